This design comes from an exercise in tuning for a short achievable clock period and few clock cycles on the open sky130 flow, not from production work.
Where RTL was checked, it was by simulation tests only, not by an equivalence proof against the original.
Runs are listed by start time; runs that overlapped did not see each other's results, and the first one shown may already differ from the original design.
Some runs may be left out. An edit can pass the tests and still lose a function that they never use.
Only the layout flow was run in runs 9 and 10; the RTL was not checked for function there.
Power and IR drop assume default switching activity.

==> flow/design.v <==
module cpu(
    input            clk,
    input            rst,
    input            prog_we,
    input      [3:0] prog_addr,
    input      [7:0] prog_data,
    output reg [7:0] output_register,
    output reg       out_valid
);
localparam LDA = 4'b0001;
localparam ADD = 4'b0010;
localparam OUT = 4'b0011;
localparam JMP = 4'b0100;
localparam STA = 4'b0101;
localparam LDI = 4'b0110;
localparam SUB = 4'b0111;
reg pc_in;
reg pc_out;
reg pc_add;
reg mar_in;
reg ram_in;
reg ram_out;
reg ir_in;
reg ir_out;
reg a_in;
reg a_imm_in;
reg a_out;
reg b_in;
reg b_out;
reg alu_out;
reg output_in;
reg last_step;
reg [7:0] pc;
reg [3:0] mar;
reg [7:0] ram [0:15];
reg [7:0] ir;
reg [7:0] a_reg;
reg [7:0] b_reg;
reg [7:0] alu;
wire [7:0] bus;
assign bus =
    pc_out  ? pc :
    ram_out ? ram[mar] :
    ir_out  ? {4'b0, ir[3:0]} :
    a_out   ? a_reg :
    b_out   ? b_reg :
    alu_out ? alu :
    8'b0;
reg [2:0] step;
always @(posedge clk) begin
    if (rst)
        step <= 3'd1;
    else if (last_step)
        step <= 3'd1;
    else
        step <= step + 3'd1;
end
always @(posedge clk) begin
    if (rst) begin
        pc <= 8'd0;
    end else begin
        if (pc_add) begin
            pc <= pc + 8'd1;
        end
        if (pc_in) begin
            pc <= {4'b0, bus[3:0]};
        end
    end
end
always @(posedge clk) begin
    if (mar_in) begin
        mar <= bus[3:0];
    end
end
always @(posedge clk) begin
    if (rst) begin
        if (prog_we)
            ram[prog_addr] <= prog_data;
    end else if (ram_in) begin
        ram[mar] <= bus;
    end
end
always @(posedge clk) begin
    if (rst)
        ir <= 8'd0;
    else if (ir_in)
        ir <= bus;
end
always @(posedge clk) begin
    if (rst) begin
        output_register <= 8'd0;
        out_valid <= 1'b0;
    end else begin
        out_valid <= output_in;
        if (output_in) begin
            output_register <= bus;
        end
    end
end
always @(posedge clk) begin
    if (rst) begin
        a_reg <= 8'd0;
    end else if (a_in) begin
        a_reg <= bus;
    end else if (a_imm_in) begin
        a_reg <= {4'b0, bus[3:0]};
    end
end
always @(posedge clk) begin
    if (b_in) begin
        b_reg <= bus;
    end
end
always @(posedge clk) begin
    if (ir[7:4] == ADD)
        alu <= a_reg + b_reg;
    else if (ir[7:4] == SUB)
        alu <= a_reg - b_reg;
    else
        alu <= a_reg;
end
always @(*) begin
    pc_in = 0;
    pc_out = 0;
    pc_add = 0;
    mar_in = 0;
    ram_in = 0;
    ram_out = 0;
    ir_in = 0;
    ir_out = 0;
    a_in = 0;
    a_imm_in = 0;
    a_out = 0;
    b_in = 0;
    b_out = 0;
    alu_out = 0;
    output_in = 0;
    last_step = 0;
    if (step == 1) begin
        pc_out = 1;
        mar_in = 1;
    end
    else if (step == 2) begin
        ram_out = 1;
        ir_in = 1;
        pc_add = 1;
    end
    else if (ir[7:4] == ADD || ir[7:4] == SUB) begin  
        if (step == 3) begin
            ir_out = 1;
            mar_in = 1;
        end
        else if (step == 4) begin
            ram_out = 1;
            b_in = 1;
        end
        else if (step == 6) begin
            alu_out = 1;
            a_in = 1;
            last_step = 1;
        end
    end
    else if (ir[7:4] == LDA) begin  
        if (step == 3) begin
            ir_out = 1;
            mar_in = 1;
        end
        else if (step == 4) begin
            ram_out = 1;
            a_in = 1;
            last_step = 1;
        end
    end
    else if (ir[7:4] == LDI) begin  
        if (step == 3) begin
            ir_out = 1;
            a_imm_in = 1;
            last_step = 1;
        end
    end
    else if (ir[7:4] == STA) begin  
        if (step == 3) begin
            ir_out = 1;
            mar_in = 1;
        end
        else if (step == 4) begin
            a_out = 1;
            ram_in = 1;
            last_step = 1;
        end
    end
    else if (ir[7:4] == OUT) begin  
        if (step == 3) begin
            a_out = 1;
            output_in = 1;
            last_step = 1;
        end
    end
    else if (ir[7:4] == JMP) begin  
        if (step == 3) begin
            ir_out = 1;
            pc_in = 1;
            last_step = 1;
        end
    end
    else begin  
        if (step == 3)
            last_step = 1;
    end
end
endmodule
==> flow/run.sh <==
#!/bin/bash
# synth_recipe.tcl (not shown) runs the flow's synth.tcl, then flattens the netlist and writes it again
# the make line also repeats each setting of config.mk as NAME=value (left out here)
make -C /OpenROAD-flow-scripts/flow DESIGN_CONFIG=/design/flow/config.mk WORK_HOME=/design/flow/orfs CLKGATE_MAP_FILE= SYNTH_SCRIPT=/design/flow/synth_recipe.tcl finish
==> flow/config.mk <==
export PLATFORM = sky130hd
export DESIGN_NAME = cpu
export DESIGN_NICKNAME = cpu
export VERILOG_FILES = /design/flow/design.v
export SDC_FILE = /design/flow/constraint.sdc
export NUM_CORES = 4
export LEC_CHECK = 0
export CAP_MARGIN = 20
export CORE_MARGIN = 2
export CORE_UTILIZATION = 40
export SLEW_MARGIN = 20
==> flow/constraint.sdc <==
create_clock -name core_clock -period 6.0 [get_ports {clk}]
set_input_delay 1.2000 -clock core_clock [delete_from_list [all_inputs] [get_ports {clk}]]
set_output_delay 1.2000 -clock core_clock [all_outputs]
set_load 0.01 [all_outputs]
==> metrics.yaml, run 1 <==
status: "no timing/DRC/antenna violations"
yosysTopAreaCell: "edfxtp_1"
htree_num_levels: 4
totalWireLength_microns: 20200
required_ps: 6130
hpwl_microns: 14500
crit_end: "ram[9][5]$_DFFE_PP_"
maxCapViolCount: 0
drc: 0
areaGrowthSynthToFinish_pct: 12.7
ios: 24
fp.dieH_microns: 150
async_reset_ff_frac: 0
avgSynthCellArea_sq_um: 13.2
synth_top_area_frac: 0.492
cts_tree: "done"
dr.pass1.iters: 5
drtIter0Drc: 487
fill_cells: 1830
fin_cells: 956
synth-seq-area-share: 0.604
largest_reg_flops: 128
peakVddDrop_v: 0.000289
vias: 5460
cp.arrival_ps: 3550
ff2ff_path_depth: 6
min_period_ps: 3430
synth_area_leaders: "edfxtp_1 49%, dfxtp_1 11%, mux4_2 8.4%"
port_buffers: 23
grt_first_pass_wirelength_microns: 31200
multi_input_area_sq_um: 3140
syn_area_sq_um: 8550
synth.net_count: 687
endpoint_kind: "register"
antenna_cells: 0
grt_antenna_before_repair: 0
ant_nets: 0
fin_skew_ps: 27.1
gr-usage-all-layers: 0.189
largest-register: "ram"
finalWorstSetupSlack_ps: 2570
drive_gt1_frac: 0.141
hold_viol: 0
synth_seq_cells: 188
gp_congestion: 0.867
slew_violations: 0
cts_buffers: 17
avgViaCountPerCell: 5.71
first_global_vias: 5461
yosysWarningCount: 1
dp.cells: 924
tns_ps: 0
p_leak_nw: 3.19
nets: 705
initial_utilization: 0.407
ctsHoldBuffers: 0
cts_sinks: 188
cts_resized: 0
fp.dieArea_sq_um: 22600
fmaxAchievable_mhz: 292
core_sq_um: 21000
grt_setup_unrepaired: "no"
path_max_fanout: 25
die_w_microns: 150
r2r_end: "ram[9][5]$_DFFE_PP_"
rows: 53
fin_crit_sh: 0.571
clockBufferDepth: 2
grt_remaining_overflow: 0
clock-root-buffer: "clkbuf_16"
setup_viol: 0
yosysUniqueCellTypes: 68
clk_latency_ps: 450
ys.flop_type: "edfxtp_1"
slew_headroom: 0.313
post_cts_buffers: 0
grt_max_degree: 41
dp_slack_ps: 2220
worstMarginPinSlew_ps: 1030
hp-class: "register to register"
clk_pin_slew_ps: 80
crit_type: "register to register"
netlist_instances: 650
cp-start-kind: "register"
seq_area_sq_um: 5170
wire_per_inst_microns: 21.1
power_per_cell_area_nw_per_um2: 351
r2r_slack_ps: 2570
hp-start: "step[0]$_SDFF_PP1_"
synth_edf_count: 140
[Yosys cell counts (5+ instances only)]
library cell / instances
a211oi_1: 13
nor4_1: 6
nor2b_1: 10
nand2_1: 45
nor3_1: 21
nand2b_1: 5
clkbuf_1: 21
a22o_1: 9
dfxtp_1: 48
mux2_2: 7
a31oi_1: 6
o21ai_0: 13
mux4_2: 32
ha_1: 20
nor3b_1: 7
and2_1: 6
a221oi_1: 7
edfxtp_1: 140
buf_2: 7
or3_1: 7
mux2i_1: 5
a21oi_1: 29
xnor2_1: 6
nor2_1: 70
a22oi_1: 8
inv_1: 26
[per-stage QoR]
stage	util	hold slack, ps	cell area (sq um)	power [mW]
floorplan	-	392	8550	2.09
global placement	0.430	402	9040	2.30
detailed placement	0.430	422	9040	2.30
CTS	0.458	448	9620	3.39
global route	0.458	474	9640	3.53
finish	0.458	442	9640	3.38
[metal layers]
| metal | track usage | vias up | wire (microns) |
|---|---|---|---|
| met5 | 0 | - | 0 |
| met4 | 0.0656 | 0 | 461 |
| met3 | 0.0503 | 28 | 1310 |
| met2 | 0.304 | 185 | 9810 |
| met1 | 0.248 | 2729 | 8580 |
| li1 | - | 2518 | - |
[how the worst min path moves through the flow]
stage                               endpoint  slack (ps)  cells after the start
after global routing      step[0]$_SDFF_PP1_         470                      1
after floorplan           step[0]$_SDFF_PP1_         390                      1
after CTS                 step[0]$_SDFF_PP1_         450                      1
after global placement    step[0]$_SDFF_PP1_         400                      1
final                     step[0]$_SDFF_PP1_         440                      1
after detailed placement  step[0]$_SDFF_PP1_         420                      1
[layout make-up]
| class | instances | share of cell area |
|---|---|---|
| Multi-Input combinational cell | 400 | 0.326 |
| Tap cell | 275 | 0.0357 |
| Timing Repair Buffer | 33 | 0.0317 |
| Sequential cell | 188 | 0.536 |
| Clock buffer | 17 | 0.0442 |
| Clock inverter | 15 | 0.0158 |
| Inverter | 28 | 0.0109 |
[cell usage in the layout (no fill, tap or decap), drive strengths merged, types with 3 or more instances in the layout]
| cell type | count |
|---|---|
| a22o | 9 |
| edfxtp | 140 |
| clkdlybuf4s50 | 23 |
| clkbuf | 17 |
| xnor2 | 6 |
| o221ai | 6 |
| mux2i | 5 |
| nor2b | 10 |
| nand3 | 4 |
| nand3b | 3 |
| nand2b | 5 |
| o22ai | 4 |
| nor2 | 70 |
| nor4 | 6 |
| o21ai | 15 |
| buf | 10 |
| clkinv | 11 |
| ha | 20 |
| o211a | 3 |
| mux2 | 7 |
| xor2 | 3 |
| mux4 | 32 |
| inv | 32 |
| or3 | 7 |
| nand4 | 3 |
| and2 | 6 |
| nand2 | 45 |
| nor3b | 7 |
| a21oi | 30 |
| a22oi | 8 |
| a221oi | 7 |
| nor3 | 21 |
| a31oi | 6 |
| a211oi | 15 |
| a311o | 4 |
| dfxtp | 48 |
[kinds of logic (layout without fill, tap and decap cells)]
logic type | Yosys count | count (layout) | synth area share
xor+xnor | 9 | 9 | 0.00922
compound gates | 126 | 126 | 0.110
mux | 44 | 44 | 0.0994
simple gates | 199 | 199 | 0.113
flops | 188 | 188 | 0.604
buf+inv | 62 | 93 | 0.0304
fa+ha+maj | 22 | 22 | 0.0340
[report_power, final]
part           leakage (nW)  internal [mW]  switching, mW  total (mW)
Sequential             1.66           1.46          0.116        1.58
Clock                 0.288          0.554          0.538        1.09
Combinational          1.25          0.310          0.402       0.712
Total                  3.19           2.33           1.06        3.38
[critical path, stage by stage (launching register included)]
cell	delay (ps)
dfxtp_2	920
buf_4	340
mux4_2	540
a22o_1	240
nor2_1	180
o221ai_1	330
mux2_2	540
Testbench counts, summed over its fixed seeds: cycles 108,791.
==> run 2: changes to the inputs <==
==> flow/design.v (replaced) <==
module cpu(
    input            clk,
    input            rst,
    input            prog_we,
    input      [3:0] prog_addr,
    input      [7:0] prog_data,
    output reg [7:0] output_register,
    output reg       out_valid
);
localparam LDA = 4'b0001;
localparam ADD = 4'b0010;
localparam OUT = 4'b0011;
localparam JMP = 4'b0100;
localparam STA = 4'b0101;
localparam LDI = 4'b0110;
localparam SUB = 4'b0111;
reg [7:0] ram [0:15];
reg [3:0] pc;
reg [7:0] ir;       
reg       ir_v;
reg [7:0] ex;       
reg       ex_v;
reg [7:0] opnd;
reg [7:0] a_reg;
wire ex_sta = ex_v && ex[7:4] == STA;
wire       fwd_f  = ex_sta && ex[3:0] == pc;
wire       stall  = ir_v && ir[7:4] == STA && ir[3:0] == pc;
wire [7:0] fetch  = fwd_f ? a_reg : ram[pc];
wire       f_jmp  = fetch[7:4] == JMP;
always @(posedge clk) begin
    if (rst) begin
        pc   <= 4'd0;
        ir_v <= 1'b0;
        ir   <= 8'd0;
    end else if (stall) begin
        ir_v <= 1'b0;
    end else begin
        ir_v <= 1'b1;
        ir   <= fetch;
        pc   <= f_jmp ? fetch[3:0] : pc + 4'd1;
    end
end
wire [7:0] mem_rd = (ex_sta && ex[3:0] == ir[3:0]) ? a_reg : ram[ir[3:0]];
always @(posedge clk) begin
    if (rst) begin
        ex_v <= 1'b0;
        ex   <= 8'd0;
    end else begin
        ex_v <= ir_v;
        ex   <= ir;
        opnd <= (ir[7:4] == LDI) ? {4'b0, ir[3:0]} : mem_rd;
    end
end
always @(posedge clk) begin
    if (rst) begin
        a_reg <= 8'd0;
        output_register <= 8'd0;
        out_valid <= 1'b0;
    end else begin
        out_valid <= ex_v && ex[7:4] == OUT;
        if (ex_v && ex[7:4] == OUT)
            output_register <= a_reg;
        if (ex_v) begin
            case (ex[7:4])
                LDA, LDI: a_reg <= opnd;
                ADD:      a_reg <= a_reg + opnd;
                SUB:      a_reg <= a_reg - opnd;
                default:  ;
            endcase
        end
    end
end
always @(posedge clk) begin
    if (rst) begin
        if (prog_we)
            ram[prog_addr] <= prog_data;
    end else if (ex_sta) begin
        ram[ex[3:0]] <= a_reg;
    end
end
endmodule
==> metrics.yaml, run 2 <==
status: "no timing/DRC/antenna violations"
hpwl_microns: 16000
tns_ps: 0
cp_top_family: "multiplexers"
crit_type: "register to register"
wire_per_inst_microns: 25.0
drive_gt1_frac: 0.197
clk_pin_slew_ps: 70
fp.dieArea_sq_um: 23000
grt_remaining_overflow: 0
nets: 616
async_reset_ff_frac: 0
slew_headroom: 0.284
totalWireLength_microns: 22100
synth.net_count: 596
comb_power_share: 0.318
worstPathBufferInverterCount: 1
top_layer_used: "met4"
slew_violations: 0
final_cell_mix: "136 x edfxtp_1, 74 x mux4_2, 55 x nor2_1"
grt_setup_unrepaired: "no"
clockBufferDepth: 2
die_w_microns: 152
fin_crit_sh: 0.554
largest-register: "ram"
slowest_delay_ps: 790
internal_power_mw: 2.79
yosysWarningCount: 1
clock-root-buffer: "clkbuf_16"
cts_resized: 0
gr-usage-all-layers: 0.206
drtIter0Drc: 404
yosysTopAreaCell: "edfxtp_1"
peakVddDrop_v: 0.000193
seq_power_share: 0.407
drc: 0
wl_met1_microns: 8930
hp-class: "register to register"
synth_seq_cells: 183
setup_viol: 0
met3_length_microns: 1390
ios: 24
post_cts_buffers: 0
fill_cells: 1918
avgSynthCellArea_sq_um: 15.3
wl_met2_microns: 11000
avgViaCountPerCell: 5.88
cp-start-kind: "register"
grt_antenna_before_repair: 0
dr.pass1.iters: 5
synth.most_common_cell: "edfxtp_1"
r2r_slack_ps: 2670
power_mw: 4.15
synth-seq-area-share: 0.576
synth_top_area_frac: 0.468
htree_num_levels: 4
power_frac_clock: 0.275
fp.dieH_microns: 152
cpMostUsedCell: "mux4_2"
crit_chain: "buf_4, mux4_2, mux4_2, mux2i_1, a21oi_2, and2_4, a311o_1"
ant_nets: 0
cts_buffers: 17
min_period_ps: 3330
required_ps: 6320
p_leak_nw: 3.30
fin_util: 0.454
vias: 5196
layout.cells.most_common: "edfxtp_1"
first_global_vias: 5240
power.switching_mw: 1.36
yosysUniqueCellTypes: 54
clk_latency_ps: 440
netlist_top_cells_count: "136 x edfxtp_1, 74 x mux4_2, 55 x nor2_1"
largest_reg_flops: 128
maxCapViolCount: 0
port_buffers: 23
hold_viol: 0
rows: 54
slowest_stage: "dfxtp_2"
ys.flop_type: "edfxtp_1"
ctsHoldBuffers: 0
antenna_cells: 0
gp_congestion: 0.886
initial_utilization: 0.403
synth_area_leaders: "edfxtp_1 47%, mux4_2 19%, dfxtp_1 11%"
cp.arrival_ps: 3650
netlist_instances: 571
fmaxAchievable_mhz: 301
cts_sinks: 183
worstMarginPinSlew_ps: 1070
path_max_fanout: 19
grt_max_degree: 41
syn_area_sq_um: 8720
p_sw_frac: 0.327
core_sq_um: 21600
fin_skew_ps: 11.5
synth_edf_count: 136
dp.cells: 852
power_per_cell_area_nw_per_um2: 423
grt_first_pass_wirelength_microns: 33400
fin_cells: 884
cts_tree: "done"
areaGrowthSynthToFinish_pct: 12.5
endpoint_kind: "register"
## run 2: path summary, 6_finish.rpt
check / from / end / cells after the start
max: register / register / 7
min: ir[6]$_SDFFE_PP0N_ / ex[6]$_SDFF_PP0_ / 1
max reg2reg: register / register / 7
min reg2reg: ir[6]$_SDFFE_PP0N_ / ex[6]$_SDFF_PP0_ / 1
## run 2: through the flow
step	instance area (sq um)	hold slack [ps]	setup WS (ps)
detailed placement	9220	475	2260
global placement	9220	463	2270
floorplan	8720	445	3080
CTS	9810	483	2630
global route	9810	499	2480
finish	9810	478	2670
## run 2: cell families after synthesis
group	Yosys count	synth area share
compound gates	67	0.0506
xor+xnor	25	0.0251
fa+ha+maj	10	0.0152
buf+inv	41	0.0212
flops	183	0.576
mux	117	0.242
simple gates	128	0.0701
## run 2: layer usage
metal  up-vias  global-route usage
li1       2290                   -
met3        49              0.0446
met2       188               0.334
met1      2669               0.265
met5         -                   0
met4         0              0.0940
## run 2: layout make-up
| type | instances | area [sq um] | area share |
|---|---|---|---|
| Multi-Input combinational cell | 347 | 3510 | 0.358 |
| Clock inverter | 13 | 161 | 0.0164 |
| Tap cell | 280 | 350 | 0.0357 |
| Inverter | 12 | 45.0 | 0.00459 |
| Timing Repair Buffer | 30 | 283 | 0.0288 |
| Clock buffer | 19 | 433 | 0.0441 |
| Sequential cell | 183 | 5030 | 0.512 |
## run 2: worst reg2reg max path, stage by stage, from the launching register on
cell and delay [ps]:
dfxtp_2 790, buf_4 450, mux4_2 540, mux4_2 500, mux2i_1 260, a21oi_2 120, and2_4 190, a311o_1 360
## run 2: power groups by stage
stage / registers, mW / logic, mW / clock network, mW
4_1_cts: 1.69 / 1.32 / 1.15
6_report: 1.69 / 1.32 / 1.14
3_3_place_gp: 1.71 / 1.31 / 0
2_1_floorplan: 1.58 / 1.09 / 0
3_5_place_dp: 1.71 / 1.31 / 0
5_1_grt: 1.71 / 1.42 / 1.21
Testbench counts for the RTL of run 2, summed over its fixed seeds: cycles 28,098.
==> run 3: changes to the inputs <==
--- a/flow/config.mk
+++ b/flow/config.mk
@@ -5,7 +5,10 @@
 export SDC_FILE = /design/flow/constraint.sdc
 export NUM_CORES = 4
 export LEC_CHECK = 0
+export ABC_CLOCK_PERIOD_IN_PS = 1000
 export CAP_MARGIN = 20
 export CORE_MARGIN = 2
-export CORE_UTILIZATION = 40
+export CORE_UTILIZATION = 30
+export SETUP_SLACK_MARGIN = 4
 export SLEW_MARGIN = 20
+export TNS_END_PERCENT = 100
==> metrics.yaml, run 3 <==
grt_first_pass_wirelength_microns: 39700
hold_viol: 0
power_per_cell_area_nw_per_um2: 408
finalWorstSetupSlack_ps: 3420
die_w_microns: 175
slew_violations: 0
largest_reg_flops: 128
netlist_instances: 571
clk_pin_slew_ps: 80
dr.pass1.iters: 5
wire_per_inst_microns: 25.3
fin_crit_sh: 0.429
drive_gt1_frac: 0.462
syn_area_sq_um: 8720
totalWireLength_microns: 27200
grt_max_degree: 33
cts_sinks: 183
synth-seq-area-share: 0.576
grt_setup_unrepaired: "yes"
vias: 6056
fp.dieArea_sq_um: 30500
avgSynthCellArea_sq_um: 15.3
gp_congestion: 0.893
cts_tree: "done"
holdPathStages: 1
synth_seq_cells: 183
yosysUniqueCellTypes: 54
netlist_top_cells_count: "136 x edfxtp_1, 74 x mux4_2, 55 x nor2_1"
cp-start-kind: "register"
clk_latency_ps: 450
core_sq_um: 28700
fmaxAchievable_mhz: 388
endpoint_kind: "register"
layout.cells.most_common: "edfxtp_1"
hp-class: "register to register"
fin_skew_ps: 12.2
crit_type: "register to register"
first_global_vias: 6044
fp.dieH_microns: 175
fill_cells: 2492
synth_area_leaders: "edfxtp_1 47%, mux4_2 19%, dfxtp_1 11%"
slew_headroom: 0.551
cp.arrival_ps: 2900
status: "no timing/DRC/antenna violations"
grt_antenna_before_repair: 0
synth.net_count: 596
power_mw: 4.82
drtIter0Drc: 824
ant_nets: 0
peakVddDrop_v: 0.000277
gr-usage-all-layers: 0.179
r2r_slack_ps: 3420
required_ps: 6330
ys.flop_type: "edfxtp_1"
path_max_fanout: 6
async_reset_ff_frac: 0
synth_edf_count: 136
p_leak_nw: 4.08
ctsHoldBuffers: 0
htree_num_levels: 4
worstMarginPinSlew_ps: 674
yosysWarningCount: 1
synth.most_common_cell: "edfxtp_1"
rows: 62
final_cell_mix: "136 x edfxtp_1, 74 x mux4_2, 38 x buf_4"
tns_ps: 0
clock-root-buffer: "clkbuf_16"
yosysTopAreaCell: "edfxtp_1"
ff2ff_path_depth: 7
nets: 704
hpwl_microns: 16400
hp-start: "ir[5]$_SDFFE_PP0N_"
grt_remaining_overflow: 0
cts_buffers: 17
initial_utilization: 0.304
drc: 0
synth_top_area_frac: 0.468
port_buffers: 23
avgViaCountPerCell: 5.63
dp_slack_ps: 2620
setup_viol: 0
clockBufferDepth: 2
maxCapViolCount: 0
largest-register: "ram"
ios: 24
min_period_ps: 2580
holdPathEnd: "ex[5]$_SDFF_PP0_"
antenna_cells: 0
areaGrowthSynthToFinish_pct: 35.7
==> run 3: routing by layer <==
| layer | vias to the layer above | share of wire | wire length (microns) | global-route usage |
|---|---|---|---|---|
| li1 | 2488 | - | - | - |
| met1 | 3118 | 0.37 | 10100 | 0.223 |
| met2 | 348 | 0.47 | 12700 | 0.283 |
| met3 | 102 | 0.10 | 2800 | 0.0560 |
| met4 | 0 | 0.058 | 1570 | 0.0882 |
| met5 | - | 0 | 0 | 0 |
==> run 3: worst max-delay path, cell delays in order (launching register included) <==
cell,delay [ps]
dfxtp_4,390
buf_8,150
mux4_2,560
mux4_2,540
mux2i_4,220
a21oi_4,70
and2_4,200
a311o_1,320
==> run 3: layout make-up <==
cell class / instances / area, sq um / share of cell area
clock inverter: 15 / 199 / 0.0168
sequential: 183 / 5060 / 0.428
multi-input combinational: 356 / 4270 / 0.361
inverter: 12 / 47.5 / 0.00402
clock buffer: 17 / 425 / 0.0359
tap: 384 / 480 / 0.0406
timing repair buffer: 109 / 1350 / 0.114
==> run 3: through the flow <==
| stage | utilization | instances | hold WS [ps] | instance area (sq um) |
|---|---|---|---|---|
| after floorplan | - | 571 | 445 | 9040 |
| after global placement | 0.334 | 954 | 463 | 9570 |
| after detailed placement | 0.334 | 954 | 471 | 9570 |
| after CTS | 0.395 | 1046 | 477 | 11300 |
| after global routing | 0.412 | 1076 | 484 | 11800 |
| final | 0.412 | 1076 | 476 | 11800 |
==> run 3: cells by family after synthesis <==
group           Yosys count  share of synthesized area
flops                   183                      0.576
mux                     117                      0.242
simple gates            128                     0.0701
fa+ha+maj                10                     0.0152
compound gates           67                     0.0506
xor+xnor                 25                     0.0251
buf+inv                  41                     0.0212
==> run 3: how the worst max path moves through the flow <==
stage,from,end
after detailed placement,rst,ram[0][5]$_DFFE_PP_
after global placement,rst,ram[7][5]$_DFFE_PP_
after floorplan,rst,ram[1][0]$_DFFE_PP_
after CTS,opnd[0]$_DFFE_PN_,a_reg[5]$_SDFFE_PP0P_
after global routing,register,register
final,register,register
==> run 3: power by group <==
part           internal (mW)  switching, mW  leakage (nW)
combinational           1.05          0.903          2.16
sequential              1.49          0.206          1.63
clock                  0.606          0.572         0.300
==> run 3: what timing repair did <==
item,CTS,global route
gates resized for setup,156,47
setup endpoints to repair,301,299
pin swaps,38,26
setup buffers,45,29
hold endpoints to repair,0,0
gates cloned,15,1
==> run 4: changes to the inputs <==
==> flow/config.mk (replaced) <==
export PLATFORM = sky130hd
export DESIGN_NAME = cpu
export DESIGN_NICKNAME = cpu
export VERILOG_FILES = /design/flow/design.v
export SDC_FILE = /design/flow/constraint.sdc
export NUM_CORES = 4
export LEC_CHECK = 0
export ABC_CLOCK_PERIOD_IN_PS = 1500
export CAP_MARGIN = 20
export CORE_MARGIN = 2
export CORE_UTILIZATION = 40
export SETUP_SLACK_MARGIN = 4
export SLEW_MARGIN = 20
==> metrics.yaml, run 4 <==
status: "no timing/DRC/antenna violations"
ctsHoldBuffers: 0
placement.cell_area_sq_um: 9440
synth.most_common_cell: "edfxtp_1"
fin_skew_ps: 7.59
fp.dieH_microns: 152
finalWorstSetupSlack_ps: 3480
ys.flop_type: "edfxtp_1"
clock-root-buffer: "clkbuf_16"
nets: 683
crit_type: "register to register"
avgSynthCellArea_sq_um: 15.3
netlist_instances: 571
hp-class: "register to register"
fin_crit_sh: 0.420
synth_seq_cells: 183
port_buffers: 23
ant_nets: 0
yosysUniqueCellTypes: 54
synth.net_count: 596
slew_violations: 0
largest-register: "ram"
tns_ps: 0
yosysTopAreaCell: "edfxtp_1"
cp-start-kind: "register"
synth_compound_area_frac: 0.0506
worstMarginPinSlew_ps: 1040
synth_area_leaders: "edfxtp_1 47%, mux4_2 19%, dfxtp_1 11%"
slowest_stage: "mux4_2"
peakVddDrop_v: 0.000229
cts_sinks: 183
endpoint_kind: "register"
crit_chain: "buf_12, mux4_2, mux4_2, mux2i_4, a21oi_4, and2_4, a311o_1"
vias: 5840
drc: 0
power_mw: 4.76
synth_fa_ha_area_frac: 0.0152
grt_max_degree: 33
maxCapViolCount: 0
async_reset_ff_frac: 0
synthMuxAreaShare: 0.242
p_leak_nw: 3.94
hold_ws_ps: 472
path_max_fanout: 8
first_global_vias: 5814
core_sq_um: 21600
gp_congestion: 0.854
clockBufferDepth: 2
grt_setup_unrepaired: "yes"
slowest_delay_ps: 560
antenna_cells: 0
drtIter0Drc: 465
hold_viol: 0
largest_reg_flops: 128
grt_remaining_overflow: 0
synth_edf_count: 136
fin_cells: 951
netlist_top_cells_count: "136 x edfxtp_1, 74 x mux4_2, 55 x nor2_1"
synth_top_family_by_area: "multiplexers"
grt_first_pass_wirelength_microns: 38400
fmaxAchievable_mhz: 397
synth-seq-area-share: 0.576
totalWireLength_microns: 26300
power_per_cell_area_nw_per_um2: 419
grt_antenna_before_repair: 2
final_cell_mix: "136 x edfxtp_1, 74 x mux4_2, 34 x nor2_1"
required_ps: 6320
yosysWarningCount: 1
syn_area_sq_um: 8720
cts_tree: "done"
rows: 54
ios: 24
slew_headroom: 0.294
clk_pin_slew_ps: 70
cts_buffers: 17
areaGrowthSynthToFinish_pct: 30.3
setup_viol: 0
clk_latency_ps: 440
dp.cells: 849
die_w_microns: 152
cp.arrival_ps: 2840
dr.pass1.iters: 5
drive_gt1_frac: 0.452
cpMostUsedCell: "mux4_2"
design_area_sq_um: 11400
fp.dieArea_sq_um: 23000
htree_num_levels: 4
initial_utilization: 0.403
fin_util: 0.526
synth-xor-area-share: 0.0251
hpwl_microns: 16500
layout.cells.most_common: "edfxtp_1"
synth-simple-area-share: 0.0701
min_period_ps: 2520
avgViaCountPerCell: 6.14
wire_per_inst_microns: 27.7
synth_top_area_frac: 0.468
gr-usage-all-layers: 0.241
dp_slack_ps: 2600
-- run 4: cell counts after synthesis --
Identical to the previous run, type by type.
-- run 4: cell type report --
cell class              count  area [sq um]
repair buffers             88          1070
inverters                  12          47.5
multi-input cells         356          4250
fillers                  1742         10200
clock buffers              17           425
flip-flops and latches    183          5060
well taps                 280           350
clock inverters            15           168
-- run 4: cells by family after synthesis --
family,Yosys count
adders and majority gates,10
xor gates and xnor gates,25
and+or+nand+nor,128
muxes,117
buffers and inverters,41
DFF,183
AOI/OAI and AO/OA,67
-- run 4: path summary, 6_finish.rpt --
| kind | start | end | slack (ps) | depth (start not counted) |
|---|---|---|---|---|
| worst max-delay path | register | register | 3480 | 7 |
| worst min-delay path | ir[5]$_SDFFE_PP0N_ | ex[5]$_SDFF_PP0_ | 470 | 1 |
| worst max register to register | register | register | 3480 | 7 |
| worst min register to register | ir[5]$_SDFFE_PP0N_ | ex[5]$_SDFF_PP0_ | 470 | 1 |
-- run 4: repair_timing --
item | in CTS | in global routing
endpoints found under the setup margin | 301 | 298
buffers inserted | 40 | 15
resized for setup | 151 | 38
pin swaps | 38 | 30
cloned | 14 | 1
-- run 4: per-layer routing --
metal	GRT usage	vias to the layer above	wire (microns)
li1	-	2456	-
met1	0.302	2954	10100
met2	0.387	327	12800
met3	0.0671	101	2080
met4	0.117	2	1330
met5	0	-	12
-- run 4: worst max-delay path: cells and delay by family (launching register included) --
family                 cells  cell delay (ps)
multiplexers               3             1290
AND/OR/NAND/NOR            1              170
buffers and inverters      1              140
AO/OA/AOI/OAI              2              400
flip-flops                 1              400
-- run 4: power by group --
group	switching (mW)	internal (mW)	total, mW	leakage (nW)
clock	0.515	0.624	1.14	0.291
combinational	0.884	1.05	1.94	2.02
sequential	0.196	1.49	1.69	1.63
==> run 5: changes to the inputs <==
==> flow/design.v (replaced) <==
module cpu(
    input            clk,
    input            rst,
    input            prog_we,
    input      [3:0] prog_addr,
    input      [7:0] prog_data,
    output reg [7:0] output_register,
    output reg       out_valid
);
localparam K = 3;
localparam LDA = 4'b0001;
localparam ADD = 4'b0010;
localparam OUT = 4'b0011;
localparam JMP = 4'b0100;
localparam STA = 4'b0101;
localparam LDI = 4'b0110;
localparam SUB = 4'b0111;
reg  [7:0]   ram [0:15];
wire [127:0] mem;
reg  [7:0]   a_reg;
reg  [3:0]   pc;
reg [K-1:0]   r_v;
reg [8*K-1:0] r_ins;
reg [K-1:0]   e_v;
reg [K-1:0]   e_sta;
reg [K-1:0]   e_out;
reg [4*K-1:0] e_n;
reg [8*K-1:0] e_x;      
reg [K-1:0]   e_xa;     
reg [K:0]       e_keep;
reg [K*K+K-1:0] e_use;
reg [K-1:0]     e_neg;
genvar g;
generate
    for (g = 0; g < 16; g = g + 1) begin : mem_rd
        assign mem[8*g +: 8] = ram[g];
    end
endgenerate
reg [8*K-1:0]   xv;
reg [8*K+7:0]   aval;     
reg [7:0]       t, s, c, s2, c2;
integer         ei, ej;
always @(*) begin
    for (ej = 0; ej < K; ej = ej + 1)
        xv[8*ej +: 8] = e_xa[ej] ? a_reg : e_x[8*ej +: 8];
    aval[7:0] = a_reg;
    for (ej = 1; ej <= K; ej = ej + 1) begin
        s = e_keep[ej] ? a_reg : 8'd0;
        c = 8'd0;
        for (ei = 0; ei < K; ei = ei + 1) begin
            t = e_use[K*ej + ei] ? (e_neg[ei] ? ~xv[8*ei +: 8] : xv[8*ei +: 8]) : 8'd0;
            s2 = s ^ c ^ t;
            c2 = (s & c) | (s & t) | (c & t);
            s = s2;
            c = {c2[6:0], e_use[K*ej + ei] & e_neg[ei]};
        end
        aval[8*ej +: 8] = s + c;
    end
end
reg       any_out;
reg [7:0] out_val;
integer   oj;
always @(*) begin
    any_out = 1'b0;
    out_val = a_reg;
    for (oj = 0; oj < K; oj = oj + 1)
        if (e_v[oj] && e_out[oj]) begin
            any_out = 1'b1;
            out_val = aval[8*oj +: 8];
        end
end
always @(posedge clk) begin
    if (rst) begin
        a_reg <= 8'd0;
        output_register <= 8'd0;
        out_valid <= 1'b0;
    end else begin
        a_reg <= aval[8*K +: 8];
        out_valid <= any_out;
        if (any_out)
            output_register <= out_val;
    end
end
generate
    for (g = 0; g < 16; g = g + 1) begin : mem_wr
        reg       st;
        reg [7:0] sv;
        integer   wj;
        always @(*) begin
            st = 1'b0;
            sv = aval[7:0];
            for (wj = 0; wj < K; wj = wj + 1)
                if (e_v[wj] && e_sta[wj] && e_n[4*wj +: 4] == g) begin
                    st = 1'b1;
                    sv = aval[8*wj +: 8];
                end
        end
        always @(posedge clk) begin
            if (rst) begin
                if (prog_we && prog_addr == g)
                    ram[g] <= prog_data;
            end else if (st) begin
                ram[g] <= sv;
            end
        end
    end
endgenerate
reg [8*K-1:0]   rd;
reg [K:0]       keep_n;
reg [K*K+K-1:0] use_n;
reg [K-1:0]     neg_n, xa_n, sta_n, out_n;
reg [3:0]       rop, rn;
reg             ld;
integer         ri, rj;
always @(*) begin
    for (rj = 0; rj < K; rj = rj + 1) begin
        rop = r_ins[8*rj+4 +: 4];
        rn  = r_ins[8*rj +: 4];
        rd[8*rj +: 8] = mem[8*rn +: 8];
        for (ri = 0; ri < K; ri = ri + 1)
            if (e_v[ri] && e_sta[ri] && e_n[4*ri +: 4] == rn)
                rd[8*rj +: 8] = aval[8*ri +: 8];
        if (rop == LDI)
            rd[8*rj +: 8] = {4'b0, rn};
        neg_n[rj] = rop == SUB;
        sta_n[rj] = rop == STA;
        out_n[rj] = rop == OUT;
        xa_n[rj]  = (rj > 0) && r_ins[7:4] == STA && r_ins[3:0] == rn &&
                    (rop == LDA || rop == ADD || rop == SUB);
    end
    for (rj = 0; rj <= K; rj = rj + 1) begin
        keep_n[rj] = 1'b1;
        use_n[K*rj +: K] = {K{1'b0}};
        for (ri = 0; ri < K; ri = ri + 1)
            if (ri < rj && r_v[ri]) begin
                rop = r_ins[8*ri+4 +: 4];
                ld = rop == LDA || rop == LDI;
                if (ld) begin
                    keep_n[rj] = 1'b0;
                    use_n[K*rj +: K] = {K{1'b0}};
                end
                if (ld || rop == ADD || rop == SUB)
                    use_n[K*rj + ri] = 1'b1;
            end
    end
end
always @(posedge clk) begin
    e_sta  <= sta_n;
    e_out  <= out_n;
    e_n    <= {r_ins[8*2 +: 4], r_ins[8*1 +: 4], r_ins[0 +: 4]};
    e_x    <= rd;
    e_xa   <= xa_n;
    e_keep <= keep_n;
    e_neg  <= neg_n;
    e_use  <= use_n;
    if (rst)
        e_v <= {K{1'b0}};
    else
        e_v <= r_v;
end
reg [4*K-1:0] fa;
reg [8*K-1:0] w;
reg [K-1:0]   fv;
reg [3:0]     npc, fj, wop, wn, iop, in_;
reg           haz, stop;
integer       fi, fk;
always @(*) begin
    for (fk = 0; fk < K; fk = fk + 1) begin
        fj = pc + fk;
        fa[4*fk +: 4] = fj;
        w[8*fk +: 8] = (e_v[0] && e_sta[0] && e_n[3:0] == fj) ? a_reg : mem[8*fj +: 8];
    end
    fv = {K{1'b0}};
    npc = pc;
    stop = 1'b0;
    for (fk = 0; fk < K; fk = fk + 1) begin
        fj  = fa[4*fk +: 4];
        wop = w[8*fk+4 +: 4];
        wn  = w[8*fk +: 4];
        haz = 1'b0;
        for (fi = 0; fi < K; fi = fi + 1) begin
            if (r_v[fi] && r_ins[8*fi+4 +: 4] == STA && r_ins[8*fi +: 4] == fj)
                haz = 1'b1;
            if (fi > 0 && e_v[fi] && e_sta[fi] && e_n[4*fi +: 4] == fj)
                haz = 1'b1;
        end
        for (fi = 0; fi < K; fi = fi + 1)
            if (fi < fk) begin
                iop = w[8*fi+4 +: 4];
                in_ = w[8*fi +: 4];
                if (iop == STA && in_ == fj)
                    haz = 1'b1;
                if (iop == OUT && wop == OUT)
                    haz = 1'b1;
                if (fi > 0 && iop == STA && in_ == wn &&
                    (wop == LDA || wop == ADD || wop == SUB))
                    haz = 1'b1;
            end
        if (haz)
            stop = 1'b1;
        if (!stop) begin
            fv[fk] = 1'b1;
            npc = (wop == JMP) ? wn : fj + 4'd1;
            if (wop == JMP)
                stop = 1'b1;
        end
    end
end
always @(posedge clk) begin
    r_ins <= w;
    if (rst) begin
        pc  <= 4'd0;
        r_v <= {K{1'b0}};
    end else begin
        pc  <= npc;
        r_v <= fv;
    end
end
endmodule
==> metrics.yaml, run 5 <==
synth_seq_cells: 235
clockBufferDepth: 3
multi_input_area_sq_um: 18000
clk_latency_ps: 590
hp-class: "register to register"
ctsHoldBuffers: 0
synth.net_count: 2472
die_w_microns: 243
gr-usage-all-layers: 0.341
yosysWarningCount: 2
syn_area_sq_um: 22800
nets: 2696
clock-root-buffer: "clkbuf_16"
maxCapViolCount: 0
cp-start-kind: "register"
synth_area_leaders: "mux4_2 21%, edfxtp_1 17%, dfxtp_1 9.4%"
fp.dieArea_sq_um: 58900
dp_slack_ps: 1360
cts_tree: "done"
worstMarginPinSlew_ps: 845
synth-seq-area-share: 0.263
peakVddDrop_v: 0.000267
tns_ps: 0
endpoint_kind: "register"
dp.cells: 2979
slew_violations: 0
clk_pin_slew_ps: 70
p_leak_nw: 11.8
min_period_ps: 3930
largestRegisters: "ram x128, e_x x24, r_ins x24"
path_max_fanout: 6
synth.most_common_cell: "nand2_1"
cts_buffers: 28
synth_edf_count: 128
first_global_vias: 21400
async_reset_ff_frac: 0
finalWorstSetupSlack_ps: 2070
placement.cell_area_sq_um: 24100
largest-register: "ram"
setup_viol: 0
yosysUniqueCellTypes: 89
largest_reg_flops: 128
yosysTopAreaCell: "mux4_2"
seq_area_sq_um: 6110
power_per_cell_area_nw_per_um2: 560
areaGrowthSynthToFinish_pct: 38.7
grt_antenna_before_repair: 1
slew_headroom: 0.434
grt_setup_unrepaired: "yes"
drtIter0Drc: 4020
hold_viol: 0
drc: 0
ys.flop_type: "edfxtp_1"
final_cell_mix: "226 x nand2_1, 218 x mux4_2, 200 x buf_4"
cts_sinks: 235
required_ps: 6430
avgSynthCellArea_sq_um: 9.62
fin_crit_sh: 0.654
rows: 87
gp_congestion: 1.00
status: "no timing/DRC/antenna violations"
grt_first_pass_wirelength_microns: 148000
design_area_sq_um: 31600
vias: 23200
crit_type: "register to register"
wire_per_inst_microns: 31.8
grt_max_degree: 77
fill_cells: 4632
power_mw: 17.7
grt_remaining_overflow: 0
fin_skew_ps: 14.8
cp.arrival_ps: 4350
drive_gt1_frac: 0.426
ios: 24
fmaxAchievable_mhz: 255
htree_num_levels: 1
netlist_instances: 2369
core_sq_um: 56400
fp.dieH_microns: 243
layout.cells.most_common: "nand2_1"
initial_utilization: 0.404
netlist_top_cells_count: "245 x nand2_1, 219 x o21ai_0, 216 x mux4_2"
dr.pass1.iters: 8
synth_top_area_frac: 0.213
avgViaCountPerCell: 6.86
fin_cells: 3374
ant_nets: 0
hpwl_microns: 64700
port_buffers: 23
totalWireLength_microns: 107000
==> run 5: cell count changes after synthesis, sizes merged, moves of 49 or more <==
cell    previous run  this run
mux2i             34       108
ha                 9        64
and2               3        64
inv               12        70
nand2             24       245
o21ai             11       222
xnor2             13       119
nor2              55       199
a21oi             19       174
nand3              6        81
dfxtp             47       107
mux4              74       222
buf               17        66
clkbuf            12       163
==> run 5: cell families after synthesis <==
kind of cell               count (synthesis)  synth area share
and+or+nand+nor                          708             0.144
xor gates and xnor gates                 173            0.0723
DFF                                      235             0.263
buffers and inverters                    299            0.0587
adders and majority gates                 88            0.0562
muxes                                    345             0.276
AOI/OAI and AO/OA                        521             0.130
==> run 5: cell type report <==
type / count / area share
sequential: 235 / 0.193
multi-input combinational: 1838 / 0.568
tap: 756 / 0.0299
clock buffer: 36 / 0.0258
clock inverter: 16 / 0.00685
inverter: 70 / 0.00954
antenna: 3 / 0.000237
timing repair buffer: 420 / 0.167
==> run 5: path summary, 6_finish.rpt <==
check | cells after the start | slack (ps) | start | to
min reg2reg | 1 | 480 | r_v[2]$_SDFF_PP0_ | e_v[2]$_SDFF_PP0_
max | 13 | 2070 | pc[2]$_SDFFE_PP0P_ | pc[0]$_SDFFE_PP0P_
min | 1 | 480 | r_v[2]$_SDFF_PP0_ | e_v[2]$_SDFF_PP0_
max reg2reg | 13 | 2070 | pc[2]$_SDFFE_PP0P_ | pc[0]$_SDFFE_PP0P_
==> run 5: worst max-delay path: stages, from the launching register on <==
cell	delay [ps]
dfxtp_4	440
buf_12	160
mux4_2	510
mux2_4	310
a21oi_4	300
or4b_4	510
buf_4	160
a21oi_4	300
buf_4	250
mux2i_2	280
a211oi_4	80
a41o_1	220
nor3_2	170
a211oi_1	80
==> run 5: stage by stage <==
| stage | hold slack (ps) | utilization |
|---|---|---|
| global route | 484 | 0.561 |
| floorplan | 329 | - |
| finish | 479 | 0.561 |
| detailed placement | 463 | 0.427 |
| CTS | 474 | 0.522 |
| global placement | 463 | 0.426 |
==> run 5: metal layers <==
metal	share of wire	global-route usage
met5	0	0
met4	0.086	0.206
met3	0.15	0.102
met2	0.42	0.499
met1	0.35	0.443
==> run 5: report_power, final <==
group	total (mW)	internal [mW]	switching, mW
Combinational	12.9	6.34	6.60
Sequential	2.79	2.10	0.692
Clock	1.96	1.17	0.789
==> run 5: what timing repair did <==
action,CTS,global route
cloned,31,8
pin swaps,88,70
gates resized for setup,498,230
setup buffers,184,117
setup endpoints to repair,340,335
Testbench counts for the RTL of run 5, summed over its fixed seeds: cycles 11,977.
==> run 6: changes to the inputs <==
==> flow/design.v (replaced) <==
module cpu(
    input            clk,
    input            rst,
    input            prog_we,
    input      [3:0] prog_addr,
    input      [7:0] prog_data,
    output reg [7:0] output_register,
    output reg       out_valid
);
localparam K = 3;
localparam LDA = 4'b0001;
localparam ADD = 4'b0010;
localparam OUT = 4'b0011;
localparam JMP = 4'b0100;
localparam STA = 4'b0101;
localparam LDI = 4'b0110;
localparam SUB = 4'b0111;
reg  [7:0]   ram [0:15];
wire [127:0] mem;
reg  [7:0]   a_reg;
reg  [15:0]  pc;        
reg [K-1:0]    r_v;
reg [8*K-1:0]  r_ins;
reg [16*K-1:0] r_sel;   
reg [K-1:0]    e_v;
reg [16*K-1:0] e_st;    
reg [K-1:0]    e_out;   
reg [K:1]      e_keep;  
reg [8*K+7:0]  e_s, e_c;
genvar g;
generate
    for (g = 0; g < 16; g = g + 1) begin : mem_rd
        assign mem[8*g +: 8] = ram[g];
    end
endgenerate
reg [8*K+7:0] aval;     
reg [7:0]     ka, cs, cc;
integer       ep;
always @(*) begin
    aval[7:0] = a_reg;
    for (ep = 1; ep <= K; ep = ep + 1) begin
        ka = e_keep[ep] ? a_reg : 8'd0;
        cs = ka ^ e_s[8*ep +: 8] ^ e_c[8*ep +: 8];
        cc = (ka & e_s[8*ep +: 8]) | (ka & e_c[8*ep +: 8]) | (e_s[8*ep +: 8] & e_c[8*ep +: 8]);
        aval[8*ep +: 8] = cs + {cc[6:0], 1'b0};
    end
end
reg       any_out;
reg [7:0] out_val;
integer   oj;
always @(*) begin
    any_out = 1'b0;
    out_val = 8'd0;
    for (oj = 0; oj < K; oj = oj + 1)
        if (e_v[oj] && e_out[oj]) begin
            any_out = 1'b1;
            out_val = out_val | aval[8*oj +: 8];
        end
end
always @(posedge clk) begin
    if (rst) begin
        a_reg <= 8'd0;
        output_register <= 8'd0;
        out_valid <= 1'b0;
    end else begin
        a_reg <= aval[8*K +: 8];
        out_valid <= any_out;
        if (any_out)
            output_register <= out_val;
    end
end
generate
    for (g = 0; g < 16; g = g + 1) begin : mem_wr
        reg       st;
        reg [7:0] sv;
        integer   wj;
        always @(*) begin
            st = 1'b0;
            sv = 8'd0;
            for (wj = 0; wj < K; wj = wj + 1)
                if (e_v[wj] && e_st[16*wj + g]) begin
                    st = 1'b1;
                    sv = sv | aval[8*wj +: 8];
                end
        end
        always @(posedge clk) begin
            if (rst) begin
                if (prog_we && prog_addr == g)
                    ram[g] <= prog_data;
            end else if (st) begin
                ram[g] <= sv;
            end
        end
    end
endgenerate
reg [8*K-1:0]   x, t;
reg [K-1:0]     cin;
reg [K:1]       keep_n;
reg [8*K+7:0]   s_n, c_n;
reg [16*K-1:0]  st_n;
reg [K-1:0]     out_n;
reg [3:0]       rop;
reg [7:0]       s1, c1, tz;
reg             ld, lds;
integer         ri, rj, rb;
always @(*) begin
    for (rj = 0; rj < K; rj = rj + 1) begin
        rop = r_ins[8*rj+4 +: 4];
        x[8*rj +: 8] = 8'd0;
        for (rb = 0; rb < 16; rb = rb + 1)
            if (r_sel[16*rj + rb])
                x[8*rj +: 8] = x[8*rj +: 8] | mem[8*rb +: 8];
        if (rop == LDI)
            x[8*rj +: 8] = {4'b0, r_ins[8*rj +: 4]};
        out_n[rj] = r_v[rj] && rop == OUT;
        for (rb = 0; rb < 16; rb = rb + 1) begin
            st_n[16*rj + rb] = r_v[rj] && rop == STA && r_ins[8*rj +: 4] == rb;
            for (ri = 0; ri < K; ri = ri + 1)
                if (ri > rj && r_v[ri] && r_ins[8*ri+4 +: 4] == STA && r_ins[8*ri +: 4] == rb)
                    st_n[16*rj + rb] = 1'b0;
        end
    end
    s_n[7:0] = 8'd0;
    c_n[7:0] = 8'd0;
    for (rj = 1; rj <= K; rj = rj + 1) begin
        keep_n[rj] = 1'b1;
        t = {8*K{1'b0}};
        cin = {K{1'b0}};
        for (ri = 0; ri < K; ri = ri + 1)
            if (ri < rj && r_v[ri]) begin
                rop = r_ins[8*ri+4 +: 4];
                ld = rop == LDA || rop == LDI;
                if (ld) begin
                    keep_n[rj] = 1'b0;
                    t = {8*K{1'b0}};
                    cin = {K{1'b0}};
                end
                if (ld || rop == ADD)
                    t[8*ri +: 8] = x[8*ri +: 8];
                if (rop == SUB) begin
                    t[8*ri +: 8] = ~x[8*ri +: 8];
                    cin[ri] = 1'b1;
                end
            end
        s1 = t[7:0];
        c1 = {7'd0, cin[0]};
        for (ri = 1; ri < K; ri = ri + 1) begin
            tz = t[8*ri +: 8];
            {s1, c1} = {s1 ^ c1 ^ tz,
                        ((s1 & c1) | (s1 & tz) | (c1 & tz)) << 1 | cin[ri]};
        end
        s_n[8*rj +: 8] = s1;
        c_n[8*rj +: 8] = c1;
    end
end
always @(posedge clk) begin
    e_st  <= st_n;
    e_out <= out_n;
    if (rst) begin
        e_v    <= {K{1'b0}};
        e_keep <= {K{1'b1}};
        e_s    <= {(8*K+8){1'b0}};
        e_c    <= {(8*K+8){1'b0}};
    end else begin
        e_v    <= r_v;
        e_keep <= keep_n;
        e_s    <= s_n;
        e_c    <= c_n;
    end
end
reg  [127:0] mf;
reg  [15:0]  is_jmp, is_out, is_sta, is_rd, blocked, rmask, raw_r;
reg  [255:0] nxt;        
reg  [16*K-1:0] cond;    
reg  [7:0]   wb, wf;
reg          bad;
integer      fb, fi, fj, fd;
always @(*) begin
    for (fb = 0; fb < 16; fb = fb + 1) begin
        mf[8*fb +: 8] = (e_v[0] && e_st[fb]) ? a_reg : mem[8*fb +: 8];
        wb = mf[8*fb +: 8];
        is_jmp[fb] = wb[7:4] == JMP;
        is_out[fb] = wb[7:4] == OUT;
        is_sta[fb] = wb[7:4] == STA;
        is_rd[fb]  = wb[7:4] == LDA || wb[7:4] == ADD || wb[7:4] == SUB;
        nxt[16*fb +: 16] = is_jmp[fb] ? (16'd1 << wb[3:0]) : (16'd1 << ((fb + 1) % 16));
        blocked[fb] = 1'b0;
        rmask[fb] = 1'b0;
        for (fi = 0; fi < K; fi = fi + 1) begin
            if (r_v[fi] && r_ins[8*fi+4 +: 4] == STA && r_ins[8*fi +: 4] == fb) begin
                blocked[fb] = 1'b1;
                rmask[fb] = 1'b1;
            end
            if (fi > 0 && e_v[fi] && e_st[16*fi + fb])
                blocked[fb] = 1'b1;
        end
    end
    for (fb = 0; fb < 16; fb = fb + 1) begin
        wb = mf[8*fb +: 8];
        raw_r[fb] = is_rd[fb] && rmask[wb[3:0]];
    end
    for (fj = 0; fj < K; fj = fj + 1)
        for (fb = 0; fb < 16; fb = fb + 1) begin
            bad = blocked[fb] || raw_r[fb];
            if (fj > 0 && is_jmp[(fb + 15) % 16])
                bad = 1'b1;
            for (fi = 0; fi < K; fi = fi + 1)
                if (fi < fj) begin
                    fd = fj - fi;
                    wb = mf[8*((fb + 16 - fd) % 16) +: 8];
                    wf = mf[8*fb +: 8];
                    if (wb[7:4] == STA && wb[3:0] == fb)
                        bad = 1'b1;
                    if (wb[7:4] == STA && is_rd[fb] && wb[3:0] == wf[3:0])
                        bad = 1'b1;
                    if (wb[7:4] == OUT && is_out[fb])
                        bad = 1'b1;
                end
            cond[16*fj + fb] = !bad;
        end
end
reg [K-1:0]   fv;
reg [8*K-1:0] w;
reg [16*K-1:0] wsel;
reg [15:0]    npc, nj;
reg           ok;
integer       sj, sb;
always @(*) begin
    npc = 16'd0;
    for (sj = 0; sj < K; sj = sj + 1) begin
        ok = 1'b0;
        w[8*sj +: 8] = 8'd0;
        nj = 16'd0;
        for (sb = 0; sb < 16; sb = sb + 1)
            if (pc[sb]) begin
                ok = ok | cond[16*sj + (sb + sj) % 16];
                w[8*sj +: 8] = w[8*sj +: 8] | mf[8*((sb + sj) % 16) +: 8];
                nj = nj | nxt[16*((sb + sj) % 16) +: 16];
            end
        fv[sj] = ok && (sj == 0 || fv[sj-1]);
        if (fv[sj])
            npc = nj;
        wsel[16*sj +: 16] = 16'd1 << w[8*sj +: 4];
    end
    if (!fv[0])
        npc = pc;
end
reg  [K-1:0]   fv0;
reg  [15:0]    npc0;
reg  [7:0]     za, zb;
reg            bad0;
integer        zi, zj;
always @(*) begin
    npc0 = 16'd1;
    for (zj = 0; zj < K; zj = zj + 1) begin
        za = mem[8*zj +: 8];
        bad0 = zj > 0 && !fv0[zj-1];
        for (zi = 0; zi < K; zi = zi + 1)
            if (zi < zj) begin
                zb = mem[8*zi +: 8];
                if (zb[7:4] == JMP && zi == zj - 1)
                    bad0 = 1'b1;
                if (zb[7:4] == STA && zb[3:0] == zj)
                    bad0 = 1'b1;
                if (zb[7:4] == STA && zb[3:0] == za[3:0] &&
                    (za[7:4] == LDA || za[7:4] == ADD || za[7:4] == SUB))
                    bad0 = 1'b1;
                if (zb[7:4] == OUT && za[7:4] == OUT)
                    bad0 = 1'b1;
            end
        fv0[zj] = !bad0;
        if (!bad0)
            npc0 = (za[7:4] == JMP) ? (16'd1 << za[3:0]) : (16'd1 << (zj + 1));
    end
end
wire pre_hit = prog_we && prog_addr < K;
reg [16*K-1:0] wsel0;
integer        qj;
always @(*)
    for (qj = 0; qj < K; qj = qj + 1)
        wsel0[16*qj +: 16] = 16'd1 << mem[8*qj +: 4];
always @(posedge clk) begin
    if (rst) begin
        r_ins <= mem[8*K-1:0];
        r_sel <= wsel0;
        pc    <= pre_hit ? 16'd1 : npc0;
        r_v   <= pre_hit ? {K{1'b0}} : fv0;
    end else begin
        r_ins <= w;
        r_sel <= wsel;
        pc    <= npc;
        r_v   <= fv;
    end
end
endmodule
==> metrics.yaml, run 6 <==
status: "stopped before the end"
flow.stopped_at: "global routing"
stop_error: "[ERROR GRT-0232] Routing congestion too high. Check the congestion heatmap in the GUI."
async_reset_ff_frac: 0
htree_num_levels: 2
synth_seq_cells: 333
clockBufferDepth: 3
grt_max_degree: 87
yosysTopAreaCell: "edfxtp_1"
ios: 24
gp_congestion: 1.28
cts_sinks: 333
synth-seq-area-share: 0.214
avgSynthCellArea_sq_um: 7.34
synth_top_area_frac: 0.114
rows: 112
hpwl_microns: 259000
synth_area_leaders: "edfxtp_1 11%, dfxtp_1 10%, a221oi_1 5.8%"
placement.cell_area_sq_um: 43000
syn_area_sq_um: 37900
gr-usage-all-layers: 0.760
port_buffers: 23
netlist_top_cells_count: "546 x nand2_1, 422 x clkbuf_1, 416 x nor2_1"
netlist_instances: 5157
clock-root-buffer: "clkbuf_16"
yosysUniqueCellTypes: 107
synth.net_count: 5244
synth.most_common_cell: "nand2_1"
yosysWarningCount: 4
grt_remaining_overflow: 2
die_w_microns: 312
synth_edf_count: 144
cts_buffers: 41
initial_utilization: 0.405
ys.flop_type: "dfxtp_1"
fp.dieH_microns: 312
-- run 6: what timing repair did --
action / in CTS
pin swaps: 131
buffers inserted: 363
endpoints found under the hold margin: 0
gates cloned: 8
endpoints found under the setup margin: 457
hold buffers: 0
resized for setup: 742
-- run 6: kinds of logic after synthesis --
group | Yosys count | share of synthesized area
xor gates and xnor gates | 183 | 0.0423
DFF | 333 | 0.214
adders and majority gates | 72 | 0.0289
AOI/OAI and AO/OA | 1879 | 0.361
buffers and inverters | 655 | 0.0691
muxes | 127 | 0.0346
and+or+nand+nor | 1908 | 0.250
-- run 6: stage by stage --
step	cells	power [mW]	setup slack (ps)	hold WS, ps	utilization
global placement	6311	12.0	545	449	0.458
detailed placement	6313	11.9	555	454	0.459
CTS	6759	16.3	1590	465	0.542
floorplan	5157	8.31	2080	432	-
-- run 6: power by group through the flow --
stage          clock [mW]  combinational (mW)  sequential [mW]
2_1_floorplan           0                5.45             2.86
3_3_place_gp            0                8.48             3.48
3_5_place_dp            0                8.47             3.47
4_1_cts              2.67                10.2             3.40
-- run 6: layer usage --
layer  GRT overflow  global-route usage
met3              1               0.670
met1              0               0.799
met4              0               0.651
met5              0               0.500
met2              1               0.857
-- run 6: how the worst min path moves through the flow --
stage          slack, ps                       startpoint  depth (start not counted)                         endpoint
2_1_floorplan        430                r_ins[15]$_DFF_P_                          1                 e_out[1]$_DFF_P_
3_3_place_gp         450  output_register[5]$_SDFFE_PP0P_                          2  output_register[5]$_SDFFE_PP0P_
3_5_place_dp         450  output_register[5]$_SDFFE_PP0P_                          2  output_register[5]$_SDFFE_PP0P_
4_1_cts              470  output_register[7]$_SDFFE_PP0P_                          2  output_register[7]$_SDFFE_PP0P_
Testbench counts for the RTL of run 6, summed over its fixed seeds: cycles 12,005.
==> run 7: changes to the inputs <==
--- a/flow/design.v
+++ b/flow/design.v
@@ -7,7 +7,7 @@
     output reg [7:0] output_register,
     output reg       out_valid
 );
-localparam K = 3;
+localparam K = 4;
 localparam LDA = 4'b0001;
 localparam ADD = 4'b0010;
 localparam OUT = 4'b0011;
==> metrics.yaml, run 7 <==
synth_top_family_by_area: "compound AO/OA/AOI/OAI gates"
synthMuxAreaShare: 0.0329
port_buffers: 23
synth_seq_cells: 391
clock-root-buffer: "clkbuf_16"
gp_congestion: 1.27
ios: 24
synth.most_common_cell: "clkbuf_1"
clockBufferDepth: 3
cts_sinks: 391
synth-xor-area-share: 0.0480
flow.stopped_at: "global routing"
synth_fa_ha_area_frac: 0.0395
synth.net_count: 6443
netlist_top_cells_count: "539 x clkbuf_1, 510 x a22oi_1, 482 x nor2_1"
ctsHoldBuffers: 0
yosysWarningCount: 4
synth_compound_area_frac: 0.367
synth_edf_count: 144
grt_max_degree: 97
fp.dieH_microns: 348
async_reset_ff_frac: 0
yosysUniqueCellTypes: 120
placement.cell_area_sq_um: 54100
synth_area_leaders: "dfxtp_1 10%, edfxtp_1 9.1%, a22oi_1 8.1%"
synth-seq-area-share: 0.196
ys.flop_type: "dfxtp_1"
syn_area_sq_um: 47300
hpwl_microns: 317000
grt_remaining_overflow: 440
initial_utilization: 0.402
first_global_vias: 77800
dp_slack_ps: 155
grt_first_pass_wirelength_microns: 716000
cts_buffers: 46
rows: 126
netlist_instances: 6307
die_w_microns: 348
avgSynthCellArea_sq_um: 7.50
stop_error: "[ERROR GRT-0116] Global routing finished with congestion. Check the congestion regions in the DRC Viewer."
synth_top_area_frac: 0.105
yosysTopAreaCell: "dfxtp_1"
gr-usage-all-layers: 0.814
synth-simple-area-share: 0.245
status: "stopped before the end"
htree_num_levels: 2
-- run 7: worst min path at each step --
stage / startpoint / end / slack, ps / depth (start not counted)
4_1_cts: output_register[2]$_SDFFE_PP0P_ / output_register[2]$_SDFFE_PP0P_ / 480 / 2
3_5_place_dp: output_register[2]$_SDFFE_PP0P_ / output_register[2]$_SDFFE_PP0P_ / 470 / 2
3_3_place_gp: output_register[2]$_SDFFE_PP0P_ / output_register[2]$_SDFFE_PP0P_ / 480 / 2
2_1_floorplan: r_ins[14]$_DFF_P_ / e_out[1]$_DFF_P_ / 450 / 1
-- run 7: through the flow --
step / total power [mW] / std cells
after floorplan: 9.88 / 6307
after global placement: 14.7 / 7810
after detailed placement: 14.7 / 7810
after CTS: 21.2 / 8320
-- run 7: per-layer routing --
metal  GRT usage  GRT overflow
met1       0.819             2
met2       0.929           204
met3       0.722            16
met4       0.781           214
met5       0.439             4
-- run 7: timing repair --
item / in CTS
gates resized for setup: 1008
setup endpoints to repair: 476
pin swaps: 302
buffers inserted: 404
cloned: 20
-- run 7: power groups by stage --
| stage | registers [mW] | clock network [mW] | logic, mW |
|---|---|---|---|
| after floorplan | 3.31 | 0 | 6.58 |
| after global placement | 4.01 | 0 | 10.6 |
| after detailed placement | 4.01 | 0 | 10.6 |
| after CTS | 3.90 | 3.11 | 14.2 |
-- run 7: cells by family after synthesis --
| group | after synthesis |
|---|---|
| AOI/OAI and AO/OA | 2321 |
| xor gates and xnor gates | 259 |
| adders and majority gates | 121 |
| buffers and inverters | 843 |
| DFF | 391 |
| muxes | 145 |
| and+or+nand+nor | 2227 |
Testbench counts for the RTL of run 7, summed over its fixed seeds: cycles 10,286.
==> run 8: changes to the inputs <==
==> flow/design.v (replaced) <==
module cpu(
    input            clk,
    input            rst,
    input            prog_we,
    input      [3:0] prog_addr,
    input      [7:0] prog_data,
    output reg [7:0] output_register,
    output reg       out_valid
);
localparam K = 3;
localparam LDA = 4'b0001;
localparam ADD = 4'b0010;
localparam OUT = 4'b0011;
localparam JMP = 4'b0100;
localparam STA = 4'b0101;
localparam LDI = 4'b0110;
localparam SUB = 4'b0111;
reg  [7:0]   ram [0:15];
wire [127:0] mem;
reg  [7:0]   a_reg;
reg  [3:0]   pc;
reg [K-1:0]   r_v;
reg [8*K-1:0] r_ins;
reg [K-1:0]   e_v;
reg [K-1:0]   e_sta;
reg [K-1:0]   e_out;
reg [4*K-1:0] e_n;
reg [8*K-1:0] e_x;      
reg [K-1:0]   e_xa;     
reg [K:0]       e_keep;
reg [K*K+K-1:0] e_use;
reg [K-1:0]     e_neg;
genvar g;
generate
    for (g = 0; g < 16; g = g + 1) begin : mem_rd
        assign mem[8*g +: 8] = ram[g];
    end
endgenerate
reg [8*K-1:0]   xv;
reg [8*K+7:0]   aval;     
reg [7:0]       t, s, c, s2, c2;
integer         ei, ej;
always @(*) begin
    for (ej = 0; ej < K; ej = ej + 1)
        xv[8*ej +: 8] = e_xa[ej] ? a_reg : e_x[8*ej +: 8];
    aval[7:0] = a_reg;
    for (ej = 1; ej <= K; ej = ej + 1) begin
        s = e_keep[ej] ? a_reg : 8'd0;
        c = 8'd0;
        for (ei = 0; ei < K; ei = ei + 1) begin
            t = e_use[K*ej + ei] ? (e_neg[ei] ? ~xv[8*ei +: 8] : xv[8*ei +: 8]) : 8'd0;
            s2 = s ^ c ^ t;
            c2 = (s & c) | (s & t) | (c & t);
            s = s2;
            c = {c2[6:0], e_use[K*ej + ei] & e_neg[ei]};
        end
        aval[8*ej +: 8] = s + c;
    end
end
reg       any_out;
reg [7:0] out_val;
integer   oj;
always @(*) begin
    any_out = 1'b0;
    out_val = a_reg;
    for (oj = 0; oj < K; oj = oj + 1)
        if (e_v[oj] && e_out[oj]) begin
            any_out = 1'b1;
            out_val = aval[8*oj +: 8];
        end
end
always @(posedge clk) begin
    if (rst) begin
        a_reg <= 8'd0;
        output_register <= 8'd0;
        out_valid <= 1'b0;
    end else begin
        a_reg <= aval[8*K +: 8];
        out_valid <= any_out;
        if (any_out)
            output_register <= out_val;
    end
end
generate
    for (g = 0; g < 16; g = g + 1) begin : mem_wr
        reg       st;
        reg [7:0] sv;
        integer   wj;
        always @(*) begin
            st = 1'b0;
            sv = aval[7:0];
            for (wj = 0; wj < K; wj = wj + 1)
                if (e_v[wj] && e_sta[wj] && e_n[4*wj +: 4] == g) begin
                    st = 1'b1;
                    sv = aval[8*wj +: 8];
                end
        end
        always @(posedge clk) begin
            if (rst) begin
                if (prog_we && prog_addr == g)
                    ram[g] <= prog_data;
            end else if (st) begin
                ram[g] <= sv;
            end
        end
    end
endgenerate
reg [8*K-1:0]   rd;
reg [K:0]       keep_n;
reg [K*K+K-1:0] use_n;
reg [K-1:0]     neg_n, xa_n, sta_n, out_n;
reg [3:0]       rop, rn;
reg             ld;
integer         ri, rj;
always @(*) begin
    for (rj = 0; rj < K; rj = rj + 1) begin
        rop = r_ins[8*rj+4 +: 4];
        rn  = r_ins[8*rj +: 4];
        rd[8*rj +: 8] = mem[8*rn +: 8];
        for (ri = 0; ri < K; ri = ri + 1)
            if (e_v[ri] && e_sta[ri] && e_n[4*ri +: 4] == rn)
                rd[8*rj +: 8] = aval[8*ri +: 8];
        if (rop == LDI)
            rd[8*rj +: 8] = {4'b0, rn};
        neg_n[rj] = rop == SUB;
        sta_n[rj] = rop == STA;
        out_n[rj] = rop == OUT;
        xa_n[rj]  = (rj > 0) && r_ins[7:4] == STA && r_ins[3:0] == rn &&
                    (rop == LDA || rop == ADD || rop == SUB);
    end
    for (rj = 0; rj <= K; rj = rj + 1) begin
        keep_n[rj] = 1'b1;
        use_n[K*rj +: K] = {K{1'b0}};
        for (ri = 0; ri < K; ri = ri + 1)
            if (ri < rj && r_v[ri]) begin
                rop = r_ins[8*ri+4 +: 4];
                ld = rop == LDA || rop == LDI;
                if (ld) begin
                    keep_n[rj] = 1'b0;
                    use_n[K*rj +: K] = {K{1'b0}};
                end
                if (ld || rop == ADD || rop == SUB)
                    use_n[K*rj + ri] = 1'b1;
            end
    end
end
always @(posedge clk) begin
    e_sta  <= sta_n;
    e_out  <= out_n;
    for (rj = 0; rj < K; rj = rj + 1)
        e_n[4*rj +: 4] <= r_ins[8*rj +: 4];
    e_x    <= rd;
    e_xa   <= xa_n;
    e_neg  <= neg_n;
    if (rst) begin
        e_keep <= {(K+1){1'b1}};
        e_use  <= {(K*K+K){1'b0}};
    end else begin
        e_keep <= keep_n;
        e_use  <= use_n;
    end
    if (rst)
        e_v <= {K{1'b0}};
    else
        e_v <= r_v;
end
function [K+3:0] group;
    input [3:0]     base;
    input [8*K-1:0] words;
    input [K-1:0]   blocked;
    reg   [K-1:0]   gv;
    reg   [3:0]     gpc, ga, wop, wn, iop, in_;
    reg             haz, stop;
    integer         gi, gk;
    begin
        gv = {K{1'b0}};
        gpc = base;
        stop = 1'b0;
        for (gk = 0; gk < K; gk = gk + 1) begin
            ga  = base + gk;
            wop = words[8*gk+4 +: 4];
            wn  = words[8*gk +: 4];
            haz = blocked[gk];
            for (gi = 0; gi < K; gi = gi + 1)
                if (gi < gk) begin
                    iop = words[8*gi+4 +: 4];
                    in_ = words[8*gi +: 4];
                    if (iop == STA && in_ == ga)
                        haz = 1'b1;
                    if (iop == OUT && wop == OUT)
                        haz = 1'b1;
                    if (gi > 0 && iop == STA && in_ == wn &&
                        (wop == LDA || wop == ADD || wop == SUB))
                        haz = 1'b1;
                end
            if (haz)
                stop = 1'b1;
            if (!stop) begin
                gv[gk] = 1'b1;
                gpc = (wop == JMP) ? wn : ga + 4'd1;
                if (wop == JMP)
                    stop = 1'b1;
            end
        end
        group = {gpc, gv};
    end
endfunction
reg [8*K-1:0] w;
reg [K-1:0]   blk;
reg [3:0]     fj;
integer       fi, fk;
always @(*) begin
    for (fk = 0; fk < K; fk = fk + 1) begin
        fj = pc + fk;
        w[8*fk +: 8] = (e_v[0] && e_sta[0] && e_n[3:0] == fj) ? a_reg : mem[8*fj +: 8];
        blk[fk] = 1'b0;
        for (fi = 0; fi < K; fi = fi + 1) begin
            if (r_v[fi] && r_ins[8*fi+4 +: 4] == STA && r_ins[8*fi +: 4] == fj)
                blk[fk] = 1'b1;
            if (fi > 0 && e_v[fi] && e_sta[fi] && e_n[4*fi +: 4] == fj)
                blk[fk] = 1'b1;
        end
    end
end
wire [K+3:0] grp = group(pc, w, blk);
wire [8*K-1:0] w0   = mem[8*K-1:0];
wire [K+3:0]   grp0 = group(4'd0, w0, {K{1'b0}});
wire           pre_hit = prog_we && prog_addr < K;
always @(posedge clk) begin
    if (rst) begin
        r_ins <= w0;
        pc    <= pre_hit ? 4'd0 : grp0[K +: 4];
        r_v   <= pre_hit ? {K{1'b0}} : grp0[K-1:0];
    end else begin
        r_ins <= w;
        pc    <= grp[K +: 4];
        r_v   <= grp[K-1:0];
    end
end
endmodule
==> metrics.yaml, run 8 <==
synth_edf_count: 132
status: "no timing/DRC/antenna violations"
crit_path_start: "e_xa[1]$_DFF_P_"
fp.dieArea_sq_um: 60600
nets: 2761
synth-simple-area-share: 0.137
vias: 24300
cp-start-kind: "register"
hpwl_microns: 67100
core_sq_um: 57800
dr.pass1.iters: 12
hold_viol: 0
port_buffers: 23
synth-xor-area-share: 0.0715
grt_first_pass_wirelength_microns: 160000
final_cell_mix: "220 x mux4_2, 197 x buf_4, 193 x nand2_1"
die_w_microns: 246
fp.dieH_microns: 246
grt_setup_unrepaired: "yes"
grt_antenna_before_repair: 3
synth_compound_area_frac: 0.135
ctsHoldBuffers: 0
slew_violations: 0
syn_area_sq_um: 23500
avgViaCountPerCell: 7.06
ys.flop_type: "edfxtp_1"
min_period_ps: 4080
hp-class: "register to register"
placement.cell_area_sq_um: 25000
gr-usage-all-layers: 0.364
required_ps: 6320
tns_ps: 0
crit_type: "register to register"
initial_utilization: 0.406
netlist_instances: 2417
areaGrowthSynthToFinish_pct: 43.6
synth-seq-area-share: 0.257
yosysTopAreaCell: "mux4_2"
clockBufferDepth: 3
synth_top_area_frac: 0.211
holdPathStages: 2
largest-register: "ram"
fin_crit_sh: 0.680
p_leak_nw: 12.5
yosysUniqueCellTypes: 84
synth.net_count: 2519
wire_per_inst_microns: 34.2
ios: 24
async_reset_ff_frac: 0
hp-start: "output_register[5]$_SDFFE_PP0P_"
clock-root-buffer: "clkbuf_16"
design_area_sq_um: 33700
power_per_cell_area_nw_per_um2: 594
synth_top_family_by_area: "multiplexers"
grt_max_degree: 52
gp_congestion: 1.01
totalWireLength_microns: 118000
cts_buffers: 30
synth.most_common_cell: "nand2_1"
avgSynthCellArea_sq_um: 9.71
cts_sinks: 235
slew_headroom: 0.386
endpoint_kind: "register"
synth_fa_ha_area_frac: 0.0541
synth_area_leaders: "mux4_2 21%, edfxtp_1 17%, dfxtp_1 8.8%"
grt_remaining_overflow: 0
reg2reg_from: "e_xa[1]$_DFF_P_"
hold_ws_ps: 477
largestRegisters: "ram x128, e_x x24, r_ins x24"
layout.cells.most_common: "mux4_2"
rows: 88
netlist_top_cells_count: "222 x nand2_1, 220 x mux4_2, 212 x o21ai_0"
clk_latency_ps: 610
cts_tree: "done"
htree_num_levels: 1
drc: 0
worstMarginPinSlew_ps: 919
setup_viol: 0
ff2ff_path_depth: 18
synthMuxAreaShare: 0.292
fin_skew_ps: 33.5
yosysWarningCount: 2
synth_seq_cells: 235
first_global_vias: 22600
cp.arrival_ps: 4400
fmaxAchievable_mhz: 245
path_max_fanout: 8
clk_pin_slew_ps: 70
ant_nets: 0
maxCapViolCount: 0
drtIter0Drc: 4071
peakVddDrop_v: 0.000307
drive_gt1_frac: 0.470
largest_reg_flops: 128
fin_util: 0.583
-- run 8: area by class of cell --
cell class | instances | area, sq um
antenna | 2 | 5.00
inverter | 62 | 269
clock buffer | 35 | 833
timing repair inverter | 2 | 22.5
tap | 765 | 957
sequential | 235 | 6130
clock inverter | 20 | 218
timing repair buffer | 451 | 5820
multi-input combinational | 1877 | 19400
fill | 4437 | 24100
-- run 8: report_power, final --
group | switching (mW) | internal [mW]
Sequential | 0.793 | 2.10
Clock | 0.805 | 1.16
Combinational | 7.54 | 7.62
-- run 8: worst paths after layout --
kind | end | slack, ps
setup reg to reg | ram[14][7]$_DFFE_PP_ | 1920
hold reg to reg | output_register[5]$_SDFFE_PP0P_ | 480
hold / removal | output_register[5]$_SDFFE_PP0P_ | 480
setup / recovery | ram[14][7]$_DFFE_PP_ | 1920
-- run 8: stage by stage --
stage          power, mW  worst slack (ps)  instances
6_report            20.0              1920       3449
5_1_grt             20.4              1830       3447
4_1_cts             17.6              2170       3348
3_5_place_dp        11.9              1490       3016
3_3_place_gp        11.8              1430       3016
2_1_floorplan       9.81              2370       2417
-- run 8: routing by layer --
metal / wire length (microns) / track usage / vias up
met5: 13 / 0 / -
met4: 10800 / 0.251 / 2
met3: 18500 / 0.123 / 640
met2: 48500 / 0.520 / 2405
met1: 40000 / 0.463 / 11800
li1: - / - / 9491
-- run 8: cells by family (layout without fill, tap and decap cells) --
| family | count (synthesis) | after routing |
|---|---|---|
| simple gates | 665 | 665 |
| mux | 403 | 403 |
| flops | 235 | 235 |
| other cells | 0 | 2 |
| fa+ha+maj | 87 | 87 |
| compound gates | 537 | 537 |
| buf+inv | 307 | 570 |
| xor+xnor | 183 | 185 |
-- run 8: worst max-delay path, cell delays in order, from the launching register on --
cell and delay (ps):
dfxtp_4 450, buf_6 130, mux2i_2 250, xnor2_1 180, nand2_1 130, fa_1 610
inv_2 60, ha_4 250, fa_2 360, a21oi_2 160, nor2_2 50, nor2_2 150
o21bai_1 120, a21oi_2 200, xnor2_2 150, buf_4 170, clkbuf_16 160, a21oi_2 140
o21ai_1 70
-- run 8: repair_timing --
item,CTS,global route
setup buffers,242,89
pin swaps,115,120
resized for setup,522,289
cloned,35,10
endpoints found under the setup margin,350,326
Testbench counts for the RTL of run 8, summed over its fixed seeds: cycles 11,644.
==> run 9: changes to the inputs <==
==> flow/design.v (replaced) <==
module cpu_group #(parameter K = 3) (
    input      [8*K-1:0]      w,       
    input      [16*K+15:0]    pcoh,    
    input      [K-1:0]        blk,     
    input      [K-1:0]        r_sta,   
    input      [8*K-1:0]      r_ins,
    output reg [K-1:0]        v,       
    output reg [15:0]         npc_oh,  
    output reg [16*K-1:0]     sel,     
    output reg [15:0]         stm      
);
    localparam LDA = 4'b0001;
    localparam ADD = 4'b0010;
    localparam OUT = 4'b0011;
    localparam JMP = 4'b0100;
    localparam STA = 4'b0101;
    localparam SUB = 4'b0111;
    reg [K-1:0] jmp, sta, out, rd, haz, last;
    reg [3:0]   n [0:K-1];
    reg [4*K-1:0] pcb;     
    integer     i, j, k;
    always @(*) begin
        for (j = 0; j < K; j = j + 1) begin
            pcb[4*j +: 4] = 4'd0;
            for (k = 0; k < 16; k = k + 1)
                if (pcoh[16*j + k])
                    pcb[4*j +: 4] = pcb[4*j +: 4] | k;
        end
        for (j = 0; j < K; j = j + 1) begin
            n[j]   = w[8*j +: 4];
            jmp[j] = w[8*j+4 +: 4] == JMP;
            sta[j] = w[8*j+4 +: 4] == STA;
            out[j] = w[8*j+4 +: 4] == OUT;
            rd[j]  = w[8*j+4 +: 4] == LDA || w[8*j+4 +: 4] == ADD ||
                     w[8*j+4 +: 4] == SUB;
            sel[16*j +: 16] = 16'd1 << n[j];
        end
        for (j = 0; j < K; j = j + 1) begin
            haz[j] = blk[j];
            for (i = 0; i < K; i = i + 1) begin
                if (rd[j] && r_sta[i] && r_ins[8*i +: 4] == n[j])
                    haz[j] = 1'b1;
                if (i < j) begin
                    if (sta[i] && n[i] == pcb[4*j +: 4])
                        haz[j] = 1'b1;
                    if (sta[i] && rd[j] && n[i] == n[j])
                        haz[j] = 1'b1;
                    if (out[i] && out[j])
                        haz[j] = 1'b1;
                    if (jmp[i])
                        haz[j] = 1'b1;
                end
            end
        end
        for (j = 0; j < K; j = j + 1)
            v[j] = (haz & ((2 << j) - 1)) == 0;
        for (j = 0; j < K; j = j + 1)
            last[j] = v[j] && (j == K - 1 || !v[j+1]);
        npc_oh = v[0] ? 16'd0 : pcoh[15:0];
        stm = 16'd0;
        for (j = 0; j < K; j = j + 1) begin
            if (last[j]) begin
                npc_oh = npc_oh | (jmp[j] ? sel[16*j +: 16] : pcoh[16*(j+1) +: 16]);
            end
            if (v[j] && sta[j])
                stm = stm | sel[16*j +: 16];
        end
    end
endmodule
module cpu(
    input            clk,
    input            rst,
    input            prog_we,
    input      [3:0] prog_addr,
    input      [7:0] prog_data,
    output reg [7:0] output_register,
    output reg       out_valid
);
localparam K = 4;
localparam LDA = 4'b0001;
localparam ADD = 4'b0010;
localparam OUT = 4'b0011;
localparam JMP = 4'b0100;
localparam STA = 4'b0101;
localparam LDI = 4'b0110;
localparam SUB = 4'b0111;
reg  [7:0]   ram [0:15];
wire [127:0] mem;
reg  [7:0]   a_reg;
reg  [16*K+15:0] pcoh;   
reg [K-1:0]    r_v;
reg [8*K-1:0]  r_ins;
reg [16*K-1:0] r_sel;   
reg [K-1:0]    r_sta;   
reg [15:0]     r_stm;   
reg [K-1:0]    e_v;
reg [16*K-1:0] e_st;    
reg [15:0]     e_stm;   
reg [K-1:0]    e_out;   
reg [K:1]      e_keep;  
reg [8*K+7:0]  e_s, e_c;
reg [2*K+1:0]  e_ci;    
genvar g;
generate
    for (g = 0; g < 16; g = g + 1) begin : mem_rd
        assign mem[8*g +: 8] = ram[g];
    end
endgenerate
reg [8*K+7:0] aval;     
reg [7:0]     ka, cs, cc;
integer       ep;
always @(*) begin
    aval[7:0] = a_reg;
    for (ep = 1; ep <= K; ep = ep + 1) begin
        ka = e_keep[ep] ? a_reg : 8'd0;
        cs = ka ^ e_s[8*ep +: 8] ^ e_c[8*ep +: 8];
        cc = (ka & e_s[8*ep +: 8]) | (ka & e_c[8*ep +: 8]) | (e_s[8*ep +: 8] & e_c[8*ep +: 8]);
        aval[8*ep +: 8] = cs + {cc[6:0], e_ci[2*ep]} + e_ci[2*ep+1];
    end
end
reg       any_out;
reg [7:0] out_val;
integer   oj;
always @(*) begin
    any_out = 1'b0;
    out_val = 8'd0;
    for (oj = 0; oj < K; oj = oj + 1)
        if (e_out[oj]) begin
            any_out = 1'b1;
            out_val = out_val | aval[8*oj +: 8];
        end
end
always @(posedge clk) begin
    if (rst) begin
        a_reg <= 8'd0;
        output_register <= 8'd0;
        out_valid <= 1'b0;
    end else begin
        a_reg <= aval[8*K +: 8];
        out_valid <= any_out;
        if (any_out)
            output_register <= out_val;
    end
end
generate
    for (g = 0; g < 16; g = g + 1) begin : mem_wr
        reg       st;
        reg [7:0] sv;
        integer   wj;
        always @(*) begin
            st = 1'b0;
            sv = 8'd0;
            for (wj = 0; wj < K; wj = wj + 1)
                if (e_st[16*wj + g]) begin
                    st = 1'b1;
                    sv = sv | aval[8*wj +: 8];
                end
        end
        always @(posedge clk) begin
            if (rst) begin
                if (prog_we && prog_addr == g)
                    ram[g] <= prog_data;
            end else if (st) begin
                ram[g] <= sv;
            end
        end
    end
endgenerate
reg [8*K-1:0]   x, t;
reg [K-1:0]     cin;
reg [K:1]       keep_n;
reg [8*K+7:0]   s_n, c_n;
reg [2*K+1:0]   ci_n;
reg [16*K-1:0]  st_n;
reg [15:0]      stm_n;
reg [K-1:0]     out_n;
reg [3:0]       rop;
reg [7:0]       s1, c1, tz;
reg             ld;
integer         ri, rj, rb;
always @(*) begin
    stm_n = 16'd0;
    for (rj = 0; rj < K; rj = rj + 1) begin
        rop = r_ins[8*rj+4 +: 4];
        x[8*rj +: 8] = 8'd0;
        for (rb = 0; rb < 16; rb = rb + 1)
            if (r_sel[16*rj + rb])
                x[8*rj +: 8] = x[8*rj +: 8] | mem[8*rb +: 8];
        if (rop == LDI)
            x[8*rj +: 8] = {4'b0, r_ins[8*rj +: 4]};
        out_n[rj] = r_v[rj] && rop == OUT;
        st_n[16*rj +: 16] = r_sta[rj] ? r_sel[16*rj +: 16] : 16'd0;
        for (ri = 0; ri < K; ri = ri + 1)
            if (ri > rj && r_sta[ri])
                st_n[16*rj +: 16] = st_n[16*rj +: 16] & ~r_sel[16*ri +: 16];
        stm_n = stm_n | st_n[16*rj +: 16];
    end
    s_n[7:0] = 8'd0;
    c_n[7:0] = 8'd0;
    ci_n[1:0] = 2'd0;
    for (rj = 1; rj <= K; rj = rj + 1) begin
        keep_n[rj] = 1'b1;
        t = {8*K{1'b0}};
        cin = {K{1'b0}};
        for (ri = 0; ri < K; ri = ri + 1)
            if (ri < rj && r_v[ri]) begin
                rop = r_ins[8*ri+4 +: 4];
                ld = rop == LDA || rop == LDI;
                if (ld) begin
                    keep_n[rj] = 1'b0;
                    t = {8*K{1'b0}};
                    cin = {K{1'b0}};
                end
                if (ld || rop == ADD)
                    t[8*ri +: 8] = x[8*ri +: 8];
                if (rop == SUB) begin
                    t[8*ri +: 8] = ~x[8*ri +: 8];
                    cin[ri] = 1'b1;
                end
            end
        if (K == 1) begin
            s1 = t[7:0];
            c1 = 8'd0;
            ci_n[2*rj +: 2] = {1'b0, cin[0]};
        end else if (K == 2) begin
            s1 = t[7:0];
            c1 = t[15:8];
            ci_n[2*rj +: 2] = cin[1:0];
        end else begin
            s1 = t[7:0];
            c1 = t[15:8];
            for (ri = 2; ri < K; ri = ri + 1) begin
                tz = t[8*ri +: 8];
                {s1, c1} = {s1 ^ c1 ^ tz,
                            ((s1 & c1) | (s1 & tz) | (c1 & tz)) << 1 | cin[ri-2]};
            end
            ci_n[2*rj +: 2] = cin[K-1:K-2];
        end
        s_n[8*rj +: 8] = s1;
        c_n[8*rj +: 8] = c1;
    end
end
always @(posedge clk) begin
    if (rst) begin
        e_v    <= {K{1'b0}};
        e_out  <= {K{1'b0}};
        e_st   <= {16*K{1'b0}};
        e_stm  <= 16'd0;
        e_keep <= {K{1'b1}};
        e_s    <= {(8*K+8){1'b0}};
        e_c    <= {(8*K+8){1'b0}};
        e_ci   <= {(2*K+2){1'b0}};
    end else begin
        e_v    <= r_v;
        e_out  <= out_n;
        e_st   <= st_n;
        e_stm  <= stm_n;
        e_keep <= keep_n;
        e_s    <= s_n;
        e_c    <= c_n;
        e_ci   <= ci_n;
    end
end
reg [8*K-1:0] w;
reg [K-1:0]   blk;
integer       fj, fb;
always @(*)
    for (fj = 0; fj < K; fj = fj + 1) begin
        w[8*fj +: 8] = 8'd0;
        for (fb = 0; fb < 16; fb = fb + 1)
            if (pcoh[16*fj + fb])
                w[8*fj +: 8] = w[8*fj +: 8] | mem[8*fb +: 8];
        blk[fj] = |(pcoh[16*fj +: 16] & (r_stm | e_stm));
    end
wire [K-1:0]     fv;
wire [15:0]      npc_oh, stm;
wire [16*K-1:0]  wsel;
cpu_group #(.K(K)) fetch_group (
    .w(w), .pcoh(pcoh), .blk(blk), .r_sta(r_sta), .r_ins(r_ins),
    .v(fv), .npc_oh(npc_oh), .sel(wsel), .stm(stm));
wire [16*K+15:0] pcoh0;
generate
    for (g = 0; g < 16; g = g + 1) begin : reset_pc
        if (g <= K)
            assign pcoh0[16*g +: 16] = 16'd1 << g;
    end
endgenerate
wire [K-1:0]     fv0;
wire [15:0]      npc_oh0, stm0;
wire [16*K-1:0]  wsel0;
cpu_group #(.K(K)) reset_group (
    .w(mem[8*K-1:0]), .pcoh(pcoh0), .blk({K{1'b0}}),
    .r_sta({K{1'b0}}), .r_ins({8*K{1'b0}}),
    .v(fv0), .npc_oh(npc_oh0), .sel(wsel0), .stm(stm0));
wire pre_hit = prog_we && prog_addr < K;
integer pj;
always @(posedge clk) begin
    if (rst) begin
        r_ins <= mem[8*K-1:0];
        r_sel <= wsel0;
        if (pre_hit) begin
            pcoh  <= pcoh0;
            r_v   <= {K{1'b0}};
            r_sta <= {K{1'b0}};
            r_stm <= 16'd0;
        end else begin
            for (pj = 0; pj <= K; pj = pj + 1)
                pcoh[16*pj +: 16] <= {npc_oh0, npc_oh0} >> (16 - pj);
            r_v   <= fv0;
            for (pj = 0; pj < K; pj = pj + 1)
                r_sta[pj] <= fv0[pj] && mem[8*pj+4 +: 4] == STA;
            r_stm <= stm0;
        end
    end else begin
        r_ins <= w;
        r_sel <= wsel;
        for (pj = 0; pj <= K; pj = pj + 1)
            pcoh[16*pj +: 16] <= {npc_oh, npc_oh} >> (16 - pj);
        r_v   <= fv;
        for (pj = 0; pj < K; pj = pj + 1)
            r_sta[pj] <= fv[pj] && w[8*pj+4 +: 4] == STA;
        r_stm <= stm;
    end
end
endmodule
==> metrics.yaml, run 9 <==
status: "stopped before the end"
flow.stopped_at: "global routing"
stop_error: "[ERROR GRT-0232] Routing congestion too high. Check the congestion heatmap in the GUI."
dp.cells: 4516
synth_edf_count: 128
yosysUniqueCellTypes: 78
gp_congestion: 1.16
clock-root-buffer: "clkbuf_16"
syn_area_sq_um: 32400
cts_sinks: 429
synth_top_area_frac: 0.186
clockBufferDepth: 3
async_reset_ff_frac: 0
synth_seq_cells: 429
grt_max_degree: 158
cts_buffers: 52
dp_slack_ps: 1240
yosysTopAreaCell: "dfxtp_1"
rows: 104
ctsHoldBuffers: 0
synth-seq-area-share: 0.304
netlist_top_cells_count: "395 x clkbuf_1, 322 x a221oi_1, 301 x dfxtp_1"
yosysWarningCount: 5
synth.most_common_cell: "clkbuf_1"
synth.net_count: 4009
htree_num_levels: 2
ys.flop_type: "dfxtp_1"
synth_area_leaders: "dfxtp_1 19%, edfxtp_1 12%, a221oi_1 8.7%"
placement.cell_area_sq_um: 34100
die_w_microns: 289
gr-usage-all-layers: 0.540
netlist_instances: 3893
port_buffers: 23
initial_utilization: 0.403
fp.dieH_microns: 289
avgSynthCellArea_sq_um: 8.33
ios: 24
grt_remaining_overflow: 1
hpwl_microns: 131000
## run 9: layer usage
| layer | track usage | overflow |
|---|---|---|
| met4 | 0.451 | 0 |
| met1 | 0.579 | 0 |
| met5 | 0.233 | 0 |
| met3 | 0.394 | 0 |
| met2 | 0.676 | 1 |
## run 9: power groups by stage
stage	logic [mW]	registers, mW	clock network, mW
after global placement	12.8	5.34	0
after floorplan	10.1	3.72	0
after detailed placement	12.8	5.30	0
after CTS	18.1	4.96	3.31
## run 9: worst min-delay path by stage
stage                                      endpoint  slack (ps)  depth (start not counted)
floorplan                       e_out[2]$_SDFF_PP0_         440                          2
global placement    output_register[1]$_SDFFE_PP0P_         460                          2
detailed placement  output_register[1]$_SDFFE_PP0P_         470                          2
CTS                 output_register[1]$_SDFFE_PP0P_         490                          2
## run 9: cells by family after synthesis
family,Yosys count,synth area share
mux,81,0.0259
buf+inv,648,0.0846
compound gates,1377,0.323
fa+ha+maj,101,0.0501
simple gates,1080,0.164
flops,429,0.304
xor+xnor,177,0.0478
## run 9: repair_timing
item | in CTS
setup buffers | 526
pin swaps | 198
resized for setup | 660
gates cloned | 13
setup endpoints to repair | 531
==> run 10: changes to the inputs <==
--- a/flow/config.mk
+++ b/flow/config.mk
@@ -8,6 +8,7 @@
 export ABC_CLOCK_PERIOD_IN_PS = 1500
 export CAP_MARGIN = 20
 export CORE_MARGIN = 2
-export CORE_UTILIZATION = 40
+export CORE_UTILIZATION = 55
+export PLACE_DENSITY = 0.72
 export SETUP_SLACK_MARGIN = 4
 export SLEW_MARGIN = 20
==> metrics.yaml, run 10 <==
netlist_instances: 3893
cts_sinks: 429
stop_error: "[ERROR GRT-0116] Global routing finished with congestion. Check the congestion regions in the DRC Viewer."
netlist_top_cells_count: "395 x clkbuf_1, 322 x a221oi_1, 301 x dfxtp_1"
synth_edf_count: 128
clockBufferDepth: 3
synth.most_common_cell: "clkbuf_1"
synth_seq_cells: 429
flow.stopped_at: "global routing"
htree_num_levels: 2
initial_utilization: 0.559
grt_first_pass_wirelength_microns: 369000
synth_top_area_frac: 0.186
yosysTopAreaCell: "dfxtp_1"
avgSynthCellArea_sq_um: 8.33
yosysUniqueCellTypes: 78
synth-seq-area-share: 0.304
grt_max_degree: 82
gr-usage-all-layers: 0.818
first_global_vias: 46200
cts_buffers: 49
ios: 24
die_w_microns: 247
synth_area_leaders: "dfxtp_1 19%, edfxtp_1 12%, a221oi_1 8.7%"
grt_remaining_overflow: 791
yosysWarningCount: 5
port_buffers: 23
status: "stopped before the end"
hpwl_microns: 129000
synth.net_count: 4009
fp.dieH_microns: 247
rows: 88
ctsHoldBuffers: 0
gp_congestion: 1.18
syn_area_sq_um: 32400
clock-root-buffer: "clkbuf_16"
ys.flop_type: "dfxtp_1"
async_reset_ff_frac: 0
## run 10: cell counts after synthesis
Identical to the previous run, type by type.
## run 10: metrics by stage
step	std cells	hold slack (ps)	area, sq um	worst slack [ps]	power, mW
after global placement	4223	464	33700	1070	17.7
after CTS	4817	525	43300	2280	27.0
after floorplan	3893	444	35000	2480	13.8
after detailed placement	4224	474	33700	898	17.9
## run 10: timing repair
action                     CTS
cloned                      18
pin swaps                  181
buffers inserted           484
setup endpoints to repair  510
gates resized for setup    806
## run 10: metal layers
layer / GRT usage / GRT overflow
met1: 0.831 / 23
met2: 0.956 / 428
met3: 0.700 / 38
met4: 0.777 / 289
met5: 0.383 / 13
## run 10: how the worst min path moves through the flow
stage / from / end / slack, ps / cells past startpoint
CTS: output_register[1]$_SDFFE_PP0P_ / output_register[1]$_SDFFE_PP0P_ / 520 / 2
detailed placement: output_register[1]$_SDFFE_PP0P_ / output_register[1]$_SDFFE_PP0P_ / 470 / 2
global placement: output_register[1]$_SDFFE_PP0P_ / output_register[1]$_SDFFE_PP0P_ / 460 / 2
floorplan: r_ins[20]$_DFF_P_ / e_out[2]$_SDFF_PP0_ / 440 / 2
## run 10: cells by family after synthesis
| logic type | after synthesis | synth area share |
|---|---|---|
| compound gates | 1377 | 0.323 |
| xor+xnor | 177 | 0.0478 |
| fa+ha+maj | 101 | 0.0501 |
| buf+inv | 648 | 0.0846 |
| flops | 429 | 0.304 |
| mux | 81 | 0.0259 |
| simple gates | 1080 | 0.164 |
## run 10: power groups by stage
stage	clock (mW)	sequential (mW)	combinational [mW]
2_1_floorplan	0	3.72	10.1
3_5_place_dp	0	5.09	12.8
4_1_cts	3.28	4.90	18.8
3_3_place_gp	0	5.09	12.6
==> run 11: changes to the inputs <==
--- a/flow/design.v
+++ b/flow/design.v
@@ -91,6 +91,8 @@
 reg [K-1:0]    r_v;
 reg [8*K-1:0]  r_ins;
 reg [16*K-1:0] r_sel;   
+reg [16*K-1:0] r_pos;   
+reg [16*K-1:0] r_neg;   
 reg [K-1:0]    r_sta;   
 reg [15:0]     r_stm;   
 reg [K-1:0]    e_v;
@@ -182,12 +184,13 @@
     stm_n = 16'd0;
     for (rj = 0; rj < K; rj = rj + 1) begin
         rop = r_ins[8*rj+4 +: 4];
-        x[8*rj +: 8] = 8'd0;
-        for (rb = 0; rb < 16; rb = rb + 1)
-            if (r_sel[16*rj + rb])
+        x[8*rj +: 8] = (rop == LDI) ? {4'b0, r_ins[8*rj +: 4]} : 8'd0;
+        for (rb = 0; rb < 16; rb = rb + 1) begin
+            if (r_pos[16*rj + rb])
                 x[8*rj +: 8] = x[8*rj +: 8] | mem[8*rb +: 8];
-        if (rop == LDI)
-            x[8*rj +: 8] = {4'b0, r_ins[8*rj +: 4]};
+            if (r_neg[16*rj + rb])
+                x[8*rj +: 8] = x[8*rj +: 8] | ~mem[8*rb +: 8];
+        end
         out_n[rj] = r_v[rj] && rop == OUT;
         st_n[16*rj +: 16] = r_sta[rj] ? r_sel[16*rj +: 16] : 16'd0;
         for (ri = 0; ri < K; ri = ri + 1)
@@ -211,12 +214,10 @@
                     t = {8*K{1'b0}};
                     cin = {K{1'b0}};
                 end
-                if (ld || rop == ADD)
+                if (ld || rop == ADD || rop == SUB)
                     t[8*ri +: 8] = x[8*ri +: 8];
-                if (rop == SUB) begin
-                    t[8*ri +: 8] = ~x[8*ri +: 8];
+                if (rop == SUB)
                     cin[ri] = 1'b1;
-                end
             end
         if (K == 1) begin
             s1 = t[7:0];
@@ -298,6 +299,10 @@
     if (rst) begin
         r_ins <= mem[8*K-1:0];
         r_sel <= wsel0;
+        for (pj = 0; pj < K; pj = pj + 1) begin
+            r_pos[16*pj +: 16] <= (mem[8*pj+4 +: 4] == LDA || mem[8*pj+4 +: 4] == ADD) ? wsel0[16*pj +: 16] : 16'd0;
+            r_neg[16*pj +: 16] <= (mem[8*pj+4 +: 4] == SUB) ? wsel0[16*pj +: 16] : 16'd0;
+        end
         if (pre_hit) begin
             pcoh  <= pcoh0;
             r_v   <= {K{1'b0}};
@@ -314,6 +319,10 @@
     end else begin
         r_ins <= w;
         r_sel <= wsel;
+        for (pj = 0; pj < K; pj = pj + 1) begin
+            r_pos[16*pj +: 16] <= (w[8*pj+4 +: 4] == LDA || w[8*pj+4 +: 4] == ADD) ? wsel[16*pj +: 16] : 16'd0;
+            r_neg[16*pj +: 16] <= (w[8*pj+4 +: 4] == SUB) ? wsel[16*pj +: 16] : 16'd0;
+        end
         for (pj = 0; pj <= K; pj = pj + 1)
             pcoh[16*pj +: 16] <= {npc_oh, npc_oh} >> (16 - pj);
         r_v   <= fv;
--- a/flow/config.mk
+++ b/flow/config.mk
@@ -8,7 +8,6 @@
 export ABC_CLOCK_PERIOD_IN_PS = 1500
 export CAP_MARGIN = 20
 export CORE_MARGIN = 2
-export CORE_UTILIZATION = 55
-export PLACE_DENSITY = 0.72
+export CORE_UTILIZATION = 30
 export SETUP_SLACK_MARGIN = 4
 export SLEW_MARGIN = 20
==> metrics.yaml, run 11 <==
status: "no timing/DRC/antenna violations"
synth-seq-area-share: 0.311
netlist_top_cells_count: "526 x mux2i_1, 445 x nand2_1, 429 x dfxtp_1"
fin_skew_ps: 54.0
tns_ps: 0
layout.cells.most_common: "buf_4"
clock-root-buffer: "clkbuf_16"
grt_max_degree: 166
fin_crit_sh: 0.646
totalWireLength_microns: 300000
first_global_vias: 45000
yosysWarningCount: 5
largest_reg_flops: 128
worstMarginPinSlew_ps: 1330
dr.pass1.iters: 12
drc: 0
r2r_slack_ps: 2120
cp.arrival_ps: 4510
hp-class: "register to register"
crit_chain: "buf_6, buf_4, buf_4, a221oi_2, and4_4, xnor2_2, nor3_1, a31oi_2, a31oi_4, buf_6, nor2_4, nand3_4, buf_6, or4_4, o221ai_2"
design_area_sq_um: 62100
power_per_cell_area_nw_per_um2: 511
synth_top_area_frac: 0.215
die_w_microns: 369
maxCapViolCount: 0
drtIter0Drc: 9102
synth_edf_count: 128
dp_slack_ps: 1270
grt_remaining_overflow: 0
largest-register: "ram"
placement.cell_area_sq_um: 43700
synth_area_leaders: "dfxtp_1 21%, mux2i_1 13%, edfxtp_1 9.6%"
cts_tree: "done"
fp.dieArea_sq_um: 136000
core_sq_um: 132000
grt_antenna_before_repair: 33
synth_seq_cells: 557
peakVddDrop_v: 0.000379
areaGrowthSynthToFinish_pct: 55.3
path_max_fanout: 7
slew_headroom: 0.115
hpwl_microns: 204000
avgSynthCellArea_sq_um: 8.46
p_leak_nw: 24.3
fp.dieH_microns: 369
endpoint_kind: "register"
clk_pin_slew_ps: 70
syn_area_sq_um: 40000
final_cell_mix: "545 x buf_4, 516 x mux2i_1, 380 x dfxtp_1"
synth.net_count: 4845
yosysTopAreaCell: "dfxtp_1"
gr-usage-all-layers: 0.415
cp_top_family: "simple AND/OR/NAND/NOR gates"
cp.depth: 15
nets: 5358
finalWorstSetupSlack_ps: 2120
ant_nets: 0
netlist_instances: 4729
clk_latency_ps: 710
vias: 49200
cts_buffers: 67
worstPathBufferInverterCount: 5
cts_sinks: 557
yosysUniqueCellTypes: 91
holdPathStages: 1
slew_violations: 0
ios: 24
gp_congestion: 1.12
clockBufferDepth: 3
grt_setup_unrepaired: "yes"
cpMostUsedCell: "buf_6"
async_reset_ff_frac: 0
synth.most_common_cell: "mux2i_1"
avgViaCountPerCell: 6.97
drive_gt1_frac: 0.436
ff2ff_path_depth: 15
cp-start-kind: "register"
setup_viol: 0
htree_num_levels: 3
slowest_stage: "or4_4"
fmaxAchievable_mhz: 258
crit_type: "register to register"
required_ps: 6630
rows: 133
port_buffers: 23
initial_utilization: 0.303
slowest_delay_ps: 600
fill_cells: 11800
hold_viol: 0
grt_first_pass_wirelength_microns: 390000
wire_per_inst_microns: 42.6
min_period_ps: 3880
ys.flop_type: "dfxtp_1"
[run 11: final timing paths]
path                              end                start
setup / recovery     r_stm[6]$_DFF_P_  ram[4][3]$_DFFE_PP_
hold / removal    e_out[3]$_SDFF_PP0_    r_ins[30]$_DFF_P_
setup reg to reg     r_stm[6]$_DFF_P_  ram[4][3]$_DFFE_PP_
hold reg to reg   e_out[3]$_SDFF_PP0_    r_ins[30]$_DFF_P_
[run 11: layout make-up]
| class | count | area, sq um | share of cell area |
|---|---|---|---|
| Tap cell | 1755 | 2200 | 0.0354 |
| Clock inverter | 23 | 360 | 0.00580 |
| Antenna cell | 11 | 27.5 | 0.000443 |
| Timing Repair inverter | 6 | 62.6 | 0.00101 |
| Inverter | 100 | 452 | 0.00727 |
| Sequential cell | 557 | 12600 | 0.202 |
| Clock buffer | 93 | 1910 | 0.0307 |
| Multi-Input combinational cell | 3429 | 32300 | 0.520 |
| Timing Repair Buffer | 1081 | 12200 | 0.197 |
[run 11: timing repair]
| item | in CTS | in global routing |
|---|---|---|
| setup endpoints to repair | 669 | 519 |
| cloned | 29 | 6 |
| buffers inserted | 628 | 176 |
| hold buffers | 0 | 0 |
| endpoints found under the hold margin | 0 | 0 |
| resized for setup | 1267 | 507 |
| pin swaps | 334 | 260 |
[run 11: through the flow]
| stage | instances | hold slack (ps) | total power [mW] | util |
|---|---|---|---|---|
| 6_report | 7055 | 457 | 31.7 | 0.470 |
| 3_3_place_gp | 6089 | 447 | 16.1 | 0.331 |
| 4_1_cts | 6862 | 453 | 27.5 | 0.437 |
| 5_1_grt | 7048 | 474 | 32.0 | 0.470 |
| 2_1_floorplan | 4729 | 421 | 12.8 | - |
| 3_5_place_dp | 6089 | 441 | 16.1 | 0.331 |
[run 11: kinds of logic after synthesis]
family	Yosys count	share of synthesized area
adder cells (fa/ha/maj)	101	0.0406
multiplexers	537	0.135
AND/OR/NAND/NOR	1395	0.177
flip-flops	557	0.311
buffers and inverters	754	0.0759
AO/OA/AOI/OAI	1206	0.222
XOR/XNOR	179	0.0392
[run 11: metal layers]
layer | global-route usage | up-vias | share of wire
met5 | 0.00463 | - | 0.0021
met4 | 0.284 | 28 | 0.10
met3 | 0.221 | 1725 | 0.17
met2 | 0.566 | 4820 | 0.38
met1 | 0.494 | 23800 | 0.35
li1 | - | 18800 | -
[run 11: power breakdown]
group / total [mW] / internal, mW / leakage (nW) / switching (mW)
Clock: 4.34 / 2.39 / 1.10 / 1.95
Sequential: 5.35 / 4.34 / 4.67 / 1.01
Combinational: 22.0 / 9.71 / 18.5 / 12.3
Testbench counts for the RTL of run 11, summed over its fixed seeds: cycles 10,569.
==> run 12: changes to the inputs <==
--- a/flow/design.v
+++ b/flow/design.v
@@ -76,7 +76,7 @@
     output reg [7:0] output_register,
     output reg       out_valid
 );
-localparam K = 4;
+localparam K = 3;
 localparam LDA = 4'b0001;
 localparam ADD = 4'b0010;
 localparam OUT = 4'b0011;
--- a/flow/config.mk
+++ b/flow/config.mk
@@ -8,6 +8,6 @@
 export ABC_CLOCK_PERIOD_IN_PS = 1500
 export CAP_MARGIN = 20
 export CORE_MARGIN = 2
-export CORE_UTILIZATION = 30
+export CORE_UTILIZATION = 35
 export SETUP_SLACK_MARGIN = 4
 export SLEW_MARGIN = 20
==> metrics.yaml, run 12 <==
clk_pin_slew_ps: 60
synth.most_common_cell: "nand2_1"
fin_util: 0.519
synth.net_count: 3688
seq_power_share: 0.189
synth-simple-area-share: 0.178
grt_antenna_before_repair: 18
fin_cells: 5097
synth-seq-area-share: 0.346
synth_top_area_frac: 0.220
totalWireLength_microns: 197000
synth_edf_count: 128
internal_power_mw: 12.7
synth_top_family_by_area: "compound AO/OA/AOI/OAI gates"
hp-start: "output_register[1]$_SDFFE_PP0P_"
wire_per_inst_microns: 38.7
worstMarginPinSlew_ps: 1090
final_cell_mix: "423 x buf_4, 394 x mux2i_1, 304 x dfxtp_1"
synth-xor-area-share: 0.0289
layout.cells.most_common: "buf_4"
r2r_end: "r_stm[5]$_DFF_P_"
slew_headroom: 0.269
power_frac_clock: 0.142
cts_sinks: 465
p_sw_frac: 0.481
maxCapViolCount: 0
crit_type: "register to register"
status: "no timing/DRC/antenna violations"
vias: 35900
cp.arrival_ps: 4160
yosysTopAreaCell: "dfxtp_1"
drive_gt1_frac: 0.417
ff2ff_path_depth: 13
ios: 24
initial_utilization: 0.353
grt_setup_unrepaired: "yes"
min_period_ps: 3600
setup_viol: 0
largest-register: "ram"
drc: 0
slowest_stage: "or4_4"
synthMuxAreaShare: 0.133
netlist_top_cells_count: "449 x nand2_1, 400 x mux2i_1, 337 x dfxtp_1"
seq_area_sq_um: 10700
fp.dieArea_sq_um: 89900
grt_first_pass_wirelength_microns: 260000
rows: 108
drtIter0Drc: 6812
cpMostUsedCell: "buf_4"
endpoint_kind: "register"
synth_seq_cells: 465
synth_area_leaders: "dfxtp_1 22%, mux2i_1 13%, edfxtp_1 13%"
holdPathStages: 2
nets: 3965
comb_power_share: 0.669
hold_viol: 0
htree_num_levels: 2
grt_max_degree: 77
hold_ws_ps: 471
port_buffers: 23
cts_tree: "done"
syn_area_sq_um: 30600
clk_latency_ps: 650
fmaxAchievable_mhz: 278
avgViaCountPerCell: 7.05
slowest_delay_ps: 600
crit_chain: "buf_4, a22o_1, a221oi_1, and4_4, buf_12, xor2_1, nor4_1, nand2_1, a311oi_2, or3_4, buf_4, or4_4, o221ai_2"
yosysUniqueCellTypes: 73
reg2reg_from: "ram[0][0]$_DFFE_PP_"
areaGrowthSynthToFinish_pct: 46.9
grt_remaining_overflow: 0
die_w_microns: 300
fp.dieH_microns: 300
async_reset_ff_frac: 0
r2r_slack_ps: 2400
slew_violations: 0
clockBufferDepth: 3
ys.flop_type: "dfxtp_1"
holdPathEnd: "output_register[1]$_SDFFE_PP0P_"
first_global_vias: 32600
fin_crit_sh: 0.600
cts_buffers: 53
p_leak_nw: 18.1
power_mw: 24.5
fill_cells: 7567
dp.cells: 4420
gp_congestion: 1.07
cp_top_family: "simple AND/OR/NAND/NOR gates"
dr.pass1.iters: 9
avgSynthCellArea_sq_um: 8.47
multi_input_area_sq_um: 23100
synth_fa_ha_area_frac: 0.0301
yosysWarningCount: 5
clock-root-buffer: "clkbuf_16"
tns_ps: 0
worstPathBufferInverterCount: 3
path_max_fanout: 9
power.switching_mw: 11.8
fin_skew_ps: 38.6
hpwl_microns: 130000
power_per_cell_area_nw_per_um2: 544
cp.depth: 13
core_sq_um: 86800
gr-usage-all-layers: 0.409
hp-class: "register to register"
cp-start-kind: "register"
largest_reg_flops: 128
ant_nets: 0
synth_compound_area_frac: 0.208
peakVddDrop_v: 0.000500
netlist_instances: 3615
required_ps: 6560
[run 12: worst max path at each step]
stage                   startpoint                 to  slack [ps]
2_1_floorplan  ram[5][3]$_DFFE_PP_  r_stm[10]$_DFF_P_        2770
3_3_place_gp      pcoh[48]$_DFF_P_   pcoh[57]$_DFF_P_        1360
3_5_place_dp      pcoh[48]$_DFF_P_   pcoh[55]$_DFF_P_        1330
4_1_cts        ram[0][3]$_DFFE_PP_  r_stm[10]$_DFF_P_        2530
5_1_grt        ram[5][7]$_DFFE_PP_   pcoh[50]$_DFF_P_        2360
6_report       ram[0][0]$_DFFE_PP_   r_stm[5]$_DFF_P_        2400
[run 12: repair_timing]
action / in CTS / in global routing
hold buffers: 0 / 0
cloned: 15 / 5
pin swaps: 194 / 214
buffers inserted: 396 / 155
endpoints found under the setup margin: 549 / 503
gates resized for setup: 802 / 425
endpoints found under the hold margin: 0 / 0
[run 12: cells by family (layout without fill, tap and decap cells)]
group / after synthesis / in the layout
AO/OA/AOI/OAI: 921 / 921
XOR/XNOR: 101 / 102
adder cells (fa/ha/maj): 58 / 58
buffers and inverters: 569 / 885
flip-flops: 465 / 465
multiplexers: 405 / 405
other: 0 / 6
AND/OR/NAND/NOR: 1096 / 1100
[run 12: cell type report]
cell class,instances,share of cell area
antenna,6,0.000334
clock buffer,72,0.0331
clock inverter,27,0.00751
inverter,60,0.00623
multi-input combinational,2586,0.513
sequential,465,0.237
tap,1155,0.0321
timing repair buffer,725,0.170
timing repair inverter,1,0.000362
[run 12: metrics by stage]
| stage | instance area [sq um] | setup slack [ps] |
|---|---|---|
| 4_1_cts | 41600 | 2530 |
| 5_1_grt | 45000 | 2360 |
| 6_report | 45000 | 2400 |
| 2_1_floorplan | 33400 | 2770 |
| 3_5_place_dp | 32700 | 1330 |
| 3_3_place_gp | 32700 | 1360 |
[run 12: worst register-to-register path, delay by kind of cell, from the launching register on]
| family | cells | cell delay, ps |
|---|---|---|
| flip-flops | 1 | 440 |
| XOR/XNOR | 1 | 160 |
| buffers and inverters | 3 | 580 |
| AND/OR/NAND/NOR | 5 | 1550 |
| AO/OA/AOI/OAI | 4 | 770 |
[run 12: power by group through the flow]
stage / registers [mW] / clock network (mW) / logic, mW
floorplan: 3.94 / 0 / 7.06
global placement: 4.65 / 0 / 8.71
detailed placement: 4.63 / 0 / 8.70
CTS: 4.52 / 3.47 / 13.3
global route: 4.59 / 3.60 / 16.5
finish: 4.62 / 3.47 / 16.4
[run 12: metal layers]
| metal | up-vias | global-route usage | routed length (microns) |
|---|---|---|---|
| met5 | - | 0.000529 | 244 |
| met2 | 3607 | 0.573 | 76800 |
| met1 | 17200 | 0.511 | 70500 |
| met4 | 16 | 0.242 | 17300 |
| li1 | 14000 | - | - |
| met3 | 1111 | 0.185 | 32100 |
Testbench counts for the RTL of run 12, summed over its fixed seeds: cycles 12,419.
==> run 13: changes to the inputs <==
--- a/flow/design.v
+++ b/flow/design.v
@@ -76,7 +76,7 @@
     output reg [7:0] output_register,
     output reg       out_valid
 );
-localparam K = 3;
+localparam K = 4;
 localparam LDA = 4'b0001;
 localparam ADD = 4'b0010;
 localparam OUT = 4'b0011;
--- a/flow/config.mk
+++ b/flow/config.mk
@@ -6,8 +6,8 @@
 export NUM_CORES = 4
 export LEC_CHECK = 0
 export ABC_CLOCK_PERIOD_IN_PS = 1500
-export CAP_MARGIN = 20
+export CAP_MARGIN = 30
 export CORE_MARGIN = 2
-export CORE_UTILIZATION = 35
+export CORE_UTILIZATION = 30
 export SETUP_SLACK_MARGIN = 4
-export SLEW_MARGIN = 20
+export SLEW_MARGIN = 30
==> metrics.yaml, run 13 <==
grt_first_pass_wirelength_microns: 389000
clk_pin_slew_ps: 60
yosysUniqueCellTypes: 91
final_cell_mix: "520 x mux2i_1, 497 x buf_4, 370 x dfxtp_1"
wire_per_inst_microns: 42.5
slew_violations: 0
hold_ws_ps: 476
yosysWarningCount: 5
cts_buffers: 69
avgViaCountPerCell: 7.01
hpwl_microns: 204000
vias: 48800
clk_latency_ps: 720
ios: 24
path_max_fanout: 7
ant_nets: 0
netlist_top_cells_count: "526 x mux2i_1, 445 x nand2_1, 429 x dfxtp_1"
fin_crit_sh: 0.630
synth_seq_cells: 557
tns_ps: 0
drc: 0
synth_area_leaders: "dfxtp_1 21%, mux2i_1 13%, edfxtp_1 9.6%"
async_reset_ff_frac: 0
htree_num_levels: 3
cp.arrival_ps: 4360
fmaxAchievable_mhz: 265
areaGrowthSynthToFinish_pct: 50.8
nets: 5255
clock-root-buffer: "clkbuf_16"
synth_top_area_frac: 0.215
grt_setup_unrepaired: "yes"
totalWireLength_microns: 296000
p_leak_nw: 23.9
fin_cells: 6964
cts_sinks: 557
port_buffers: 23
layout.cells.most_common: "mux2i_1"
maxCapViolCount: 0
grt_use_met1: 0.497
syn_area_sq_um: 40000
peakVddDrop_v: 0.000418
setup_viol: 0
largest-register: "ram"
use_met2: 0.568
synth_edf_count: 128
grt_remaining_overflow: 0
fin_skew_ps: 37.4
yosysTopAreaCell: "dfxtp_1"
status: "no timing/DRC/antenna violations"
grt_max_degree: 84
largest_reg_flops: 128
crit_type: "register to register"
busiest_layer: "met2"
required_ps: 6580
die_w_microns: 369
netlist_instances: 4729
endpoint_kind: "register"
hp-class: "register to register"
rows: 133
drtIter0Drc: 9587
grt_util_met3: 0.212
clockBufferDepth: 3
core_sq_um: 132000
dp.cells: 6089
worstMarginPinSlew_ps: 1100
hold_viol: 0
synth.most_common_cell: "mux2i_1"
first_global_vias: 44400
gr-usage-all-layers: 0.415
cts_tree: "done"
synth-seq-area-share: 0.311
cp-start-kind: "register"
gp_congestion: 1.12
min_period_ps: 3780
fin_util: 0.457
power_per_cell_area_nw_per_um2: 498
ys.flop_type: "dfxtp_1"
initial_utilization: 0.303
avgSynthCellArea_sq_um: 8.46
grt_antenna_before_repair: 31
dr.pass1.iters: 14
slew_headroom: 0.265
synth.net_count: 4845
fp.dieArea_sq_um: 136000
fp.dieH_microns: 369
drive_gt1_frac: 0.422
[run 13: changes by cell type after synthesis, sizes merged, moves of 48 or more]
cell    before  now
xor2        27   75
a222oi       4   53
a22oi       49  108
a221o        0   61
nor2       131  257
mux2i      400  526
dfxtp      337  429
buf        200  270
clkbuf     309  384
[run 13: cell type report]
type                       instances  area (sq um)
inverter                         100           455
timing repair inverter             5          66.3
antenna                           17          42.5
multi-input combinational       3430         31600
sequential                       557         12600
clock inverter                    30           384
fill                           12100         71700
clock buffer                      94          2000
tap                             1755          2200
timing repair buffer             976         11000
[run 13: repair_timing]
item                       in CTS  in global routing
hold endpoints to repair        0                  0
resized for setup            1205                404
pin swaps                     333                240
setup endpoints to repair     663                508
gates cloned                   29                  4
hold buffers                    0                  0
buffers inserted              569                132
[run 13: critical path: stages, from the launching register on]
cell and delay (ps):
edfxtp_1 550, buf_6 200, a221oi_4 300, and4_4 400, buf_6 130, xnor2_2 100, nand2_1 90, or4_4 530
a31oi_4 280, or2_4 250, buf_8 160, buf_6 110, nor3_4 50, buf_12 160, a31oi_4 190, o221ai_4 120
[run 13: logic make-up after synthesis]
family	after synthesis	share of synthesized area
AND/OR/NAND/NOR	1395	0.177
AO/OA/AOI/OAI	1206	0.222
buffers and inverters	754	0.0759
flip-flops	557	0.311
multiplexers	537	0.135
XOR/XNOR	179	0.0392
adder cells (fa/ha/maj)	101	0.0406
[run 13: through the flow]
step	worst slack, ps	total power [mW]	cell area (sq um)
global placement	1230	16.1	43700
floorplan	2570	12.8	43900
global route	2230	30.3	60200
finish	2220	30.0	60300
detailed placement	1260	16.1	43800
CTS	2380	26.8	57100
[run 13: path summary, 6_finish.rpt]
kind	start	to	slack, ps	depth (start not counted)
hold / removal	r_ins[30]$_DFF_P_	e_out[3]$_SDFF_PP0_	480	1
setup reg to reg	ram[10][1]$_DFFE_PP_	r_stm[4]$_DFF_P_	2220	15
setup / recovery	ram[10][1]$_DFFE_PP_	r_stm[4]$_DFF_P_	2220	15
hold reg to reg	r_ins[30]$_DFF_P_	e_out[3]$_SDFF_PP0_	480	1
[run 13: layer usage]
layer / vias up / part of all wire
met3: 1635 / 0.16
met5: - / 0.0014
met2: 4915 / 0.38
met1: 23600 / 0.36
li1: 18600 / -
met4: 18 / 0.099
[run 13: power breakdown]
group          internal [mW]  total, mW  switching [mW]
clock network           2.55       4.49            1.94
registers               4.34       5.35            1.00
logic                   8.57       20.2            11.6
Testbench counts for the RTL of run 13, summed over its fixed seeds: cycles 10,569.
==> run 14: changes to the inputs <==
--- a/flow/design.v
+++ b/flow/design.v
@@ -93,8 +93,16 @@
 reg [16*K-1:0] r_sel;   
 reg [16*K-1:0] r_pos;   
 reg [16*K-1:0] r_neg;   
-reg [K-1:0]    r_sta;   
+reg [K-1:0]    r_stau;  
+wire [K-1:0]   r_sta = r_v & r_stau;   
 reg [15:0]     r_stm;   
+integer        mj;
+always @(*) begin
+    r_stm = 16'd0;
+    for (mj = 0; mj < K; mj = mj + 1)
+        if (r_sta[mj])
+            r_stm = r_stm | r_sel[16*mj +: 16];
+end
 reg [K-1:0]    e_v;
 reg [16*K-1:0] e_st;    
 reg [15:0]     e_stm;   
@@ -306,16 +314,13 @@
         if (pre_hit) begin
             pcoh  <= pcoh0;
             r_v   <= {K{1'b0}};
-            r_sta <= {K{1'b0}};
-            r_stm <= 16'd0;
         end else begin
             for (pj = 0; pj <= K; pj = pj + 1)
                 pcoh[16*pj +: 16] <= {npc_oh0, npc_oh0} >> (16 - pj);
             r_v   <= fv0;
-            for (pj = 0; pj < K; pj = pj + 1)
-                r_sta[pj] <= fv0[pj] && mem[8*pj+4 +: 4] == STA;
-            r_stm <= stm0;
         end
+        for (pj = 0; pj < K; pj = pj + 1)
+            r_stau[pj] <= mem[8*pj+4 +: 4] == STA;
     end else begin
         r_ins <= w;
         r_sel <= wsel;
@@ -327,8 +332,7 @@
             pcoh[16*pj +: 16] <= {npc_oh, npc_oh} >> (16 - pj);
         r_v   <= fv;
         for (pj = 0; pj < K; pj = pj + 1)
-            r_sta[pj] <= fv[pj] && w[8*pj+4 +: 4] == STA;
-        r_stm <= stm;
+            r_stau[pj] <= w[8*pj+4 +: 4] == STA;
     end
 end
 endmodule
==> metrics.yaml, run 14 <==
status: "no timing/DRC/antenna violations"
grt_antenna_before_repair: 20
required_ps: 6610
synth_compound_area_frac: 0.214
reg2reg_from: "ram[0][4]$_DFFE_PP_"
nets: 5172
fmaxAchievable_mhz: 277
ios: 24
hold_viol: 0
synth_seq_cells: 541
vias: 47100
ff2ff_path_depth: 14
finalWorstSetupSlack_ps: 2390
netlist_instances: 4475
grt_setup_unrepaired: "yes"
worstMarginPinSlew_ps: 1010
min_period_ps: 3610
synth_top_area_frac: 0.215
drive_gt1_frac: 0.448
endpoint_kind: "register"
layout.cells.most_common: "buf_4"
synth.most_common_cell: "mux2i_1"
setup_viol: 0
cts_sinks: 541
die_w_microns: 362
grt_first_pass_wirelength_microns: 379000
grt_remaining_overflow: 0
synthMuxAreaShare: 0.141
grt_max_degree: 69
netlist_top_cells_count: "531 x mux2i_1, 413 x dfxtp_1, 387 x nand2_1"
areaGrowthSynthToFinish_pct: 54.7
slew_headroom: 0.324
totalWireLength_microns: 293000
drc: 0
power_per_cell_area_nw_per_um2: 404
fp.dieArea_sq_um: 131000
async_reset_ff_frac: 0
syn_area_sq_um: 38500
synth-xor-area-share: 0.0398
fin_cells: 6782
ant_nets: 0
cp-start-kind: "register"
rows: 131
dr.pass1.iters: 12
hp-start: "r_sel[44]$_DFF_P_"
holdPathStages: 2
gr-usage-all-layers: 0.420
p_leak_nw: 24.0
first_global_vias: 43400
cts_buffers: 68
avgViaCountPerCell: 6.94
placement.cell_area_sq_um: 41400
synth.net_count: 4591
synth-simple-area-share: 0.172
holdPathEnd: "e_st[44]$_SDFF_PP0_"
yosysWarningCount: 5
synth-seq-area-share: 0.314
fp.dieH_microns: 362
yosysTopAreaCell: "dfxtp_1"
hpwl_microns: 194000
maxCapViolCount: 0
yosysUniqueCellTypes: 83
synth_fa_ha_area_frac: 0.0422
core_sq_um: 128000
clk_latency_ps: 700
port_buffers: 23
r2r_end: "pcoh[76]$_DFF_P_"
crit_type: "register to register"
cp.arrival_ps: 4220
final_cell_mix: "666 x buf_4, 518 x mux2i_1, 344 x dfxtp_1"
dp_slack_ps: 1550
hp-class: "register to register"
clock-root-buffer: "clkbuf_16"
tns_ps: 0
clk_pin_slew_ps: 70
htree_num_levels: 3
initial_utilization: 0.302
dp.cells: 5702
design_area_sq_um: 59600
gp_congestion: 1.07
path_max_fanout: 7
synth_edf_count: 128
ctsHoldBuffers: 0
ys.flop_type: "dfxtp_1"
fin_skew_ps: 56.4
fin_crit_sh: 0.601
largest_reg_flops: 128
drtIter0Drc: 8025
wire_per_inst_microns: 43.2
r2r_slack_ps: 2390
largest-register: "ram"
avgSynthCellArea_sq_um: 8.61
peakVddDrop_v: 0.000341
clockBufferDepth: 3
slew_violations: 0
cts_tree: "done"
synth_area_leaders: "dfxtp_1 21%, mux2i_1 14%, edfxtp_1 10%"
synth_top_family_by_area: "compound AO/OA/AOI/OAI gates"
fill_cells: 11700
-- run 14: cell count changes after synthesis, moves of 26 or more --
cell	delta
a21oi_1	+28
xor2_1	-30
and3_1	+38
nand2_1	-58
nor2_1	-50
o21ai_0	-98
clkbuf_1	-37
xnor2_1	+26
nor3b_1	-27
-- run 14: worst max-delay path by stage --
| stage | startpoint | end | slack (ps) | cells past startpoint |
|---|---|---|---|---|
| detailed placement | ram[2][7]$_DFFE_PP_ | pcoh[70]$_DFF_P_ | 1550 | 12 |
| floorplan | a_reg[1]$_SDFF_PP0_ | ram[10][7]$_DFFE_PP_ | 2790 | 16 |
| global placement | ram[2][7]$_DFFE_PP_ | pcoh[70]$_DFF_P_ | 1540 | 12 |
| finish | ram[0][4]$_DFFE_PP_ | pcoh[76]$_DFF_P_ | 2390 | 14 |
| CTS | ram[0][4]$_DFFE_PP_ | pcoh[76]$_DFF_P_ | 2540 | 14 |
| global route | ram[0][4]$_DFFE_PP_ | pcoh[76]$_DFF_P_ | 2400 | 14 |
-- run 14: cell type report --
class	count	area [sq um]	area share
flip-flops and latches	541	12300	0.206
repair inverters	6	86.3	0.00145
well taps	1662	2080	0.0349
repair buffers	1130	12200	0.204
clock buffers	96	2010	0.0338
diodes	11	27.5	0.000462
inverters	96	484	0.00812
clock inverters	27	408	0.00684
multi-input cells	3213	30100	0.505
-- run 14: where the power goes --
| part | leakage (nW) | switching (mW) | internal [mW] | total (mW) |
|---|---|---|---|---|
| Clock | 1.17 | 1.93 | 2.61 | 4.54 |
| Sequential | 4.56 | 0.833 | 4.10 | 4.94 |
| Combinational | 18.3 | 8.31 | 6.29 | 14.6 |
-- run 14: what timing repair did --
item | in CTS | in global routing
gates resized for setup | 1030 | 497
pin swaps | 329 | 309
cloned | 24 | 10
endpoints found under the setup margin | 631 | 510
buffers inserted | 743 | 169
-- run 14: critical path, cell delays in order, from the launching register on --
cell	delay (ps)
edfxtp_1	510
buf_6	190
a22o_1	210
a221oi_2	180
and4_1	240
buf_6	160
nand2b_4	150
nor2_2	50
a222oi_1	400
nand4_1	250
a211oi_4	220
buf_6	220
nand2b_4	110
or4_1	480
o211ai_1	110
-- run 14: cells by family (layout without fill, tap and decap cells) --
| kind of cell | count (synthesis) | count (layout) |
|---|---|---|
| and+or+nand+nor | 1272 | 1277 |
| AOI/OAI and AO/OA | 1119 | 1119 |
| buffers and inverters | 726 | 1355 |
| muxes | 541 | 541 |
| DFF | 541 | 541 |
| xor gates and xnor gates | 175 | 175 |
| adders and majority gates | 101 | 101 |
| other | 0 | 11 |
-- run 14: layer usage --
metal,part of all wire,GRT usage,vias up
li1,-,-,18100
met3,0.15,0.182,1451
met5,0.00062,0.000370,-
met1,0.35,0.495,23100
met2,0.39,0.592,4482
met4,0.10,0.331,20
-- run 14: stage by stage --
step | hold slack (ps) | total power [mW] | utilization
2_1_floorplan | 412 | 10.3 | -
3_3_place_gp | 440 | 12.7 | 0.324
3_5_place_dp | 431 | 12.7 | 0.325
4_1_cts | 444 | 21.3 | 0.435
5_1_grt | 474 | 24.3 | 0.467
6_report | 443 | 24.1 | 0.468
Testbench counts for the RTL of run 14, summed over its fixed seeds: cycles 10,569.
==> run 15: changes to the inputs <==
--- a/flow/config.mk
+++ b/flow/config.mk
@@ -8,6 +8,6 @@
 export ABC_CLOCK_PERIOD_IN_PS = 1500
 export CAP_MARGIN = 30
 export CORE_MARGIN = 2
-export CORE_UTILIZATION = 30
-export SETUP_SLACK_MARGIN = 4
+export CORE_UTILIZATION = 35
+export SETUP_SLACK_MARGIN = 2.6
 export SLEW_MARGIN = 30
==> metrics.yaml, run 15 <==
setup_viol: 0
fmaxAchievable_mhz: 259
cts_buffers: 67
fp.dieArea_sq_um: 113000
synth.most_common_cell: "mux2i_1"
drc: 0
clk_latency_ps: 680
slew_headroom: 0.271
crit_path_start: "rst"
p_leak_nw: 20.3
design_area_sq_um: 49100
endpoint_kind: "register"
fin_crit_sh: 0.644
finalWorstSetupSlack_ps: 2140
port_buffers: 23
hold_ws_ps: 451
initial_utilization: 0.353
grt_max_degree: 156
avgSynthCellArea_sq_um: 8.61
grt_first_pass_wirelength_microns: 346000
dr.pass1.iters: 13
multi_input_area_sq_um: 25300
fin_skew_ps: 35.3
synth_edf_count: 128
final_cell_mix: "572 x buf_4, 529 x mux2i_1, 389 x dfxtp_1"
totalWireLength_microns: 261000
clk_pin_slew_ps: 60
fp.dieH_microns: 336
cp-start-kind: "primary input"
ios: 24
vias: 44800
placement.cell_area_sq_um: 39400
grt_antenna_before_repair: 36
rows: 121
netlist_top_cells_count: "531 x mux2i_1, 413 x dfxtp_1, 387 x nand2_1"
largest_reg_flops: 128
areaGrowthSynthToFinish_pct: 27.3
wire_per_inst_microns: 42.4
nets: 4787
maxCapViolCount: 0
status: "no timing/DRC/antenna violations"
seq_area_sq_um: 12200
power_mw: 19.8
synth_area_leaders: "dfxtp_1 21%, mux2i_1 14%, edfxtp_1 10%"
r2r_end: "pcoh[70]$_DFF_P_"
hold_viol: 0
required_ps: 6480
dp_slack_ps: 1260
synth-seq-area-share: 0.314
r2r_slack_ps: 2140
cts_sinks: 541
avgViaCountPerCell: 7.27
async_reset_ff_frac: 0
power_per_cell_area_nw_per_um2: 405
gp_congestion: 1.12
ff2ff_path_depth: 15
grt_setup_unrepaired: "yes"
clockBufferDepth: 3
synth_top_area_frac: 0.215
path_max_fanout: 56
peakVddDrop_v: 0.000370
slew_violations: 0
ctsHoldBuffers: 0
netlist_instances: 4475
hp-class: "register to register"
first_global_vias: 41600
die_w_microns: 336
core_sq_um: 109000
syn_area_sq_um: 38500
grt_remaining_overflow: 0
ys.flop_type: "dfxtp_1"
cp.arrival_ps: 4340
crit_end: "r_sel[58]$_DFF_P_"
gr-usage-all-layers: 0.441
ant_nets: 0
hpwl_microns: 177000
min_period_ps: 3860
crit_type: "primary input to register"
clock-root-buffer: "clkbuf_16"
htree_num_levels: 3
holdPathStages: 2
yosysTopAreaCell: "dfxtp_1"
yosysUniqueCellTypes: 83
synth_seq_cells: 541
reg2reg_from: "ram[14][2]$_DFFE_PP_"
largest-register: "ram"
cts_tree: "done"
fill_cells: 10500
drive_gt1_frac: 0.252
synth.net_count: 4591
yosysWarningCount: 5
worstMarginPinSlew_ps: 1090
drtIter0Drc: 9013
layout.cells.most_common: "buf_4"
tns_ps: 0
run 15: changes by cell type in the layout (fill, tap and decap cells not counted), sizes merged:
cell,change
bufinv,-3
bufbuf,-5
clkbuf,-7
clkdlybuf4s15,-1
clkdlybuf4s50,+14
clkinvlp,-1
nand4,-1
buf,-378
nand3,-1
diode,+9
run 15: per-stage QoR:
stage | utilization | std cells
finish | 0.450 | 6160
global route | 0.450 | 6151
CTS | 0.438 | 6079
detailed placement | 0.362 | 5457
global placement | 0.361 | 5455
floorplan | - | 4475
run 15: critical path, cell delays in order:
cell and delay, ps:
buf_8 410, clkinv_2 740, buf_4 540, nor2_1 480
nand2_1 220, nand2_1 630
run 15: cell type report:
| type | count | share of cell area |
|---|---|---|
| multi-input combinational | 3211 | 0.517 |
| sequential | 541 | 0.249 |
| timing repair buffer | 754 | 0.143 |
| clock buffer | 95 | 0.0397 |
| tap | 1414 | 0.0361 |
| inverter | 96 | 0.00752 |
| clock inverter | 29 | 0.00740 |
| antenna | 20 | 0.00102 |
run 15: worst min path at each step:
stage | start | slack [ps] | to
after CTS | r_sel[33]$_DFF_P_ | 440 | e_st[33]$_SDFF_PP0_
after detailed placement | r_sel[43]$_DFF_P_ | 430 | e_st[43]$_SDFF_PP0_
after floorplan | r_sel[32]$_DFF_P_ | 410 | e_st[32]$_SDFF_PP0_
after global routing | r_sel[33]$_DFF_P_ | 460 | e_st[33]$_SDFF_PP0_
after global placement | r_sel[33]$_DFF_P_ | 420 | e_st[33]$_SDFF_PP0_
final | r_sel[33]$_DFF_P_ | 450 | e_st[33]$_SDFF_PP0_
run 15: timing repair:
| action | 4_1_cts | 5_1_grt |
|---|---|---|
| pin swaps | 106 | 97 |
| setup endpoints to repair | 205 | 108 |
| resized for setup | 344 | 169 |
| gates cloned | 8 | 8 |
| buffers inserted | 490 | 53 |
run 15: power breakdown:
part           leakage (nW)  internal (mW)  switching, mW
Clock                  1.13           2.42           1.91
Sequential             4.54           4.09          0.842
Combinational          14.6           4.04           6.55
Total                  20.3           10.5           9.30
run 15: kinds of logic after synthesis:
| family | Yosys count | share of synthesized area |
|---|---|---|
| and+or+nand+nor | 1272 | 0.172 |
| buffers and inverters | 726 | 0.0771 |
| muxes | 541 | 0.141 |
| AOI/OAI and AO/OA | 1119 | 0.214 |
| xor gates and xnor gates | 175 | 0.0398 |
| adders and majority gates | 101 | 0.0422 |
| DFF | 541 | 0.314 |
run 15: routing by layer:
metal | part of all wire | global-route usage | up-vias
li1 | - | - | 17200
met1 | 0.34 | 0.512 | 21400
met2 | 0.38 | 0.599 | 4521
met3 | 0.17 | 0.228 | 1537
met4 | 0.11 | 0.361 | 36
met5 | 0.0014 | 0.00638 | -
==> run 16: changes to the inputs <==
--- a/flow/config.mk
+++ b/flow/config.mk
@@ -8,6 +8,6 @@
 export ABC_CLOCK_PERIOD_IN_PS = 1500
 export CAP_MARGIN = 30
 export CORE_MARGIN = 2
-export CORE_UTILIZATION = 35
-export SETUP_SLACK_MARGIN = 2.6
+export CORE_UTILIZATION = 30
+export SETUP_SLACK_MARGIN = 5
 export SLEW_MARGIN = 30
==> metrics.yaml, run 16 <==
cts_buffers: 60
yosysWarningCount: 5
placement.cell_area_sq_um: 41200
yosysTopAreaCell: "dfxtp_1"
synth-seq-area-share: 0.314
port_buffers: 23
clock-root-buffer: "clkbuf_16"
ios: 24
grt_remaining_overflow: 3
synth_seq_cells: 541
status: "stopped before the end"
yosysUniqueCellTypes: 83
gr-usage-all-layers: 0.389
synth_top_area_frac: 0.215
gp_congestion: 1.06
rows: 131
hpwl_microns: 168000
synth.most_common_cell: "mux2i_1"
cts_sinks: 541
netlist_instances: 4475
ctsHoldBuffers: 0
stop_error: "[ERROR GRT-0232] Routing congestion too high. Check the congestion heatmap in the GUI."
synth.net_count: 4591
netlist_top_cells_count: "531 x mux2i_1, 413 x dfxtp_1, 387 x nand2_1"
htree_num_levels: 2
initial_utilization: 0.302
ys.flop_type: "dfxtp_1"
clockBufferDepth: 3
synth_edf_count: 128
die_w_microns: 362
grt_max_degree: 53
async_reset_ff_frac: 0
synth_area_leaders: "dfxtp_1 21%, mux2i_1 14%, edfxtp_1 10%"
syn_area_sq_um: 38500
flow.stopped_at: "global routing"
avgSynthCellArea_sq_um: 8.61
fp.dieH_microns: 362
## run 16: cell families after synthesis
kind of cell | after synthesis | share of synthesized area
multiplexers | 541 | 0.141
flip-flops | 541 | 0.314
AND/OR/NAND/NOR | 1272 | 0.172
buffers and inverters | 726 | 0.0771
AO/OA/AOI/OAI | 1119 | 0.214
XOR/XNOR | 175 | 0.0398
adder cells (fa/ha/maj) | 101 | 0.0422
## run 16: through the flow
stage          instances  setup slack (ps)  utilization  hold WS (ps)  power [mW]
4_1_cts             6516              2450        0.429           455        20.8
3_3_place_gp        5672              1110        0.323           448        12.6
3_5_place_dp        5672              1120        0.323           441        12.6
2_1_floorplan       4475              2790            -           417        10.4
## run 16: worst max path at each step
stage                     slack (ps)                   end           startpoint  cells past startpoint
after detailed placement        1120      pcoh[75]$_DFF_P_     pcoh[70]$_DFF_P_                     12
after global placement          1110      pcoh[75]$_DFF_P_     pcoh[70]$_DFF_P_                     12
after floorplan                 2790  ram[10][7]$_DFFE_PP_  a_reg[1]$_SDFF_PP0_                     16
after CTS                       2450      pcoh[78]$_DFF_P_  ram[4][6]$_DFFE_PP_                     13
## run 16: metal layers
metal / GRT usage / overflow
met1: 0.443 / 3
met2: 0.536 / 0
met3: 0.188 / 0
met4: 0.338 / 0
met5: 0.0474 / 0
## run 16: power by group through the flow
stage,Sequential (mW),Combinational (mW),Clock [mW]
global placement,5.04,7.59,0
floorplan,4.29,6.14,0
CTS,4.77,12.0,4.02
detailed placement,5.03,7.61,0
## run 16: repair_timing
action | CTS
setup endpoints to repair | 678
gates resized for setup | 998
cloned | 47
endpoints found under the hold margin | 0
setup buffers | 683
pin swaps | 374
==> run 17: changes to the inputs <==
--- a/flow/config.mk
+++ b/flow/config.mk
@@ -8,6 +8,6 @@
 export ABC_CLOCK_PERIOD_IN_PS = 1500
 export CAP_MARGIN = 30
 export CORE_MARGIN = 2
-export CORE_UTILIZATION = 30
-export SETUP_SLACK_MARGIN = 5
+export CORE_UTILIZATION = 25
+export SETUP_SLACK_MARGIN = 4
 export SLEW_MARGIN = 30
==> metrics.yaml, run 17 <==
drive_gt1_frac: 0.425
cp_top_family: "compound AO/OA/AOI/OAI gates"
fin_crit_sh: 0.613
synth_seq_cells: 541
clk_latency_ps: 720
totalWireLength_microns: 284000
final_cell_mix: "613 x buf_4, 506 x mux2i_1, 338 x dfxtp_1"
avgViaCountPerCell: 6.54
worstPathBufferInverterCount: 4
cts_sinks: 541
initial_utilization: 0.251
layout.cells.most_common: "buf_4"
grt_first_pass_wirelength_microns: 367000
ios: 24
areaGrowthSynthToFinish_pct: 53.7
syn_area_sq_um: 38500
async_reset_ff_frac: 0
r2r_slack_ps: 2320
synth.net_count: 4591
gp_congestion: 1.08
grt_remaining_overflow: 0
largest-register: "ram"
grt_max_degree: 44
yosysWarningCount: 5
vias: 46500
htree_num_levels: 3
largest_reg_flops: 128
p_leak_nw: 23.7
endpoint_kind: "register"
use_met2: 0.474
setup_viol: 0
clock-root-buffer: "clkbuf_16"
slowest_delay_ps: 610
wire_per_inst_microns: 39.9
nets: 5131
ys.flop_type: "dfxtp_1"
drc: 0
power_per_cell_area_nw_per_um2: 400
ant_nets: 0
dr.pass1.iters: 11
clk_pin_slew_ps: 60
grt_util_met3: 0.136
synth_edf_count: 128
die_w_microns: 397
design_area_sq_um: 59200
grt_antenna_before_repair: 31
cpMostUsedCell: "buf_4"
cp-start-kind: "register"
first_global_vias: 42400
fin_skew_ps: 47.4
core_sq_um: 154000
cts_buffers: 67
synth.most_common_cell: "mux2i_1"
peakVddDrop_v: 0.000301
grt_use_met1: 0.416
hp-class: "register to register"
synth-seq-area-share: 0.314
cp.arrival_ps: 4270
placement.cell_area_sq_um: 42100
cts_tree: "done"
synth_top_area_frac: 0.215
busiest_layer: "met2"
grt_setup_unrepaired: "yes"
slowest_stage: "or4_4"
gr-usage-all-layers: 0.338
status: "no timing/DRC/antenna violations"
worstMarginPinSlew_ps: 1170
netlist_top_cells_count: "531 x mux2i_1, 413 x dfxtp_1, 387 x nand2_1"
power_mw: 23.7
port_buffers: 23
crit_chain: "buf_12, buf_4, a22oi_2, nand2_2, or4_4, nand4_4, o31ai_4, a221oi_2, and3_4, o2111ai_4, buf_6, buf_4, mux2i_2, a221o_1"
slew_violations: 0
crit_type: "register to register"
clockBufferDepth: 3
required_ps: 6590
hpwl_microns: 190000
maxCapViolCount: 0
fin_cells: 7118
synth_area_leaders: "dfxtp_1 21%, mux2i_1 14%, edfxtp_1 10%"
netlist_instances: 4475
tns_ps: 0
fp.dieArea_sq_um: 157000
avgSynthCellArea_sq_um: 8.61
rows: 144
fill_cells: 14900
fp.dieH_microns: 397
fmaxAchievable_mhz: 272
slew_headroom: 0.216
yosysUniqueCellTypes: 83
min_period_ps: 3680
drtIter0Drc: 8177
fin_util: 0.386
path_max_fanout: 5
yosysTopAreaCell: "dfxtp_1"
dp.cells: 6104
hold_viol: 0
[run 17: cell counts after synthesis]
No cell type changed its count.
[run 17: per-layer routing]
metal / share of wire / up-vias / wire length (microns)
met1: 0.36 / 23000 / 104000
met5: 0.0026 / - / 753
met4: 0.097 / 28 / 27700
met3: 0.14 / 1232 / 40700
met2: 0.39 / 4238 / 112000
li1: - / 18000 / -
[run 17: worst paths after layout]
check	endpoint	depth (start not counted)	startpoint
max	pcoh[72]$_DFF_P_	14	pcoh[65]$_DFF_P_
min	e_st[40]$_SDFF_PP0_	2	r_sel[40]$_DFF_P_
max reg2reg	pcoh[72]$_DFF_P_	14	pcoh[65]$_DFF_P_
min reg2reg	e_st[40]$_SDFF_PP0_	2	r_sel[40]$_DFF_P_
[run 17: kinds of logic (layout without fill, tap and decap cells)]
family	after synthesis	after routing	share of synthesized area
AO/OA/AOI/OAI	1119	1120	0.214
AND/OR/NAND/NOR	1272	1282	0.172
flip-flops	541	541	0.314
multiplexers	541	541	0.141
adder cells (fa/ha/maj)	101	101	0.0422
other	0	7	0
XOR/XNOR	175	176	0.0398
buffers and inverters	726	1306	0.0771
[run 17: cell type report]
cell class | instances | area [sq um] | share of cell area
clock inverters | 36 | 458 | 0.00774
well taps | 2044 | 2560 | 0.0432
repair buffers | 1084 | 11900 | 0.201
repair inverters | 5 | 56.3 | 0.000951
flip-flops and latches | 541 | 12300 | 0.207
clock buffers | 85 | 1810 | 0.0306
multi-input cells | 3220 | 29700 | 0.501
inverters | 96 | 472 | 0.00797
diodes | 7 | 17.5 | 0.000296
[run 17: per-stage QoR]
stage | hold WS, ps | setup WS (ps)
floorplan | 412 | 2790
global placement | 423 | 889
detailed placement | 424 | 1470
CTS | 428 | 2480
global route | 458 | 2300
finish | 440 | 2320
[run 17: timing repair]
item / 4_1_cts / 5_1_grt
gates cloned: 21 / 16
hold buffers: 0 / 0
pin swaps: 354 / 286
setup endpoints to repair: 647 / 527
resized for setup: 940 / 482
setup buffers: 651 / 198
[run 17: where the power goes]
group          internal [mW]  leakage [nW]  switching [mW]
Sequential              4.10          4.56           0.831
Clock                   2.44          1.11            1.88
Combinational           6.10          18.1            8.32
[run 17: worst register-to-register path, delay by kind of cell (launching register included)]
family | cells | cell delay (ps)
compound gates | 5 | 1180
simple gates | 4 | 1170
buf+inv | 4 | 660
flops | 1 | 390
mux | 1 | 150
==> run 18: changes to the inputs <==
==> flow/config.mk (replaced) <==
export PLATFORM = sky130hd
export DESIGN_NAME = cpu
export DESIGN_NICKNAME = cpu
export VERILOG_FILES = /design/flow/design.v
export SDC_FILE = /design/flow/constraint.sdc
export NUM_CORES = 4
export LEC_CHECK = 0
export ABC_CLOCK_PERIOD_IN_PS = 1000
export CAP_MARGIN = 30
export CORE_MARGIN = 2
export CORE_UTILIZATION = 30
export SETUP_SLACK_MARGIN = 4
export SLEW_MARGIN = 30
==> metrics.yaml, run 18 <==
internal_power_mw: 13.0
hold_viol: 0
clk_pin_slew_ps: 70
synth-xor-area-share: 0.0398
fmaxAchievable_mhz: 277
largest_reg_flops: 128
grt_max_degree: 69
endpoint_kind: "register"
fin_crit_sh: 0.601
yosysUniqueCellTypes: 83
fin_util: 0.468
setup_viol: 0
fin_cells: 6782
largest-register: "ram"
slew_violations: 0
maxCapViolCount: 0
comb_power_share: 0.606
clockBufferDepth: 3
avgViaCountPerCell: 6.94
cts_sinks: 541
crit_chain: "buf_6, a22o_1, a221oi_2, and4_1, buf_6, nand2b_4, nor2_2, a222oi_1, nand4_1, a211oi_4, buf_6, nand2b_4, or4_1, o211ai_1"
hp-class: "register to register"
ios: 24
rows: 131
grt_first_pass_wirelength_microns: 379000
layout.cells.most_common: "buf_4"
power_frac_clock: 0.189
nets: 5172
synth_edf_count: 128
required_ps: 6610
synth_area_leaders: "dfxtp_1 21%, mux2i_1 14%, edfxtp_1 10%"
cts_tree: "done"
syn_area_sq_um: 38500
ant_nets: 0
cp_top_family: "simple AND/OR/NAND/NOR gates"
ys.flop_type: "dfxtp_1"
async_reset_ff_frac: 0
fin_skew_ps: 56.4
final_cell_mix: "666 x buf_4, 518 x mux2i_1, 344 x dfxtp_1"
crit_type: "register to register"
clock-root-buffer: "clkbuf_16"
initial_utilization: 0.302
synth.most_common_cell: "mux2i_1"
synth-simple-area-share: 0.172
grt_remaining_overflow: 0
grt_setup_unrepaired: "yes"
fp.dieArea_sq_um: 131000
min_period_ps: 3610
worstMarginPinSlew_ps: 1010
power.switching_mw: 11.1
first_global_vias: 43400
status: "no timing/DRC/antenna violations"
avgSynthCellArea_sq_um: 8.61
synth_seq_cells: 541
slew_headroom: 0.324
vias: 47100
drc: 0
power_per_cell_area_nw_per_um2: 404
synth_fa_ha_area_frac: 0.0422
cts_buffers: 68
fill_cells: 11700
synth.net_count: 4591
gr-usage-all-layers: 0.420
seq_power_share: 0.205
netlist_top_cells_count: "531 x mux2i_1, 413 x dfxtp_1, 387 x nand2_1"
core_sq_um: 128000
slowest_delay_ps: 510
p_leak_nw: 24.0
worstPathBufferInverterCount: 3
synthMuxAreaShare: 0.141
slowest_stage: "edfxtp_1"
peakVddDrop_v: 0.000341
totalWireLength_microns: 293000
power_mw: 24.1
yosysTopAreaCell: "dfxtp_1"
path_max_fanout: 7
cp.arrival_ps: 4220
grt_antenna_before_repair: 20
dr.pass1.iters: 12
die_w_microns: 362
gp_congestion: 1.07
tns_ps: 0
clk_latency_ps: 700
synth_compound_area_frac: 0.214
p_sw_frac: 0.460
drtIter0Drc: 8025
netlist_instances: 4475
cpMostUsedCell: "buf_6"
cp-start-kind: "register"
areaGrowthSynthToFinish_pct: 54.7
fp.dieH_microns: 362
hold_ws_ps: 443
htree_num_levels: 3
synth_top_area_frac: 0.215
synth_top_family_by_area: "compound AO/OA/AOI/OAI gates"
dp.cells: 5702
wire_per_inst_microns: 43.2
drive_gt1_frac: 0.448
hpwl_microns: 194000
synth-seq-area-share: 0.314
port_buffers: 23
yosysWarningCount: 5
[run 18: cell counts after synthesis]
Identical to the previous run, type by type.
[run 18: layout make-up]
| type | instances | area [sq um] | share of cell area |
|---|---|---|---|
| multi-input combinational | 3213 | 30100 | 0.505 |
| sequential | 541 | 12300 | 0.206 |
| timing repair buffer | 1130 | 12200 | 0.204 |
| tap | 1662 | 2080 | 0.0349 |
| clock buffer | 96 | 2010 | 0.0338 |
| inverter | 96 | 484 | 0.00812 |
| clock inverter | 27 | 408 | 0.00684 |
| timing repair inverter | 6 | 86.3 | 0.00145 |
| antenna | 11 | 27.5 | 0.000462 |
[run 18: routing by layer]
| metal | up-vias | global-route usage | routed length [microns] | share of wire |
|---|---|---|---|---|
| met5 | - | 0.000370 | 182 | 0.00062 |
| met4 | 20 | 0.331 | 30400 | 0.10 |
| met3 | 1451 | 0.182 | 43200 | 0.15 |
| met2 | 4482 | 0.592 | 115000 | 0.39 |
| met1 | 23100 | 0.495 | 104000 | 0.35 |
| li1 | 18100 | - | - | - |
[run 18: repair_timing]
action	4_1_cts	5_1_grt
pin swaps	329	309
gates resized for setup	1030	497
cloned	24	10
endpoints found under the setup margin	631	510
hold buffers	0	0
buffers inserted	743	169
[run 18: kinds of logic after synthesis]
| kind of cell | after synthesis |
|---|---|
| multiplexers | 541 |
| AND/OR/NAND/NOR | 1272 |
| adder cells (fa/ha/maj) | 101 |
| buffers and inverters | 726 |
| AO/OA/AOI/OAI | 1119 |
| XOR/XNOR | 175 |
| flip-flops | 541 |
[run 18: power groups by stage]
stage | combinational, mW | sequential (mW) | clock [mW]
CTS | 12.0 | 4.82 | 4.50
global route | 14.7 | 4.90 | 4.64
detailed placement | 7.56 | 5.14 | 0
floorplan | 6.04 | 4.28 | 0
global placement | 7.59 | 5.16 | 0
finish | 14.6 | 4.94 | 4.54
[run 18: final timing paths]
path | from | endpoint | slack [ps] | cells past startpoint
hold reg to reg | r_sel[44]$_DFF_P_ | e_st[44]$_SDFF_PP0_ | 440 | 2
setup / recovery | ram[0][4]$_DFFE_PP_ | pcoh[76]$_DFF_P_ | 2390 | 14
hold / removal | r_sel[44]$_DFF_P_ | e_st[44]$_SDFF_PP0_ | 440 | 2
setup reg to reg | ram[0][4]$_DFFE_PP_ | pcoh[76]$_DFF_P_ | 2390 | 14
[run 18: stage by stage]
stage | instance area, sq um | setup WS, ps
final | 59600 | 2390
after global routing | 59600 | 2400
after CTS | 55400 | 2540
after detailed placement | 41400 | 1550
after global placement | 41300 | 1540
after floorplan | 41600 | 2790
[run 18: worst min-delay path, stage by stage, from the launching register on]
cell,delay [ps]
dfxtp_1,310
nand2_1,50
a21oi_1,40
==> run 19: changes to the inputs <==
--- a/flow/design.v
+++ b/flow/design.v
@@ -170,6 +170,8 @@
             if (rst) begin
                 if (prog_we && prog_addr == g)
                     ram[g] <= prog_data;
+            end else if (r_sta[0] && r_sel[g]) begin
+                ram[g] <= aval[8*K +: 8];
             end else if (st) begin
                 ram[g] <= sv;
             end
@@ -200,7 +202,7 @@
                 x[8*rj +: 8] = x[8*rj +: 8] | ~mem[8*rb +: 8];
         end
         out_n[rj] = r_v[rj] && rop == OUT;
-        st_n[16*rj +: 16] = r_sta[rj] ? r_sel[16*rj +: 16] : 16'd0;
+        st_n[16*rj +: 16] = (rj > 0 && r_sta[rj]) ? r_sel[16*rj +: 16] : 16'd0;
         for (ri = 0; ri < K; ri = ri + 1)
             if (ri > rj && r_sta[ri])
                 st_n[16*rj +: 16] = st_n[16*rj +: 16] & ~r_sel[16*ri +: 16];
@@ -285,7 +287,7 @@
 wire [15:0]      npc_oh, stm;
 wire [16*K-1:0]  wsel;
 cpu_group #(.K(K)) fetch_group (
-    .w(w), .pcoh(pcoh), .blk(blk), .r_sta(r_sta), .r_ins(r_ins),
+    .w(w), .pcoh(pcoh), .blk(blk), .r_sta({r_sta[K-1:1], 1'b0}), .r_ins(r_ins),
     .v(fv), .npc_oh(npc_oh), .sel(wsel), .stm(stm));
 wire [16*K+15:0] pcoh0;
 generate
--- a/flow/config.mk
+++ b/flow/config.mk
@@ -5,7 +5,7 @@
 export SDC_FILE = /design/flow/constraint.sdc
 export NUM_CORES = 4
 export LEC_CHECK = 0
-export ABC_CLOCK_PERIOD_IN_PS = 1000
+export ABC_CLOCK_PERIOD_IN_PS = 1500
 export CAP_MARGIN = 30
 export CORE_MARGIN = 2
 export CORE_UTILIZATION = 30
==> metrics.yaml, run 19 <==
slew_violations: 0
min_period_ps: 3810
largest-register: "ram"
ant_nets: 0
cts_tree: "done"
synth-seq-area-share: 0.306
hp-class: "register to register"
dr.pass1.iters: 13
slew_headroom: 0.249
synth_top_area_frac: 0.206
layout.cells.most_common: "buf_4"
peakVddDrop_v: 0.000286
gp_congestion: 1.17
hpwl_microns: 182000
grt_max_degree: 81
grt_antenna_before_repair: 42
avgSynthCellArea_sq_um: 8.42
cts_sinks: 525
synth_seq_cells: 525
vias: 48200
fin_util: 0.454
drive_gt1_frac: 0.412
final_cell_mix: "586 x buf_4, 518 x mux2i_1, 373 x nand2_1"
hold_viol: 0
cp-start-kind: "register"
power_per_cell_area_nw_per_um2: 430
synth.net_count: 4689
hold_ws_ps: 468
avgViaCountPerCell: 7.07
cts_buffers: 61
crit_type: "register to register"
wire_per_inst_microns: 41.8
drtIter0Drc: 9857
areaGrowthSynthToFinish_pct: 50.5
gr-usage-all-layers: 0.409
ios: 24
design_area_sq_um: 57900
netlist_instances: 4573
syn_area_sq_um: 38500
status: "no timing/DRC/antenna violations"
htree_num_levels: 2
cp.arrival_ps: 4450
grt_remaining_overflow: 0
grt_first_pass_wirelength_microns: 373000
ctsHoldBuffers: 0
fin_crit_sh: 0.635
core_sq_um: 128000
worstMarginPinSlew_ps: 1120
async_reset_ff_frac: 0
cpMostUsedCell: "buf_4"
endpoint_kind: "register"
synth_edf_count: 128
first_global_vias: 43900
power_mw: 24.9
path_max_fanout: 7
seq_area_sq_um: 11900
multi_input_area_sq_um: 29700
yosysWarningCount: 5
totalWireLength_microns: 285000
fmaxAchievable_mhz: 263
yosysUniqueCellTypes: 83
yosysTopAreaCell: "dfxtp_1"
rows: 131
setup_viol: 0
tns_ps: 0
grt_setup_unrepaired: "yes"
largest_reg_flops: 128
fill_cells: 11600
r2r_slack_ps: 2190
fin_skew_ps: 116
clockBufferDepth: 3
port_buffers: 23
slowest_stage: "and4b_2"
required_ps: 6650
ys.flop_type: "dfxtp_1"
initial_utilization: 0.302
fp.dieH_microns: 362
drc: 0
die_w_microns: 362
netlist_top_cells_count: "547 x nand2_1, 530 x mux2i_1, 397 x dfxtp_1"
nets: 5183
fp.dieArea_sq_um: 131000
synth_area_leaders: "dfxtp_1 21%, mux2i_1 14%, edfxtp_1 10%"
crit_chain: "buf_12, and2_4, a222oi_1, buf_4, nand3b_1, buf_4, buf_4, a22oi_1, nand4_1, a211oi_2, and4b_2, and2_4, nor2_1, a221oi_2, o211ai_1"
clock-root-buffer: "clkbuf_16"
synth.most_common_cell: "nand2_1"
clk_pin_slew_ps: 70
p_leak_nw: 23.9
slowest_delay_ps: 360
placement.cell_area_sq_um: 41000
maxCapViolCount: 0
clk_latency_ps: 780
## run 19: changes by cell type in the layout (fill, tap and decap cells not counted), sizes merged, moves of 29 or more
cell	previous run	this run
o21ai	41	271
a222oi	56	91
nor2	205	156
nand2	388	549
diode	11	40
a221o	57	3
a221oi	203	166
buf	1105	1020
a21oi	248	108
## run 19: final cells by class
type / instances / area share
Antenna cell: 40 / 0.00173
Tap cell: 1662 / 0.0359
Timing Repair inverter: 4 / 0.000605
Sequential cell: 525 / 0.206
Multi-Input combinational cell: 3338 / 0.513
Timing Repair Buffer: 1043 / 0.197
Clock buffer: 80 / 0.0295
Inverter: 94 / 0.00773
Clock inverter: 35 / 0.00898
## run 19: timing repair
action / 4_1_cts / 5_1_grt
pin swaps: 370 / 291
buffers inserted: 686 / 150
gates cloned: 22 / 7
setup endpoints to repair: 622 / 556
gates resized for setup: 1201 / 460
## run 19: where the power goes
part	switching [mW]	internal (mW)
Clock	1.85	2.42
Sequential	0.824	4.02
Combinational	9.18	6.64
Total	11.9	13.1
## run 19: logic make-up after synthesis
| kind of cell | count (synthesis) | share of synthesized area |
|---|---|---|
| AO/OA/AOI/OAI | 1161 | 0.214 |
| flip-flops | 525 | 0.306 |
| AND/OR/NAND/NOR | 1361 | 0.177 |
| XOR/XNOR | 168 | 0.0382 |
| adder cells (fa/ha/maj) | 101 | 0.0422 |
| buffers and inverters | 717 | 0.0807 |
| multiplexers | 540 | 0.141 |
## run 19: worst paths after layout
path	endpoint	depth (start not counted)	startpoint
setup / recovery	pcoh[70]$_DFF_P_	15	r_v[1]$_DFF_P_
hold / removal	e_st[21]$_SDFF_PP0_	1	r_sel[21]$_DFF_P_
setup reg to reg	pcoh[70]$_DFF_P_	15	r_v[1]$_DFF_P_
hold reg to reg	e_st[21]$_SDFF_PP0_	1	r_sel[21]$_DFF_P_
## run 19: through the flow
stage	setup slack, ps	std cells
after global placement	1050	5797
after detailed placement	1120	5800
after floorplan	2870	4573
after CTS	2360	6623
after global routing	2220	6806
final	2190	6821
## run 19: worst max-delay path: cells and delay by family (launching register included)
family	cells	cell delay, ps
buffers and inverters	4	680
AOI/OAI and AO/OA	5	1240
and+or+nand+nor	6	1440
DFF	1	330
## run 19: layer usage
layer / vias up / share of wire / global-route usage
li1: 18100 / - / -
met2: 5114 / 0.37 / 0.537
met5: - / 0.0030 / 0.0792
met3: 1924 / 0.18 / 0.264
met4: 46 / 0.11 / 0.330
met1: 23000 / 0.34 / 0.450
Testbench counts for the RTL of run 19, summed over its fixed seeds: cycles 10,240.
==> run 20: changes to the inputs <==
--- a/flow/config.mk
+++ b/flow/config.mk
@@ -9,5 +9,5 @@
 export CAP_MARGIN = 30
 export CORE_MARGIN = 2
 export CORE_UTILIZATION = 30
-export SETUP_SLACK_MARGIN = 4
+export SETUP_SLACK_MARGIN = 4.4
 export SLEW_MARGIN = 30
==> metrics.yaml, run 20 <==
clock-root-buffer: "clkbuf_16"
avgSynthCellArea_sq_um: 8.42
stop_error: "[ERROR GRT-0232] Routing congestion too high. Check the congestion heatmap in the GUI."
synth_seq_cells: 525
grt_remaining_overflow: 1
synth_edf_count: 128
synth-simple-area-share: 0.177
die_w_microns: 362
ios: 24
syn_area_sq_um: 38500
synth_fa_ha_area_frac: 0.0422
status: "stopped before the end"
synthMuxAreaShare: 0.141
grt_max_degree: 40
gr-usage-all-layers: 0.423
async_reset_ff_frac: 0
netlist_instances: 4573
ctsHoldBuffers: 0
synth_compound_area_frac: 0.214
netlist_top_cells_count: "547 x nand2_1, 530 x mux2i_1, 397 x dfxtp_1"
synth_area_leaders: "dfxtp_1 21%, mux2i_1 14%, edfxtp_1 10%"
gp_congestion: 1.12
port_buffers: 23
htree_num_levels: 2
hpwl_microns: 189000
rows: 131
synth.most_common_cell: "nand2_1"
yosysUniqueCellTypes: 83
synth-seq-area-share: 0.306
fp.dieH_microns: 362
synth_top_area_frac: 0.206
cts_buffers: 58
synth_top_family_by_area: "compound AO/OA/AOI/OAI gates"
yosysTopAreaCell: "dfxtp_1"
synth-xor-area-share: 0.0382
cts_sinks: 525
yosysWarningCount: 5
flow.stopped_at: "global routing"
synth.net_count: 4689
clockBufferDepth: 3
initial_utilization: 0.302
dp.cells: 5842
placement.cell_area_sq_um: 41500
ys.flop_type: "dfxtp_1"
[run 20: worst max path at each step]
stage	startpoint	end	slack, ps	cells after the start
floorplan	pcoh[69]$_DFF_P_	pcoh[64]$_DFF_P_	2870	16
global placement	rst	r_stau[3]$_DFF_P_	600	5
CTS	ram[12][7]$_DFFE_PP_	pcoh[69]$_DFF_P_	2590	15
detailed placement	ram[15][1]$_DFFE_PP_	r_v[3]$_DFF_P_	1040	11
[run 20: stage by stage]
step	hold slack (ps)	total power, mW	worst slack (ps)	utilization
detailed placement	466	13.7	1040	0.325
global placement	486	13.8	600	0.324
floorplan	424	10.8	2870	-
CTS	488	22.9	2590	0.439
[run 20: repair_timing]
action / 4_1_cts
cloned: 29
endpoints found under the hold margin: 0
endpoints found under the setup margin: 644
buffers inserted: 682
pin swaps: 353
gates resized for setup: 1376
[run 20: power groups by stage]
| stage | registers (mW) | logic (mW) | clock network, mW |
|---|---|---|---|
| floorplan | 4.22 | 6.63 | 0 |
| global placement | 5.11 | 8.65 | 0 |
| detailed placement | 5.07 | 8.65 | 0 |
| CTS | 4.81 | 14.1 | 3.99 |
[run 20: routing by layer]
metal	track usage	GRT overflow
met4	0.329	0
met3	0.213	0
met1	0.489	0
met5	0.0359	0
met2	0.583	1
[run 20: kinds of logic after synthesis]
logic type	after synthesis
xor gates and xnor gates	168
and+or+nand+nor	1361
muxes	540
buffers and inverters	717
DFF	525
AOI/OAI and AO/OA	1161
adders and majority gates	101
==> run 21: changes to the inputs <==
--- a/flow/design.v
+++ b/flow/design.v
@@ -170,8 +170,6 @@
             if (rst) begin
                 if (prog_we && prog_addr == g)
                     ram[g] <= prog_data;
-            end else if (r_sta[0] && r_sel[g]) begin
-                ram[g] <= aval[8*K +: 8];
             end else if (st) begin
                 ram[g] <= sv;
             end
@@ -202,7 +200,7 @@
                 x[8*rj +: 8] = x[8*rj +: 8] | ~mem[8*rb +: 8];
         end
         out_n[rj] = r_v[rj] && rop == OUT;
-        st_n[16*rj +: 16] = (rj > 0 && r_sta[rj]) ? r_sel[16*rj +: 16] : 16'd0;
+        st_n[16*rj +: 16] = r_sta[rj] ? r_sel[16*rj +: 16] : 16'd0;
         for (ri = 0; ri < K; ri = ri + 1)
             if (ri > rj && r_sta[ri])
                 st_n[16*rj +: 16] = st_n[16*rj +: 16] & ~r_sel[16*ri +: 16];
@@ -287,7 +285,7 @@
 wire [15:0]      npc_oh, stm;
 wire [16*K-1:0]  wsel;
 cpu_group #(.K(K)) fetch_group (
-    .w(w), .pcoh(pcoh), .blk(blk), .r_sta({r_sta[K-1:1], 1'b0}), .r_ins(r_ins),
+    .w(w), .pcoh(pcoh), .blk(blk), .r_sta(r_sta), .r_ins(r_ins),
     .v(fv), .npc_oh(npc_oh), .sel(wsel), .stm(stm));
 wire [16*K+15:0] pcoh0;
 generate
--- a/flow/config.mk
+++ b/flow/config.mk
@@ -8,6 +8,6 @@
 export ABC_CLOCK_PERIOD_IN_PS = 1500
 export CAP_MARGIN = 30
 export CORE_MARGIN = 2
-export CORE_UTILIZATION = 30
+export CORE_UTILIZATION = 22
 export SETUP_SLACK_MARGIN = 4.4
 export SLEW_MARGIN = 30
==> metrics.yaml, run 21 <==
status: "stopped before the end"
flow.stopped_at: "global routing"
stop_error: "[ERROR GRT-0232] Routing congestion too high. Check the congestion heatmap in the GUI."
clock-root-buffer: "clkbuf_16"
yosysTopAreaCell: "dfxtp_1"
ctsHoldBuffers: 0
yosysWarningCount: 5
avgSynthCellArea_sq_um: 8.61
grt_max_degree: 88
hpwl_microns: 190000
cts_buffers: 61
fp.dieH_microns: 422
synth_edf_count: 128
port_buffers: 23
gr-usage-all-layers: 0.317
synth_area_leaders: "dfxtp_1 21%, mux2i_1 14%, edfxtp_1 10%"
grt_remaining_overflow: 1
yosysUniqueCellTypes: 83
synth_seq_cells: 541
die_w_microns: 422
synth-seq-area-share: 0.314
netlist_top_cells_count: "531 x mux2i_1, 413 x dfxtp_1, 387 x nand2_1"
synth.net_count: 4591
clockBufferDepth: 3
ios: 24
netlist_instances: 4475
syn_area_sq_um: 38500
async_reset_ff_frac: 0
htree_num_levels: 2
ys.flop_type: "dfxtp_1"
synth_top_area_frac: 0.215
initial_utilization: 0.221
gp_congestion: 1.12
synth.most_common_cell: "mux2i_1"
rows: 153
cts_sinks: 541
[run 21: cell count changes after synthesis, sizes merged, moves of 17 or more]
cell | previous run | this run
a2111oi | 17 | 0
a21oi | 108 | 248
a221o | 3 | 57
a221oi | 166 | 203
a222oi | 91 | 56
a22o | 128 | 111
a22oi | 88 | 115
buf | 231 | 282
clkbuf | 392 | 348
nand2 | 549 | 388
nand3 | 70 | 44
nor2 | 155 | 205
o21ai | 271 | 41
[run 21: per-layer routing]
metal / GRT usage / overflow
met3: 0.187 / 0
met1: 0.352 / 1
met5: 0.0360 / 0
met4: 0.288 / 0
met2: 0.416 / 0
[run 21: worst max-delay path by stage]
stage / cells after the start / slack (ps) / to
4_1_cts: 13 / 2480 / pcoh[72]$_DFF_P_
3_5_place_dp: 12 / 1470 / r_v[3]$_DFF_P_
3_3_place_gp: 12 / 1220 / pcoh[70]$_DFF_P_
2_1_floorplan: 16 / 2790 / ram[10][7]$_DFFE_PP_
[run 21: power groups by stage]
| stage | registers (mW) | logic, mW | clock network [mW] |
|---|---|---|---|
| after CTS | 4.72 | 12.4 | 4.05 |
| after detailed placement | 5.03 | 7.90 | 0 |
| after global placement | 5.03 | 7.88 | 0 |
| after floorplan | 4.29 | 6.14 | 0 |
[run 21: timing repair]
action                     in CTS
pin swaps                     306
gates cloned                   38
buffers inserted              587
resized for setup            1032
setup endpoints to repair     661
[run 21: kinds of logic after synthesis]
group | after synthesis | synth area share
multiplexers | 541 | 0.141
buffers and inverters | 726 | 0.0771
flip-flops | 541 | 0.314
AND/OR/NAND/NOR | 1272 | 0.172
XOR/XNOR | 175 | 0.0398
AO/OA/AOI/OAI | 1119 | 0.214
adder cells (fa/ha/maj) | 101 | 0.0422
[run 21: through the flow]
| step | setup WS [ps] | instance area (sq um) | instances | total power [mW] |
|---|---|---|---|---|
| CTS | 2480 | 55500 | 7187 | 21.2 |
| detailed placement | 1470 | 42900 | 6446 | 12.9 |
| global placement | 1220 | 42800 | 6443 | 12.9 |
| floorplan | 2790 | 42100 | 4475 | 10.4 |
Testbench counts for the RTL of run 21, summed over its fixed seeds: cycles 10,569.

-- static timing again, ports no longer ideal --
No port has a modelled driver above. Below, the same layouts with a new extraction and two added sets of constraints. Step 1: set_driving_cell puts a clkbuf_16 on clk and a buf_2 on each other input, an assumption about the parent block. Step 2 adds t to the input delays and takes it off the output delays; t is the mean of the earliest and latest rising clock arrival at the registers after step 1. Input paths then give back, and output paths get back, about the clock's delay inside the block. Three values: ideal ports, drivers, drivers and shift; two values: the first two.
run | shift t [ns] | setup WS [ns] | slew at the worst register clock pin (ns) | pins driven straight from the clock port
run 1 | 0.479 | 2.573 / 2.573 / 2.231 | 0.08 / 0.08 | 1
run 2 | 0.483 | 2.674 / 2.674 / 2.224 | 0.07 / 0.07 | 1
run 3 | 0.496 | 3.425 / 3.425 / 3.211 | 0.08 / 0.08 | 1
run 4 | 0.487 | 3.482 / 3.482 / 3.148 | 0.07 / 0.07 | 1
run 5 | 0.641 | 2.073 / 2.073 / 2.073 | 0.07 / 0.07 | 1
run 8 | 0.651 | 1.920 / 1.920 / 1.920 | 0.07 / 0.07 | 1
run 11 | 0.772 | 2.122 / 2.122 / 2.122 | 0.07 / 0.07 | 1
run 12 | 0.705 | 2.401 / 2.401 / 2.175 | 0.07 / 0.07 | 1
run 13 | 0.778 | 2.222 / 2.222 / 2.222 | 0.07 / 0.07 | 1
run 14 | 0.758 | 2.393 / 2.393 / 2.206 | 0.07 / 0.07 | 1
run 15 | 0.742 | 2.139 / 2.142 / 1.424 | 0.07 / 0.07 | 1
run 17 | 0.772 | 2.322 / 2.322 / 2.322 | 0.07 / 0.07 | 1
run 18 | 0.758 | 2.393 / 2.393 / 2.206 | 0.07 / 0.07 | 1
run 19 | 0.803 | 2.193 / 2.193 / 2.193 | 0.08 / 0.08 | 1
After both steps setup and hold are still met in every run listed. The setup slack of run 15, which loses most, moves by +0.003 ns with the drivers and by -0.715 ns with both steps.
